Context: an optimization exercise on an open-source flow, tuned for small area, a short achievable clock period and few clock cycles. The choices shown serve that exercise and are no tape-out recipe.
At most, simulation tests tie the RTL to the original design; equivalence was not proved.
The runs stand in the order in which they began. Some may have run side by side, so a run need not build on the results above it, and the first need not be the original design.
Some runs may be left out. An edit can pass the tests and still lose a function that they never use.
The RTL of runs 2, 3, 7 to 9 and 11 was laid out without a check of its function.
Power is estimated from default activity; no workload was simulated.

$ cat design/flow/design.v
module MUX2_1( out, in1, in0, sel ) ;
output	out;
input	in1, in0, sel;
wire	out;
assign	out = sel ? in1 : in0;
endmodule
module fulladder( sum, cout, a, b, cin ) ;
output sum, cout ;
input a, b, cin ;
wire e1, e2, e3 ;
xor( e1, a, b ) ;
and( e2, a, b ) ;
xor( sum, e1, cin ) ;
and( e3, e1, cin ) ;
xor( cout, e2, e3 ) ;
endmodule
module alu1( a, b, cin, cout, sum, Signal ) ;
output cout, sum ;
input a, b, cin ;
input [2:0] Signal ;
wire binvert ;
wire btemp ;
wire s0, s1, s2 ;  
wire ct ;
and( s0, a, b ) ;
or( s1, a, b ) ;
assign binvert = Signal[2] ;
xor( btemp, binvert, b ) ;
fulladder addsub( .sum(s2), .cout(cout), .a(a), .b(btemp), .cin(cin) ) ;
assign sum = ( Signal == 3'b000 ) ? s0 : ( Signal == 3'b001 ) ? s1 : s2 ;  
endmodule
module ALU32( a, b, Signal, result, zero ) ;
input [31:0] a, b ;
input [2:0] Signal ; 
output zero;
output [31:0] result;
wire less ;
wire [31:0] c, sum, set ;
assign set = 32'b0 ;
	alu1 a0( .a(a[0]), .b(b[0]), .cin(Signal[2]), .cout(c[0]), .sum(sum[0]), .Signal(Signal) ) ;
	alu1 a1( .a(a[1]), .b(b[1]), .cin(c[0]), .cout(c[1]), .sum(sum[1]), .Signal(Signal) ) ;
	alu1 a2( .a(a[2]), .b(b[2]), .cin(c[1]), .cout(c[2]), .sum(sum[2]), .Signal(Signal) ) ;
	alu1 a3( .a(a[3]), .b(b[3]), .cin(c[2]), .cout(c[3]), .sum(sum[3]), .Signal(Signal) ) ;
	alu1 a4( .a(a[4]), .b(b[4]), .cin(c[3]), .cout(c[4]), .sum(sum[4]), .Signal(Signal) ) ;
	alu1 a5( .a(a[5]), .b(b[5]), .cin(c[4]), .cout(c[5]), .sum(sum[5]), .Signal(Signal) ) ;
	alu1 a6( .a(a[6]), .b(b[6]), .cin(c[5]), .cout(c[6]), .sum(sum[6]), .Signal(Signal) ) ;
	alu1 a7( .a(a[7]), .b(b[7]), .cin(c[6]), .cout(c[7]), .sum(sum[7]), .Signal(Signal) ) ;
	alu1 a8( .a(a[8]), .b(b[8]), .cin(c[7]), .cout(c[8]), .sum(sum[8]), .Signal(Signal) ) ;
	alu1 a9( .a(a[9]), .b(b[9]), .cin(c[8]), .cout(c[9]), .sum(sum[9]), .Signal(Signal) ) ;
	alu1 a10( .a(a[10]), .b(b[10]), .cin(c[9]), .cout(c[10]), .sum(sum[10]), .Signal(Signal) ) ;
	alu1 a11( .a(a[11]), .b(b[11]), .cin(c[10]), .cout(c[11]), .sum(sum[11]), .Signal(Signal) ) ;
	alu1 a12( .a(a[12]), .b(b[12]), .cin(c[11]), .cout(c[12]), .sum(sum[12]), .Signal(Signal) ) ;
	alu1 a13( .a(a[13]), .b(b[13]), .cin(c[12]), .cout(c[13]), .sum(sum[13]), .Signal(Signal) ) ;
	alu1 a14( .a(a[14]), .b(b[14]), .cin(c[13]), .cout(c[14]), .sum(sum[14]), .Signal(Signal) ) ;
	alu1 a15( .a(a[15]), .b(b[15]), .cin(c[14]), .cout(c[15]), .sum(sum[15]), .Signal(Signal) ) ;
	alu1 a16( .a(a[16]), .b(b[16]), .cin(c[15]), .cout(c[16]), .sum(sum[16]), .Signal(Signal) ) ;
	alu1 a17( .a(a[17]), .b(b[17]), .cin(c[16]), .cout(c[17]), .sum(sum[17]), .Signal(Signal) ) ;
	alu1 a18( .a(a[18]), .b(b[18]), .cin(c[17]), .cout(c[18]), .sum(sum[18]), .Signal(Signal) ) ;
	alu1 a19( .a(a[19]), .b(b[19]), .cin(c[18]), .cout(c[19]), .sum(sum[19]), .Signal(Signal) ) ;
	alu1 a20( .a(a[20]), .b(b[20]), .cin(c[19]), .cout(c[20]), .sum(sum[20]), .Signal(Signal) ) ;
	alu1 a21( .a(a[21]), .b(b[21]), .cin(c[20]), .cout(c[21]), .sum(sum[21]), .Signal(Signal) ) ;
	alu1 a22( .a(a[22]), .b(b[22]), .cin(c[21]), .cout(c[22]), .sum(sum[22]), .Signal(Signal) ) ;
	alu1 a23( .a(a[23]), .b(b[23]), .cin(c[22]), .cout(c[23]), .sum(sum[23]), .Signal(Signal) ) ;
	alu1 a24( .a(a[24]), .b(b[24]), .cin(c[23]), .cout(c[24]), .sum(sum[24]), .Signal(Signal) ) ;
	alu1 a25( .a(a[25]), .b(b[25]), .cin(c[24]), .cout(c[25]), .sum(sum[25]), .Signal(Signal) ) ;
	alu1 a26( .a(a[26]), .b(b[26]), .cin(c[25]), .cout(c[26]), .sum(sum[26]), .Signal(Signal) ) ;
	alu1 a27( .a(a[27]), .b(b[27]), .cin(c[26]), .cout(c[27]), .sum(sum[27]), .Signal(Signal) ) ;
	alu1 a28( .a(a[28]), .b(b[28]), .cin(c[27]), .cout(c[28]), .sum(sum[28]), .Signal(Signal) ) ;
	alu1 a29( .a(a[29]), .b(b[29]), .cin(c[28]), .cout(c[29]), .sum(sum[29]), .Signal(Signal) ) ;
	alu1 a30( .a(a[30]), .b(b[30]), .cin(c[29]), .cout(c[30]), .sum(sum[30]), .Signal(Signal) ) ;
	alu1 a31( .a(a[31]), .b(b[31]), .cin(c[30]), .cout(c[31]), .sum(sum[31]), .Signal(Signal) ) ;
	assign less = ( sum[31] == 1'b1 ) ? 1 : 0 ;  
	assign result = ( Signal == 3'b111 ) ? less : sum[31:0] ; 
	assign zero = ( result == 32'b0 ) ? 1'b1 : 1'b0 ; 
endmodule
module Shifter( dataA, dataB, dataOut );
input [31:0] dataA ;
input [4:0] dataB ;  
output [31:0] dataOut ;
wire [31:0] 	ST1, ST2, ST3, ST4;  
wire [31:0]     set, temp;
MUX2_1 m0( ST1[0], 1'b0, dataA[0], dataB[0] );
MUX2_1 m1( ST1[1], dataA[0], dataA[1], dataB[0] );
MUX2_1 m2( ST1[2], dataA[1], dataA[2], dataB[0] );
MUX2_1 m3( ST1[3], dataA[2], dataA[3], dataB[0] );
MUX2_1 m4( ST1[4], dataA[3], dataA[4], dataB[0] );
MUX2_1 m5( ST1[5], dataA[4], dataA[5], dataB[0] );
MUX2_1 m6( ST1[6], dataA[5], dataA[6], dataB[0] );
MUX2_1 m7( ST1[7], dataA[6], dataA[7], dataB[0] );
MUX2_1 m8( ST1[8], dataA[7], dataA[8], dataB[0] );
MUX2_1 m9( ST1[9], dataA[8], dataA[9], dataB[0] );
MUX2_1 m10( ST1[10], dataA[9], dataA[10], dataB[0] );
MUX2_1 m11( ST1[11], dataA[10], dataA[11], dataB[0] );
MUX2_1 m12( ST1[12], dataA[11], dataA[12], dataB[0] );
MUX2_1 m13( ST1[13], dataA[12], dataA[13], dataB[0] );
MUX2_1 m14( ST1[14], dataA[13], dataA[14], dataB[0] );
MUX2_1 m15( ST1[15], dataA[14], dataA[15], dataB[0] );
MUX2_1 m16( ST1[16], dataA[15], dataA[16], dataB[0] );
MUX2_1 m17( ST1[17], dataA[16], dataA[17], dataB[0] );
MUX2_1 m18( ST1[18], dataA[17], dataA[18], dataB[0] );
MUX2_1 m19( ST1[19], dataA[18], dataA[19], dataB[0] );
MUX2_1 m20( ST1[20], dataA[19], dataA[20], dataB[0] );
MUX2_1 m21( ST1[21], dataA[20], dataA[21], dataB[0] );
MUX2_1 m22( ST1[22], dataA[21], dataA[22], dataB[0] );
MUX2_1 m23( ST1[23], dataA[22], dataA[23], dataB[0] );
MUX2_1 m24( ST1[24], dataA[23], dataA[24], dataB[0] );
MUX2_1 m25( ST1[25], dataA[24], dataA[25], dataB[0] );
MUX2_1 m26( ST1[26], dataA[25], dataA[26], dataB[0] );
MUX2_1 m27( ST1[27], dataA[26], dataA[27], dataB[0] );
MUX2_1 m28( ST1[28], dataA[27], dataA[28], dataB[0] );
MUX2_1 m29( ST1[29], dataA[28], dataA[29], dataB[0] );
MUX2_1 m30( ST1[30], dataA[29], dataA[30], dataB[0] );
MUX2_1 m31( ST1[31], dataA[30], dataA[31], dataB[0] );
MUX2_1 ms0( ST2[0], 1'b0, ST1[0], dataB[1] );
MUX2_1 ms1( ST2[1], 1'b0, ST1[1], dataB[1] );
MUX2_1 ms2( ST2[2], ST1[0], ST1[2], dataB[1] );
MUX2_1 ms3( ST2[3], ST1[1], ST1[3], dataB[1] );
MUX2_1 ms4( ST2[4], ST1[2], ST1[4], dataB[1] );
MUX2_1 ms5( ST2[5], ST1[3], ST1[5], dataB[1] );
MUX2_1 ms6( ST2[6], ST1[4], ST1[6], dataB[1] );
MUX2_1 ms7( ST2[7], ST1[5], ST1[7], dataB[1] );
MUX2_1 ms8( ST2[8], ST1[6], ST1[8], dataB[1] );
MUX2_1 ms9( ST2[9], ST1[7], ST1[9], dataB[1] );
MUX2_1 ms10( ST2[10], ST1[8], ST1[10], dataB[1] );
MUX2_1 ms11( ST2[11], ST1[9], ST1[11], dataB[1] );
MUX2_1 ms12( ST2[12], ST1[10], ST1[12], dataB[1] );
MUX2_1 ms13( ST2[13], ST1[11], ST1[13], dataB[1] );
MUX2_1 ms14( ST2[14], ST1[12], ST1[14], dataB[1] );
MUX2_1 ms15( ST2[15], ST1[13], ST1[15], dataB[1] );
MUX2_1 ms16( ST2[16], ST1[14], ST1[16], dataB[1] );
MUX2_1 ms17( ST2[17], ST1[15], ST1[17], dataB[1] );
MUX2_1 ms18( ST2[18], ST1[16], ST1[18], dataB[1] );
MUX2_1 ms19( ST2[19], ST1[17], ST1[19], dataB[1] );
MUX2_1 ms20( ST2[20], ST1[18], ST1[20], dataB[1] );
MUX2_1 ms21( ST2[21], ST1[19], ST1[21], dataB[1] );
MUX2_1 ms22( ST2[22], ST1[20], ST1[22], dataB[1] );
MUX2_1 ms23( ST2[23], ST1[21], ST1[23], dataB[1] );
MUX2_1 ms24( ST2[24], ST1[22], ST1[24], dataB[1] );
MUX2_1 ms25( ST2[25], ST1[23], ST1[25], dataB[1] );
MUX2_1 ms26( ST2[26], ST1[24], ST1[26], dataB[1] );
MUX2_1 ms27( ST2[27], ST1[25], ST1[27], dataB[1] );
MUX2_1 ms28( ST2[28], ST1[26], ST1[28], dataB[1] );
MUX2_1 ms29( ST2[29], ST1[27], ST1[29], dataB[1] );
MUX2_1 ms30( ST2[30], ST1[28], ST1[30], dataB[1] );
MUX2_1 ms31( ST2[31], ST1[29], ST1[31], dataB[1] );
MUX2_1 mt0( ST3[0], 1'b0, ST2[0], dataB[2] );
MUX2_1 mt1( ST3[1], 1'b0, ST2[1], dataB[2] );
MUX2_1 mt2( ST3[2], 1'b0, ST2[2], dataB[2] );
MUX2_1 mt3( ST3[3], 1'b0, ST2[3], dataB[2] );
MUX2_1 mt4( ST3[4], ST2[0], ST2[4], dataB[2] );
MUX2_1 mt5( ST3[5], ST2[1], ST2[5], dataB[2] );
MUX2_1 mt6( ST3[6], ST2[2], ST2[6], dataB[2] );
MUX2_1 mt7( ST3[7], ST2[3], ST2[7], dataB[2] );
MUX2_1 mt8( ST3[8], ST2[4], ST2[8], dataB[2] );
MUX2_1 mt9( ST3[9], ST2[5], ST2[9], dataB[2] );
MUX2_1 mt10( ST3[10], ST2[6], ST2[10], dataB[2] );
MUX2_1 mt11( ST3[11], ST2[7], ST2[11], dataB[2] );
MUX2_1 mt12( ST3[12], ST2[8], ST2[12], dataB[2] );
MUX2_1 mt13( ST3[13], ST2[9], ST2[13], dataB[2] );
MUX2_1 mt14( ST3[14], ST2[10], ST2[14], dataB[2] );
MUX2_1 mt15( ST3[15], ST2[11], ST2[15], dataB[2] );
MUX2_1 mt16( ST3[16], ST2[12], ST2[16], dataB[2] );
MUX2_1 mt17( ST3[17], ST2[13], ST2[17], dataB[2] );
MUX2_1 mt18( ST3[18], ST2[14], ST2[18], dataB[2] );
MUX2_1 mt19( ST3[19], ST2[15], ST2[19], dataB[2] );
MUX2_1 mt20( ST3[20], ST2[16], ST2[20], dataB[2] );
MUX2_1 mt21( ST3[21], ST2[17], ST2[21], dataB[2] );
MUX2_1 mt22( ST3[22], ST2[18], ST2[22], dataB[2] );
MUX2_1 mt23( ST3[23], ST2[19], ST2[23], dataB[2] );
MUX2_1 mt24( ST3[24], ST2[20], ST2[24], dataB[2] );
MUX2_1 mt25( ST3[25], ST2[21], ST2[25], dataB[2] );
MUX2_1 mt26( ST3[26], ST2[22], ST2[26], dataB[2] );
MUX2_1 mt27( ST3[27], ST2[23], ST2[27], dataB[2] );
MUX2_1 mt28( ST3[28], ST2[24], ST2[28], dataB[2] );
MUX2_1 mt29( ST3[29], ST2[25], ST2[29], dataB[2] );
MUX2_1 mt30( ST3[30], ST2[26], ST2[30], dataB[2] );
MUX2_1 mt31( ST3[31], ST2[27], ST2[31], dataB[2] );
MUX2_1 mf0( ST4[0], 1'b0, ST3[0], dataB[3] );
MUX2_1 mf1( ST4[1], 1'b0, ST3[1], dataB[3] );
MUX2_1 mf2( ST4[2], 1'b0, ST3[2], dataB[3] );
MUX2_1 mf3( ST4[3], 1'b0, ST3[3], dataB[3] );
MUX2_1 mf4( ST4[4], 1'b0, ST3[4], dataB[3] );
MUX2_1 mf5( ST4[5], 1'b0, ST3[5], dataB[3] );
MUX2_1 mf6( ST4[6], 1'b0, ST3[6], dataB[3] );
MUX2_1 mf7( ST4[7], 1'b0, ST3[7], dataB[3] );
MUX2_1 mf8( ST4[8], ST3[0], ST3[8], dataB[3] );
MUX2_1 mf9( ST4[9], ST3[1], ST3[9], dataB[3] );
MUX2_1 mf10( ST4[10], ST3[2], ST3[10], dataB[3] );
MUX2_1 mf11( ST4[11], ST3[3], ST3[11], dataB[3] );
MUX2_1 mf12( ST4[12], ST3[4], ST3[12], dataB[3] );
MUX2_1 mf13( ST4[13], ST3[5], ST3[13], dataB[3] );
MUX2_1 mf14( ST4[14], ST3[6], ST3[14], dataB[3] );
MUX2_1 mf15( ST4[15], ST3[7], ST3[15], dataB[3] );
MUX2_1 mf16( ST4[16], ST3[8], ST3[16], dataB[3] );
MUX2_1 mf17( ST4[17], ST3[9], ST3[17], dataB[3] );
MUX2_1 mf18( ST4[18], ST3[10], ST3[18], dataB[3] );
MUX2_1 mf19( ST4[19], ST3[11], ST3[19], dataB[3] );
MUX2_1 mf20( ST4[20], ST3[12], ST3[20], dataB[3] );
MUX2_1 mf21( ST4[21], ST3[13], ST3[21], dataB[3] );
MUX2_1 mf22( ST4[22], ST3[14], ST3[22], dataB[3] );
MUX2_1 mf23( ST4[23], ST3[15], ST3[23], dataB[3] );
MUX2_1 mf24( ST4[24], ST3[16], ST3[24], dataB[3] );
MUX2_1 mf25( ST4[25], ST3[17], ST3[25], dataB[3] );
MUX2_1 mf26( ST4[26], ST3[18], ST3[26], dataB[3] );
MUX2_1 mf27( ST4[27], ST3[19], ST3[27], dataB[3] );
MUX2_1 mf28( ST4[28], ST3[20], ST3[28], dataB[3] );
MUX2_1 mf29( ST4[29], ST3[21], ST3[29], dataB[3] );
MUX2_1 mf30( ST4[30], ST3[22], ST3[30], dataB[3] );
MUX2_1 mf31( ST4[31], ST3[23], ST3[31], dataB[3] );
MUX2_1 mff0( temp[0], 1'b0, ST4[0], dataB[4] );
MUX2_1 mff1( temp[1], 1'b0, ST4[1], dataB[4] );
MUX2_1 mff2( temp[2], 1'b0, ST4[2], dataB[4] );
MUX2_1 mff3( temp[3], 1'b0, ST4[3], dataB[4] );
MUX2_1 mff4( temp[4], 1'b0, ST4[4], dataB[4] );
MUX2_1 mff5( temp[5], 1'b0, ST4[5], dataB[4] );
MUX2_1 mff6( temp[6], 1'b0, ST4[6], dataB[4] );
MUX2_1 mff7( temp[7], 1'b0, ST4[7], dataB[4] );
MUX2_1 mff8( temp[8], 1'b0, ST4[8], dataB[4] );
MUX2_1 mff9( temp[9], 1'b0, ST4[9], dataB[4] );
MUX2_1 mff10( temp[10], 1'b0, ST4[10], dataB[4] );
MUX2_1 mff11( temp[11], 1'b0, ST4[11], dataB[4] );
MUX2_1 mff12( temp[12], 1'b0, ST4[12], dataB[4] );
MUX2_1 mff13( temp[13], 1'b0, ST4[13], dataB[4] );
MUX2_1 mff14( temp[14], 1'b0, ST4[14], dataB[4] );
MUX2_1 mff15( temp[15], 1'b0, ST4[15], dataB[4] );
MUX2_1 mff16( temp[16], ST4[0], ST4[16], dataB[4] );
MUX2_1 mff17( temp[17], ST4[1], ST4[17], dataB[4] );
MUX2_1 mff18( temp[18], ST4[2], ST4[18], dataB[4] );
MUX2_1 mff19( temp[19], ST4[3], ST4[19], dataB[4] );
MUX2_1 mff20( temp[20], ST4[4], ST4[20], dataB[4] );
MUX2_1 mff21( temp[21], ST4[5], ST4[21], dataB[4] );
MUX2_1 mff22( temp[22], ST4[6], ST4[22], dataB[4] );
MUX2_1 mff23( temp[23], ST4[7], ST4[23], dataB[4] );
MUX2_1 mff24( temp[24], ST4[8], ST4[24], dataB[4] );
MUX2_1 mff25( temp[25], ST4[9], ST4[25], dataB[4] );
MUX2_1 mff26( temp[26], ST4[10], ST4[26], dataB[4] );
MUX2_1 mff27( temp[27], ST4[11], ST4[27], dataB[4] );
MUX2_1 mff28( temp[28], ST4[12], ST4[28], dataB[4] );
MUX2_1 mff29( temp[29], ST4[13], ST4[29], dataB[4] );
MUX2_1 mff30( temp[30], ST4[14], ST4[30], dataB[4] );
MUX2_1 mff31( temp[31], ST4[15], ST4[31], dataB[4] );
assign dataOut = temp ; 
endmodule
module TotalALU( Operation, opcode, immed, a, b, result, zero, clk );
input clk;
input [2:0] Operation;
input [5:0] opcode ;
input [15:0] immed ;
input [31:0] a, b ;
output zero ;
output [31:0] result ;
parameter AND = 6'b100100;
parameter OR  = 6'b100101;
parameter ADD = 6'b100000;
parameter SUB = 6'b100010;
parameter SLT = 6'b101010;
parameter SLL = 6'b000000;
parameter MULTU=6'b011001;
parameter MFHI= 6'b010000;
parameter MFLO= 6'b010010;
wire [5:0] get_immed ;
wire [31:0] ALUOut, ShifterOut ;
	assign get_immed = immed[5:0];
ALU32 ALU( .a(a), .b(b), .Signal(Operation), .result(ALUOut), .zero(zero) );
Shifter Shifter( .dataA(b), .dataB(immed[10:6]), .dataOut(ShifterOut) );
	assign result = ( Operation == 3'b100 ) ? ShifterOut : ALUOut;
endmodule
module mux2( sel, a, b, y );
    parameter bitwidth=32;
    input sel;
    input  [bitwidth-1:0] a, b;
    output [bitwidth-1:0] y;
    assign y = sel ? b : a;
endmodule
module mux3( sel, a, b, c, y );
    parameter bitwidth=32;
    input [1:0] sel;
    input  [bitwidth-1:0] a, b, c;
    output [bitwidth-1:0] y;
    assign y = (sel == 2'b01) ? b : (sel == 2'b10) ? c : a;
endmodule
module add32(a, b, result);
  input [31:0] a, b;
  output [31:0] result;
  assign result = a + b;
endmodule
module sign_extend( immed_in, ext_immed_out );
	input[15:0] immed_in;
	output[31:0] ext_immed_out;
	assign ext_immed_out = { {16{immed_in[15]}}, immed_in };
endmodule
module alu_ctl(ALUOp, Funct, ALUOperation);
    input [1:0] ALUOp;
    input [5:0] Funct;
    output [2:0] ALUOperation;
    reg    [2:0] ALUOperation;
    parameter F_add = 6'd32;
    parameter F_sub = 6'd34;
    parameter F_and = 6'd36;
    parameter F_or  = 6'd37;
    parameter F_slt = 6'd42;
    parameter F_sll = 6'd00;
    parameter ALU_add = 3'b010;
    parameter ALU_sub = 3'b110;
    parameter ALU_and = 3'b000;
    parameter ALU_or  = 3'b001;
    parameter ALU_slt = 3'b111;
    parameter ALU_sll = 3'b100;
    always @(*) begin
        case (ALUOp)
            2'b00 : ALUOperation = ALU_add;
            2'b01 : ALUOperation = ALU_sub;
            default : case (Funct)
                        F_sub : ALUOperation = ALU_sub;
                        F_and : ALUOperation = ALU_and;
                        F_or  : ALUOperation = ALU_or;
                        F_slt : ALUOperation = ALU_slt;
                        F_sll : ALUOperation = ALU_sll;
                        default : ALUOperation = ALU_add;
                      endcase
        endcase
    end
endmodule
module control_unit( opcode, funct, RegDst, ALUSrc, MemtoReg, RegWrite, MemRead, MemWrite,
                     Branch, Jump, Link, ALUOp, Mult, MfHi, MfLo, UseRs, UseRt );
    input  [5:0] opcode, funct;
    output RegDst, ALUSrc, MemtoReg, RegWrite, MemRead, MemWrite, Branch, Jump, Link;
    output Mult, MfHi, MfLo, UseRs, UseRt;
    output [1:0] ALUOp;
    reg RegDst, ALUSrc, MemtoReg, RegWrite, MemRead, MemWrite, Branch, Jump, Link;
    reg Mult, MfHi, MfLo, UseRs, UseRt;
    reg [1:0] ALUOp;
    parameter R_FORMAT = 6'd0;
    parameter ADDIU = 6'd9;
    parameter LW = 6'd35;
    parameter SW = 6'd43;
    parameter BEQ = 6'd4;
    parameter J = 6'd2;
    parameter JAL = 6'd3;
    parameter F_mul  = 6'd25;
    parameter F_sll  = 6'd0;
    parameter F_mfhi = 6'b010000;
    parameter F_mflo = 6'b010010;
    always @(*) begin
        RegDst = 1'b0; ALUSrc = 1'b0; MemtoReg = 1'b0; RegWrite = 1'b0; MemRead = 1'b0;
        MemWrite = 1'b0; Branch = 1'b0; Jump = 1'b0; Link = 1'b0; ALUOp = 2'b00;
        Mult = 1'b0; MfHi = 1'b0; MfLo = 1'b0; UseRs = 1'b0; UseRt = 1'b0;
        case ( opcode )
          R_FORMAT : begin
                RegDst = 1'b1; ALUOp = 2'b10;
                case ( funct )
                  F_mul  : begin Mult = 1'b1; UseRs = 1'b1; UseRt = 1'b1; end
                  F_mfhi : begin MfHi = 1'b1; RegWrite = 1'b1; end
                  F_mflo : begin MfLo = 1'b1; RegWrite = 1'b1; end
                  F_sll  : begin UseRt = 1'b1; RegWrite = 1'b1; end
                  default: begin UseRs = 1'b1; UseRt = 1'b1; RegWrite = 1'b1; end
                endcase
            end
          ADDIU : begin ALUSrc = 1'b1; RegWrite = 1'b1; UseRs = 1'b1; end
          LW    : begin ALUSrc = 1'b1; MemtoReg = 1'b1; RegWrite = 1'b1; MemRead = 1'b1; UseRs = 1'b1; end
          SW    : begin ALUSrc = 1'b1; MemWrite = 1'b1; UseRs = 1'b1; UseRt = 1'b1; end
          BEQ   : begin Branch = 1'b1; ALUOp = 2'b01; UseRs = 1'b1; UseRt = 1'b1; end
          J     : begin Jump = 1'b1; end
          JAL   : begin Jump = 1'b1; Link = 1'b1; RegWrite = 1'b1; end
          default : ;
        endcase
    end
endmodule
module reg_file( clk, RegWrite, RN1, RN2, WN, WD, RD1, RD2 );
	input clk;
	input RegWrite;
	input [4:0] RN1, RN2, WN;
	input [31:0] WD;
	output [31:0] RD1, RD2;
	reg [31:0] file_array [31:1];
	assign RD1 = ( RN1 == 5'd0 ) ? 32'd0 :
	             ( RegWrite && ( WN == RN1 ) ) ? WD : file_array[RN1];
	assign RD2 = ( RN2 == 5'd0 ) ? 32'd0 :
	             ( RegWrite && ( WN == RN2 ) ) ? WD : file_array[RN2];
	always @( posedge clk ) begin
		if ( RegWrite && ( WN != 5'd0 ) )
			file_array[WN] <= WD;
	end
endmodule
module ForwardingUnit( MEM_wr, MEM_rd, WB_wr, WB_rd, EX_rs, EX_rt, ForwardA, ForwardB );
input MEM_wr, WB_wr;
input [4:0] MEM_rd, WB_rd, EX_rs, EX_rt;
output [1:0] ForwardA, ForwardB;
assign ForwardA = ( MEM_wr && MEM_rd != 5'd0 && MEM_rd == EX_rs ) ? 2'b10 :
                  ( WB_wr  && WB_rd  != 5'd0 && WB_rd  == EX_rs ) ? 2'b01 : 2'b00;
assign ForwardB = ( MEM_wr && MEM_rd != 5'd0 && MEM_rd == EX_rt ) ? 2'b10 :
                  ( WB_wr  && WB_rd  != 5'd0 && WB_rd  == EX_rt ) ? 2'b01 : 2'b00;
endmodule
module Multiplier( clk, reset, start, dataA, dataB, busy, HiOut, LoOut );
input clk, reset, start;
input [31:0] dataA, dataB;
output busy;
output [31:0] HiOut, LoOut;
reg busy;
reg [4:0] counter;
reg [31:0] mcand;
reg [63:0] prod;
reg [63:0] HiLo;
wire [32:0] sum;
assign sum = prod[0] ? ( {1'b0, prod[63:32]} + {1'b0, mcand} ) : {1'b0, prod[63:32]};
always @( posedge clk ) begin
  if ( reset ) begin
    busy <= 1'b0;
    counter <= 5'd0;
    HiLo <= 64'd0;
  end
  else if ( start ) begin
    busy <= 1'b1;
    counter <= 5'd0;
    mcand <= dataA;
    prod <= {32'd0, dataB};
  end
  else if ( busy ) begin
    prod <= {sum, prod[31:1]};
    counter <= counter + 5'd1;
    if ( counter == 5'd31 ) begin
      busy <= 1'b0;
      HiLo <= {sum, prod[31:1]};
    end
  end
end
assign HiOut = HiLo[63:32];
assign LoOut = HiLo[31:0];
endmodule
module pipeline_cpu( clk, rst,
                     imem_addr, imem_rdata,
                     dmem_addr, dmem_wdata, dmem_we, dmem_re, dmem_rdata,
                     wb_we, wb_addr, wb_data );
	input clk, rst;
	output [31:0] imem_addr;
	input  [31:0] imem_rdata;
	output [31:0] dmem_addr, dmem_wdata;
	output dmem_we, dmem_re;
	input  [31:0] dmem_rdata;
	output wb_we;
	output [4:0] wb_addr;
	output [31:0] wb_data;
	reg  [31:0] pc;
	wire [31:0] pc_incr, pc_next;
	reg         ifid_valid;
	reg  [31:0] ifid_instr, ifid_pc;
	reg         idex_valid;
	reg         idex_RegDst, idex_ALUSrc, idex_MemtoReg, idex_RegWrite, idex_MemRead, idex_MemWrite;
	reg         idex_Branch, idex_Link, idex_Mult, idex_MfHi, idex_MfLo;
	reg  [1:0]  idex_ALUOp;
	reg  [4:0]  idex_rs, idex_rt, idex_rd;
	reg  [5:0]  idex_funct;
	reg  [31:0] idex_pc, idex_rd1, idex_rd2, idex_imm;
	reg         exmem_valid, exmem_RegWrite, exmem_MemtoReg, exmem_MemWrite, exmem_MemRead;
	reg  [4:0]  exmem_wn;
	reg  [31:0] exmem_result, exmem_sd;
	reg         memwb_valid, memwb_RegWrite;
	reg  [4:0]  memwb_wn;
	reg  [31:0] memwb_wd;
	add32 PCADD( .a(pc), .b(32'd4), .result(pc_incr) );
	assign imem_addr = pc;
	wire [5:0]  opcode = ifid_instr[31:26];
	wire [4:0]  rs     = ifid_instr[25:21];
	wire [4:0]  rt     = ifid_instr[20:16];
	wire [4:0]  rd     = ifid_instr[15:11];
	wire [5:0]  funct  = ifid_instr[5:0];
	wire [31:0] extend_immed, id_pc_incr, b_tgt, jump_addr, rfile_rd1, rfile_rd2;
	wire RegDst, ALUSrc, MemtoReg, RegWrite, MemRead, MemWrite, Branch, Jump, Link, Mult, MfHi, MfLo, UseRs, UseRt;
	wire [1:0] ALUOp;
	wire rf_we = memwb_valid & memwb_RegWrite;
	control_unit CTLS( .opcode(opcode), .funct(funct), .RegDst(RegDst), .ALUSrc(ALUSrc), .MemtoReg(MemtoReg),
	                   .RegWrite(RegWrite), .MemRead(MemRead), .MemWrite(MemWrite), .Branch(Branch), .Jump(Jump),
	                   .Link(Link), .ALUOp(ALUOp), .Mult(Mult), .MfHi(MfHi), .MfLo(MfLo), .UseRs(UseRs), .UseRt(UseRt) );
	reg_file RegFile( .clk(clk), .RegWrite(rf_we), .RN1(rs), .RN2(rt), .WN(memwb_wn), .WD(memwb_wd),
	                  .RD1(rfile_rd1), .RD2(rfile_rd2) );
	sign_extend SignExt( .immed_in(ifid_instr[15:0]), .ext_immed_out(extend_immed) );
	add32 IDPCADD( .a(ifid_pc), .b(32'd4), .result(id_pc_incr) );
	add32 BRADD( .a(id_pc_incr), .b({extend_immed[29:0], 2'b00}), .result(b_tgt) );
	assign jump_addr = { id_pc_incr[31:28], ifid_instr[25:0], 2'b00 };
	wire mul_busy;
	wire load_use = idex_valid & idex_MemRead & ( idex_rt != 5'd0 ) &
	                ( ( UseRs & ( rs == idex_rt ) ) | ( UseRt & ( rt == idex_rt ) ) );
	wire mul_haz  = ( Mult | MfHi | MfLo ) & ( mul_busy | ( idex_valid & idex_Mult ) );
	wire id_stall = ifid_valid & ( load_use | mul_haz );
	wire id_go    = ifid_valid & ~id_stall;
	wire [1:0]  ForwardA, ForwardB;
	wire [31:0] OprandA, OprandB, alu_b, alu_out, ex_pc_incr, HiOut, LoOut;
	wire [2:0]  Operation;
	wire [4:0]  rfile_wn;
	wire        Zero;
	reg  [31:0] ex_result;
	ForwardingUnit Fw_Unit( .MEM_wr(exmem_valid & exmem_RegWrite), .MEM_rd(exmem_wn),
	                        .WB_wr(memwb_valid & memwb_RegWrite), .WB_rd(memwb_wn),
	                        .EX_rs(idex_rs), .EX_rt(idex_rt), .ForwardA(ForwardA), .ForwardB(ForwardB) );
	mux3 #(32) OprandAMUX( .sel(ForwardA), .a(idex_rd1), .b(memwb_wd), .c(exmem_result), .y(OprandA) );
	mux3 #(32) OprandBMUX( .sel(ForwardB), .a(idex_rd2), .b(memwb_wd), .c(exmem_result), .y(OprandB) );
	mux2 #(32) ALUMUX( .sel(idex_ALUSrc), .a(OprandB), .b(idex_imm), .y(alu_b) );
	alu_ctl ALUCTL( .ALUOp(idex_ALUOp), .Funct(idex_funct), .ALUOperation(Operation) );
	TotalALU total_alu( .Operation(Operation), .opcode(6'd0), .immed(idex_imm[15:0]),
	                    .a(OprandA), .b(alu_b), .result(alu_out), .zero(Zero), .clk(clk) );
	Multiplier Mult_Unit( .clk(clk), .reset(rst), .start(idex_valid & idex_Mult), .dataA(OprandA), .dataB(OprandB),
	                      .busy(mul_busy), .HiOut(HiOut), .LoOut(LoOut) );
	add32 EXPCADD( .a(idex_pc), .b(32'd4), .result(ex_pc_incr) );
	always @(*) begin
		if ( idex_Link )      ex_result = ex_pc_incr;
		else if ( idex_MfHi ) ex_result = HiOut;
		else if ( idex_MfLo ) ex_result = LoOut;
		else                  ex_result = alu_out;
	end
	mux2 #(5) RFMUX( .sel(idex_RegDst), .a(idex_rt), .b(idex_rd), .y(rfile_wn) );
	wire mispredict = idex_valid & idex_Branch & ~Zero;
	assign dmem_addr  = exmem_result;
	assign dmem_wdata = exmem_sd;
	assign dmem_we    = exmem_valid & exmem_MemWrite;
	assign dmem_re    = exmem_valid & exmem_MemRead;
	assign wb_we   = memwb_valid & memwb_RegWrite & ( memwb_wn != 5'd0 );
	assign wb_addr = memwb_wn;
	assign wb_data = memwb_wd;
	assign pc_next = mispredict            ? ex_pc_incr :
	                 id_stall              ? pc :
	                 ( id_go & Branch )    ? b_tgt :
	                 ( id_go & Jump )      ? jump_addr : pc_incr;
	always @( posedge clk ) begin
		if ( rst ) begin
			pc          <= 32'd0;
			ifid_valid  <= 1'b0;
			idex_valid  <= 1'b0;
			exmem_valid <= 1'b0;
			memwb_valid <= 1'b0;
		end
		else begin
			pc <= pc_next;
			if ( mispredict || ( id_go && ( Branch || Jump ) ) )
				ifid_valid <= 1'b0;
			else if ( !id_stall ) begin
				ifid_valid <= 1'b1;
				ifid_instr <= imem_rdata;
				ifid_pc    <= pc;
			end
			idex_valid <= id_go & ~mispredict;
			idex_RegDst <= RegDst;  idex_ALUSrc <= ALUSrc;  idex_MemtoReg <= MemtoReg;
			idex_RegWrite <= RegWrite;  idex_MemRead <= MemRead;  idex_MemWrite <= MemWrite;
			idex_Branch <= Branch;  idex_Link <= Link;  idex_Mult <= Mult;
			idex_MfHi <= MfHi;  idex_MfLo <= MfLo;  idex_ALUOp <= ALUOp;
			idex_rs <= rs;  idex_rt <= rt;  idex_rd <= rd;  idex_funct <= funct;
			idex_pc <= ifid_pc;  idex_rd1 <= rfile_rd1;  idex_rd2 <= rfile_rd2;  idex_imm <= extend_immed;
			exmem_valid    <= idex_valid;
			exmem_RegWrite <= idex_RegWrite;
			exmem_MemtoReg <= idex_MemtoReg;
			exmem_MemWrite <= idex_MemWrite;
			exmem_MemRead  <= idex_MemRead;
			exmem_wn       <= idex_Link ? 5'd31 : rfile_wn;
			exmem_result   <= ex_result;
			exmem_sd       <= OprandB;
			memwb_valid    <= exmem_valid;
			memwb_RegWrite <= exmem_RegWrite;
			memwb_wn       <= exmem_wn;
			memwb_wd       <= exmem_MemtoReg ? dmem_rdata : exmem_result;
		end
	end
endmodule
$ cat design/flow/run.sh
#!/bin/bash
# synth_recipe.tcl (not shown) runs the flow's synth.tcl, then flattens the netlist and writes it again
# the make line also repeats each setting of config.mk as NAME=value (left out here)
make -C /OpenROAD-flow-scripts/flow DESIGN_CONFIG=/design/flow/config.mk WORK_HOME=/design/flow/orfs CLKGATE_MAP_FILE= SYNTH_SCRIPT=/design/flow/synth_recipe.tcl finish
$ cat design/flow/config.mk
export PLATFORM = sky130hd
export DESIGN_NAME = pipeline_cpu
export DESIGN_NICKNAME = pipeline_cpu
export VERILOG_FILES = /design/flow/design.v
export SDC_FILE = /design/flow/constraint.sdc
export NUM_CORES = 4
export LEC_CHECK = 0
export CAP_MARGIN = 20
export CORE_MARGIN = 2
export CORE_UTILIZATION = 40
export SLEW_MARGIN = 20
$ cat design/flow/constraint.sdc
create_clock -name core_clock -period 16.5 [get_ports {clk}]
set_input_delay 3.3000 -clock core_clock [delete_from_list [all_inputs] [get_ports {clk}]]
set_output_delay 3.3000 -clock core_clock [all_outputs]
set_load 0.01 [all_outputs]
==> results of run 1 <==
==> worst paths after layout <==
check,to,cells past startpoint,slack [ns]
max,ifid_pc[2],47,0.46
min,exmem_MemWrite,0,0.43
max reg2reg,ifid_pc[2],47,0.46
min reg2reg,exmem_MemWrite,0,0.43
==> report_power, final <==
part | internal [mW] | total [mW] | switching, mW
logic | 0.487 | 1.25 | 0.760
clock network | 2.01 | 3.64 | 1.63
registers | 4.27 | 4.36 | 0.0905
==> per-layer routing <==
layer | part of all wire [%] | up-vias
li1 | - | 21590
met1 | 38 | 26370
met2 | 47 | 2614
met3 | 9.1 | 565
met4 | 5.4 | 8
met5 | 0.022 | -
==> timing repair <==
item | 4_1_cts | 5_1_grt
setup buffers | 13 | 3
gates resized for setup | 8 | 12
gates cloned | 2 | 0
endpoints found under the setup margin | 70 | 98
hold buffers | 0 | 0
pin swaps | 2 | 4
==> cell type report <==
cell class | instances | area, sq um
inverter | 56 | 217.7
multi-input combinational | 3369 | 30950
tap | 2511 | 3142
timing repair buffer | 428 | 3887
fill | 16530 | 102300
clock buffer | 218 | 4506
sequential | 1501 | 44010
clock inverter | 83 | 777.0
==> Yosys cell counts, drive strengths merged (30+ instances only) <==
cell       n  area share [%]
a211oi    91            0.93
a21o      33            0.32
a21oi    315             2.1
a221oi    65            0.75
a31oi     71            0.63
and3      33            0.27
buf      109            0.69
clkbuf   278             1.4
dfxtp    106             2.8
edfxtp  1395              55
fa        32            0.84
ha        68             1.1
inv       54            0.27
mux2     100             1.5
mux2i    225             3.0
mux4     521              15
nand2    364             1.8
nand3    116            0.77
nor2     408             2.0
nor3     112            0.73
o211ai    30            0.36
o21ai    214             1.4
o221ai    43            0.49
xnor2    123             1.4
xor2      87             1.0
==> cell families (layout without fill, tap and decap cells) <==
group	Yosys count	in the layout	synth area share (%)
and+or+nand+nor	1203	1203	7.075
xor gates and xnor gates	210	210	2.410
adders and majority gates	103	103	1.999
buffers and inverters	443	785	2.332
DFF	1501	1501	57.68
AOI/OAI and AO/OA	1007	1007	8.677
muxes	846	846	19.83
==> worst max-delay path, delay by kind of cell, from the launching register on <==
kind	cells	cell delay [ns]
buffers and inverters	3	0.47
multiplexers	1	0.30
AO/OA/AOI/OAI	3	0.52
flip-flops	1	0.45
adder cells (fa/ha/maj)	30	11.33
XOR/XNOR	4	0.67
AND/OR/NAND/NOR	6	1.95
==> run notes, run 1 <==
status: complete, no violations
final WL: 263.5 mm
grt total ovfl: 0
Slew Limit Fails: 0
TNS Setup: 0 ns
CP max FO: 14
CP max stage delay: 0.58 ns
Syn Area/Cell: 14.36 sq um
CTS tree: yes
register with the most flip-flops: RegFile.file_array
Power per Cell Area: 105.7 mW/mm^2
distinct cell type count after synthesis: 97
Critical Path AT: 16.57 ns
GR Layer Usage met2: 43.21%
max reg flops: 992
antenna-violating nets left: 0
Area after DPL: 0.08194 sq mm
total CTS buffers: 168
DRC viols: 0
DR vias/cell: 6.264
First-pass DRT Iterations: 8
worst slew pin tran: 1.213 ns
clk buf depth: 3
CP Data Required Time: 17.03 ns
Initial DRC Count: 5919
post-synthesis cell count: 5313
met3 Track Usage GR: 5.665%
Sink Count: 1501
fin crit period: 16.04 ns
Worst R2R Start: idex_rt[2]
share of cells above drive strength 1: 21.79%
CP Capture Type: register
# rows: 160
Tcrit/Tclk final: 97.19%
main flop type after synthesis: edfxtp_1
CP Launch Point: idex_rt[2]
die width: 440.8 um
htree depth: 4
Die Span Y: 440.8 um
Final setup viols: 0
Global Route Usage Sum: 26.91%
max-cap check violation count: 0
# IOs: 202
initial antenna violation count: 8
ys async rst share: 0%
Final nets: 5690
root buffer cell: clkbuf_16
startpoint types: register
via count: 51160
Netlist Area Pre-Place: 0.07631 sq mm
# placed instances: 7847
dpl ws: 0.01427 ns
Leakage: 28.88 nW
min-delay src: idex_MemWrite
commonest non-fill, non-tap cell in the layout: edfxtp_1
Worst path slowest cell: or4_4
crit path kind: register to register
hpwl dp: 165.7 mm
number of synthesized register bits: 1501
fin util: 46.10%
Worst Slack Setup Final: 0.4629 ns
grt met1 use: 34.64%
Clock Skews: 0.06033 ns
first-pass GRT wire length: 372.9 mm
I/O Buffers: 201
Total Power Consumption: 9.251 mW
worst skew pair latency: 0.86 ns
initial core utilization: 40.21%
fmax: 62.36 MHz
Final GP Congestion: 0.9404
Post-synth EDFFs: 1395
max_slew headroom: 18.77%
Routed wire per std cell: 32.27 um
commonest cells after routing, fill and taps aside: 1395 x edfxtp_1, 521 x mux4_2, 374 x nor2_1
Clock transition at path regs: 0.06 ns
post-layout instance area: 0.08749 sq mm
Hold Crit Class: register to register
Fin Hold WS: 0.4263 ns
sequential area share after synthesis: 57.68%
antenna cells: 0
Hold Vio Cnt, Final: 0
vias in the first global route: 50280
Die ar.: 0.1943 sq mm
Area Overhead vs Synth: 14.66%
Top Registers: RegFile.file_array (992), Mult_Unit.HiLo (64), Mult_Unit.prod (64)
Core Area: 0.1898 sq mm
largest net degree at the start of global routing: 128
GR peak layer: met2
yosys warns: 5
Cell Count, Final, Fillers Out: 8166
VDD IR max: 0.1095 mV
CP most frequent cell: fa_2
Testbench counts, summed over its fixed seeds: cycles 19,369.
==> inputs of run 2 (changes only) <==
--- a/design/flow/design.v
+++ b/design/flow/design.v
@@ -440,122 +440,186 @@
 	output wb_we;
 	output [4:0] wb_addr;
 	output [31:0] wb_data;
-	reg  [31:0] pc;
-	wire [31:0] pc_incr, pc_next;
+	localparam MK = 8;
+	localparam MN = 32 / MK;
+	reg  [31:2] pc;
 	reg         ifid_valid;
-	reg  [31:0] ifid_instr, ifid_pc;
-	reg         idex_valid;
-	reg         idex_RegDst, idex_ALUSrc, idex_MemtoReg, idex_RegWrite, idex_MemRead, idex_MemWrite;
-	reg         idex_Branch, idex_Link, idex_Mult, idex_MfHi, idex_MfLo;
-	reg  [1:0]  idex_ALUOp;
-	reg  [4:0]  idex_rs, idex_rt, idex_rd;
-	reg  [5:0]  idex_funct;
-	reg  [31:0] idex_pc, idex_rd1, idex_rd2, idex_imm;
-	reg         exmem_valid, exmem_RegWrite, exmem_MemtoReg, exmem_MemWrite, exmem_MemRead;
+	reg  [31:0] ifid_ir;
+	reg  [31:2] ifid_pc4;
+	reg         idex_valid, idex_we, idex_memrd, idex_memwr, idex_beq, idex_mult, idex_sub;
+	reg         idex_s_add, idex_s_and, idex_s_or, idex_s_slt, idex_s_sll, idex_s_hi, idex_s_lo, idex_s_link;
+	reg         idex_fa_mem, idex_fa_wb, idex_fa_reg;
+	reg         idex_fb_mem, idex_fb_wb, idex_fb_reg;
+	reg         idex_bi, idex_bm, idex_bw, idex_br;
+	reg  [4:0]  idex_wn;
+	reg  [15:0] idex_imm;
+	reg  [31:0] idex_a, idex_b;
+	reg  [31:2] idex_pcv;
+	reg         exmem_we, exmem_memrd, exmem_memwr;
 	reg  [4:0]  exmem_wn;
 	reg  [31:0] exmem_result, exmem_sd;
-	reg         memwb_valid, memwb_RegWrite;
+	reg         memwb_we;
 	reg  [4:0]  memwb_wn;
 	reg  [31:0] memwb_wd;
-	add32 PCADD( .a(pc), .b(32'd4), .result(pc_incr) );
-	assign imem_addr = pc;
-	wire [5:0]  opcode = ifid_instr[31:26];
-	wire [4:0]  rs     = ifid_instr[25:21];
-	wire [4:0]  rt     = ifid_instr[20:16];
-	wire [4:0]  rd     = ifid_instr[15:11];
-	wire [5:0]  funct  = ifid_instr[5:0];
-	wire [31:0] extend_immed, id_pc_incr, b_tgt, jump_addr, rfile_rd1, rfile_rd2;
-	wire RegDst, ALUSrc, MemtoReg, RegWrite, MemRead, MemWrite, Branch, Jump, Link, Mult, MfHi, MfLo, UseRs, UseRt;
-	wire [1:0] ALUOp;
-	wire rf_we = memwb_valid & memwb_RegWrite;
-	control_unit CTLS( .opcode(opcode), .funct(funct), .RegDst(RegDst), .ALUSrc(ALUSrc), .MemtoReg(MemtoReg),
-	                   .RegWrite(RegWrite), .MemRead(MemRead), .MemWrite(MemWrite), .Branch(Branch), .Jump(Jump),
-	                   .Link(Link), .ALUOp(ALUOp), .Mult(Mult), .MfHi(MfHi), .MfLo(MfLo), .UseRs(UseRs), .UseRt(UseRt) );
-	reg_file RegFile( .clk(clk), .RegWrite(rf_we), .RN1(rs), .RN2(rt), .WN(memwb_wn), .WD(memwb_wd),
-	                  .RD1(rfile_rd1), .RD2(rfile_rd2) );
-	sign_extend SignExt( .immed_in(ifid_instr[15:0]), .ext_immed_out(extend_immed) );
-	add32 IDPCADD( .a(ifid_pc), .b(32'd4), .result(id_pc_incr) );
-	add32 BRADD( .a(id_pc_incr), .b({extend_immed[29:0], 2'b00}), .result(b_tgt) );
-	assign jump_addr = { id_pc_incr[31:28], ifid_instr[25:0], 2'b00 };
-	wire mul_busy;
-	wire load_use = idex_valid & idex_MemRead & ( idex_rt != 5'd0 ) &
-	                ( ( UseRs & ( rs == idex_rt ) ) | ( UseRt & ( rt == idex_rt ) ) );
-	wire mul_haz  = ( Mult | MfHi | MfLo ) & ( mul_busy | ( idex_valid & idex_Mult ) );
+	reg  [31:0] rf [31:1];
+	reg         mul_busy;
+	reg  [4:0]  mul_cnt;
+	reg  [31:0] mcand;
+	reg  [63:0] hilo;
+	wire [31:2] pc4 = pc + 30'd1;
+	assign imem_addr = { pc, 2'b00 };
+	wire if_jump = ~imem_rdata[31] & imem_rdata[27];
+	wire [5:0]  opcode = ifid_ir[31:26];
+	wire [4:0]  rs     = ifid_ir[25:21];
+	wire [4:0]  rt     = ifid_ir[20:16];
+	wire [4:0]  rd     = ifid_ir[15:11];
+	wire [5:0]  funct  = ifid_ir[5:0];
+	wire op_r     = ( opcode == 6'd0 );
+	wire op_addiu = ( opcode == 6'd9 );
+	wire op_lw    = ( opcode == 6'd35 );
+	wire op_sw    = ( opcode == 6'd43 );
+	wire op_beq   = ( opcode == 6'd4 );
+	wire op_jal   = ( opcode == 6'd3 );
+	wire f_mult   = op_r & ( funct == 6'd25 );
+	wire f_mfhi   = op_r & ( funct == 6'd16 );
+	wire f_mflo   = op_r & ( funct == 6'd18 );
+	wire f_sll    = op_r & ( funct == 6'd0 );
+	wire f_alu    = op_r & funct[5];
+	wire f_sub    = f_alu & ( funct[3:0] == 4'd2 );
+	wire f_and    = f_alu & ( funct[3:0] == 4'd4 );
+	wire f_or     = f_alu & ( funct[3:0] == 4'd5 );
+	wire f_slt    = f_alu & ( funct[3:0] == 4'd10 );
+	wire f_add    = f_alu & ( funct[3:0] == 4'd0 );
+	wire beq_same = op_beq & ( rs == rt );
+	wire beq_cond = op_beq & ~beq_same;
+	wire use_rs   = f_alu | f_mult | op_addiu | op_lw | op_sw | beq_cond;
+	wire use_rt   = f_alu | f_sll | f_mult | op_sw | beq_cond;
+	wire [4:0] wn = op_jal ? 5'd31 : op_r ? rd : rt;
+	wire wr       = ( f_alu | f_sll | f_mfhi | f_mflo | op_addiu | op_lw | op_jal ) & ( wn != 5'd0 );
+	wire alusrc   = op_addiu | op_lw | op_sw;
+	wire [31:0] rf_a = ( rs == 5'd0 ) ? 32'd0 : ( memwb_we && ( memwb_wn == rs ) ) ? memwb_wd : rf[rs];
+	wire [31:0] rf_b = ( rt == 5'd0 ) ? 32'd0 : ( memwb_we && ( memwb_wn == rt ) ) ? memwb_wd : rf[rt];
+	wire fa_mem = idex_valid & idex_we & ( idex_wn == rs );
+	wire fa_wb  = ~fa_mem & exmem_we & ( exmem_wn == rs );
+	wire fb_mem = idex_valid & idex_we & ( idex_wn == rt );
+	wire fb_wb  = ~fb_mem & exmem_we & ( exmem_wn == rt );
+	wire [31:2] id_target = ifid_pc4 + { {14{ifid_ir[15]}}, ifid_ir[15:0] };
+	wire mul_last = mul_busy & ( mul_cnt == MN - 1 );
+	wire load_use = idex_valid & idex_memrd & idex_we &
+	                ( ( use_rs & ( rs == idex_wn ) ) | ( use_rt & ( rt == idex_wn ) ) );
+	wire mul_haz  = ( f_mult | f_mfhi | f_mflo ) & ( ( idex_valid & idex_mult ) | ( mul_busy & ~mul_last ) );
 	wire id_stall = ifid_valid & ( load_use | mul_haz );
 	wire id_go    = ifid_valid & ~id_stall;
-	wire [1:0]  ForwardA, ForwardB;
-	wire [31:0] OprandA, OprandB, alu_b, alu_out, ex_pc_incr, HiOut, LoOut;
-	wire [2:0]  Operation;
-	wire [4:0]  rfile_wn;
-	wire        Zero;
-	reg  [31:0] ex_result;
-	ForwardingUnit Fw_Unit( .MEM_wr(exmem_valid & exmem_RegWrite), .MEM_rd(exmem_wn),
-	                        .WB_wr(memwb_valid & memwb_RegWrite), .WB_rd(memwb_wn),
-	                        .EX_rs(idex_rs), .EX_rt(idex_rt), .ForwardA(ForwardA), .ForwardB(ForwardB) );
-	mux3 #(32) OprandAMUX( .sel(ForwardA), .a(idex_rd1), .b(memwb_wd), .c(exmem_result), .y(OprandA) );
-	mux3 #(32) OprandBMUX( .sel(ForwardB), .a(idex_rd2), .b(memwb_wd), .c(exmem_result), .y(OprandB) );
-	mux2 #(32) ALUMUX( .sel(idex_ALUSrc), .a(OprandB), .b(idex_imm), .y(alu_b) );
-	alu_ctl ALUCTL( .ALUOp(idex_ALUOp), .Funct(idex_funct), .ALUOperation(Operation) );
-	TotalALU total_alu( .Operation(Operation), .opcode(6'd0), .immed(idex_imm[15:0]),
-	                    .a(OprandA), .b(alu_b), .result(alu_out), .zero(Zero), .clk(clk) );
-	Multiplier Mult_Unit( .clk(clk), .reset(rst), .start(idex_valid & idex_Mult), .dataA(OprandA), .dataB(OprandB),
-	                      .busy(mul_busy), .HiOut(HiOut), .LoOut(LoOut) );
-	add32 EXPCADD( .a(idex_pc), .b(32'd4), .result(ex_pc_incr) );
-	always @(*) begin
-		if ( idex_Link )      ex_result = ex_pc_incr;
-		else if ( idex_MfHi ) ex_result = HiOut;
-		else if ( idex_MfLo ) ex_result = LoOut;
-		else                  ex_result = alu_out;
-	end
-	mux2 #(5) RFMUX( .sel(idex_RegDst), .a(idex_rt), .b(idex_rd), .y(rfile_wn) );
-	wire mispredict = idex_valid & idex_Branch & ~Zero;
+	wire [31:0] ex_a  = ( {32{idex_fa_mem}} & exmem_result ) | ( {32{idex_fa_wb}} & memwb_wd ) | ( {32{idex_fa_reg}} & idex_a );
+	wire [31:0] ex_b  = ( {32{idex_fb_mem}} & exmem_result ) | ( {32{idex_fb_wb}} & memwb_wd ) | ( {32{idex_fb_reg}} & idex_b );
+	wire [31:0] ex_imm = { {16{idex_imm[15]}}, idex_imm };
+	wire [31:0] alu_b = ( {32{idex_bm}} & exmem_result ) | ( {32{idex_bw}} & memwb_wd ) | ( {32{idex_br}} & idex_b ) |
+	                    ( {32{idex_bi}} & ex_imm );
+	wire [31:0] sum   = ex_a + ( alu_b ^ {32{idex_sub}} ) + { 31'd0, idex_sub };
+	wire [31:0] shl   = alu_b << idex_imm[10:6];
+	wire [31:0] ex_result = ( {32{idex_s_add}}  & sum ) |
+	                        ( {32{idex_s_and}}  & ( ex_a & alu_b ) ) |
+	                        ( {32{idex_s_or}}   & ( ex_a | alu_b ) ) |
+	                        ( {32{idex_s_slt}}  & { 31'd0, sum[31] } ) |
+	                        ( {32{idex_s_sll}}  & shl ) |
+	                        ( {32{idex_s_hi}}   & hilo[63:32] ) |
+	                        ( {32{idex_s_lo}}   & hilo[31:0] ) |
+	                        ( {32{idex_s_link}} & { idex_pcv, 2'b00 } );
+	wire mispredict = idex_valid & idex_beq & ( ex_a == ex_b );
+	wire mul_start  = idex_valid & idex_mult;
 	assign dmem_addr  = exmem_result;
 	assign dmem_wdata = exmem_sd;
-	assign dmem_we    = exmem_valid & exmem_MemWrite;
-	assign dmem_re    = exmem_valid & exmem_MemRead;
-	assign wb_we   = memwb_valid & memwb_RegWrite & ( memwb_wn != 5'd0 );
+	assign dmem_we    = exmem_memwr;
+	assign dmem_re    = exmem_memrd;
+	assign wb_we   = memwb_we;
 	assign wb_addr = memwb_wn;
 	assign wb_data = memwb_wd;
-	assign pc_next = mispredict            ? ex_pc_incr :
-	                 id_stall              ? pc :
-	                 ( id_go & Branch )    ? b_tgt :
-	                 ( id_go & Jump )      ? jump_addr : pc_incr;
+	always @( posedge clk ) begin
+		if ( memwb_we )
+			rf[memwb_wn] <= memwb_wd;
+	end
+	wire [31+MK:0] macc = { {MK{1'b0}}, hilo[63:32] } + mcand * hilo[MK-1:0];
+	always @( posedge clk ) begin
+		if ( rst ) begin
+			mul_busy <= 1'b0;
+			mul_cnt  <= 5'd0;
+			hilo     <= 64'd0;
+		end
+		else if ( mul_start ) begin
+			mul_busy <= 1'b1;
+			mul_cnt  <= 5'd0;
+			mcand    <= ex_a;
+			hilo     <= { 32'd0, ex_b };
+		end
+		else if ( mul_busy ) begin
+			hilo    <= { macc, hilo[31:MK] };
+			mul_cnt <= mul_cnt + 5'd1;
+			if ( mul_last )
+				mul_busy <= 1'b0;
+		end
+	end
 	always @( posedge clk ) begin
 		if ( rst ) begin
-			pc          <= 32'd0;
+			pc          <= 30'd0;
 			ifid_valid  <= 1'b0;
 			idex_valid  <= 1'b0;
-			exmem_valid <= 1'b0;
-			memwb_valid <= 1'b0;
+			exmem_we    <= 1'b0;
+			exmem_memrd <= 1'b0;
+			exmem_memwr <= 1'b0;
+			memwb_we    <= 1'b0;
 		end
 		else begin
-			pc <= pc_next;
-			if ( mispredict || ( id_go && ( Branch || Jump ) ) )
+			if ( mispredict )                pc <= idex_pcv;
+			else if ( id_stall )             pc <= pc;
+			else if ( id_go & beq_same )     pc <= id_target;
+			else if ( if_jump )              pc <= { pc4[31:28], imem_rdata[25:0] };
+			else                             pc <= pc4;
+			if ( mispredict || ( id_go && beq_same ) )
 				ifid_valid <= 1'b0;
 			else if ( !id_stall ) begin
 				ifid_valid <= 1'b1;
-				ifid_instr <= imem_rdata;
-				ifid_pc    <= pc;
+				ifid_ir    <= imem_rdata;
+				ifid_pc4   <= pc4;
 			end
 			idex_valid <= id_go & ~mispredict;
-			idex_RegDst <= RegDst;  idex_ALUSrc <= ALUSrc;  idex_MemtoReg <= MemtoReg;
-			idex_RegWrite <= RegWrite;  idex_MemRead <= MemRead;  idex_MemWrite <= MemWrite;
-			idex_Branch <= Branch;  idex_Link <= Link;  idex_Mult <= Mult;
-			idex_MfHi <= MfHi;  idex_MfLo <= MfLo;  idex_ALUOp <= ALUOp;
-			idex_rs <= rs;  idex_rt <= rt;  idex_rd <= rd;  idex_funct <= funct;
-			idex_pc <= ifid_pc;  idex_rd1 <= rfile_rd1;  idex_rd2 <= rfile_rd2;  idex_imm <= extend_immed;
-			exmem_valid    <= idex_valid;
-			exmem_RegWrite <= idex_RegWrite;
-			exmem_MemtoReg <= idex_MemtoReg;
-			exmem_MemWrite <= idex_MemWrite;
-			exmem_MemRead  <= idex_MemRead;
-			exmem_wn       <= idex_Link ? 5'd31 : rfile_wn;
-			exmem_result   <= ex_result;
-			exmem_sd       <= OprandB;
-			memwb_valid    <= exmem_valid;
-			memwb_RegWrite <= exmem_RegWrite;
-			memwb_wn       <= exmem_wn;
-			memwb_wd       <= exmem_MemtoReg ? dmem_rdata : exmem_result;
+			exmem_we    <= idex_valid & idex_we;
+			exmem_memrd <= idex_valid & idex_memrd;
+			exmem_memwr <= idex_valid & idex_memwr;
+			memwb_we    <= exmem_we;
 		end
+		idex_we   <= wr;
+		idex_memrd <= op_lw;
+		idex_memwr <= op_sw;
+		idex_beq  <= beq_cond;
+		idex_mult <= f_mult;
+		idex_sub  <= f_sub | f_slt;
+		idex_s_add <= f_add | f_sub | op_addiu | op_lw | op_sw;
+		idex_s_and <= f_and;
+		idex_s_or  <= f_or;
+		idex_s_slt <= f_slt;
+		idex_s_sll <= f_sll;
+		idex_s_hi  <= f_mfhi;
+		idex_s_lo  <= f_mflo;
+		idex_s_link <= op_jal;
+		idex_fa_mem <= fa_mem;
+		idex_fa_wb  <= fa_wb;
+		idex_fa_reg <= ~fa_mem & ~fa_wb;
+		idex_fb_mem <= fb_mem;
+		idex_fb_wb  <= fb_wb;
+		idex_fb_reg <= ~fb_mem & ~fb_wb;
+		idex_bi <= alusrc;
+		idex_bm <= ~alusrc & fb_mem;
+		idex_bw <= ~alusrc & fb_wb;
+		idex_br <= ~alusrc & ~fb_mem & ~fb_wb;
+		idex_wn  <= wn;
+		idex_imm <= ifid_ir[15:0];
+		idex_a   <= rf_a;
+		idex_b   <= rf_b;
+		idex_pcv <= op_jal ? ifid_pc4 : id_target;
+		exmem_wn     <= idex_wn;
+		exmem_result <= ex_result;
+		exmem_sd     <= ex_b;
+		memwb_wn <= exmem_wn;
+		memwb_wd <= exmem_memrd ? dmem_rdata : exmem_result;
 	end
 endmodule
==> run notes, run 2 <==
Sink Count: 1437 (was 1501)
Yosys top cell by area: edfxtp_1 (unchanged)
ys async rst share: 0% (unchanged)
hpwl dp: 184.0 mm (was 165.7 mm)
Final setup viols: 0 (unchanged)
CTS tree: yes (unchanged)
share of the synthesized area in the top cell type: 41.80% (was 54.90%)
Synth top cells by count: 1086 x edfxtp_1, 445 x mux4_2, 367 x nand2_1 (was 1395 x edfxtp_1, 521 x mux4_2, 407 x nor2_1)
Clk pwr share: 38.4% (was 39.4%)
Die Span Y: 445.6 um (was 440.8 um)
I/O Buffers: 199 (was 201)
Routed wire per std cell: 31.37 um (was 32.27 um)
main combinational cell family by area after synthesis: multiplexers (unchanged)
Hold Crit Class: register to register (unchanged)
Synth Area in XOR/XNOR: 2.324% (was 2.410%)
worst slew pin tran: 1.378 ns (was 1.213 ns)
DRC viols: 0 (unchanged)
initial antenna violation count: 3 (was 8)
startpoint types: register (unchanged)
critical path endpoint: hilo[60] (was ifid_pc[2])
Worst R2R Start: hilo[1] (was idex_rt[2])
max reg flops: 992 (unchanged)
Final GP Congestion: 1.006 (was 0.9404)
TNS Setup: 0 ns (unchanged)
Syn Area/Cell: 13.00 sq um (was 14.36 sq um)
root buffer cell: clkbuf_16 (unchanged)
Final nets: 6557 (was 5690)
simple-gate share of the synthesized area: 8.111% (was 7.075%)
fmax: 159.7 MHz (was 62.36 MHz)
most frequent cell after synthesis: edfxtp_1 (unchanged)
# IOs: 202 (unchanged)
worst skew pair latency: 0.84 ns (was 0.86 ns)
fin util: 45.62% (was 46.10%)
Initial DRC Count: 6475 (was 5919)
Core Area: 0.1944 sq mm (was 0.1898 sq mm)
crit path kind: register to register (unchanged)
Netlist Area Pre-Place: 0.07801 sq mm (was 0.07631 sq mm)
Area Overhead vs Synth: 13.68% (was 14.66%)
setup bufs post-CTS: 0 (was 13)
CP max FO: 19 (was 14)
htree depth: 4 (unchanged)
sequential area share after synthesis: 50.81% (was 57.68%)
max_slew headroom: 8.162% (was 18.77%)
Critical Path AT: 6.92 ns (was 16.57 ns)
reg2reg end: hilo[60] (was ifid_pc[2])
first-pass GRT wire length: 394.0 mm (was 372.9 mm)
Net Sw Frac: 28.73% (was 26.83%)
cts hold-fix bufs: 0 (unchanged)
CP Launch Point: hilo[1] (was idex_rt[2])
First-pass DRT Iterations: 12 (was 8)
Synth Area in Adders: 7.432% (was 1.999%)
DR vias/cell: 6.213 (was 6.264)
CP Data Required Time: 17.16 ns (was 17.03 ns)
dominant cells by area after synthesis: edfxtp_1 42%, mux4_2 13%, dfxtp_1 9.0%, fa_1 5.5%, mux2i_1 3.5% (was edfxtp_1 55%, mux4_2 15%, mux2i_1 2.9%, dfxtp_1 2.8%, a21oi_1 2.0%)
Hold Vio Cnt, Final: 0 (unchanged)
main flop type after synthesis: edfxtp_1 (unchanged)
RSZ-0062 raised after global routing: false
Worst path slowest cell: dfxtp_1 (was or4_4)
die width: 445.6 um (was 440.8 um)
CP max stage delay: 0.79 ns (was 0.58 ns)
total CTS buffers: 159 (was 168)
distinct cell type count after synthesis: 89 (was 97)
reg2reg setup slack: 10.24 ns (was 0.46 ns)
commonest cells after routing, fill and taps aside: 1086 x edfxtp_1, 445 x mux4_2, 365 x nand2_1 (was 1395 x edfxtp_1, 521 x mux4_2, 374 x nor2_1)
status: complete, no violations (unchanged)
# rows: 162 (was 160)
vias in the first global route: 54600 (was 50280)
Leakage: 32.57 nW (was 28.88 nW)
P_sw: 2.672 mW (was 2.483 mW)
final WL: 277.2 mm (was 263.5 mm)
grt total ovfl: 0 (unchanged)
largest net degree at the start of global routing: 112 (was 128)
Fill cells: 17220 (was 16530)
Clock Skews: 0.05967 ns (was 0.06033 ns)
fin crit period: 6.262 ns (was 16.04 ns)
multiplexer share of the synthesized area: 18.00% (was 19.83%)
post-synthesis cell count: 6002 (was 5313)
Int Pwr: 6.628 mW (was 6.769 mW)
Clock transition at path regs: 0.06 ns (about the same)
Post-synth EDFFs: 1086 (was 1395)
register with the most flip-flops: rf (was RegFile.file_array)
crit-path cells: buf_4 -> nand2_1 -> fa_1 -> inv_1 -> fa_1 -> fa_1 -> inv_1 -> fa_1 -> inv_1 -> ha_1 -> a21oi_1 -> o21ai_0 -> a21o_1 -> a31o_1 -> a211o_1 -> a2111o_1 -> a211o_1 -> o21ai_1 -> xor2_1 -> a211oi_1
initial core utilization: 40.13% (was 40.21%)
Slew Limit Fails: 0 (unchanged)
Compound-Gate Fraction of Synth Area: 9.485% (was 8.677%)
Global Route Usage Sum: 27.52% (was 26.91%)
share of cells above drive strength 1: 17.18% (was 21.79%)
commonest non-fill, non-tap cell in the layout: edfxtp_1 (unchanged)
number of synthesized register bits: 1437 (was 1501)
Worst R2R Path Depth: 20 (was 47)
via count: 54890 (was 51160)
CTS resizes: 0 (was 8)
CP Capture Type: register (unchanged)
Die ar.: 0.1986 sq mm (was 0.1943 sq mm)
CP most frequent cell: fa_1 (was fa_2)
antenna-violating nets left: 0 (unchanged)
Reg power frac: 44.5% (was 47.2%)
max-cap check violation count: 0 (unchanged)
yosys warns: 1 (was 5)
Power per Cell Area: 104.9 mW/mm^2 (was 105.7 mW/mm^2)
Top Registers: rf (992), hilo (64) (was RegFile.file_array (992), Mult_Unit.HiLo (64), Mult_Unit.prod (64))
Comb power frac: 17.1% (was 13.5%)
Tcrit/Tclk final: 37.95% (was 97.19%)
VDD IR max: 0.1052 mV (was 0.1095 mV)
clk buf depth: 3 (unchanged)
## run 2: changes by cell type after synthesis, moves of 76 or more
cell and delta:
edfxtp_1 -309, inv_1 +297, dfxtp_1 +245, fa_1 +182, and2_1 +160, nor2_1 -78
mux4_2 -76
## run 2: logic make-up (layout without fill, tap and decap cells)
group,after synthesis,count (layout)
AO/OA/AOI/OAI,1110,1110
buffers and inverters,759,1042
multiplexers,832,832
flip-flops,1437,1437
AND/OR/NAND/NOR,1321,1321
adder cells (fa/ha/maj),335,335
XOR/XNOR,207,207
other,1,9
## run 2: power groups by stage
stage	Combinational (mW)	Clock (mW)	Sequential [mW]
final	1.59	3.57	4.14
after global routing	1.67	3.75	4.14
after CTS	1.56	3.61	4.13
after detailed placement	1.55	0	4.21
after global placement	1.54	0	4.20
after floorplan	0.947	0	4.16
## run 2: worst max-delay path: cells and delay by family, from the launching register on
kind,cells,cell delay (ns)
flip-flops,1,0.79
AO/OA/AOI/OAI,9,2.12
buffers and inverters,4,0.53
adder cells (fa/ha/maj),5,2.40
XOR/XNOR,1,0.16
AND/OR/NAND/NOR,1,0.10
## run 2: layout make-up
cell class                 instances  area [sq um]  area share (%)
sequential                      1437         39650           44.71
multi-input combinational       3807         35700           40.26
clock buffer                     212          4300           4.849
timing repair buffer             399          3601           4.060
tap                             2542          3181           3.586
inverter                         352          1321           1.490
clock inverter                    79         912.1           1.029
antenna                            7         17.52         0.01975
## run 2: worst min path at each step
| stage | from | endpoint | slack [ns] | cells after the start |
|---|---|---|---|---|
| 3_3_place_gp | idex_wn[1] | exmem_wn[1] | 0.39 | 0 |
| 5_1_grt | exmem_wn[0] | memwb_wn[0] | 0.39 | 0 |
| 3_5_place_dp | idex_wn[1] | exmem_wn[1] | 0.38 | 0 |
| 4_1_cts | idex_wn[4] | exmem_wn[4] | 0.39 | 0 |
| 2_1_floorplan | ifid_ir[10] | idex_imm[10] | 0.35 | 0 |
| 6_report | exmem_wn[0] | memwb_wn[0] | 0.39 | 0 |
## run 2: per-layer routing
layer / vias up / wire, um / track usage [%]
li1: 23040 / - / -
met1: 28210 / 107600 / 36.24
met2: 2981 / 126500 / 42.87
met3: 656 / 26540 / 5.789
met4: 4 / 16550 / 14.39
met5: - / 27 / 0
## run 2: through the flow
step           cell area [sq um]  setup WS [ns]  power [mW]  cells  hold slack [ns]
2_1_floorplan              78020          7.955       5.106   6003           0.3546
6_report                   88680          10.24       9.300   8835           0.3863
4_1_cts                    88640          10.16       9.301   8825           0.3879
5_1_grt                    88670          9.836       9.565   8828           0.3900
3_3_place_gp               83420          10.35       5.748   8532           0.3860
3_5_place_dp               83430          10.21       5.756   8534           0.3839
==> inputs of run 3 (changes only) <==
--- a/design/flow/design.v
+++ b/design/flow/design.v
@@ -444,17 +444,15 @@
 	localparam MN = 32 / MK;
 	reg  [31:2] pc;
 	reg         ifid_valid;
-	reg  [31:0] ifid_ir;
-	reg  [31:2] ifid_pc4;
+	reg  [31:0] ifid_ir;	 
 	reg         idex_valid, idex_we, idex_memrd, idex_memwr, idex_beq, idex_mult, idex_sub;
-	reg         idex_s_add, idex_s_and, idex_s_or, idex_s_slt, idex_s_sll, idex_s_hi, idex_s_lo, idex_s_link;
+	reg         idex_s_add, idex_s_and, idex_s_or, idex_s_slt, idex_s_sll, idex_s_hi, idex_s_lo;
 	reg         idex_fa_mem, idex_fa_wb, idex_fa_reg;
 	reg         idex_fb_mem, idex_fb_wb, idex_fb_reg;
 	reg         idex_bi, idex_bm, idex_bw, idex_br;
 	reg  [4:0]  idex_wn;
-	reg  [15:0] idex_imm;
+	reg  [29:0] idex_imm;	 
 	reg  [31:0] idex_a, idex_b;
-	reg  [31:2] idex_pcv;
 	reg         exmem_we, exmem_memrd, exmem_memwr;
 	reg  [4:0]  exmem_wn;
 	reg  [31:0] exmem_result, exmem_sd;
@@ -491,19 +489,32 @@
 	wire f_slt    = f_alu & ( funct[3:0] == 4'd10 );
 	wire f_add    = f_alu & ( funct[3:0] == 4'd0 );
 	wire beq_same = op_beq & ( rs == rt );
+	wire [31:0] link = { pc[31:28], ifid_ir[25:0], 2'b00 };
 	wire beq_cond = op_beq & ~beq_same;
 	wire use_rs   = f_alu | f_mult | op_addiu | op_lw | op_sw | beq_cond;
 	wire use_rt   = f_alu | f_sll | f_mult | op_sw | beq_cond;
 	wire [4:0] wn = op_jal ? 5'd31 : op_r ? rd : rt;
 	wire wr       = ( f_alu | f_sll | f_mfhi | f_mflo | op_addiu | op_lw | op_jal ) & ( wn != 5'd0 );
 	wire alusrc   = op_addiu | op_lw | op_sw;
-	wire [31:0] rf_a = ( rs == 5'd0 ) ? 32'd0 : ( memwb_we && ( memwb_wn == rs ) ) ? memwb_wd : rf[rs];
-	wire [31:0] rf_b = ( rt == 5'd0 ) ? 32'd0 : ( memwb_we && ( memwb_wn == rt ) ) ? memwb_wd : rf[rt];
-	wire fa_mem = idex_valid & idex_we & ( idex_wn == rs );
-	wire fa_wb  = ~fa_mem & exmem_we & ( exmem_wn == rs );
-	wire fb_mem = idex_valid & idex_we & ( idex_wn == rt );
-	wire fb_wb  = ~fb_mem & exmem_we & ( exmem_wn == rt );
-	wire [31:2] id_target = ifid_pc4 + { {14{ifid_ir[15]}}, ifid_ir[15:0] };
+	reg  [31:0] rf_ra, rf_rb;
+	integer ri;
+	always @(*) begin
+		rf_ra = 32'd0;
+		rf_rb = 32'd0;
+		for ( ri = 1; ri < 32; ri = ri + 1 ) begin
+			rf_ra = rf_ra | ( {32{rs == ri}} & rf[ri] );
+			rf_rb = rf_rb | ( {32{rt == ri}} & rf[ri] );
+		end
+	end
+	wire byp_a = memwb_we & ( memwb_wn == rs );
+	wire byp_b = memwb_we & ( memwb_wn == rt );
+	wire [31:0] rf_a = byp_a ? memwb_wd : op_jal ? 32'd0 : rf_ra;
+	wire [31:0] rf_b = byp_b ? memwb_wd : op_jal ? link  : rf_rb;
+	wire fa_mem = ~op_jal & idex_valid & idex_we & ( idex_wn == rs );
+	wire fa_wb  = ~op_jal & ~fa_mem & exmem_we & ( exmem_wn == rs );
+	wire fb_mem = ~op_jal & idex_valid & idex_we & ( idex_wn == rt );
+	wire fb_wb  = ~op_jal & ~fb_mem & exmem_we & ( exmem_wn == rt );
+	wire [31:2] id_target = pc + { {14{ifid_ir[15]}}, ifid_ir[15:0] };
 	wire mul_last = mul_busy & ( mul_cnt == MN - 1 );
 	wire load_use = idex_valid & idex_memrd & idex_we &
 	                ( ( use_rs & ( rs == idex_wn ) ) | ( use_rt & ( rt == idex_wn ) ) );
@@ -512,7 +523,7 @@
 	wire id_go    = ifid_valid & ~id_stall;
 	wire [31:0] ex_a  = ( {32{idex_fa_mem}} & exmem_result ) | ( {32{idex_fa_wb}} & memwb_wd ) | ( {32{idex_fa_reg}} & idex_a );
 	wire [31:0] ex_b  = ( {32{idex_fb_mem}} & exmem_result ) | ( {32{idex_fb_wb}} & memwb_wd ) | ( {32{idex_fb_reg}} & idex_b );
-	wire [31:0] ex_imm = { {16{idex_imm[15]}}, idex_imm };
+	wire [31:0] ex_imm = { {16{idex_imm[15]}}, idex_imm[15:0] };
 	wire [31:0] alu_b = ( {32{idex_bm}} & exmem_result ) | ( {32{idex_bw}} & memwb_wd ) | ( {32{idex_br}} & idex_b ) |
 	                    ( {32{idex_bi}} & ex_imm );
 	wire [31:0] sum   = ex_a + ( alu_b ^ {32{idex_sub}} ) + { 31'd0, idex_sub };
@@ -523,8 +534,7 @@
 	                        ( {32{idex_s_slt}}  & { 31'd0, sum[31] } ) |
 	                        ( {32{idex_s_sll}}  & shl ) |
 	                        ( {32{idex_s_hi}}   & hilo[63:32] ) |
-	                        ( {32{idex_s_lo}}   & hilo[31:0] ) |
-	                        ( {32{idex_s_link}} & { idex_pcv, 2'b00 } );
+	                        ( {32{idex_s_lo}}   & hilo[31:0] );
 	wire mispredict = idex_valid & idex_beq & ( ex_a == ex_b );
 	wire mul_start  = idex_valid & idex_mult;
 	assign dmem_addr  = exmem_result;
@@ -569,7 +579,7 @@
 			memwb_we    <= 1'b0;
 		end
 		else begin
-			if ( mispredict )                pc <= idex_pcv;
+			if ( mispredict )                pc <= idex_imm;
 			else if ( id_stall )             pc <= pc;
 			else if ( id_go & beq_same )     pc <= id_target;
 			else if ( if_jump )              pc <= { pc4[31:28], imem_rdata[25:0] };
@@ -578,8 +588,7 @@
 				ifid_valid <= 1'b0;
 			else if ( !id_stall ) begin
 				ifid_valid <= 1'b1;
-				ifid_ir    <= imem_rdata;
-				ifid_pc4   <= pc4;
+				ifid_ir    <= if_jump ? { imem_rdata[31:26], pc4[27:2] } : imem_rdata;
 			end
 			idex_valid <= id_go & ~mispredict;
 			exmem_we    <= idex_valid & idex_we;
@@ -593,14 +602,13 @@
 		idex_beq  <= beq_cond;
 		idex_mult <= f_mult;
 		idex_sub  <= f_sub | f_slt;
-		idex_s_add <= f_add | f_sub | op_addiu | op_lw | op_sw;
+		idex_s_add <= f_add | f_sub | op_addiu | op_lw | op_sw | op_jal;
 		idex_s_and <= f_and;
 		idex_s_or  <= f_or;
 		idex_s_slt <= f_slt;
 		idex_s_sll <= f_sll;
 		idex_s_hi  <= f_mfhi;
 		idex_s_lo  <= f_mflo;
-		idex_s_link <= op_jal;
 		idex_fa_mem <= fa_mem;
 		idex_fa_wb  <= fa_wb;
 		idex_fa_reg <= ~fa_mem & ~fa_wb;
@@ -612,10 +620,9 @@
 		idex_bw <= ~alusrc & fb_wb;
 		idex_br <= ~alusrc & ~fb_mem & ~fb_wb;
 		idex_wn  <= wn;
-		idex_imm <= ifid_ir[15:0];
+		idex_imm <= op_beq ? id_target : { 14'd0, ifid_ir[15:0] };
 		idex_a   <= rf_a;
 		idex_b   <= rf_b;
-		idex_pcv <= op_jal ? ifid_pc4 : id_target;
 		exmem_wn     <= idex_wn;
 		exmem_result <= ex_result;
 		exmem_sd     <= ex_b;
--- a/design/flow/config.mk
+++ b/design/flow/config.mk
@@ -5,6 +5,7 @@
 export SDC_FILE = /design/flow/constraint.sdc
 export NUM_CORES = 4
 export LEC_CHECK = 0
+export ABC_CLOCK_PERIOD_IN_PS = 4000
 export CAP_MARGIN = 20
 export CORE_MARGIN = 2
 export CORE_UTILIZATION = 40
==> run notes, run 3 <==
max reg flops: 992 (unchanged)
Area after DPL: 0.07748 sq mm (was 0.08343 sq mm)
share of cells above drive strength 1: 10.27% (was 17.18%)
First-pass DRT Iterations: 10 (was 12)
final WL: 349.1 mm (was 277.2 mm)
Syn Area/Cell: 11.52 sq um (was 13.00 sq um)
Worst R2R Start: hilo[0] (was hilo[1])
Routed wire per std cell: 39.33 um (was 31.37 um)
crit path kind: register to register (unchanged)
total CTS buffers: 150 (was 159)
grt total ovfl: 0 (unchanged)
CP Capture Type: register (unchanged)
Final GP Congestion: 0.9951 (was 1.006)
reg2reg end: hilo[62] (was hilo[60])
# placed instances: 8581 (was 8534)
via count: 62320 (was 54890)
Clock transition at path regs: 0.08 ns (was 0.06 ns)
hold endpoint: exmem_wn[4] (was memwb_wn[0])
most frequent cell after synthesis: edfxtp_1 (unchanged)
commonest cells after routing, fill and taps aside: 1056 x edfxtp_1, 526 x nand2_1, 525 x a22oi_1 (was 1086 x edfxtp_1, 445 x mux4_2, 365 x nand2_1)
Top Registers: rf (992), hilo (64) (unchanged)
status: complete, no violations (unchanged)
reg2reg setup slack: 10.27 ns (was 10.24 ns)
Leakage: 29.22 nW (was 32.57 nW)
sequential area share after synthesis: 53.55% (was 50.81%)
Cell Count, Final, Fillers Out: 8876 (was 8835)
yosys warns: 1 (unchanged)
I/O Buffers: 199 (unchanged)
dominant cells by area after synthesis: edfxtp_1 44%, dfxtp_1 9.3%, fa_1 6.0%, a22oi_1 5.5%, a221oi_1 3.2% (was edfxtp_1 42%, mux4_2 13%, dfxtp_1 9.0%, fa_1 5.5%, mux2i_1 3.5%)
TNS Setup: 0 ns (unchanged)
Initial DRC Count: 13270 (was 6475)
Power per Cell Area: 105.9 mW/mm^2 (was 104.9 mW/mm^2)
share of the synthesized area in the top cell type: 44.23% (was 41.80%)
cts hold-fix bufs: 0 (unchanged)
min-delay src: idex_wn[4] (was exmem_wn[0])
number of synthesized register bits: 1390 (was 1437)
CP Data Required Time: 17.20 ns (was 17.16 ns)
Slew Limit Fails: 0 (unchanged)
max_slew headroom: 13.48% (was 8.162%)
# rows: 155 (was 162)
setup bufs post-CTS: 0 (unchanged)
post-layout instance area: 0.08261 sq mm (was 0.08868 sq mm)
Fill cells: 16170 (was 17220)
Die ar.: 0.1826 sq mm (was 0.1986 sq mm)
main flop type after synthesis: edfxtp_1 (unchanged)
fin util: 46.35% (was 45.62%)
clk buf depth: 3 (unchanged)
VDD IR max: 0.1200 mV (was 0.1052 mV)
htree depth: 4 (unchanged)
worst skew pair latency: 0.85 ns (was 0.84 ns)
die width: 427.4 um (was 445.6 um)
max-cap check violation count: 0 (unchanged)
fin crit period: 6.229 ns (was 6.262 ns)
startpoint types: register (unchanged)
Area Overhead vs Synth: 15.22% (was 13.68%)
Die Span Y: 427.4 um (was 445.6 um)
hpwl dp: 213.4 mm (was 184.0 mm)
RSZ-0062 raised after global routing: false (unchanged)
Critical Path AT: 6.93 ns (was 6.92 ns)
ys async rst share: 0% (unchanged)
commonest non-fill, non-tap cell in the layout: edfxtp_1 (unchanged)
WHS Path Cells: 0 (unchanged)
DR vias/cell: 7.021 (was 6.213)
vias in the first global route: 59010 (was 54600)
Sink Count: 1390 (was 1437)
post-synthesis cell count: 6225 (was 6002)
fmax: 160.5 MHz (was 159.7 MHz)
DRC viols: 0 (unchanged)
CTS resizes: 0 (unchanged)
Worst R2R Path Depth: 18 (was 20)
Total Power Consumption: 8.746 mW (was 9.300 mW)
root buffer cell: clkbuf_16 (unchanged)
Final setup viols: 0 (unchanged)
Yosys top cell by area: edfxtp_1 (unchanged)
antenna-violating nets left: 0 (unchanged)
dpl ws: 10.29 ns (was 10.21 ns)
Post-synth EDFFs: 1056 (was 1086)
Core Area: 0.1782 sq mm (was 0.1944 sq mm)
Clock Skews: 0.05935 ns (was 0.05967 ns)
initial antenna violation count: 21 (was 3)
Fin Hold WS: 0.3844 ns (was 0.3863 ns)
CP Launch Point: hilo[0] (was hilo[1])
worst slew pin tran: 1.284 ns (was 1.378 ns)
Synth top cells by count: 1056 x edfxtp_1, 526 x nand2_1, 525 x a22oi_1 (was 1086 x edfxtp_1, 445 x mux4_2, 367 x nand2_1)
initial core utilization: 40.23% (was 40.13%)
Hold Vio Cnt, Final: 0 (unchanged)
first-pass GRT wire length: 473.5 mm (was 394.0 mm)
Worst Slack Setup Final: 10.27 ns (was 10.24 ns)
CTS tree: yes (unchanged)
Netlist Area Pre-Place: 0.07170 sq mm (was 0.07801 sq mm)
register with the most flip-flops: rf (unchanged)
distinct cell type count after synthesis: 83 (was 89)
Tcrit/Tclk final: 37.75% (was 37.95%)
CP max FO: 34 (was 19)
largest net degree at the start of global routing: 103 (was 112)
# IOs: 202 (unchanged)
Global Route Usage Sum: 37.27% (was 27.52%)
Final nets: 6782 (was 6557)
Hold Crit Class: register to register (unchanged)
[run 3: cell types whose count changed after synthesis, sizes merged, moves of 65 or more]
cell    previous run  this run
a22o               8       255
buf              127        62
clkbuf           280       366
nand2            367       526
mux4             445         3
and2             182       116
mux2i            269        55
a221oi            71       264
a21oi            340       164
a22oi             77       525
nand4             36       173
[run 3: final cells by class]
class / count / area (sq um) / share of cell area [%]
Sequential cell: 1390 / 38410 / 46.49
Multi-Input combinational cell: 4096 / 31230 / 37.81
Clock buffer: 185 / 4039 / 4.889
Timing Repair Buffer: 431 / 3784 / 4.580
Tap cell: 2355 / 2947 / 3.567
Inverter: 312 / 1171 / 1.418
Clock inverter: 93 / 996.0 / 1.206
Antenna cell: 14 / 35.03 / 0.04241
[run 3: worst max path at each step]
| stage | endpoint | slack (ns) | depth (start not counted) |
|---|---|---|---|
| 2_1_floorplan | ifid_ir[0] | 10.97 | 4 |
| 3_3_place_gp | hilo[62] | 10.00 | 18 |
| 3_5_place_dp | hilo[62] | 10.29 | 18 |
| 4_1_cts | hilo[62] | 10.26 | 18 |
| 5_1_grt | hilo[56] | 9.86 | 18 |
| 6_report | hilo[62] | 10.27 | 18 |
[run 3: logic make-up after synthesis]
| kind of cell | count (synthesis) | share of synthesized area [%] |
|---|---|---|
| compound gates | 1897 | 19.77 |
| simple gates | 1555 | 10.54 |
| flops | 1390 | 53.55 |
| buf+inv | 740 | 3.944 |
| fa+ha+maj | 335 | 8.087 |
| xor+xnor | 193 | 2.358 |
| mux | 114 | 1.742 |
| other cells | 1 | 0.005230 |
[run 3: per-layer routing]
metal / share of wire [%] / vias up / global-route usage (%) / wire length (um)
li1: - / 24440 / - / -
met1: 34 / 30260 / 44.59 / 118500
met2: 42 / 5846 / 54.32 / 145700
met3: 15 / 1745 / 14.32 / 51630
met4: 9.4 / 32 / 27.76 / 32980
met5: 0.081 / - / 0.07937 / 284
[run 3: critical path, cell delays in order, from the launching register on]
cell and delay, ns:
dfxtp_1 0.30, buf_4 0.38, nand2_1 0.14, fa_1 0.56, fa_1 0.45, fa_1 0.50
fa_1 0.50, inv_1 0.04, ha_1 0.30, o21ai_0 0.12, o21bai_1 0.30, o21ai_0 0.21
a211oi_1 0.43, o21bai_1 0.29, o31ai_1 0.75, a211oi_1 0.21, o31a_1 0.34, o21ai_0 0.16
a21oi_1 0.08
[run 3: power by group]
part | switching [mW] | total, mW | internal, mW
Clock | 1.54 | 3.52 | 1.98
Sequential | 0.0994 | 3.95 | 3.85
Combinational | 0.867 | 1.28 | 0.415
==> inputs of run 4 (changes only) <==
--- a/design/flow/design.v
+++ b/design/flow/design.v
@@ -440,7 +440,7 @@
 	output wb_we;
 	output [4:0] wb_addr;
 	output [31:0] wb_data;
-	localparam MK = 8;
+	localparam MK = 4;
 	localparam MN = 32 / MK;
 	reg  [31:2] pc;
 	reg         ifid_valid;
==> design/flow/flow/run.sh (new file) <==
#!/bin/bash
# The standard layout (standard.sh) with two changes to how it is made:
#  - the resizer's setup repair aims for SETUP_SLACK_MARGIN ns of slack at the design's
#    clock period (the constraints themselves are unchanged);
#  - the port buffers that buffer_ports inserts are plain buffers (buf_2) instead of the
#    default delay cell; the resizer may resize them like any other cell.
# make's full output goes to flow_make.log in the work folder.
set -euo pipefail
bash standard.sh SETUP_SLACK_MARGIN=11.5 "BUFFER_PORTS_ARGS=-buffer_cell sky130_fd_sc_hd__buf_2" finish > flow_make.log 2>&1
==> design/flow/standard.sh (new file) <==
#!/bin/bash
# synth_recipe.tcl (not shown) runs the flow's synth.tcl, then flattens the netlist and writes it again
# the make line also repeats each setting of config.mk as NAME=value (left out here)
make -C /OpenROAD-flow-scripts/flow DESIGN_CONFIG=/design/flow/config.mk WORK_HOME=/design/flow/orfs CLKGATE_MAP_FILE= SYNTH_SCRIPT=/design/flow/synth_recipe.tcl "${@:-finish}"
--- a/design/flow/config.mk
+++ b/design/flow/config.mk
@@ -5,8 +5,11 @@
 export SDC_FILE = /design/flow/constraint.sdc
 export NUM_CORES = 4
 export LEC_CHECK = 0
-export ABC_CLOCK_PERIOD_IN_PS = 4000
 export CAP_MARGIN = 20
+export CELL_PAD_IN_SITES_DETAIL_PLACEMENT = 1
+export CELL_PAD_IN_SITES_GLOBAL_PLACEMENT = 1
 export CORE_MARGIN = 2
 export CORE_UTILIZATION = 40
+export CTS_CLUSTER_DIAMETER = 100
+export CTS_CLUSTER_SIZE = 20
 export SLEW_MARGIN = 20
removed: design/flow/run.sh
==> run notes, run 4 <==
largest net degree at the start of global routing: 103 (unchanged)
Worst path slowest cell: dfxtp_1 (was o31ai_1)
Routed wire per std cell: 43.60 um (was 39.33 um)
Fin Hold WS: 0.3961 ns (was 0.3844 ns)
Final setup viols: 0 (unchanged)
CP Buf/Inv Count: 2 (unchanged)
Critical Path AT: 1.69 ns (was 6.93 ns)
distinct cell type count after synthesis: 84 (was 83)
Core Area: 0.1672 sq mm (was 0.1782 sq mm)
Initial DRC Count: 11400 (was 13270)
CTS tree: yes (unchanged)
sequential cell area: 0.03843 sq mm (was 0.03841 sq mm)
initial core utilization: 40.30% (was 40.23%)
CP Capture Type: primary output (was register)
Total Power Consumption: 7.490 mW (was 8.746 mW)
Compound-Gate Fraction of Synth Area: 20.60% (was 19.77%)
CP Launch Point: memwb_wd[30] (was hilo[0])
first-pass GRT wire length: 474.4 mm (was 473.5 mm)
clk buf depth: 3 (unchanged)
commonest cells after routing, fill and taps aside: 1056 x edfxtp_1, 475 x a22oi_1, 465 x nand2_1 (was 1056 x edfxtp_1, 526 x nand2_1, 525 x a22oi_1)
met3 routed WL: 46.75 mm (was 51.63 mm)
share of the synthesized area in the top cell type: 47.05% (was 44.23%)
dominant cells by area after synthesis: edfxtp_1 47%, dfxtp_1 9.9%, a22oi_1 5.3%, a221oi_1 3.7%, a22o_1 3.6% (was edfxtp_1 44%, dfxtp_1 9.3%, fa_1 6.0%, a22oi_1 5.5%, a221oi_1 3.2%)
fin crit period: 4.992 ns (was 6.229 ns)
post-synthesis cell count: 5720 (was 6225)
Netlist Area Pre-Place: 0.06740 sq mm (was 0.07170 sq mm)
Hold Vio Cnt, Final: 0 (unchanged)
worst slew pin tran: 1.317 ns (was 1.284 ns)
# placed instances: 7937 (was 8581)
main combinational cell family by area after synthesis: compound AO/OA/AOI/OAI gates (unchanged)
CP Data Required Time: 13.20 ns (was 17.20 ns)
wl on met1: 134.1 mm (was 118.5 mm)
grt total ovfl: 0 (unchanged)
sequential area share after synthesis: 56.97% (was 53.55%)
Power per Cell Area: 100.0 mW/mm^2 (was 105.9 mW/mm^2)
met2 WL: 146.2 mm (was 145.7 mm)
Area Overhead vs Synth: 11.13% (was 15.22%)
TNS Setup: 0 ns (unchanged)
VDD IR max: 0.08661 mV (was 0.1200 mV)
multiplexer share of the synthesized area: 1.908% (was 1.742%)
fin util: 44.79% (was 46.35%)
root buffer cell: clkbuf_16 (unchanged)
min-delay src: idex_wn[4] (unchanged)
yosys warns: 1 (unchanged)
max-cap check violation count: 0 (unchanged)
crit path kind: register to primary output (was register to register)
Sink Count: 1390 (unchanged)
Synth top cells by count: 1056 x edfxtp_1, 475 x a22oi_1, 465 x nand2_1 (was 1056 x edfxtp_1, 526 x nand2_1, 525 x a22oi_1)
crit-path cells: buf_6 -> buf_2 (was buf_4 -> nand2_1 -> fa_1 -> fa_1 -> fa_1 -> fa_1 -> inv_1 -> ha_1 -> o21ai_0 -> o21bai_1 -> o21ai_0 -> a211oi_1 -> o21bai_1 -> o31ai_1 -> a211oi_1 -> o31a_1 -> o21ai_0 -> a21oi_1)
Hold Crit Class: register to register (unchanged)
via count: 59090 (was 62320)
number of synthesized register bits: 1390 (unchanged)
Syn Area/Cell: 11.78 sq um (was 11.52 sq um)
share of cells above drive strength 1: 12.72% (was 10.27%)
Cell Count, Final, Fillers Out: 8084 (was 8876)
Worst R2R Start: idex_fa_wb (was hilo[0])
Fill cells: 17560 (was 16170)
Die Span Y: 414.5 um (was 427.4 um)
max_slew headroom: 12.21% (was 13.48%)
multi-input logic area: 0.02771 sq mm (was 0.03123 sq mm)
DR vias/cell: 7.310 (was 7.021)
commonest non-fill, non-tap cell in the layout: edfxtp_1 (unchanged)
Final nets: 6096 (was 6782)
Tcrit/Tclk final: 30.25% (was 37.75%)
CP max stage delay: 0.33 ns (was 0.75 ns)
Die ar.: 0.1718 sq mm (was 0.1826 sq mm)
most frequent cell after synthesis: edfxtp_1 (unchanged)
startpoint types: register (unchanged)
top sig layer: met5 (unchanged)
hpwl dp: 208.7 mm (was 213.4 mm)
total CTS buffers: 84 (was 150)
Final GP Congestion: 0.9708 (was 0.9951)
Synth Area in Adders: 4.712% (was 8.087%)
simple-gate share of the synthesized area: 10.14% (was 10.54%)
fmax: 200.3 MHz (was 160.5 MHz)
CP max FO: 37 (was 34)
ys async rst share: 0% (unchanged)
die width: 414.5 um (was 427.4 um)
final WL: 352.4 mm (was 349.1 mm)
# IOs: 202 (unchanged)
Synth Area in XOR/XNOR: 2.534% (was 2.358%)
status: complete, no violations (unchanged)
RSZ-0062 raised after global routing: true (was false)
main flop type after synthesis: edfxtp_1 (unchanged)
antenna-violating nets left: 0 (unchanged)
Clock Skews: 0.08298 ns (was 0.05935 ns)
register with the most flip-flops: rf (unchanged)
vias in the first global route: 56410 (was 59010)
Clock transition at path regs: 0.08 ns (about the same)
Largest delay share family, worst path: buffers and inverters (was compound AO/OA/AOI/OAI gates)
Top Registers: rf (992), hilo (64) (unchanged)
Leakage: 26.67 nW (was 29.22 nW)
htree depth: 3 (was 4)
I/O Buffers: 199 (unchanged)
Slew Limit Fails: 0 (unchanged)
worst skew pair latency: 0.81 ns (was 0.85 ns)
max reg flops: 992 (unchanged)
Global Route Usage Sum: 39.61% (was 37.27%)
DRC viols: 0 (unchanged)
Post-synth EDFFs: 1056 (unchanged)
First-pass DRT Iterations: 9 (was 10)
cts hold-fix bufs: 0 (unchanged)
Yosys top cell by area: edfxtp_1 (unchanged)
# rows: 150 (was 155)
initial antenna violation count: 22 (was 21)
-- run 4: cell count changes in the layout (fill, tap and decap cells not counted), moves of 61 or more --
cell / delta
buf_2: +195
fa_1: -121
clkbuf_16: -68
nand2_1: -61
inv_1: -167
and2_1: -65
clkdlybuf4s50_1: -198
-- run 4: metrics by stage --
| step | setup WS (ns) | instance area [sq um] |
|---|---|---|
| after global routing | 11.45 | 74880 |
| after floorplan | 11.51 | 67440 |
| after detailed placement | 11.00 | 72010 |
| final | 11.51 | 74900 |
| after global placement | 10.66 | 72010 |
| after CTS | 11.50 | 74730 |
-- run 4: routing by layer --
| metal | vias up | GRT usage [%] |
|---|---|---|
| li1 | 22790 | - |
| met1 | 30010 | 52.79 |
| met2 | 5020 | 56.99 |
| met3 | 1252 | 11.66 |
| met4 | 16 | 23.30 |
| met5 | - | 0.4168 |
-- run 4: path summary, 6_finish.rpt --
path | to | slack, ns | cells after the start
worst max-delay path | wb_data[30] | 11.51 | 2
worst min-delay path | exmem_wn[4] | 0.40 | 0
worst max register to register | exmem_result[31] | 11.51 | 14
worst min register to register | exmem_wn[4] | 0.40 | 0
-- run 4: report_power, final --
part | switching (mW) | leakage, nW | internal [mW]
Sequential | 0.107 | 12.5 | 3.84
Combinational | 0.848 | 13.0 | 0.388
Clock | 1.30 | 1.22 | 1.00
Total | 2.26 | 26.7 | 5.23
-- run 4: area by class of cell --
| type | instances | share of cell area, % |
|---|---|---|
| diodes | 8 | 0.02673 |
| clock buffers | 107 | 2.950 |
| clock inverters | 19 | 0.4460 |
| inverters | 146 | 0.7317 |
| multi-input cells | 3781 | 36.99 |
| flip-flops and latches | 1390 | 51.31 |
| well taps | 2204 | 3.682 |
| repair buffers | 429 | 3.862 |
-- run 4: cell families after synthesis --
kind of cell / Yosys count
multiplexers: 120
AND/OR/NAND/NOR: 1403
flip-flops: 1390
XOR/XNOR: 195
adder cells (fa/ha/maj): 198
buffers and inverters: 550
AO/OA/AOI/OAI: 1863
other: 1
-- run 4: worst register-to-register path, delay by kind of cell (launching register included) --
family,cells,cell delay [ns]
XOR/XNOR,1,0.22
flip-flops,1,0.49
adder cells (fa/ha/maj),1,0.57
AND/OR/NAND/NOR,4,0.76
AO/OA/AOI/OAI,7,2.49
buffers and inverters,1,0.34
-- run 4: what timing repair did --
| item | in CTS | in global routing |
|---|---|---|
| buffers inserted | 3 | 10 |
| resized for setup | 40 | 19 |
| pin swaps | 0 | 2 |
| setup endpoints to repair | 48 | 20 |
Testbench counts for the RTL of run 4, summed over its fixed seeds: cycles 13,324.
==> inputs of run 5 (changes only) <==
--- a/design/flow/design.v
+++ b/design/flow/design.v
@@ -440,8 +440,7 @@
 	output wb_we;
 	output [4:0] wb_addr;
 	output [31:0] wb_data;
-	localparam MK = 4;
-	localparam MN = 32 / MK;
+	localparam MN = 8;
 	reg  [31:2] pc;
 	reg         ifid_valid;
 	reg  [31:0] ifid_ir;	 
@@ -459,10 +458,14 @@
 	reg         memwb_we;
 	reg  [4:0]  memwb_wn;
 	reg  [31:0] memwb_wd;
+	reg         wbo_we;
+	reg  [4:0]  wbo_wn;
+	reg  [31:0] wbo_wd;
 	reg  [31:0] rf [31:1];
 	reg         mul_busy;
 	reg  [4:0]  mul_cnt;
 	reg  [31:0] mcand;
+	reg  [33:0] mcand3;		 
 	reg  [63:0] hilo;
 	wire [31:2] pc4 = pc + 30'd1;
 	assign imem_addr = { pc, 2'b00 };
@@ -541,14 +544,20 @@
 	assign dmem_wdata = exmem_sd;
 	assign dmem_we    = exmem_memwr;
 	assign dmem_re    = exmem_memrd;
-	assign wb_we   = memwb_we;
-	assign wb_addr = memwb_wn;
-	assign wb_data = memwb_wd;
+	assign wb_we   = wbo_we;
+	assign wb_addr = wbo_wn;
+	assign wb_data = wbo_wd;
 	always @( posedge clk ) begin
 		if ( memwb_we )
 			rf[memwb_wn] <= memwb_wd;
 	end
-	wire [31+MK:0] macc = { {MK{1'b0}}, hilo[63:32] } + mcand * hilo[MK-1:0];
+	wire [1:0]  md0 = hilo[1:0];
+	wire [1:0]  md1 = hilo[3:2];
+	wire [33:0] pp0 = ( {34{md0 == 2'd1}} & { 2'b00, mcand } ) | ( {34{md0 == 2'd2}} & { 1'b0, mcand, 1'b0 } ) |
+	                  ( {34{md0 == 2'd3}} & mcand3 );
+	wire [33:0] pp1 = ( {34{md1 == 2'd1}} & { 2'b00, mcand } ) | ( {34{md1 == 2'd2}} & { 1'b0, mcand, 1'b0 } ) |
+	                  ( {34{md1 == 2'd3}} & mcand3 );
+	wire [35:0] macc = { 4'd0, hilo[63:32] } + { 2'b00, pp0 } + { pp1, 2'b00 };
 	always @( posedge clk ) begin
 		if ( rst ) begin
 			mul_busy <= 1'b0;
@@ -559,10 +568,11 @@
 			mul_busy <= 1'b1;
 			mul_cnt  <= 5'd0;
 			mcand    <= ex_a;
+			mcand3   <= { 2'b00, ex_a } + { 1'b0, ex_a, 1'b0 };
 			hilo     <= { 32'd0, ex_b };
 		end
 		else if ( mul_busy ) begin
-			hilo    <= { macc, hilo[31:MK] };
+			hilo    <= { macc, hilo[31:4] };
 			mul_cnt <= mul_cnt + 5'd1;
 			if ( mul_last )
 				mul_busy <= 1'b0;
@@ -577,6 +587,7 @@
 			exmem_memrd <= 1'b0;
 			exmem_memwr <= 1'b0;
 			memwb_we    <= 1'b0;
+			wbo_we      <= 1'b0;
 		end
 		else begin
 			if ( mispredict )                pc <= idex_imm;
@@ -595,6 +606,7 @@
 			exmem_memrd <= idex_valid & idex_memrd;
 			exmem_memwr <= idex_valid & idex_memwr;
 			memwb_we    <= exmem_we;
+			wbo_we      <= exmem_we;
 		end
 		idex_we   <= wr;
 		idex_memrd <= op_lw;
@@ -628,5 +640,7 @@
 		exmem_sd     <= ex_b;
 		memwb_wn <= exmem_wn;
 		memwb_wd <= exmem_memrd ? dmem_rdata : exmem_result;
+		wbo_wn   <= {5{exmem_we}} & exmem_wn;
+		wbo_wd   <= {32{exmem_we}} & ( exmem_memrd ? dmem_rdata : exmem_result );
 	end
 endmodule
--- a/design/flow/flow/run.sh
+++ b/design/flow/flow/run.sh
@@ -6,4 +6,4 @@
 #    default delay cell; the resizer may resize them like any other cell.
 # make's full output goes to flow_make.log in the work folder.
 set -euo pipefail
-bash standard.sh SETUP_SLACK_MARGIN=11.5 "BUFFER_PORTS_ARGS=-buffer_cell sky130_fd_sc_hd__buf_2" finish > flow_make.log 2>&1
+bash standard.sh SETUP_SLACK_MARGIN=12.0 "BUFFER_PORTS_ARGS=-buffer_cell sky130_fd_sc_hd__buf_2" finish > flow_make.log 2>&1
==> run notes, run 5 <==
Core Area: 0.1738 sq mm (was 0.1672 sq mm)
crit path kind: register to primary output (unchanged)
VDD IR max: 0.09713 mV (was 0.08661 mV)
most frequent cell after synthesis: edfxtp_1 (unchanged)
CTS tree: yes (unchanged)
TNS Setup: 0 ns (unchanged)
first-pass GRT wire length: 476.1 mm (was 474.4 mm)
DRC viols: 0 (unchanged)
max-cap check violation count: 0 (unchanged)
dominant cells by area after synthesis: edfxtp_1 47%, dfxtp_1 11%, a22oi_1 4.8%, a22o_1 4.5%, a221oi_1 3.7% (was edfxtp_1 47%, dfxtp_1 9.9%, a22oi_1 5.3%, a221oi_1 3.7%, a22o_1 3.6%)
Top Registers: rf (992), hilo (64), mcand3 (34) (was rf (992), hilo (64))
Initial DRC Count: 9768 (was 11400)
reg2reg setup slack: 12.02 ns (was 11.51 ns)
I/O Buffers: 199 (unchanged)
Die ar.: 0.1783 sq mm (was 0.1718 sq mm)
Final GP Congestion: 0.9139 (was 0.9708)
clk buf depth: 3 (unchanged)
# rows: 153 (was 150)
First-pass DRT Iterations: 10 (was 9)
CP max FO: 2 (was 37)
die width: 422.2 um (was 414.5 um)
Slew Limit Fails: 0 (unchanged)
CP Launch Point: exmem_memrd (was memwb_wd[30])
Netlist Area Pre-Place: 0.06996 sq mm (was 0.06740 sq mm)
main flop type after synthesis: edfxtp_1 (unchanged)
WHS Path Cells: 0 (unchanged)
Final setup viols: 0 (unchanged)
grt total ovfl: 0 (unchanged)
Synth top cells by count: 1089 x edfxtp_1, 446 x a22oi_1, 379 x nand2_1 (was 1056 x edfxtp_1, 475 x a22oi_1, 465 x nand2_1)
hold endpoint: exmem_wn[3] (was exmem_wn[4])
ys async rst share: 0% (unchanged)
fmax: 214.7 MHz (was 200.3 MHz)
vias in the first global route: 58640 (was 56410)
Global Route Usage Sum: 37.98% (was 39.61%)
Worst R2R Path Depth: 10 (was 14)
Worst R2R Start: ifid_ir[22] (was idex_fa_wb)
status: complete, no violations (unchanged)
startpoint types: register (unchanged)
sequential area share after synthesis: 57.36% (was 56.97%)
reg2reg end: idex_a[29] (was exmem_result[31])
max reg flops: 992 (unchanged)
Clock Skews: 0.05772 ns (was 0.08298 ns)
commonest non-fill, non-tap cell in the layout: edfxtp_1 (unchanged)
fin crit period: 4.658 ns (was 4.992 ns)
Sink Count: 1460 (was 1390)
# IOs: 202 (unchanged)
register with the most flip-flops: rf (unchanged)
final WL: 350.7 mm (was 352.4 mm)
worst slew pin tran: 1.272 ns (was 1.317 ns)
Hold Vio Cnt, Final: 0 (unchanged)
share of the synthesized area in the top cell type: 46.74% (was 47.05%)
Hold Crit Class: register to register (unchanged)
post-synthesis cell count: 5828 (was 5720)
share of cells above drive strength 1: 16.77% (was 12.72%)
CP Data Required Time: 13.20 ns (about the same)
Post-synth EDFFs: 1089 (was 1056)
distinct cell type count after synthesis: 89 (was 84)
min-delay src: idex_wn[3] (was idex_wn[4])
hpwl dp: 205.8 mm (was 208.7 mm)
largest net degree at the start of global routing: 80 (was 103)
Critical Path AT: 1.36 ns (was 1.69 ns)
commonest cells after routing, fill and taps aside: 1089 x edfxtp_1, 445 x a22oi_1, 377 x nand2_1 (was 1056 x edfxtp_1, 475 x a22oi_1, 465 x nand2_1)
Leakage: 27.80 nW (was 26.67 nW)
Area after DPL: 0.07467 sq mm (was 0.07201 sq mm)
Area Overhead vs Synth: 13.14% (was 11.13%)
Syn Area/Cell: 12.00 sq um (was 11.78 sq um)
number of synthesized register bits: 1460 (was 1390)
Tcrit/Tclk final: 28.23% (was 30.25%)
htree depth: 3 (unchanged)
total CTS buffers: 85 (was 84)
DR vias/cell: 7.131 (was 7.310)
via count: 59940 (was 59090)
Yosys top cell by area: edfxtp_1 (unchanged)
RSZ-0062 raised after global routing: true (unchanged)
max_slew headroom: 14.41% (was 12.21%)
yosys warns: 1 (unchanged)
CP Capture Type: primary output (unchanged)
worst skew pair latency: 0.79 ns (was 0.81 ns)
Clock transition at path regs: 0.10 ns (was 0.08 ns)
Die Span Y: 422.2 um (was 414.5 um)
Final nets: 6258 (was 6096)
Power per Cell Area: 99.76 mW/mm^2 (was 100.0 mW/mm^2)
root buffer cell: clkbuf_16 (unchanged)
antenna-violating nets left: 0 (unchanged)
Routed wire per std cell: 41.72 um (was 43.60 um)
initial antenna violation count: 16 (was 22)
post-layout instance area: 0.07915 sq mm (was 0.07490 sq mm)
initial core utilization: 40.25% (was 40.30%)
[run 5: worst max path at each step]
stage | cells past startpoint | end | slack [ns]
floorplan | 4 | mcand3[0] | 11.39
global placement | 4 | ifid_ir[27] | 11.17
detailed placement | 4 | ifid_ir[31] | 11.14
CTS | 2 | dmem_re | 11.83
global route | 2 | dmem_re | 11.80
finish | 2 | dmem_re | 11.84
[run 5: area by class of cell]
class                           instances  area (sq um)
Clock inverter                         16         182.7
Inverter                               82         311.5
Clock buffer                          114          2257
Multi-Input combinational cell       3884         28800
Sequential cell                      1460         40450
Antenna cell                           12         30.03
Timing Repair inverter                  1         7.507
Timing Repair Buffer                  512          4199
Tap cell                             2325          2909
Fill cell                           18180         94670
[run 5: worst max-delay path: stages, from the launching register on]
cell and delay, ns:
dfxtp_4 0.36, buf_12 0.12, buf_6 0.11
[run 5: repair_timing]
action                                  in CTS  in global routing
buffers inserted                            76                 22
hold buffers                                 0                  0
endpoints found under the setup margin     196                201
pin swaps                                    6                  9
cloned                                       2                  0
gates resized for setup                    298                 57
[run 5: cells by family after synthesis]
logic type      share of synthesized area, %
mux                                    3.200
other cells                         0.005360
xor+xnor                               2.917
flops                                  57.36
buf+inv                                2.676
fa+ha+maj                              3.334
simple gates                           9.198
compound gates                         21.31
[run 5: metal layers]
metal / share of wire, % / global-route usage [%]
met1: 36 / 46.59
met2: 44 / 58.89
met3: 12 / 10.65
met4: 7.8 / 24.20
met5: 0.012 / 0
[run 5: where the power goes]
group	switching [mW]	total (mW)	internal [mW]
Sequential	0.0849	4.12	4.04
Combinational	0.975	1.49	0.514
Clock	1.31	2.28	0.974
Total	2.37	7.90	5.53
[run 5: metrics by stage]
step                      utilization, %  instances  power [mW]  hold WS, ns  worst slack, ns
after floorplan                        -       5829       4.985       0.3730            11.39
after global placement             42.96       8162       5.542       0.3857            11.17
after detailed placement           42.96       8163       5.563       0.3901            11.14
after CTS                          45.28       8371       7.836       0.3862            11.83
after global routing               45.52       8394       8.094       0.3881            11.80
final                              45.54       8406       7.896       0.3854            11.84
Testbench counts for the RTL of run 5, summed over its fixed seeds: cycles 13,324.
==> inputs of run 6 (changes only) <==
==> design/flow/flow/run.sh (replaced) <==
#!/bin/bash
# The standard layout (standard.sh) with two changes to how it is made:
#  - the resizer's setup repair aims for SETUP_SLACK_MARGIN ns of slack at the design's
#    clock period (the constraints themselves are unchanged);
#  - the port buffers that buffer_ports inserts are plain buffers (buf_1) instead of the
#    default delay cell; the resizer may resize them like any other cell.
# make's full output goes to flow_make.log in the work folder.
set -euo pipefail
bash standard.sh SETUP_SLACK_MARGIN=11.8 "BUFFER_PORTS_ARGS=-buffer_cell sky130_fd_sc_hd__buf_1" finish > flow_make.log 2>&1
--- a/design/flow/config.mk
+++ b/design/flow/config.mk
@@ -9,7 +9,7 @@
 export CELL_PAD_IN_SITES_DETAIL_PLACEMENT = 1
 export CELL_PAD_IN_SITES_GLOBAL_PLACEMENT = 1
 export CORE_MARGIN = 2
-export CORE_UTILIZATION = 40
+export CORE_UTILIZATION = 50
 export CTS_CLUSTER_DIAMETER = 100
 export CTS_CLUSTER_SIZE = 20
 export SLEW_MARGIN = 20
==> run notes, run 6 <==
cts hold-fix bufs: 0 (unchanged)
yosys warns: 1 (unchanged)
most frequent cell after synthesis: edfxtp_1 (unchanged)
commonest cells after routing, fill and taps aside: 1089 x edfxtp_1, 446 x a22oi_1, 377 x nand2_1 (was 1089 x edfxtp_1, 445 x a22oi_1, 377 x nand2_1)
Hold Crit Class: register to register (unchanged)
Slew Limit Fails: 0 (unchanged)
Clock Skews: 0.04898 ns (was 0.05772 ns)
largest net degree at the start of global routing: 103 (was 80)
Synth top cells by count: 1089 x edfxtp_1, 446 x a22oi_1, 379 x nand2_1 (unchanged)
# rows: 137 (was 153)
Initial DRC Count: 11120 (was 9768)
Syn Area/Cell: 12.00 sq um (unchanged)
CP most frequent cell: o21ai_0
Area Overhead vs Synth: 9.568% (was 13.14%)
commonest non-fill, non-tap cell in the layout: edfxtp_1 (unchanged)
max reg flops: 992 (unchanged)
I/O Buffers: 199 (unchanged)
RSZ-0062 raised after global routing: true (unchanged)
grt total ovfl: 0 (unchanged)
Routed wire per std cell: 42.74 um (was 41.72 um)
crit-path cells: nand2b_1 -> nor2_4 -> buf_4 -> a22o_1 -> a221oi_1 -> nand4_1 -> o21ai_0 -> o21ai_0 (was buf_12 -> buf_6)
Post-synth EDFFs: 1089 (unchanged)
post-layout instance area: 0.07665 sq mm (was 0.07915 sq mm)
Worst path slowest cell: nor2_4 (was dfxtp_4)
dominant cells by area after synthesis: edfxtp_1 47%, dfxtp_1 11%, a22oi_1 4.8%, a22o_1 4.5%, a221oi_1 3.7% (unchanged)
first-pass GRT wire length: 456.2 mm (was 476.1 mm)
CP Capture Type: register (was primary output)
# IOs: 202 (unchanged)
Cell Count, Final, Fillers Out: 7842 (was 8406)
max-cap check violation count: 0 (unchanged)
CP Buf/Inv Count: 1 (was 2)
# placed instances: 7698 (was 8163)
status: complete, no violations (unchanged)
clk buf depth: 3 (unchanged)
main flop type after synthesis: edfxtp_1 (unchanged)
initial antenna violation count: 22 (was 16)
vias in the first global route: 58210 (was 58640)
share of cells above drive strength 1: 11.51% (was 16.77%)
distinct cell type count after synthesis: 89 (unchanged)
VDD IR max: 0.1216 mV (was 0.09713 mV)
register with the most flip-flops: rf (unchanged)
Final nets: 6159 (was 6258)
die width: 378.1 um (was 422.2 um)
startpoint types: register (unchanged)
htree depth: 3 (unchanged)
DRC viols: 0 (unchanged)
total CTS buffers: 84 (was 85)
Tcrit/Tclk final: 28.94% (was 28.23%)
Largest delay share family, worst path: simple AND/OR/NAND/NOR gates (was flip-flops)
post-synthesis cell count: 5828 (unchanged)
First-pass DRT Iterations: 8 (was 10)
worst skew pair latency: 0.78 ns (was 0.79 ns)
Final setup viols: 0 (unchanged)
Sink Count: 1460 (unchanged)
final WL: 335.1 mm (was 350.7 mm)
Top Registers: rf (992), hilo (64), mcand3 (34) (unchanged)
sequential area share after synthesis: 57.36% (unchanged)
worst slew pin tran: 1.232 ns (was 1.272 ns)
fin crit period: 4.775 ns (was 4.658 ns)
Netlist Area Pre-Place: 0.06996 sq mm (unchanged)
CTS tree: yes (unchanged)
crit path kind: register to register (was register to primary output)
CP max FO: 22 (was 2)
Area after DPL: 0.07375 sq mm (was 0.07467 sq mm)
Power per Cell Area: 101.7 mW/mm^2 (was 99.76 mW/mm^2)
max_slew headroom: 16.97% (was 14.41%)
hpwl dp: 200.0 mm (was 205.8 mm)
Yosys top cell by area: edfxtp_1 (unchanged)
Core Area: 0.1392 sq mm (was 0.1738 sq mm)
Global Route Usage Sum: 45.65% (was 37.98%)
via count: 60450 (was 59940)
fmax: 209.4 MHz (was 214.7 MHz)
number of synthesized register bits: 1460 (unchanged)
Hold Vio Cnt, Final: 0 (unchanged)
CP max stage delay: 1.05 ns (was 0.36 ns)
DR vias/cell: 7.709 (was 7.131)
Leakage: 26.49 nW (was 27.80 nW)
Die Span Y: 378.1 um (was 422.2 um)
ys async rst share: 0% (unchanged)
Clock transition at path regs: 0.10 ns (about the same)
initial core utilization: 50.26% (was 40.25%)
Critical Path AT: 5.37 ns (was 1.36 ns)
share of the synthesized area in the top cell type: 46.74% (unchanged)
CP Data Required Time: 17.10 ns (was 13.20 ns)
Final GP Congestion: 0.9557 (was 0.9139)
TNS Setup: 0 ns (unchanged)
Die ar.: 0.1429 sq mm (was 0.1783 sq mm)
antenna-violating nets left: 0 (unchanged)
root buffer cell: clkbuf_16 (unchanged)
==> run 6: through the flow <==
step	setup slack, ns	total power, mW	hold slack, ns	util [%]
2_1_floorplan	11.39	4.985	0.3730	-
6_report	11.73	7.792	0.3999	55.07
3_5_place_dp	10.75	5.529	0.3862	52.98
3_3_place_gp	10.72	5.507	0.3857	52.97
5_1_grt	11.68	7.968	0.4070	55.06
4_1_cts	11.59	7.720	0.3987	54.94
==> run 6: worst paths after layout <==
| check | to | cells after the start | slack [ns] | from |
|---|---|---|---|---|
| worst max-delay path | idex_b[0] | 8 | 11.73 | ifid_ir[17] |
| worst min-delay path | exmem_wn[4] | 0 | 0.40 | idex_wn[4] |
| worst max register to register | idex_b[0] | 8 | 11.73 | ifid_ir[17] |
| worst min register to register | exmem_wn[4] | 0 | 0.40 | idex_wn[4] |
==> run 6: logic make-up after synthesis <==
kind of cell,share of synthesized area (%)
XOR/XNOR,2.917
adder cells (fa/ha/maj),3.334
buffers and inverters,2.676
multiplexers,3.200
AND/OR/NAND/NOR,9.198
AO/OA/AOI/OAI,21.31
flip-flops,57.36
other,0.005360
==> run 6: cell type report <==
type | instances | area, sq um
Clock buffer | 106 | 2237
Antenna cell | 8 | 20.02
Tap cell | 1876 | 2347
Clock inverter | 11 | 210.2
Sequential cell | 1460 | 40300
Timing Repair Buffer | 414 | 2451
Multi-Input combinational cell | 3884 | 28770
Inverter | 82 | 311.5
Fill cell | 14080 | 62540
Timing Repair inverter | 1 | 7.507
==> run 6: timing repair <==
| item | 4_1_cts | 5_1_grt |
|---|---|---|
| pin swaps | 4 | 4 |
| setup endpoints to repair | 114 | 68 |
| gates cloned | 1 | 0 |
| setup buffers | 9 | 8 |
| gates resized for setup | 109 | 33 |
| hold endpoints to repair | 0 | 0 |
==> run 6: layer usage <==
layer | wire, um | GRT usage (%) | up-vias
met2 | 143600 | 67.73 | 5277
met5 | 235 | 0.4460 | -
met1 | 118200 | 56.99 | 30170
met4 | 25400 | 28.39 | 22
li1 | - | - | 23470
met3 | 47760 | 15.94 | 1515
==> run 6: report_power, final <==
part	internal, mW	leakage, nW	switching (mW)
Clock	0.986	1.18	1.28
Sequential	4.04	13.1	0.102
Combinational	0.458	12.2	0.926
Total	5.48	26.5	2.31
==> run 6: worst register-to-register path, cell delays in order (launching register included) <==
cell and delay, ns:
edfxtp_1 0.87, nand2b_1 0.67, nor2_4 1.05, buf_4 0.69, a22o_1 0.24, a221oi_1 0.06
nand4_1 0.11, o21ai_0 0.40, o21ai_0 0.56
==> inputs of run 7 (changes only) <==
--- a/design/flow/design.v
+++ b/design/flow/design.v
@@ -446,18 +446,15 @@
 	reg  [31:0] ifid_ir;	 
 	reg         idex_valid, idex_we, idex_memrd, idex_memwr, idex_beq, idex_mult, idex_sub;
 	reg         idex_s_add, idex_s_and, idex_s_or, idex_s_slt, idex_s_sll, idex_s_hi, idex_s_lo;
-	reg         idex_fa_mem, idex_fa_wb, idex_fa_reg;
-	reg         idex_fb_mem, idex_fb_wb, idex_fb_reg;
-	reg         idex_bi, idex_bm, idex_bw, idex_br;
+	reg         idex_fa_mem, idex_fa_reg;
+	reg         idex_fb_mem, idex_fb_reg;
+	reg         idex_bi, idex_bm, idex_br;
 	reg  [4:0]  idex_wn;
 	reg  [29:0] idex_imm;	 
 	reg  [31:0] idex_a, idex_b;
 	reg         exmem_we, exmem_memrd, exmem_memwr;
 	reg  [4:0]  exmem_wn;
 	reg  [31:0] exmem_result, exmem_sd;
-	reg         memwb_we;
-	reg  [4:0]  memwb_wn;
-	reg  [31:0] memwb_wd;
 	reg         wbo_we;
 	reg  [4:0]  wbo_wn;
 	reg  [31:0] wbo_wd;
@@ -509,14 +506,13 @@
 			rf_rb = rf_rb | ( {32{rt == ri}} & rf[ri] );
 		end
 	end
-	wire byp_a = memwb_we & ( memwb_wn == rs );
-	wire byp_b = memwb_we & ( memwb_wn == rt );
-	wire [31:0] rf_a = byp_a ? memwb_wd : op_jal ? 32'd0 : rf_ra;
-	wire [31:0] rf_b = byp_b ? memwb_wd : op_jal ? link  : rf_rb;
+	wire [31:0] mem_wd;
+	wire byp_a = exmem_we & ( exmem_wn == rs );
+	wire byp_b = exmem_we & ( exmem_wn == rt );
+	wire [31:0] rf_a = byp_a ? mem_wd : op_jal ? 32'd0 : rf_ra;
+	wire [31:0] rf_b = byp_b ? mem_wd : op_jal ? link  : rf_rb;
 	wire fa_mem = ~op_jal & idex_valid & idex_we & ( idex_wn == rs );
-	wire fa_wb  = ~op_jal & ~fa_mem & exmem_we & ( exmem_wn == rs );
 	wire fb_mem = ~op_jal & idex_valid & idex_we & ( idex_wn == rt );
-	wire fb_wb  = ~op_jal & ~fb_mem & exmem_we & ( exmem_wn == rt );
 	wire [31:2] id_target = pc + { {14{ifid_ir[15]}}, ifid_ir[15:0] };
 	wire mul_last = mul_busy & ( mul_cnt == MN - 1 );
 	wire load_use = idex_valid & idex_memrd & idex_we &
@@ -524,11 +520,10 @@
 	wire mul_haz  = ( f_mult | f_mfhi | f_mflo ) & ( ( idex_valid & idex_mult ) | ( mul_busy & ~mul_last ) );
 	wire id_stall = ifid_valid & ( load_use | mul_haz );
 	wire id_go    = ifid_valid & ~id_stall;
-	wire [31:0] ex_a  = ( {32{idex_fa_mem}} & exmem_result ) | ( {32{idex_fa_wb}} & memwb_wd ) | ( {32{idex_fa_reg}} & idex_a );
-	wire [31:0] ex_b  = ( {32{idex_fb_mem}} & exmem_result ) | ( {32{idex_fb_wb}} & memwb_wd ) | ( {32{idex_fb_reg}} & idex_b );
+	wire [31:0] ex_a  = ( {32{idex_fa_mem}} & exmem_result ) | ( {32{idex_fa_reg}} & idex_a );
+	wire [31:0] ex_b  = ( {32{idex_fb_mem}} & exmem_result ) | ( {32{idex_fb_reg}} & idex_b );
 	wire [31:0] ex_imm = { {16{idex_imm[15]}}, idex_imm[15:0] };
-	wire [31:0] alu_b = ( {32{idex_bm}} & exmem_result ) | ( {32{idex_bw}} & memwb_wd ) | ( {32{idex_br}} & idex_b ) |
-	                    ( {32{idex_bi}} & ex_imm );
+	wire [31:0] alu_b = ( {32{idex_bm}} & exmem_result ) | ( {32{idex_br}} & idex_b ) | ( {32{idex_bi}} & ex_imm );
 	wire [31:0] sum   = ex_a + ( alu_b ^ {32{idex_sub}} ) + { 31'd0, idex_sub };
 	wire [31:0] shl   = alu_b << idex_imm[10:6];
 	wire [31:0] ex_result = ( {32{idex_s_add}}  & sum ) |
@@ -544,13 +539,14 @@
 	assign dmem_wdata = exmem_sd;
 	assign dmem_we    = exmem_memwr;
 	assign dmem_re    = exmem_memrd;
+	assign mem_wd     = exmem_memrd ? dmem_rdata : exmem_result;
+	always @( posedge clk ) begin
+		if ( exmem_we && !rst )
+			rf[exmem_wn] <= mem_wd;
+	end
 	assign wb_we   = wbo_we;
 	assign wb_addr = wbo_wn;
 	assign wb_data = wbo_wd;
-	always @( posedge clk ) begin
-		if ( memwb_we )
-			rf[memwb_wn] <= memwb_wd;
-	end
 	wire [1:0]  md0 = hilo[1:0];
 	wire [1:0]  md1 = hilo[3:2];
 	wire [33:0] pp0 = ( {34{md0 == 2'd1}} & { 2'b00, mcand } ) | ( {34{md0 == 2'd2}} & { 1'b0, mcand, 1'b0 } ) |
@@ -586,7 +582,6 @@
 			exmem_we    <= 1'b0;
 			exmem_memrd <= 1'b0;
 			exmem_memwr <= 1'b0;
-			memwb_we    <= 1'b0;
 			wbo_we      <= 1'b0;
 		end
 		else begin
@@ -605,7 +600,6 @@
 			exmem_we    <= idex_valid & idex_we;
 			exmem_memrd <= idex_valid & idex_memrd;
 			exmem_memwr <= idex_valid & idex_memwr;
-			memwb_we    <= exmem_we;
 			wbo_we      <= exmem_we;
 		end
 		idex_we   <= wr;
@@ -622,15 +616,12 @@
 		idex_s_hi  <= f_mfhi;
 		idex_s_lo  <= f_mflo;
 		idex_fa_mem <= fa_mem;
-		idex_fa_wb  <= fa_wb;
-		idex_fa_reg <= ~fa_mem & ~fa_wb;
+		idex_fa_reg <= ~fa_mem;
 		idex_fb_mem <= fb_mem;
-		idex_fb_wb  <= fb_wb;
-		idex_fb_reg <= ~fb_mem & ~fb_wb;
+		idex_fb_reg <= ~fb_mem;
 		idex_bi <= alusrc;
 		idex_bm <= ~alusrc & fb_mem;
-		idex_bw <= ~alusrc & fb_wb;
-		idex_br <= ~alusrc & ~fb_mem & ~fb_wb;
+		idex_br <= ~alusrc & ~fb_mem;
 		idex_wn  <= wn;
 		idex_imm <= op_beq ? id_target : { 14'd0, ifid_ir[15:0] };
 		idex_a   <= rf_a;
@@ -638,9 +629,7 @@
 		exmem_wn     <= idex_wn;
 		exmem_result <= ex_result;
 		exmem_sd     <= ex_b;
-		memwb_wn <= exmem_wn;
-		memwb_wd <= exmem_memrd ? dmem_rdata : exmem_result;
-		wbo_wn   <= {5{exmem_we}} & exmem_wn;
-		wbo_wd   <= {32{exmem_we}} & ( exmem_memrd ? dmem_rdata : exmem_result );
+		wbo_wn   <= exmem_wn;
+		wbo_wd   <= mem_wd;
 	end
 endmodule
==> design/flow/flow/run.sh (replaced) <==
#!/bin/bash
# The standard layout (standard.sh) with two changes to how it is made:
#  - the resizer's setup repair aims for SETUP_SLACK_MARGIN ns of slack at the design's
#    clock period (the constraints themselves are unchanged);
#  - the port buffers that buffer_ports inserts are plain buffers (buf_2) instead of the
#    default delay cell; the resizer may resize them like any other cell.
# make's full output goes to flow_make.log in the work folder.
set -euo pipefail
bash standard.sh SETUP_SLACK_MARGIN=12.0 "BUFFER_PORTS_ARGS=-buffer_cell sky130_fd_sc_hd__buf_2" finish > flow_make.log 2>&1
--- a/design/flow/config.mk
+++ b/design/flow/config.mk
@@ -9,7 +9,7 @@
 export CELL_PAD_IN_SITES_DETAIL_PLACEMENT = 1
 export CELL_PAD_IN_SITES_GLOBAL_PLACEMENT = 1
 export CORE_MARGIN = 2
-export CORE_UTILIZATION = 50
+export CORE_UTILIZATION = 40
 export CTS_CLUSTER_DIAMETER = 100
 export CTS_CLUSTER_SIZE = 20
 export SLEW_MARGIN = 20
==> run notes, run 7 <==
sequential area share after synthesis: 57.49% (was 57.36%)
fin crit period: 4.774 ns (was 4.775 ns)
final WL: 362.8 mm (was 335.1 mm)
min-delay src: idex_wn[1] (was idex_wn[4])
DR vias/cell: 7.355 (was 7.709)
sequential cell area: 0.03966 sq mm (was 0.04030 sq mm)
worst skew pair latency: 0.80 ns (was 0.78 ns)
TNS Setup: 0 ns (unchanged)
Global Route Usage Sum: 40.11% (was 45.65%)
die width: 417.6 um (was 378.1 um)
Post-synth EDFFs: 1089 (unchanged)
htree depth: 3 (unchanged)
via count: 60250 (was 60450)
commonest cells after routing, fill and taps aside: 1089 x edfxtp_1, 469 x a22oi_1, 351 x a22o_1 (was 1089 x edfxtp_1, 446 x a22oi_1, 377 x nand2_1)
number of synthesized register bits: 1420 (was 1460)
Slew Limit Fails: 0 (unchanged)
antenna-violating nets left: 0 (unchanged)
vias in the first global route: 58020 (was 58210)
# placed instances: 7893 (was 7698)
share of cells above drive strength 1: 17.02% (was 11.51%)
register with the most flip-flops: rf (unchanged)
Tcrit/Tclk final: 28.93% (was 28.94%)
Worst R2R Start: ifid_ir[21] (was ifid_ir[17])
# IOs: 202 (unchanged)
clk buf depth: 3 (unchanged)
Die ar.: 0.1744 sq mm (was 0.1429 sq mm)
CP max stage delay: 0.90 ns (was 1.05 ns)
Clock transition at path regs: 0.09 ns (was 0.10 ns)
largest net degree at the start of global routing: 103 (unchanged)
Core Area: 0.1697 sq mm (was 0.1392 sq mm)
startpoint types: primary input (was register)
most frequent cell after synthesis: edfxtp_1 (unchanged)
WHS Path Cells: 0 (unchanged)
P_sw: 2.475 mW (was 2.308 mW)
RSZ-0062 raised after global routing: true (unchanged)
CP Capture Type: register (unchanged)
Die Span Y: 417.6 um (was 378.1 um)
Clk pwr share: 29.2% (was 29.1%)
root buffer cell: clkbuf_16 (unchanged)
DRC viols: 0 (unchanged)
Hold Crit Class: register to register (unchanged)
Largest delay share family, worst path: buffers and inverters (was simple AND/OR/NAND/NOR gates)
post-synthesis cell count: 5671 (was 5828)
grt total ovfl: 0 (unchanged)
Hold Vio Cnt, Final: 0 (unchanged)
Synth top cells by count: 1089 x edfxtp_1, 471 x a22oi_1, 353 x a22o_1 (was 1089 x edfxtp_1, 446 x a22oi_1, 379 x nand2_1)
Comb power frac: 20.2% (was 17.8%)
fin util: 46.31% (was 55.07%)
yosys warns: 1 (unchanged)
Sink Count: 1420 (was 1460)
Leakage: 27.57 nW (was 26.49 nW)
Clock Skews: 0.07259 ns (was 0.04898 ns)
share of the synthesized area in the top cell type: 47.80% (was 46.74%)
Power per Cell Area: 101.5 mW/mm^2 (was 101.7 mW/mm^2)
ys async rst share: 0% (unchanged)
multi-input logic area: 0.02815 sq mm (was 0.02877 sq mm)
crit path kind: primary input to register (was register to register)
Fill cells: 17510 (was 14080)
max_slew headroom: 15.31% (was 16.97%)
max-cap check violation count: 0 (unchanged)
Netlist Area Pre-Place: 0.06841 sq mm (was 0.06996 sq mm)
Final setup viols: 0 (unchanged)
Yosys top cell by area: edfxtp_1 (unchanged)
total CTS buffers: 84 (unchanged)
initial core utilization: 40.32% (was 50.26%)
Worst path slowest cell: clkinvlp_2 (was nor2_4)
CP Buf/Inv Count: 2 (was 1)
max reg flops: 992 (unchanged)
Net Sw Frac: 31.03% (was 29.61%)
Int Pwr: 5.502 mW (was 5.484 mW)
CP Launch Point: dmem_rdata[5] (was ifid_ir[17])
VDD IR max: 0.1012 mV (was 0.1216 mV)
Worst R2R Path Depth: 8 (unchanged)
distinct cell type count after synthesis: 85 (was 89)
Top Registers: rf (992), hilo (64), mcand3 (34) (unchanged)
Routed wire per std cell: 44.29 um (was 42.74 um)
CP Data Required Time: 16.79 ns (was 17.10 ns)
CTS tree: yes (unchanged)
worst slew pin tran: 1.261 ns (was 1.232 ns)
Syn Area/Cell: 12.06 sq um (was 12.00 sq um)
main flop type after synthesis: edfxtp_1 (unchanged)
fmax: 209.5 MHz (was 209.4 MHz)
instance count on the critical path: 3 (was 8)
status: complete, no violations (unchanged)
crit-path cells: buf_2 -> mux2i_2 -> clkinvlp_2 (was nand2b_1 -> nor2_4 -> buf_4 -> a22o_1 -> a221oi_1 -> nand4_1 -> o21ai_0 -> o21ai_0)
commonest non-fill, non-tap cell in the layout: edfxtp_1 (unchanged)
Critical Path AT: 5.07 ns (was 5.37 ns)
CP max FO: 16 (was 22)
initial antenna violation count: 14 (was 22)
first-pass GRT wire length: 485.3 mm (was 456.2 mm)
dominant cells by area after synthesis: edfxtp_1 48%, dfxtp_1 9.7%, a22oi_1 5.2%, a22o_1 4.5%, a221oi_1 3.5% (was edfxtp_1 47%, dfxtp_1 11%, a22oi_1 4.8%, a22o_1 4.5%, a221oi_1 3.7%)
Area Overhead vs Synth: 14.86% (was 9.568%)
Initial DRC Count: 10450 (was 11120)
First-pass DRT Iterations: 9 (was 8)
Cell Count, Final, Fillers Out: 8191 (was 7842)
Reg power frac: 50.6% (was 53.2%)
# rows: 151 (was 137)
hpwl dp: 223.3 mm (was 200.0 mm)
I/O Buffers: 199 (unchanged)
Final nets: 6127 (was 6159)
Final GP Congestion: 0.9737 (was 0.9557)
## run 7: cell count changes in the layout (fill, tap and decap cells not counted), moves of 41 or more
cell | previous run | this run
buf_4 | 203 | 251
xor2_1 | 110 | 68
buf_2 | 11 | 88
nand3_1 | 139 | 196
buf_1 | 181 | 0
dfxtp_4 | 31 | 73
dfxtp_1 | 297 | 215
o22ai_1 | 14 | 55
buf_6 | 9 | 119
nand2_1 | 377 | 286
o21ai_0 | 246 | 198
mux2i_1 | 77 | 134
nand4_1 | 177 | 113
## run 7: metrics by stage
stage | setup slack [ns] | hold slack, ns | area (sq um) | total power [mW]
after CTS | 11.81 | 0.3996 | 77950 | 7.893
after detailed placement | 10.32 | 0.3829 | 72970 | 5.584
after floorplan | 11.42 | 0.3290 | 68760 | 4.941
after global routing | 11.80 | 0.4094 | 78550 | 8.162
final | 11.73 | 0.3994 | 78570 | 7.977
after global placement | 10.32 | 0.3858 | 72970 | 5.566
## run 7: per-layer routing
layer	up-vias	track usage (%)	wire (um)
li1	23260	-	-
met1	30430	50.38	131500
met2	5113	60.73	156800
met3	1428	11.37	44950
met4	14	25.48	29280
met5	-	0.6669	228
## run 7: layout make-up
type | count | area share (%)
diodes | 9 | 0.02866
clock buffers | 140 | 3.010
clock inverters | 15 | 0.3041
inverters | 123 | 0.6210
multi-input cells | 3744 | 35.82
flip-flops and latches | 1420 | 50.47
well taps | 2218 | 3.532
repair buffers | 516 | 6.161
repair inverters | 6 | 0.05414
## run 7: cell families (layout without fill, tap and decap cells)
group / Yosys count / count (layout) / share of synthesized area (%)
buffers and inverters: 508 / 800 / 2.806
other: 1 / 11 / 0.005482
muxes: 236 / 236 / 3.696
AOI/OAI and AO/OA: 1958 / 1958 / 21.58
and+or+nand+nor: 1169 / 1169 / 8.291
adders and majority gates: 166 / 166 / 3.409
xor gates and xnor gates: 213 / 213 / 2.727
DFF: 1420 / 1420 / 57.49
## run 7: final timing paths
kind	endpoint	slack [ns]
worst max-delay path	rf[5][5]	11.73
worst min register to register	exmem_wn[1]	0.40
worst max register to register	idex_a[24]	11.92
worst min-delay path	exmem_wn[1]	0.40
## run 7: repair_timing
action,in CTS,in global routing
pin swaps,20,8
gates resized for setup,391,81
setup endpoints to repair,1228,352
gates cloned,5,9
hold buffers,0,0
buffers inserted,100,18
## run 7: power groups by stage
stage / clock network, mW / logic (mW) / registers, mW
final: 2.33 / 1.61 / 4.04
after global routing: 2.44 / 1.68 / 4.04
after CTS: 2.33 / 1.52 / 4.04
after detailed placement: 0 / 1.45 / 4.13
after global placement: 0 / 1.44 / 4.13
after floorplan: 0 / 0.862 / 4.08
==> inputs of run 8 (changes only) <==
--- a/design/flow/design.v
+++ b/design/flow/design.v
@@ -460,7 +460,7 @@
 	reg  [31:0] wbo_wd;
 	reg  [31:0] rf [31:1];
 	reg         mul_busy;
-	reg  [4:0]  mul_cnt;
+	reg  [2:0]  mul_cnt;
 	reg  [31:0] mcand;
 	reg  [33:0] mcand3;		 
 	reg  [63:0] hilo;
@@ -557,19 +557,19 @@
 	always @( posedge clk ) begin
 		if ( rst ) begin
 			mul_busy <= 1'b0;
-			mul_cnt  <= 5'd0;
+			mul_cnt  <= 3'd0;
 			hilo     <= 64'd0;
 		end
 		else if ( mul_start ) begin
 			mul_busy <= 1'b1;
-			mul_cnt  <= 5'd0;
+			mul_cnt  <= 3'd0;
 			mcand    <= ex_a;
 			mcand3   <= { 2'b00, ex_a } + { 1'b0, ex_a, 1'b0 };
 			hilo     <= { 32'd0, ex_b };
 		end
 		else if ( mul_busy ) begin
 			hilo    <= { macc, hilo[31:4] };
-			mul_cnt <= mul_cnt + 5'd1;
+			mul_cnt <= mul_cnt + 3'd1;
 			if ( mul_last )
 				mul_busy <= 1'b0;
 		end
==> design/flow/flow/run.sh (replaced) <==
#!/bin/bash
# The standard layout (standard.sh) with two changes to how it is made:
#  - the resizer's setup repair aims for SETUP_SLACK_MARGIN ns of slack at the design's
#    clock period (the constraints themselves are unchanged);
#  - the port buffers that buffer_ports inserts are plain buffers (buf_1) instead of the
#    default delay cell; the resizer may resize them like any other cell.
# make's full output goes to flow_make.log in the work folder.
set -euo pipefail
bash standard.sh SETUP_SLACK_MARGIN=12.0 "BUFFER_PORTS_ARGS=-buffer_cell sky130_fd_sc_hd__buf_1" finish > flow_make.log 2>&1
--- a/design/flow/config.mk
+++ b/design/flow/config.mk
@@ -9,7 +9,7 @@
 export CELL_PAD_IN_SITES_DETAIL_PLACEMENT = 1
 export CELL_PAD_IN_SITES_GLOBAL_PLACEMENT = 1
 export CORE_MARGIN = 2
-export CORE_UTILIZATION = 40
+export CORE_UTILIZATION = 50
 export CTS_CLUSTER_DIAMETER = 100
 export CTS_CLUSTER_SIZE = 20
 export SLEW_MARGIN = 20
==> run notes, run 8 <==
hpwl dp: 217.0 mm (was 223.3 mm)
max-cap check violation count: 0 (unchanged)
post-synthesis cell count: 5687 (was 5671)
Sink Count: 1418 (was 1420)
Clk pwr share: 29.3% (was 29.2%)
share of cells above drive strength 1: 16.52% (was 17.02%)
grt total ovfl: 0 (unchanged)
dominant cells by area after synthesis: edfxtp_1 48%, dfxtp_1 9.7%, a22oi_1 6.6%, a22o_1 3.7%, a221oi_1 2.7% (was edfxtp_1 48%, dfxtp_1 9.7%, a22oi_1 5.2%, a22o_1 4.5%, a221oi_1 3.5%)
max reg flops: 992 (unchanged)
Die ar.: 0.1394 sq mm (was 0.1744 sq mm)
Final nets: 6182 (was 6127)
Comb power frac: 20.0% (was 20.2%)
Fill cells: 13470 (was 17510)
P_sw: 2.452 mW (was 2.475 mW)
TNS Setup: 0 ns (unchanged)
Global Route Usage Sum: 49.15% (was 40.11%)
Reg power frac: 50.7% (was 50.6%)
worst slew pin tran: 1.317 ns (was 1.261 ns)
CTS tree: yes (unchanged)
most frequent cell after synthesis: edfxtp_1 (unchanged)
ys async rst share: 0% (unchanged)
Tcrit/Tclk final: 28.21% (was 28.93%)
Area Overhead vs Synth: 14.77% (was 14.86%)
Initial DRC Count: 12450 (was 10450)
commonest cells after routing, fill and taps aside: 1089 x edfxtp_1, 592 x a22oi_1, 288 x a22o_1 (was 1089 x edfxtp_1, 469 x a22oi_1, 351 x a22o_1)
Int Pwr: 5.502 mW (about the same)
main flop type after synthesis: edfxtp_1 (unchanged)
CP Data Required Time: 13.20 ns (was 16.79 ns)
largest net degree at the start of global routing: 100 (was 103)
die width: 373.4 um (was 417.6 um)
DRC viols: 0 (unchanged)
sequential area share after synthesis: 57.60% (was 57.49%)
number of synthesized register bits: 1418 (was 1420)
CP max FO: 2 (was 16)
initial antenna violation count: 33 (was 14)
Clock transition at path regs: 0.10 ns (was 0.09 ns)
root buffer cell: clkbuf_16 (unchanged)
Post-synth EDFFs: 1089 (unchanged)
reg2reg setup slack: 11.96 ns (was 11.92 ns)
share of the synthesized area in the top cell type: 47.94% (was 47.80%)
vias in the first global route: 59190 (was 58020)
Hold Crit Class: register to register (unchanged)
DR vias/cell: 7.985 (was 7.355)
first-pass GRT wire length: 477.6 mm (was 485.3 mm)
Leakage: 27.52 nW (was 27.57 nW)
max_slew headroom: 11.52% (was 15.31%)
Core Area: 0.1355 sq mm (was 0.1697 sq mm)
Slew Limit Fails: 0 (unchanged)
# rows: 135 (was 151)
Netlist Area Pre-Place: 0.06821 sq mm (was 0.06841 sq mm)
Final GP Congestion: 0.9970 (was 0.9737)
Hold Vio Cnt, Final: 0 (unchanged)
yosys warns: 1 (unchanged)
Synth top cells by count: 1089 x edfxtp_1, 599 x a22oi_1, 345 x clkbuf_1 (was 1089 x edfxtp_1, 471 x a22oi_1, 353 x a22o_1)
Total Power Consumption: 7.954 mW (was 7.977 mW)
antenna-violating nets left: 0 (unchanged)
I/O Buffers: 199 (unchanged)
register with the most flip-flops: rf (unchanged)
distinct cell type count after synthesis: 83 (was 85)
startpoint types: register (was primary input)
Clock Skews: 0.05093 ns (was 0.07259 ns)
final WL: 359.0 mm (was 362.8 mm)
status: complete, no violations (unchanged)
CP Capture Type: primary output (was register)
Power per Cell Area: 101.6 mW/mm^2 (was 101.5 mW/mm^2)
VDD IR max: 0.1170 mV (was 0.1012 mV)
Cell Count, Final, Fillers Out: 7808 (was 8191)
# IOs: 202 (unchanged)
fin crit period: 4.655 ns (was 4.774 ns)
Critical Path AT: 1.35 ns (was 5.07 ns)
Routed wire per std cell: 45.98 um (was 44.29 um)
clk buf depth: 3 (unchanged)
total CTS buffers: 84 (unchanged)
Syn Area/Cell: 11.99 sq um (was 12.06 sq um)
Die Span Y: 373.4 um (was 417.6 um)
htree depth: 3 (unchanged)
cts hold-fix bufs: 0 (unchanged)
Top Registers: rf (992), hilo (64), mcand3 (34) (unchanged)
Yosys top cell by area: edfxtp_1 (unchanged)
Net Sw Frac: 30.83% (was 31.03%)
fmax: 214.8 MHz (was 209.5 MHz)
commonest non-fill, non-tap cell in the layout: edfxtp_1 (unchanged)
initial core utilization: 50.35% (was 40.32%)
RSZ-0062 raised after global routing: true (unchanged)
Final setup viols: 0 (unchanged)
via count: 62350 (was 60250)
First-pass DRT Iterations: 11 (was 9)
# placed instances: 7467 (was 7893)
crit path kind: register to primary output (was primary input to register)
fin util: 57.79% (was 46.31%)
worst skew pair latency: 0.79 ns (was 0.80 ns)
-- run 8: cell count changes after synthesis, moves of 13 or more --
cell | before | now
a22oi_1 | 471 | 599
a221oi_1 | 277 | 209
a22o_1 | 353 | 292
nor2_1 | 282 | 319
nand4_1 | 113 | 143
mux2i_1 | 142 | 120
nand2_1 | 290 | 271
a221o_1 | 10 | 27
nand3_1 | 200 | 184
nor3b_1 | 10 | 26
o22ai_1 | 55 | 41
xor2_1 | 68 | 81
-- run 8: layout make-up --
type / instances / area [sq um] / area share (%)
diodes: 15 / 37.54 / 0.04795
clock buffers: 132 / 2325 / 2.969
clock inverters: 17 / 294.0 / 0.3756
inverters: 115 / 469.2 / 0.5993
multi-input cells: 3764 / 28030 / 35.80
flip-flops and latches: 1418 / 39600 / 50.58
well taps: 1781 / 2228 / 2.846
repair buffers: 557 / 5246 / 6.701
repair inverters: 9 / 60.06 / 0.07671
-- run 8: per-layer routing --
metal | up-vias | global-route usage (%) | share of wire, %
li1 | 23360 | - | -
met1 | 30410 | 58.02 | 33
met2 | 6357 | 70.43 | 41
met3 | 2174 | 20.77 | 15
met4 | 44 | 38.71 | 11
met5 | - | 0.5832 | 0.14
-- run 8: path summary, 6_finish.rpt --
kind,start,end,cells after the start
max,exmem_result[8],dmem_addr[8],2
min,idex_wn[1],exmem_wn[1],0
max reg2reg,ifid_ir[17],idex_b[9],8
min reg2reg,idex_wn[1],exmem_wn[1],0
-- run 8: per-stage QoR --
| stage | hold slack, ns | instance area (sq um) | setup slack (ns) |
|---|---|---|---|
| floorplan | 0.3290 | 68520 | 11.35 |
| global placement | 0.3967 | 71880 | 9.677 |
| CTS | 0.4055 | 77300 | 11.84 |
| global route | 0.4187 | 78260 | 11.84 |
| finish | 0.4087 | 78290 | 11.85 |
| detailed placement | 0.3945 | 71940 | 9.628 |
-- run 8: cell families after synthesis --
family | after synthesis | share of synthesized area [%]
compound gates | 1959 | 21.46
flops | 1418 | 57.60
simple gates | 1216 | 8.746
buf+inv | 508 | 2.838
xor+xnor | 214 | 2.748
mux | 204 | 3.170
fa+ha+maj | 167 | 3.437
other cells | 1 | 0.005498
-- run 8: repair_timing --
item,in CTS,in global routing
endpoints found under the setup margin,1319,1006
pin swaps,29,17
endpoints found under the hold margin,0,0
cloned,13,17
setup buffers,125,18
gates resized for setup,514,115
-- run 8: power groups by stage --
stage | combinational, mW | clock [mW] | sequential, mW
6_report | 1.59 | 2.33 | 4.04
5_1_grt | 1.64 | 2.42 | 4.04
4_1_cts | 1.48 | 2.31 | 4.03
3_5_place_dp | 1.40 | 0 | 4.12
3_3_place_gp | 1.37 | 0 | 4.12
2_1_floorplan | 0.838 | 0 | 4.07
-- run 8: worst max-delay path, cell delays in order, from the launching register on --
cell	delay (ns)
dfxtp_2	0.34
buf_6	0.13
buf_6	0.12
==> inputs of run 9 (changes only) <==
--- a/design/flow/config.mk
+++ b/design/flow/config.mk
@@ -13,3 +13,4 @@
 export CTS_CLUSTER_DIAMETER = 100
 export CTS_CLUSTER_SIZE = 20
 export SLEW_MARGIN = 20
+export TNS_END_PERCENT = 10
==> run notes, run 9 <==
status: complete, no violations (unchanged)
Leakage: 26.38 nW (was 27.52 nW)
Area Overhead vs Synth: 11.41% (was 14.77%)
CP Buf/Inv Count: 2 (unchanged)
post-synthesis cell count: 5687 (unchanged)
TNS Setup: 0 ns (unchanged)
CP Data Required Time: 16.79 ns (was 13.20 ns)
Sink Count: 1418 (unchanged)
Final nets: 6083 (was 6182)
Largest delay share family, worst path: multiplexers (was flip-flops)
commonest cells after routing, fill and taps aside: 1089 x edfxtp_1, 592 x a22oi_1, 288 x a22o_1 (unchanged)
most frequent cell after synthesis: edfxtp_1 (unchanged)
Clk pwr share: 29.1% (was 29.3%)
CP max FO: 32 (was 2)
fmax: 206.8 MHz (was 214.8 MHz)
share of cells above drive strength 1: 11.99% (was 16.52%)
die width: 373.4 um (unchanged)
Area after DPL: 0.07183 sq mm (was 0.07194 sq mm)
Routed wire per std cell: 44.63 um (was 45.98 um)
crit path kind: primary input to register (was register to primary output)
Fill cells: 13670 (was 13470)
Die ar.: 0.1394 sq mm (unchanged)
largest net degree at the start of global routing: 100 (unchanged)
dominant cells by area after synthesis: edfxtp_1 48%, dfxtp_1 9.7%, a22oi_1 6.6%, a22o_1 3.7%, a221oi_1 2.7% (unchanged)
commonest non-fill, non-tap cell in the layout: edfxtp_1 (unchanged)
total CTS buffers: 83 (was 84)
multi-input logic area: 0.02799 sq mm (was 0.02803 sq mm)
CTS tree: yes (unchanged)
Core Area: 0.1355 sq mm (unchanged)
Reg power frac: 51.6% (was 50.7%)
Net Sw Frac: 30.64% (was 30.83%)
final WL: 344.4 mm (was 359.0 mm)
root buffer cell: clkbuf_16 (unchanged)
Slew Limit Fails: 0 (unchanged)
fin crit period: 4.836 ns (was 4.655 ns)
yosys warns: 1 (unchanged)
P_sw: 2.401 mW (was 2.452 mW)
# IOs: 202 (unchanged)
initial antenna violation count: 36 (was 33)
I/O Buffers: 199 (unchanged)
Syn Area/Cell: 11.99 sq um (unchanged)
number of synthesized register bits: 1418 (unchanged)
Clock transition at path regs: 0.09 ns (was 0.10 ns)
sequential cell area: 0.03943 sq mm (was 0.03960 sq mm)
CP Capture Type: register (was primary output)
Die Span Y: 373.4 um (unchanged)
Synth top cells by count: 1089 x edfxtp_1, 599 x a22oi_1, 345 x clkbuf_1 (unchanged)
ys async rst share: 0% (unchanged)
CP max stage delay: 0.91 ns (was 0.34 ns)
max_slew headroom: 10.33% (was 11.52%)
register with the most flip-flops: rf (unchanged)
distinct cell type count after synthesis: 83 (unchanged)
Yosys top cell by area: edfxtp_1 (unchanged)
hpwl dp: 214.2 mm (was 217.0 mm)
startpoint types: primary input (was register)
Tcrit/Tclk final: 29.31% (was 28.21%)
first-pass GRT wire length: 468.0 mm (was 477.6 mm)
Int Pwr: 5.435 mW (was 5.502 mW)
vias in the first global route: 58800 (was 59190)
DR vias/cell: 7.938 (was 7.985)
DRC viols: 0 (unchanged)
initial core utilization: 50.35% (unchanged)
max-cap check violation count: 0 (unchanged)
share of the synthesized area in the top cell type: 47.94% (unchanged)
# rows: 135 (unchanged)
antenna-violating nets left: 0 (unchanged)
Worst path slowest cell: mux2i_1 (was dfxtp_2)
clk buf depth: 3 (unchanged)
grt total ovfl: 0 (unchanged)
post-layout instance area: 0.07599 sq mm (was 0.07829 sq mm)
First-pass DRT Iterations: 10 (was 11)
Critical Path AT: 5.13 ns (was 1.35 ns)
htree depth: 3 (unchanged)
max reg flops: 992 (unchanged)
crit-path cells: buf_1 -> mux2i_1 -> inv_1 (was buf_6 -> buf_6)
main flop type after synthesis: edfxtp_1 (unchanged)
Clock Skews: 0.07890 ns (was 0.05093 ns)
Comb power frac: 19.3% (was 20.0%)
worst skew pair latency: 0.78 ns (was 0.79 ns)
RSZ-0062 raised after global routing: true (unchanged)
VDD IR max: 0.1103 mV (was 0.1170 mV)
Initial DRC Count: 11850 (was 12450)
Netlist Area Pre-Place: 0.06821 sq mm (unchanged)
reg2reg setup slack: 11.80 ns (was 11.96 ns)
worst slew pin tran: 1.342 ns (was 1.317 ns)
Hold Vio Cnt, Final: 0 (unchanged)
cts hold-fix bufs: 0 (unchanged)
Final setup viols: 0 (unchanged)
Post-synth EDFFs: 1089 (unchanged)
Hold Crit Class: register to register (unchanged)
Power per Cell Area: 103.1 mW/mm^2 (was 101.6 mW/mm^2)
sequential area share after synthesis: 57.60% (unchanged)
via count: 61260 (was 62350)
Top Registers: rf (992), hilo (64), mcand3 (34) (unchanged)
Final GP Congestion: 1.038 (was 0.9970)
Global Route Usage Sum: 47.76% (was 49.15%)
## run 9: final timing paths
check	depth (start not counted)	endpoint	from
worst max-delay path	3	rf[31][30]	dmem_rdata[30]
worst min-delay path	0	exmem_wn[1]	idex_wn[1]
worst max register to register	9	idex_b[17]	ifid_ir[17]
worst min register to register	0	exmem_wn[1]	idex_wn[1]
## run 9: what timing repair did
item                                    4_1_cts  5_1_grt
pin swaps                                    22       11
gates resized for setup                     107      176
setup buffers                                34       48
cloned                                        3        2
endpoints found under the hold margin         0        0
endpoints found under the setup margin     1368     1110
## run 9: per-layer routing
metal | global-route usage [%] | part of all wire (%)
met2 | 69.05 | 41
met4 | 33.95 | 9.2
met1 | 57.05 | 33
met3 | 20.47 | 16
met5 | 1.235 | 0.16
## run 9: cell type report
| type | instances | area share [%] |
|---|---|---|
| repair buffers | 466 | 4.330 |
| well taps | 1781 | 2.932 |
| repair inverters | 2 | 0.01317 |
| inverters | 115 | 0.5779 |
| flip-flops and latches | 1418 | 51.88 |
| diodes | 16 | 0.05269 |
| multi-input cells | 3764 | 36.83 |
| clock inverters | 15 | 0.2865 |
| clock buffers | 140 | 3.099 |
## run 9: power by group through the flow
stage          Clock (mW)  Combinational (mW)  Sequential, mW
2_1_floorplan           0               0.837            4.07
3_3_place_gp            0                1.37            4.12
3_5_place_dp            0                1.39            4.12
4_1_cts              2.27                1.40            4.04
5_1_grt              2.38                1.58            4.04
6_report             2.28                1.52            4.04
## run 9: worst register-to-register path, cell delays in order, from the launching register on
cell,delay (ns)
edfxtp_1,0.95
nand2b_1,0.73
nor2_4,1.00
buf_4,0.70
a22o_1,0.27
a221oi_1,0.06
nand3_1,0.13
or4_1,0.54
o211ai_1,0.19
o21ai_0,0.12
## run 9: metrics by stage
stage               std cells  util, %  hold slack, ns  setup slack [ns]  power [mW]
floorplan                5688        -          0.3290             11.35       4.909
global placement         7458    53.02          0.3810             9.809       5.490
detailed placement       7458    53.02          0.3868             9.816       5.509
CTS                      7650    55.37          0.3970             11.73       7.709
global route             7702    56.07          0.4080             11.71       8.000
finish                   7717    56.10          0.3941             11.66       7.836
## run 9: logic make-up after synthesis
kind of cell    Yosys count  synth area share [%]
mux                     204                 3.170
other cells               1              0.005498
flops                  1418                 57.60
compound gates         1959                 21.46
fa+ha+maj               167                 3.437
buf+inv                 508                 2.838
simple gates           1216                 8.746
xor+xnor                214                 2.748
==> inputs of run 10 (changes only) <==
==> design/flow/design.v: back to that of run 5 <==
--- a/design/flow/config.mk
+++ b/design/flow/config.mk
@@ -13,4 +13,3 @@
 export CTS_CLUSTER_DIAMETER = 100
 export CTS_CLUSTER_SIZE = 20
 export SLEW_MARGIN = 20
-export TNS_END_PERCENT = 10
==> run notes, run 10 <==
Clk pwr share: 29.0% (was 29.1%)
Clock Skews: 0.04445 ns (was 0.07890 ns)
Final GP Congestion: 0.9334 (was 1.038)
Synth Area in Adders: 3.334% (was 3.437%)
Final setup viols: 0 (unchanged)
fin util: 56.30% (was 56.10%)
ys async rst share: 0% (unchanged)
die width: 378.1 um (was 373.4 um)
number of synthesized register bits: 1460 (was 1418)
Die ar.: 0.1429 sq mm (was 0.1394 sq mm)
distinct cell type count after synthesis: 89 (was 83)
Compound-Gate Fraction of Synth Area: 21.31% (was 21.46%)
Die Span Y: 378.1 um (was 373.4 um)
I/O Buffers: 199 (unchanged)
Critical Path AT: 1.35 ns (was 5.13 ns)
DR vias/cell: 7.696 (was 7.938)
max_slew headroom: 11.99% (was 10.33%)
Post-synth EDFFs: 1089 (unchanged)
Int Pwr: 5.540 mW (was 5.435 mW)
main combinational cell family by area after synthesis: compound AO/OA/AOI/OAI gates (unchanged)
Area Overhead vs Synth: 12.01% (was 11.41%)
fmax: 215.0 MHz (was 206.8 MHz)
Reg power frac: 52.5% (was 51.6%)
final WL: 337.6 mm (was 344.4 mm)
Netlist Area Pre-Place: 0.06996 sq mm (was 0.06821 sq mm)
Leakage: 27.55 nW (was 26.38 nW)
CP Capture Type: primary output (was register)
worst slew pin tran: 1.309 ns (was 1.342 ns)
yosys warns: 1 (unchanged)
TNS Setup: 0 ns (unchanged)
Routed wire per std cell: 42.62 um (was 44.63 um)
multiplexer share of the synthesized area: 3.200% (was 3.170%)
antenna-violating nets left: 0 (unchanged)
First-pass DRT Iterations: 10 (unchanged)
share of the synthesized area in the top cell type: 46.74% (was 47.94%)
Net Sw Frac: 29.67% (was 30.64%)
CP Launch Point: pc[28] (was dmem_rdata[30])
DRC viols: 0 (unchanged)
initial antenna violation count: 24 (was 36)
Syn Area/Cell: 12.00 sq um (was 11.99 sq um)
Synth Area in XOR/XNOR: 2.917% (was 2.748%)
hpwl dp: 196.6 mm (was 214.2 mm)
Global Route Usage Sum: 46.06% (was 47.76%)
CP Data Required Time: 13.20 ns (was 16.79 ns)
total CTS buffers: 85 (was 83)
Sink Count: 1460 (was 1418)
vias in the first global route: 58910 (was 58800)
max reg flops: 992 (unchanged)
register with the most flip-flops: rf (unchanged)
main flop type after synthesis: edfxtp_1 (unchanged)
clk buf depth: 3 (unchanged)
root buffer cell: clkbuf_16 (unchanged)
CTS tree: yes (unchanged)
Initial DRC Count: 11240 (was 11850)
status: complete, no violations (unchanged)
simple-gate share of the synthesized area: 9.198% (was 8.746%)
Comb power frac: 18.5% (was 19.3%)
sequential area share after synthesis: 57.36% (was 57.60%)
post-synthesis cell count: 5828 (was 5687)
largest net degree at the start of global routing: 103 (was 100)
Hold Vio Cnt, Final: 0 (unchanged)
Synth top cells by count: 1089 x edfxtp_1, 446 x a22oi_1, 379 x nand2_1 (was 1089 x edfxtp_1, 599 x a22oi_1, 345 x clkbuf_1)
share of cells above drive strength 1: 15.60% (was 11.99%)
Fill cells: 14010 (was 13670)
RSZ-0062 raised after global routing: true (unchanged)
Slew Limit Fails: 0 (unchanged)
first-pass GRT wire length: 459.7 mm (was 468.0 mm)
grt total ovfl: 0 (unchanged)
commonest non-fill, non-tap cell in the layout: edfxtp_1 (unchanged)
commonest cells after routing, fill and taps aside: 1089 x edfxtp_1, 445 x a22oi_1, 377 x nand2_1 (was 1089 x edfxtp_1, 592 x a22oi_1, 288 x a22o_1)
startpoint types: register (was primary input)
Final nets: 6240 (was 6083)
# IOs: 202 (unchanged)
worst skew pair latency: 0.76 ns (was 0.78 ns)
P_sw: 2.337 mW (was 2.401 mW)
fin crit period: 4.651 ns (was 4.836 ns)
Yosys top cell by area: edfxtp_1 (unchanged)
dominant cells by area after synthesis: edfxtp_1 47%, dfxtp_1 11%, a22oi_1 4.8%, a22o_1 4.5%, a221oi_1 3.7% (was edfxtp_1 48%, dfxtp_1 9.7%, a22oi_1 6.6%, a22o_1 3.7%, a221oi_1 2.7%)
min-delay src: idex_wn[0] (was idex_wn[1])
crit path kind: register to primary output (was primary input to register)
# rows: 137 (was 135)
CP max FO: 2 (was 32)
Power per Cell Area: 100.5 mW/mm^2 (was 103.1 mW/mm^2)
VDD IR max: 0.1164 mV (was 0.1103 mV)
most frequent cell after synthesis: edfxtp_1 (unchanged)
max-cap check violation count: 0 (unchanged)
via count: 60970 (was 61260)
Hold Crit Class: register to register (unchanged)
Top Registers: rf (992), hilo (64), mcand3 (34) (unchanged)
initial core utilization: 50.26% (was 50.35%)
htree depth: 3 (unchanged)
Tcrit/Tclk final: 28.19% (was 29.31%)
Clock transition at path regs: 0.09 ns (about the same)
Worst R2R Start: ifid_ir[22] (was ifid_ir[17])
Core Area: 0.1392 sq mm (was 0.1355 sq mm)
## run 10: changes by cell type after synthesis, sizes merged, moves of 35 or more
cell    delta
a22o      +66
dfxtp     +42
nand2    +109
a221oi    +88
nor2      -37
mux2i     -43
a22oi    -152
nand3     -44
and2      +39
mux2      +39
o21ai     +48
nand4     +35
## run 10: final cells by class
cell class	instances	area, sq um	share of cell area [%]
diodes	6	15.01	0.01916
clock buffers	104	2220	2.833
clock inverters	15	257.7	0.3289
inverters	82	311.5	0.3976
multi-input cells	3884	28840	36.81
flip-flops and latches	1460	40450	51.62
well taps	1876	2347	2.996
repair buffers	494	3909	4.988
repair inverters	1	7.507	0.009581
## run 10: final timing paths
check,to,slack [ns],cells past startpoint
min reg2reg,exmem_wn[0],0.40,0
max,imem_addr[28],11.85,2
min,exmem_wn[0],0.40,0
max reg2reg,idex_a[26],11.95,8
## run 10: metrics by stage
| step | instance area, sq um | power, mW | cells | setup slack, ns | hold WS (ns) |
|---|---|---|---|---|---|
| floorplan | 70050 | 4.985 | 5829 | 11.39 | 0.3730 |
| global placement | 73790 | 5.505 | 7703 | 11.11 | 0.3832 |
| detailed placement | 73800 | 5.527 | 7704 | 11.05 | 0.3826 |
| CTS | 77880 | 7.790 | 7892 | 11.69 | 0.3956 |
| global route | 78340 | 8.061 | 7916 | 11.81 | 0.4067 |
| finish | 78360 | 7.877 | 7922 | 11.85 | 0.3971 |
## run 10: layer usage
metal	global-route usage, %	vias to the layer above	routed length, um	share of wire [%]
li1	-	23630	-	-
met3	16.25	1512	49250	15
met5	0.1372	-	355	0.11
met2	68.56	5386	144800	43
met1	57.64	30390	117700	35
met4	27.62	44	25450	7.5
## run 10: cells by family after synthesis
logic type,count (synthesis)
AOI/OAI and AO/OA,1975
DFF,1460
and+or+nand+nor,1305
buffers and inverters,485
xor gates and xnor gates,233
muxes,203
adders and majority gates,166
other,1
## run 10: critical path: stages (launching register included)
cell and delay, ns:
dfxtp_2 0.34, buf_12 0.13, buf_6 0.12
## run 10: power by group through the flow
| stage | Combinational [mW] | Sequential, mW | Clock, mW |
|---|---|---|---|
| finish | 1.46 | 4.13 | 2.29 |
| global route | 1.53 | 4.14 | 2.40 |
| global placement | 1.28 | 4.22 | 0 |
| CTS | 1.38 | 4.13 | 2.29 |
| detailed placement | 1.31 | 4.22 | 0 |
| floorplan | 0.789 | 4.20 | 0 |
## run 10: what timing repair did
item / CTS / global route
endpoints found under the setup margin: 201 / 196
hold endpoints to repair: 0 / 0
gates cloned: 1 / 0
pin swaps: 2 / 11
hold buffers: 0 / 0
setup buffers: 68 / 21
resized for setup: 423 / 73
Testbench counts for the RTL of run 10, summed over its fixed seeds: cycles 13,324.
==> inputs of run 11 (changes only) <==
==> design/flow/design.v: back to that of run 8 <==
--- a/design/flow/config.mk
+++ b/design/flow/config.mk
@@ -9,7 +9,7 @@
 export CELL_PAD_IN_SITES_DETAIL_PLACEMENT = 1
 export CELL_PAD_IN_SITES_GLOBAL_PLACEMENT = 1
 export CORE_MARGIN = 2
-export CORE_UTILIZATION = 50
+export CORE_UTILIZATION = 60
 export CTS_CLUSTER_DIAMETER = 100
 export CTS_CLUSTER_SIZE = 20
 export SLEW_MARGIN = 20
==> run notes, run 11 <==
stage reached: global routing (5_1_grt)
First Err: [ERROR GRT-0232] Routing congestion too high. Check the congestion heatmap in the GUI.
main flop type after synthesis: edfxtp_1 (unchanged)
yosys warns: 1 (unchanged)
grt total ovfl: 169
post-synthesis cell count: 5687 (was 5828)
Area after DPL: 0.07139 sq mm (was 0.07380 sq mm)
total CTS buffers: 83 (was 85)
Final GP Congestion: 1.072 (was 0.9334)
Yosys top cell by area: edfxtp_1 (unchanged)
ys async rst share: 0% (unchanged)
dpl ws: 9.672 ns (was 11.05 ns)
worst ep type: primary output
post-GRT worst EP: dmem_re
die width: 341.2 um (was 378.1 um)
sequential area share after synthesis: 57.60% (was 57.36%)
initial antenna violation count: 66
# IOs: 202 (unchanged)
largest net degree at the start of global routing: 100
initial core utilization: 60.55% (was 50.26%)
Netlist Area Pre-Place: 0.06821 sq mm (was 0.06996 sq mm)
distinct cell type count after synthesis: 83 (was 89)
number of synthesized register bits: 1418 (was 1460)
clk buf depth: 3 (unchanged)
hpwl dp: 209.1 mm (was 196.6 mm)
# rows: 123 (was 137)
htree depth: 3 (unchanged)
Die Span Y: 341.2 um (was 378.1 um)
# placed instances: 7168 (was 7704)
Post-synth EDFFs: 1089 (unchanged)
status: aborted with a tool error (was complete, no violations)
most frequent cell after synthesis: edfxtp_1 (unchanged)
cts hold-fix bufs: 0 (unchanged)
dominant cells by area after synthesis: edfxtp_1 48%, dfxtp_1 9.7%, a22oi_1 6.6%, a22o_1 3.7%, a221oi_1 2.7% (was edfxtp_1 47%, dfxtp_1 11%, a22oi_1 4.8%, a22o_1 4.5%, a221oi_1 3.7%)
I/O Buffers: 199 (unchanged)
Syn Area/Cell: 11.99 sq um (was 12.00 sq um)
Global Route Usage Sum: 81.48%
share of the synthesized area in the top cell type: 47.94% (was 46.74%)
root buffer cell: clkbuf_16 (unchanged)
Sink Count: 1418 (was 1460)
Synth top cells by count: 1089 x edfxtp_1, 599 x a22oi_1, 345 x clkbuf_1 (was 1089 x edfxtp_1, 446 x a22oi_1, 379 x nand2_1)
[run 11: cell count changes after synthesis, sizes merged, moves of 35 or more]
cell    delta
a221oi    -88
a22o      -66
a22oi    +152
and2      -39
dfxtp     -42
mux2      -39
mux2i     +43
nand2    -109
nand3     +44
nand4     -35
nor2      +37
o21ai     -48
[run 11: timing repair]
item                       in CTS
setup endpoints to repair    1223
pin swaps                      28
buffers inserted              125
cloned                         10
gates resized for setup       508
[run 11: how the worst max path moves through the flow]
stage                           start         end  slack [ns]  cells past startpoint
after CTS                 exmem_memrd     dmem_re       11.86                      2
after floorplan                   rst   rf[10][0]       11.35                      4
after global placement            rst  rf[21][13]        9.84                      6
after detailed placement          rst  rf[21][13]        9.67                      6
[run 11: cells by family after synthesis]
logic type / synth area share [%]
compound gates: 21.46
flops: 57.60
simple gates: 8.746
buf+inv: 2.838
xor+xnor: 2.748
mux: 3.170
fa+ha+maj: 3.437
other cells: 0.005498
[run 11: power by group through the flow]
stage                     clock network [mW]  logic, mW  registers (mW)
after CTS                               2.21       1.45            4.03
after detailed placement                   0       1.36            4.12
after floorplan                            0      0.838            4.07
after global placement                     0       1.32            4.12
[run 11: layer usage]
| layer | GRT overflow | global-route usage [%] |
|---|---|---|
| met3 | 10 | 72.24 |
| met4 | 74 | 76.91 |
| met1 | 5 | 82.33 |
| met5 | 0 | 51.02 |
| met2 | 80 | 92.79 |
==> inputs of run 12 (changes only) <==
--- a/design/flow/design.v
+++ b/design/flow/design.v
@@ -446,15 +446,18 @@
 	reg  [31:0] ifid_ir;	 
 	reg         idex_valid, idex_we, idex_memrd, idex_memwr, idex_beq, idex_mult, idex_sub;
 	reg         idex_s_add, idex_s_and, idex_s_or, idex_s_slt, idex_s_sll, idex_s_hi, idex_s_lo;
-	reg         idex_fa_mem, idex_fa_reg;
-	reg         idex_fb_mem, idex_fb_reg;
-	reg         idex_bi, idex_bm, idex_br;
+	reg         idex_fa_mem, idex_fa_wb, idex_fa_reg;
+	reg         idex_fb_mem, idex_fb_wb, idex_fb_reg;
+	reg         idex_bi, idex_bm, idex_bw, idex_br;
 	reg  [4:0]  idex_wn;
 	reg  [29:0] idex_imm;	 
 	reg  [31:0] idex_a, idex_b;
 	reg         exmem_we, exmem_memrd, exmem_memwr;
 	reg  [4:0]  exmem_wn;
 	reg  [31:0] exmem_result, exmem_sd;
+	reg         memwb_we;
+	reg  [4:0]  memwb_wn;
+	reg  [31:0] memwb_wd;
 	reg         wbo_we;
 	reg  [4:0]  wbo_wn;
 	reg  [31:0] wbo_wd;
@@ -506,13 +509,14 @@
 			rf_rb = rf_rb | ( {32{rt == ri}} & rf[ri] );
 		end
 	end
-	wire [31:0] mem_wd;
-	wire byp_a = exmem_we & ( exmem_wn == rs );
-	wire byp_b = exmem_we & ( exmem_wn == rt );
-	wire [31:0] rf_a = byp_a ? mem_wd : op_jal ? 32'd0 : rf_ra;
-	wire [31:0] rf_b = byp_b ? mem_wd : op_jal ? link  : rf_rb;
+	wire byp_a = memwb_we & ( memwb_wn == rs );
+	wire byp_b = memwb_we & ( memwb_wn == rt );
+	wire [31:0] rf_a = byp_a ? memwb_wd : op_jal ? 32'd0 : rf_ra;
+	wire [31:0] rf_b = byp_b ? memwb_wd : op_jal ? link  : rf_rb;
 	wire fa_mem = ~op_jal & idex_valid & idex_we & ( idex_wn == rs );
+	wire fa_wb  = ~op_jal & ~fa_mem & exmem_we & ( exmem_wn == rs );
 	wire fb_mem = ~op_jal & idex_valid & idex_we & ( idex_wn == rt );
+	wire fb_wb  = ~op_jal & ~fb_mem & exmem_we & ( exmem_wn == rt );
 	wire [31:2] id_target = pc + { {14{ifid_ir[15]}}, ifid_ir[15:0] };
 	wire mul_last = mul_busy & ( mul_cnt == MN - 1 );
 	wire load_use = idex_valid & idex_memrd & idex_we &
@@ -520,10 +524,11 @@
 	wire mul_haz  = ( f_mult | f_mfhi | f_mflo ) & ( ( idex_valid & idex_mult ) | ( mul_busy & ~mul_last ) );
 	wire id_stall = ifid_valid & ( load_use | mul_haz );
 	wire id_go    = ifid_valid & ~id_stall;
-	wire [31:0] ex_a  = ( {32{idex_fa_mem}} & exmem_result ) | ( {32{idex_fa_reg}} & idex_a );
-	wire [31:0] ex_b  = ( {32{idex_fb_mem}} & exmem_result ) | ( {32{idex_fb_reg}} & idex_b );
+	wire [31:0] ex_a  = ( {32{idex_fa_mem}} & exmem_result ) | ( {32{idex_fa_wb}} & memwb_wd ) | ( {32{idex_fa_reg}} & idex_a );
+	wire [31:0] ex_b  = ( {32{idex_fb_mem}} & exmem_result ) | ( {32{idex_fb_wb}} & memwb_wd ) | ( {32{idex_fb_reg}} & idex_b );
 	wire [31:0] ex_imm = { {16{idex_imm[15]}}, idex_imm[15:0] };
-	wire [31:0] alu_b = ( {32{idex_bm}} & exmem_result ) | ( {32{idex_br}} & idex_b ) | ( {32{idex_bi}} & ex_imm );
+	wire [31:0] alu_b = ( {32{idex_bm}} & exmem_result ) | ( {32{idex_bw}} & memwb_wd ) | ( {32{idex_br}} & idex_b ) |
+	                    ( {32{idex_bi}} & ex_imm );
 	wire [31:0] sum   = ex_a + ( alu_b ^ {32{idex_sub}} ) + { 31'd0, idex_sub };
 	wire [31:0] shl   = alu_b << idex_imm[10:6];
 	wire [31:0] ex_result = ( {32{idex_s_add}}  & sum ) |
@@ -539,14 +544,13 @@
 	assign dmem_wdata = exmem_sd;
 	assign dmem_we    = exmem_memwr;
 	assign dmem_re    = exmem_memrd;
-	assign mem_wd     = exmem_memrd ? dmem_rdata : exmem_result;
-	always @( posedge clk ) begin
-		if ( exmem_we && !rst )
-			rf[exmem_wn] <= mem_wd;
-	end
 	assign wb_we   = wbo_we;
 	assign wb_addr = wbo_wn;
 	assign wb_data = wbo_wd;
+	always @( posedge clk ) begin
+		if ( memwb_we )
+			rf[memwb_wn] <= memwb_wd;
+	end
 	wire [1:0]  md0 = hilo[1:0];
 	wire [1:0]  md1 = hilo[3:2];
 	wire [33:0] pp0 = ( {34{md0 == 2'd1}} & { 2'b00, mcand } ) | ( {34{md0 == 2'd2}} & { 1'b0, mcand, 1'b0 } ) |
@@ -582,6 +586,7 @@
 			exmem_we    <= 1'b0;
 			exmem_memrd <= 1'b0;
 			exmem_memwr <= 1'b0;
+			memwb_we    <= 1'b0;
 			wbo_we      <= 1'b0;
 		end
 		else begin
@@ -600,6 +605,7 @@
 			exmem_we    <= idex_valid & idex_we;
 			exmem_memrd <= idex_valid & idex_memrd;
 			exmem_memwr <= idex_valid & idex_memwr;
+			memwb_we    <= exmem_we;
 			wbo_we      <= exmem_we;
 		end
 		idex_we   <= wr;
@@ -616,12 +622,15 @@
 		idex_s_hi  <= f_mfhi;
 		idex_s_lo  <= f_mflo;
 		idex_fa_mem <= fa_mem;
-		idex_fa_reg <= ~fa_mem;
+		idex_fa_wb  <= fa_wb;
+		idex_fa_reg <= ~fa_mem & ~fa_wb;
 		idex_fb_mem <= fb_mem;
-		idex_fb_reg <= ~fb_mem;
+		idex_fb_wb  <= fb_wb;
+		idex_fb_reg <= ~fb_mem & ~fb_wb;
 		idex_bi <= alusrc;
 		idex_bm <= ~alusrc & fb_mem;
-		idex_br <= ~alusrc & ~fb_mem;
+		idex_bw <= ~alusrc & fb_wb;
+		idex_br <= ~alusrc & ~fb_mem & ~fb_wb;
 		idex_wn  <= wn;
 		idex_imm <= op_beq ? id_target : { 14'd0, ifid_ir[15:0] };
 		idex_a   <= rf_a;
@@ -629,7 +638,9 @@
 		exmem_wn     <= idex_wn;
 		exmem_result <= ex_result;
 		exmem_sd     <= ex_b;
-		wbo_wn   <= exmem_wn;
-		wbo_wd   <= mem_wd;
+		memwb_wn <= exmem_wn;
+		memwb_wd <= exmem_memrd ? dmem_rdata : exmem_result;
+		wbo_wn   <= {5{exmem_we}} & exmem_wn;
+		wbo_wd   <= {32{exmem_we}} & ( exmem_memrd ? dmem_rdata : exmem_result );
 	end
 endmodule
--- a/design/flow/config.mk
+++ b/design/flow/config.mk
@@ -9,7 +9,7 @@
 export CELL_PAD_IN_SITES_DETAIL_PLACEMENT = 1
 export CELL_PAD_IN_SITES_GLOBAL_PLACEMENT = 1
 export CORE_MARGIN = 2
-export CORE_UTILIZATION = 60
+export CORE_UTILIZATION = 50
 export CTS_CLUSTER_DIAMETER = 100
-export CTS_CLUSTER_SIZE = 20
+export CTS_CLUSTER_SIZE = 24
 export SLEW_MARGIN = 20
==> run notes, run 12 <==
fmax: 214.1 MHz
Final GP Congestion: 0.9570 (was 1.072)
initial antenna violation count: 22
Top Registers: rf (992), hilo (64), mcand3 (34)
Worst Slack Setup Final: 11.83 ns
simple-gate share of the synthesized area: 9.388% (was 8.746%)
Synth Area in Adders: 3.356% (was 3.437%)
largest net degree at the start of global routing: 77
Leakage: 27.31 nW
Compound-Gate Fraction of Synth Area: 21.45% (was 21.46%)
status: complete, no violations (was aborted with a tool error)
First-pass DRT Iterations: 10
TNS Setup: 0 ns
number of synthesized register bits: 1458 (was 1418)
total CTS buffers: 74 (was 83)
ys async rst share: 0% (unchanged)
crit path kind: register to register
hpwl dp: 199.9 mm (was 209.1 mm)
CP Capture Type: register
CP Data Required Time: 17.17 ns
Core Area: 0.1392 sq mm
sequential area share after synthesis: 57.37% (was 57.60%)
max_slew headroom: 15.34%
RSZ-0062 raised after global routing: true
Critical Path AT: 5.34 ns
Synth Area in XOR/XNOR: 2.908% (was 2.748%)
Tcrit/Tclk final: 28.30%
Hold Crit Class: register to register
I/O Buffers: 199 (unchanged)
met3 Track Usage GR: 16.56%
Hold Vio Cnt, Final: 0
DRC viols: 0
commonest non-fill, non-tap cell in the layout: edfxtp_1
via count: 60820
Syn Area/Cell: 11.91 sq um (was 11.99 sq um)
Die Span Y: 377.8 um (was 341.2 um)
# IOs: 202 (unchanged)
multiplexer share of the synthesized area: 2.879% (was 3.170%)
grt met1 use: 56.12%
Routed wire per std cell: 42.35 um
distinct cell type count after synthesis: 86 (was 83)
max reg flops: 992
Slew Limit Fails: 0
Post-synth EDFFs: 1089 (unchanged)
final WL: 336.7 mm
htree depth: 3 (unchanged)
Die ar.: 0.1428 sq mm
share of the synthesized area in the top cell type: 46.80% (was 47.94%)
post-synthesis cell count: 5865 (was 5687)
dpl ws: 10.88 ns (was 9.672 ns)
initial core utilization: 50.20% (was 60.55%)
CP max stage delay: 0.98 ns
most frequent cell after synthesis: edfxtp_1 (unchanged)
vias in the first global route: 59160
VDD IR max: 0.1295 mV
fin crit period: 4.670 ns
main combinational cell family by area after synthesis: compound AO/OA/AOI/OAI gates (unchanged)
Final setup viols: 0
Final nets: 6269
grt total ovfl: 0
Sink Count: 1458 (was 1418)
yosys warns: 1 (unchanged)
register with the most flip-flops: rf
GR Layer Usage met2: 68.64%
max-cap check violation count: 0
CTS tree: yes
GR peak layer: met2
root buffer cell: clkbuf_16 (unchanged)
Clock Skews: 0.07881 ns
dominant cells by area after synthesis: edfxtp_1 47%, dfxtp_1 11%, a22oi_1 5.0%, a22o_1 4.3%, a221oi_1 3.7% (was edfxtp_1 48%, dfxtp_1 9.7%, a22oi_1 6.6%, a22o_1 3.7%, a221oi_1 2.7%)
Clock transition at path regs: 0.11 ns
startpoint types: register
Synth top cells by count: 1089 x edfxtp_1, 468 x a22oi_1, 376 x nand2_1 (was 1089 x edfxtp_1, 599 x a22oi_1, 345 x clkbuf_1)
Netlist Area Pre-Place: 0.06988 sq mm (was 0.06821 sq mm)
Area Overhead vs Synth: 11.83%
worst skew pair latency: 0.79 ns
Global Route Usage Sum: 46.08%
CP max FO: 23
CP most frequent cell: o21ai_0
commonest cells after routing, fill and taps aside: 1089 x edfxtp_1, 464 x a22oi_1, 372 x nand2_1
crit-path cells: nand2b_1 -> nor2_4 -> buf_4 -> a22o_1 -> a221oi_1 -> nand3_1 -> or4_1 -> o21ai_0 -> o21ai_0
Worst path slowest cell: edfxtp_1
first-pass GRT wire length: 460.5 mm
Initial DRC Count: 10990
clk buf depth: 3 (unchanged)
Yosys top cell by area: edfxtp_1 (unchanged)
worst slew pin tran: 1.267 ns
main flop type after synthesis: edfxtp_1 (unchanged)
Power per Cell Area: 98.97 mW/mm^2
die width: 377.8 um (was 341.2 um)
share of cells above drive strength 1: 15.25%
# rows: 137 (was 123)
Fill cells: 14050
DR vias/cell: 7.650
antenna-violating nets left: 0
## run 12: changes by cell type after synthesis, sizes merged, moves of 41 or more
cell	delta
a221oi	+83
o211ai	-41
inv	-44
nand2	+105
a22oi	-132
nor2	-42
a22o	+52
mux2i	-54
o21ai	+105
## run 12: final timing paths
kind,end,slack (ns),start,cells past startpoint
setup / recovery,idex_b[2],11.83,ifid_ir[17],9
hold / removal,exmem_wn[0],0.41,idex_wn[0],0
setup reg to reg,idex_b[2],11.83,ifid_ir[17],9
hold reg to reg,exmem_wn[0],0.41,idex_wn[0],0
## run 12: per-stage QoR
stage	utilization, %	total power [mW]	area (sq um)	std cells	hold slack [ns]
3_5_place_dp	52.95	5.497	73700	7740	0.3948
4_1_cts	55.79	7.647	77650	7916	0.4086
3_3_place_gp	52.94	5.474	73690	7739	0.3903
6_report	56.14	7.734	78150	7951	0.4097
5_1_grt	56.13	7.910	78120	7941	0.4185
2_1_floorplan	-	4.971	69950	5866	0.3730
## run 12: final cells by class
cell class / instances / area [sq um] / area share, %
flip-flops and latches: 1458 / 40400 / 51.70
repair buffers: 500 / 4001 / 5.120
clock inverters: 21 / 332.8 / 0.4259
diodes: 11 / 27.53 / 0.03522
multi-input cells: 3932 / 28850 / 36.92
well taps: 1876 / 2347 / 3.004
clock buffers: 83 / 1917 / 2.453
inverters: 70 / 265.3 / 0.3394
## run 12: logic make-up after synthesis
| logic type | count (synthesis) |
|---|---|
| XOR/XNOR | 232 |
| AND/OR/NAND/NOR | 1330 |
| other | 1 |
| AO/OA/AOI/OAI | 2018 |
| multiplexers | 183 |
| adder cells (fa/ha/maj) | 167 |
| flip-flops | 1458 |
| buffers and inverters | 476 |
## run 12: per-layer routing
metal / routed length [um] / vias up
met5: 281 / -
met4: 29210 / 24
met3: 47210 / 1649
met2: 143900 / 5110
met1: 116100 / 30280
li1: - / 23760
## run 12: timing repair
| item | CTS | global route |
|---|---|---|
| pin swaps | 3 | 11 |
| setup endpoints to repair | 265 | 178 |
| setup buffers | 70 | 20 |
| gates resized for setup | 404 | 83 |
| hold buffers | 0 | 0 |
| gates cloned | 2 | 0 |
## run 12: report_power, final
part / total [mW] / switching, mW / internal (mW)
Combinational: 1.43 / 0.933 / 0.493
Sequential: 4.12 / 0.0847 / 4.04
Clock: 2.19 / 1.30 / 0.893
## run 12: worst max-delay path: cells and delay by family (launching register included)
kind	cells	cell delay [ns]
AOI/OAI and AO/OA	4	0.65
and+or+nand+nor	4	2.22
DFF	1	0.98
buffers and inverters	1	0.69
Testbench counts for the RTL of run 12, summed over its fixed seeds: cycles 13,324.

## static timing again, ports no longer ideal
In the flow no input, the clock included, has a driving cell. The finished layouts below were timed again as built, in two steps. Step 1 sets driving cells, clkbuf_16 on the clock port and buf_2 on the other inputs (assumed; they add their load-dependent delay and slew). Step 2, shift: input delay + t, output delay - t, t = (earliest + latest rising clock arrival at the registers) / 2. This alone moves slack from input paths to output paths. Three values: ideal, step 1, step 2; two values: the first two.
run | t, ns | setup WS [ns] | worst setup path at the end
run 1 | 0.919 | 0.463 / 0.463 / 0.463 | register to register
run 2 | 0.895 | 10.238 / 10.238 / 10.238 | register to register
run 3 | 0.908 | 10.271 / 10.271 / 10.271 | register to register
run 4 | 0.857 | 11.508 / 11.419 / 10.980 | input to register
run 5 | 0.848 | 11.842 / 11.756 / 11.316 | input to register
run 6 | 0.834 | 11.725 / 11.725 / 11.092 | input to register
run 7 | 0.855 | 11.726 / 11.738 / 10.940 | input to register
run 8 | 0.843 | 11.845 / 11.760 / 11.123 | input to register
run 9 | 0.815 | 11.664 / 11.624 / 10.904 | input to register
run 10 | 0.830 | 11.849 / 11.765 / 11.317 | input to register
run 12 | 0.836 | 11.830 / 11.776 / 11.346 | input to register
After both steps every run listed still meets setup and hold. For run 7, which loses most, drivers alone change the setup slack by +0.012 ns; drivers and shift together by -0.786 ns.
